This is an optimization exercise on Yosys and OpenROAD, whose aim is small area, not a production implementation. RTL that was checked went through simulation tests only; none was proved equivalent to the original. The runs stand in the order in which they began. Some may have run side by side, so a run need not build on the results above it, and the first need not be the original design. Not every run is shown, and edits may drop behaviour that the tests do not exercise. Function not checked in runs 3 and 4: the RTL went through the layout flow alone.

==> flow/design.v <==
module signal(
	input clk,							 
	input rst,
	input [9:0] input_signal,		 
	input en_dec,						 
	input en_inc,						 
	output reg SPWM_1,				 
	output reg SPWM_2				 
);
reg [9:0] conteo;
localparam [9:0] limite = 1023 / 5;
always @(posedge clk) begin
	if(rst)begin
		conteo <= 0;
	end else if(input_signal < 1)begin
		conteo <= conteo + limite;
	end
end
always @(posedge clk)begin
	if(rst)begin
		SPWM_1 <= 1'b0;
		SPWM_2 <= 1'b0;
	end else if(en_inc == 1'b1 && en_dec == 1'b0)begin
		SPWM_2 <= 1'b0;
		if(input_signal <= conteo && input_signal < 1023)begin
			SPWM_1 <= 1'b1;
		end else begin
			SPWM_1 <= 1'b0;
		end
	end else if(en_inc == 1'b0 && en_dec == 1'b1)begin
		SPWM_1 <= 1'b0;
		if(input_signal >= conteo)begin
			SPWM_2 <= 1'b1;
		end else begin
			SPWM_2 <= 1'b0;
		end
	end
end
endmodule
module mem2(
	input clk,									 
	input rst,
	input  [14:0] selector2,				 
	output reg[9:0] output_data_2 		 
);
reg [9:0] mem2 [0:15359];
initial begin
	$readmemh("mem2.hex", mem2);
end
always @(posedge clk) begin
	if (rst)
		output_data_2 <= 10'd0;
	else if (selector2 < 15'd15360)
		output_data_2 <= mem2[selector2[13:0]];
	else
		output_data_2 <= 10'd0;
end
endmodule
module Incrementador(
	input clk,
	input rst,
	input en,
	output reg[14:0] i
);
reg[10:0] contador;
always @(posedge clk) begin
	if(rst)begin
		contador <= 0;
		i <= 0;
	end else if(en == 1'b1 || i < 15359)begin
		contador <= contador + 1'b1;
			if(contador > 1)begin
				i <= i + 1'b1;
				contador <= 0;
			end
	end else begin
		contador <= 0;
		i <= 0;	
	end
end
endmodule
module Decrementador(
	input clk,
	input rst,
	input en,
	output reg[14:0] salida
);
reg[13:0]i;
reg[10:0] contador;
always @(posedge clk) begin
	if(rst)begin
		contador <= 0;
		i <= 0;
		salida <= 0;
	end else if(en == 1'b1 || i < 15359)begin
		contador <= contador + 1'b1;
			if(contador > 1)begin
				i <= i + 1'b1;
				salida <= 15'd15358 - {1'b0, i};
				contador <= 0;
			end
	end else begin
		contador <= 0;
		i <= 0;	
	end
end
endmodule
module contador1(
	input clk,						 
	input rst,
	input [14:0] cnt_inc,		 
	input [14:0] cnt_dec,		 
	output reg en_inc,			 
	output reg en_dec,			 
	output reg[14:0] salida,		 
	output reg[13:0]cont_in_inc,	 
	output reg[13:0]cont_in_dec	 
);
reg[10:0] contador;
reg e_inc, e_dec;
reg[13:0] c_inc, c_dec;
always @(posedge clk) begin
	if(rst)begin
		en_inc <= 1'b1;
		en_dec <= 1'b0;
		salida <= 0;
		cont_in_inc <= 0;
		cont_in_dec <= 0;
		contador <= 0;
	end else begin
	e_inc = en_inc;
	e_dec = en_dec;
	c_inc = cont_in_inc;
	c_dec = cont_in_dec;
	if(cnt_inc == 15358 && (e_inc == 1'b1 && e_dec == 1'b0))begin
	contador <= contador + 1'b1;
		if(contador == 1)begin
			c_inc = c_inc + 1'b1;
			c_dec = 0;
			contador <= 0;
			if(c_inc == 5)begin
				e_dec = 1'b1;
				e_inc = ~e_dec;
				c_inc = 0;
			end
		end
	end else begin
		if(e_inc == 1'b0 && e_dec == 1'b1)begin
			salida <= cnt_dec;
		end else begin
			salida <= cnt_inc;
		end
	end
	if(cnt_dec == 0 && (e_inc == 1'b0 && e_dec == 1'b1))begin
	contador <= contador + 1'b1;
		if(contador == 1)begin
			c_dec = c_dec + 1'b1;
			c_inc = 0;
			contador <= 0;
			if(c_dec == 5)begin	 
				e_inc = 1'b1;
				e_dec = ~e_inc;
				c_dec = 0;
			end
		end	
	end else begin
		if(e_inc == 1'b1 && e_dec == 1'b0)begin
			salida <= cnt_inc;
		end else begin
			salida <= cnt_dec;
		end
	end
	en_inc <= e_inc;
	en_dec <= e_dec;
	cont_in_inc <= c_inc;
	cont_in_dec <= c_dec;
	end
end
endmodule
module TopLevel(
	input clk,
	input rst,
	output [9:0] output_data,
	output SPWM_1,
	output SPWM_2
);
wire [9:0] input_signal_top;
wire en1;
wire en2;
wire[14:0] salida_inc;
wire[14:0] salida_dec;
wire[14:0] salida_contador_ic_dec;
wire[13:0] conteo_incrementos;
wire[13:0] conteo_decrementos;
signal inst_signal(
	.clk(clk),
	.rst(rst),
	.input_signal(input_signal_top),
	.en_dec(en2),
	.en_inc(en1),
	.SPWM_1(SPWM_1),
	.SPWM_2(SPWM_2)
);
mem2 inst_mem2(
	.clk(clk),
	.rst(rst),
	.output_data_2(input_signal_top),
	.selector2({1'b0, salida_contador_ic_dec[13:0]})
);
Incrementador inst_inc(
	.clk(clk),
	.rst(rst),
	.en(en1),
	.i(salida_inc)
);
Decrementador inst_dec(
	.clk(clk),
	.rst(rst),
	.en(en2),
	.salida(salida_dec)
);
contador1 inst_contador1(
	.clk(clk),
	.rst(rst),
	.salida(salida_contador_ic_dec),
	.en_inc(en1),
	.en_dec(en2),
	.cnt_inc({1'b0, salida_inc[13:0]}),
	.cnt_dec({1'b0, salida_dec[13:0]}),
	.cont_in_inc(conteo_incrementos),
	.cont_in_dec(conteo_decrementos)
);
assign output_data = input_signal_top;
endmodule
==> flow/mem2.hex <==
000
000
000
000
000
000
000
000
000
000
000
000
000
000
000
000
000
000
000
000
000
000
000
000
000
000
000
000
000
000
000
000
000
000
000
000
000
000
000
000
000
000
000
000
000
000
000
000
000
000
000
000
000
000
000
000
000
000
000
000
000
000
000
000
000
000
000
000
000
000
000
000
000
000
000
000
000
000
000
000
000
000
000
000
000
000
000
000
000
000
000
000
000
000
000
000
000
000
000
000
000
000
000
000
000
000
000
000
000
000
000
000
000
000
000
000
000
000
000
000
000
000
000
000
000
000
000
000
000
000
000
000
000
000
000
000
000
000
000
000
000
000
000
000
000
000
000
000
000
000
000
000
000
000
000
000
000
000
000
000
000
000
000
000
000
000
000
000
000
000
000
000
000
000
000
000
000
000
000
000
000
000
000
000
000
000
000
000
000
000
000
000
000
000
000
000
000
000
000
000
000
000
000
000
000
000
000
000
000
000
000
000
000
000
000
000
000
000
000
000
000
000
000
000
000
000
000
000
000
000
000
000
000
000
000
000
000
000
000
000
000
000
000
000
000
000
000
000
000
000
000
000
000
000
000
000
000
000
000
000
000
000
000
000
000
000
000
000
000
000
000
000
000
000
000
000
000
000
000
000
000
000
000
000
000
000
000
000
000
000
000
000
000
000
000
000
000
000
000
000
000
000
000
000
000
000
001
001
001
001
001
001
001
001
001
001
001
001
001
001
001
001
001
001
001
001
001
001
001
001
001
001
001
001
001
001
001
001
001
001
001
001
001
001
001
001
001
001
001
001
001
001
001
001
001
001
001
001
001
001
001
001
001
001
001
001
001
001
001
001
001
001
001
001
001
001
001
001
001
001
001
001
001
001
001
001
001
001
001
001
001
001
001
001
001
001
001
001
001
001
001
001
001
001
001
001
001
001
001
001
001
001
001
001
001
001
001
001
001
001
001
001
001
001
001
001
001
001
001
001
001
001
001
002
002
002
002
002
002
002
002
002
002
002
002
002
002
002
002
002
002
002
002
002
002
002
002
002
002
002
002
002
002
002
002
002
002
002
002
002
002
002
002
002
002
002
002
002
002
002
002
002
002
002
002
002
002
002
002
002
002
002
002
002
002
002
002
002
002
002
002
002
002
002
002
002
002
002
002
002
002
002
002
002
002
002
002
002
002
002
002
002
002
002
002
002
002
002
002
002
003
003
003
003
003
003
003
003
003
003
003
003
003
003
003
003
003
003
003
003
003
003
003
003
003
003
003
003
003
003
003
003
003
003
003
003
003
003
003
003
003
003
003
003
003
003
003
003
003
003
003
003
003
003
003
003
003
003
003
003
003
003
003
003
003
003
003
003
003
003
003
003
003
003
003
003
003
003
003
003
003
003
004
004
004
004
004
004
004
004
004
004
004
004
004
004
004
004
004
004
004
004
004
004
004
004
004
004
004
004
004
004
004
004
004
004
004
004
004
004
004
004
004
004
004
004
004
004
004
004
004
004
004
004
004
004
004
004
004
004
004
004
004
004
004
004
004
004
004
004
004
004
004
004
005
005
005
005
005
005
005
005
005
005
005
005
005
005
005
005
005
005
005
005
005
005
005
005
005
005
005
005
005
005
005
005
005
005
005
005
005
005
005
005
005
005
005
005
005
005
005
005
005
005
005
005
005
005
005
005
005
005
005
005
005
005
005
005
005
006
006
006
006
006
006
006
006
006
006
006
006
006
006
006
006
006
006
006
006
006
006
006
006
006
006
006
006
006
006
006
006
006
006
006
006
006
006
006
006
006
006
006
006
006
006
006
006
006
006
006
006
006
006
006
006
006
006
006
006
006
007
007
007
007
007
007
007
007
007
007
007
007
007
007
007
007
007
007
007
007
007
007
007
007
007
007
007
007
007
007
007
007
007
007
007
007
007
007
007
007
007
007
007
007
007
007
007
007
007
007
007
007
007
007
007
007
008
008
008
008
008
008
008
008
008
008
008
008
008
008
008
008
008
008
008
008
008
008
008
008
008
008
008
008
008
008
008
008
008
008
008
008
008
008
008
008
008
008
008
008
008
008
008
008
008
008
008
008
009
009
009
009
009
009
009
009
009
009
009
009
009
009
009
009
009
009
009
009
009
009
009
009
009
009
009
009
009
009
009
009
009
009
009
009
009
009
009
009
009
009
009
009
009
009
009
009
009
009
00a
00a
00a
00a
00a
00a
00a
00a
00a
00a
00a
00a
00a
00a
00a
00a
00a
00a
00a
00a
00a
00a
00a
00a
00a
00a
00a
00a
00a
00a
00a
00a
00a
00a
00a
00a
00a
00a
00a
00a
00a
00a
00a
00a
00a
00a
00a
00a
00b
00b
00b
00b
00b
00b
00b
00b
00b
00b
00b
00b
00b
00b
00b
00b
00b
00b
00b
00b
00b
00b
00b
00b
00b
00b
00b
00b
00b
00b
00b
00b
00b
00b
00b
00b
00b
00b
00b
00b
00b
00b
00b
00b
00b
00c
00c
00c
00c
00c
00c
00c
00c
00c
00c
00c
00c
00c
00c
00c
00c
00c
00c
00c
00c
00c
00c
00c
00c
00c
00c
00c
00c
00c
00c
00c
00c
00c
00c
00c
00c
00c
00c
00c
00c
00c
00c
00c
00d
00d
00d
00d
00d
00d
00d
00d
00d
00d
00d
00d
00d
00d
00d
00d
00d
00d
00d
00d
00d
00d
00d
00d
00d
00d
00d
00d
00d
00d
00d
00d
00d
00d
00d
00d
00d
00d
00d
00d
00d
00d
00e
00e
00e
00e
00e
00e
00e
00e
00e
00e
00e
00e
00e
00e
00e
00e
00e
00e
00e
00e
00e
00e
00e
00e
00e
00e
00e
00e
00e
00e
00e
00e
00e
00e
00e
00e
00e
00e
00e
00e
00e
00f
00f
00f
00f
00f
00f
00f
00f
00f
00f
00f
00f
00f
00f
00f
00f
00f
00f
00f
00f
00f
00f
00f
00f
00f
00f
00f
00f
00f
00f
00f
00f
00f
00f
00f
00f
00f
00f
00f
010
010
010
010
010
010
010
010
010
010
010
010
010
010
010
010
010
010
010
010
010
010
010
010
010
010
010
010
010
010
010
010
010
010
010
010
010
010
011
011
011
011
011
011
011
011
011
011
011
011
011
011
011
011
011
011
011
011
011
011
011
011
011
011
011
011
011
011
011
011
011
011
011
011
012
012
012
012
012
012
012
012
012
012
012
012
012
012
012
012
012
012
012
012
012
012
012
012
012
012
012
012
012
012
012
012
012
012
012
012
013
013
013
013
013
013
013
013
013
013
013
013
013
013
013
013
013
013
013
013
013
013
013
013
013
013
013
013
013
013
013
013
013
013
013
014
014
014
014
014
014
014
014
014
014
014
014
014
014
014
014
014
014
014
014
014
014
014
014
014
014
014
014
014
014
014
014
014
014
015
015
015
015
015
015
015
015
015
015
015
015
015
015
015
015
015
015
015
015
015
015
015
015
015
015
015
015
015
015
015
015
015
015
016
016
016
016
016
016
016
016
016
016
016
016
016
016
016
016
016
016
016
016
016
016
016
016
016
016
016
016
016
016
016
016
017
017
017
017
017
017
017
017
017
017
017
017
017
017
017
017
017
017
017
017
017
017
017
017
017
017
017
017
017
017
017
017
018
018
018
018
018
018
018
018
018
018
018
018
018
018
018
018
018
018
018
018
018
018
018
018
018
018
018
018
018
018
018
019
019
019
019
019
019
019
019
019
019
019
019
019
019
019
019
019
019
019
019
019
019
019
019
019
019
019
019
019
019
019
01a
01a
01a
01a
01a
01a
01a
01a
01a
01a
01a
01a
01a
01a
01a
01a
01a
01a
01a
01a
01a
01a
01a
01a
01a
01a
01a
01a
01a
01a
01b
01b
01b
01b
01b
01b
01b
01b
01b
01b
01b
01b
01b
01b
01b
01b
01b
01b
01b
01b
01b
01b
01b
01b
01b
01b
01b
01b
01b
01b
01c
01c
01c
01c
01c
01c
01c
01c
01c
01c
01c
01c
01c
01c
01c
01c
01c
01c
01c
01c
01c
01c
01c
01c
01c
01c
01c
01c
01c
01d
01d
01d
01d
01d
01d
01d
01d
01d
01d
01d
01d
01d
01d
01d
01d
01d
01d
01d
01d
01d
01d
01d
01d
01d
01d
01d
01d
01e
01e
01e
01e
01e
01e
01e
01e
01e
01e
01e
01e
01e
01e
01e
01e
01e
01e
01e
01e
01e
01e
01e
01e
01e
01e
01e
01e
01f
01f
01f
01f
01f
01f
01f
01f
01f
01f
01f
01f
01f
01f
01f
01f
01f
01f
01f
01f
01f
01f
01f
01f
01f
01f
01f
01f
020
020
020
020
020
020
020
020
020
020
020
020
020
020
020
020
020
020
020
020
020
020
020
020
020
020
020
021
021
021
021
021
021
021
021
021
021
021
021
021
021
021
021
021
021
021
021
021
021
021
021
021
021
021
022
022
022
022
022
022
022
022
022
022
022
022
022
022
022
022
022
022
022
022
022
022
022
022
022
022
023
023
023
023
023
023
023
023
023
023
023
023
023
023
023
023
023
023
023
023
023
023
023
023
023
023
023
024
024
024
024
024
024
024
024
024
024
024
024
024
024
024
024
024
024
024
024
024
024
024
024
024
025
025
025
025
025
025
025
025
025
025
025
025
025
025
025
025
025
025
025
025
025
025
025
025
025
025
026
026
026
026
026
026
026
026
026
026
026
026
026
026
026
026
026
026
026
026
026
026
026
026
026
027
027
027
027
027
027
027
027
027
027
027
027
027
027
027
027
027
027
027
027
027
027
027
027
027
028
028
028
028
028
028
028
028
028
028
028
028
028
028
028
028
028
028
028
028
028
028
028
028
029
029
029
029
029
029
029
029
029
029
029
029
029
029
029
029
029
029
029
029
029
029
029
029
02a
02a
02a
02a
02a
02a
02a
02a
02a
02a
02a
02a
02a
02a
02a
02a
02a
02a
02a
02a
02a
02a
02a
02a
02b
02b
02b
02b
02b
02b
02b
02b
02b
02b
02b
02b
02b
02b
02b
02b
02b
02b
02b
02b
02b
02b
02b
02b
02c
02c
02c
02c
02c
02c
02c
02c
02c
02c
02c
02c
02c
02c
02c
02c
02c
02c
02c
02c
02c
02c
02c
02d
02d
02d
02d
02d
02d
02d
02d
02d
02d
02d
02d
02d
02d
02d
02d
02d
02d
02d
02d
02d
02d
02d
02d
02e
02e
02e
02e
02e
02e
02e
02e
02e
02e
02e
02e
02e
02e
02e
02e
02e
02e
02e
02e
02e
02e
02f
02f
02f
02f
02f
02f
02f
02f
02f
02f
02f
02f
02f
02f
02f
02f
02f
02f
02f
02f
02f
02f
02f
030
030
030
030
030
030
030
030
030
030
030
030
030
030
030
030
030
030
030
030
030
030
030
031
031
031
031
031
031
031
031
031
031
031
031
031
031
031
031
031
031
031
031
031
031
032
032
032
032
032
032
032
032
032
032
032
032
032
032
032
032
032
032
032
032
032
032
033
033
033
033
033
033
033
033
033
033
033
033
033
033
033
033
033
033
033
033
033
033
034
034
034
034
034
034
034
034
034
034
034
034
034
034
034
034
034
034
034
034
034
035
035
035
035
035
035
035
035
035
035
035
035
035
035
035
035
035
035
035
035
035
035
036
036
036
036
036
036
036
036
036
036
036
036
036
036
036
036
036
036
036
036
036
037
037
037
037
037
037
037
037
037
037
037
037
037
037
037
037
037
037
037
037
037
038
038
038
038
038
038
038
038
038
038
038
038
038
038
038
038
038
038
038
038
038
039
039
039
039
039
039
039
039
039
039
039
039
039
039
039
039
039
039
039
039
039
03a
03a
03a
03a
03a
03a
03a
03a
03a
03a
03a
03a
03a
03a
03a
03a
03a
03a
03a
03a
03a
03b
03b
03b
03b
03b
03b
03b
03b
03b
03b
03b
03b
03b
03b
03b
03b
03b
03b
03b
03b
03c
03c
03c
03c
03c
03c
03c
03c
03c
03c
03c
03c
03c
03c
03c
03c
03c
03c
03c
03c
03d
03d
03d
03d
03d
03d
03d
03d
03d
03d
03d
03d
03d
03d
03d
03d
03d
03d
03d
03d
03e
03e
03e
03e
03e
03e
03e
03e
03e
03e
03e
03e
03e
03e
03e
03e
03e
03e
03e
03e
03f
03f
03f
03f
03f
03f
03f
03f
03f
03f
03f
03f
03f
03f
03f
03f
03f
03f
03f
03f
040
040
040
040
040
040
040
040
040
040
040
040
040
040
040
040
040
040
040
040
041
041
041
041
041
041
041
041
041
041
041
041
041
041
041
041
041
041
041
042
042
042
042
042
042
042
042
042
042
042
042
042
042
042
042
042
042
042
042
043
043
043
043
043
043
043
043
043
043
043
043
043
043
043
043
043
043
043
044
044
044
044
044
044
044
044
044
044
044
044
044
044
044
044
044
044
044
045
045
045
045
045
045
045
045
045
045
045
045
045
045
045
045
045
045
045
046
046
046
046
046
046
046
046
046
046
046
046
046
046
046
046
046
046
046
047
047
047
047
047
047
047
047
047
047
047
047
047
047
047
047
047
047
048
048
048
048
048
048
048
048
048
048
048
048
048
048
048
048
048
048
048
049
049
049
049
049
049
049
049
049
049
049
049
049
049
049
049
049
049
049
04a
04a
04a
04a
04a
04a
04a
04a
04a
04a
04a
04a
04a
04a
04a
04a
04a
04a
04b
04b
04b
04b
04b
04b
04b
04b
04b
04b
04b
04b
04b
04b
04b
04b
04b
04b
04c
04c
04c
04c
04c
04c
04c
04c
04c
04c
04c
04c
04c
04c
04c
04c
04c
04c
04d
04d
04d
04d
04d
04d
04d
04d
04d
04d
04d
04d
04d
04d
04d
04d
04d
04d
04e
04e
04e
04e
04e
04e
04e
04e
04e
04e
04e
04e
04e
04e
04e
04e
04e
04e
04f
04f
04f
04f
04f
04f
04f
04f
04f
04f
04f
04f
04f
04f
04f
04f
04f
04f
050
050
050
050
050
050
050
050
050
050
050
050
050
050
050
050
050
050
051
051
051
051
051
051
051
051
051
051
051
051
051
051
051
051
051
051
052
052
052
052
052
052
052
052
052
052
052
052
052
052
052
052
052
053
053
053
053
053
053
053
053
053
053
053
053
053
053
053
053
053
053
054
054
054
054
054
054
054
054
054
054
054
054
054
054
054
054
054
055
055
055
055
055
055
055
055
055
055
055
055
055
055
055
055
055
056
056
056
056
056
056
056
056
056
056
056
056
056
056
056
056
056
057
057
057
057
057
057
057
057
057
057
057
057
057
057
057
057
057
058
058
058
058
058
058
058
058
058
058
058
058
058
058
058
058
058
059
059
059
059
059
059
059
059
059
059
059
059
059
059
059
059
059
05a
05a
05a
05a
05a
05a
05a
05a
05a
05a
05a
05a
05a
05a
05a
05a
05a
05b
05b
05b
05b
05b
05b
05b
05b
05b
05b
05b
05b
05b
05b
05b
05b
05b
05c
05c
05c
05c
05c
05c
05c
05c
05c
05c
05c
05c
05c
05c
05c
05c
05c
05d
05d
05d
05d
05d
05d
05d
05d
05d
05d
05d
05d
05d
05d
05d
05d
05e
05e
05e
05e
05e
05e
05e
05e
05e
05e
05e
05e
05e
05e
05e
05e
05e
05f
05f
05f
05f
05f
05f
05f
05f
05f
05f
05f
05f
05f
05f
05f
05f
060
060
060
060
060
060
060
060
060
060
060
060
060
060
060
060
061
061
061
061
061
061
061
061
061
061
061
061
061
061
061
061
061
062
062
062
062
062
062
062
062
062
062
062
062
062
062
062
062
063
063
063
063
063
063
063
063
063
063
063
063
063
063
063
063
064
064
064
064
064
064
064
064
064
064
064
064
064
064
064
064
065
065
065
065
065
065
065
065
065
065
065
065
065
065
065
065
066
066
066
066
066
066
066
066
066
066
066
066
066
066
066
066
067
067
067
067
067
067
067
067
067
067
067
067
067
067
067
067
068
068
068
068
068
068
068
068
068
068
068
068
068
068
068
068
069
069
069
069
069
069
069
069
069
069
069
069
069
069
069
06a
06a
06a
06a
06a
06a
06a
06a
06a
06a
06a
06a
06a
06a
06a
06a
06b
06b
06b
06b
06b
06b
06b
06b
06b
06b
06b
06b
06b
06b
06b
06c
06c
06c
06c
06c
06c
06c
06c
06c
06c
06c
06c
06c
06c
06c
06c
06d
06d
06d
06d
06d
06d
06d
06d
06d
06d
06d
06d
06d
06d
06d
06e
06e
06e
06e
06e
06e
06e
06e
06e
06e
06e
06e
06e
06e
06e
06e
06f
06f
06f
06f
06f
06f
06f
06f
06f
06f
06f
06f
06f
06f
06f
070
070
070
070
070
070
070
070
070
070
070
070
070
070
070
071
071
071
071
071
071
071
071
071
071
071
071
071
071
071
071
072
072
072
072
072
072
072
072
072
072
072
072
072
072
072
073
073
073
073
073
073
073
073
073
073
073
073
073
073
073
074
074
074
074
074
074
074
074
074
074
074
074
074
074
074
075
075
075
075
075
075
075
075
075
075
075
075
075
075
075
076
076
076
076
076
076
076
076
076
076
076
076
076
076
076
077
077
077
077
077
077
077
077
077
077
077
077
077
077
077
078
078
078
078
078
078
078
078
078
078
078
078
078
078
079
079
079
079
079
079
079
079
079
079
079
079
079
079
079
07a
07a
07a
07a
07a
07a
07a
07a
07a
07a
07a
07a
07a
07a
07a
07b
07b
07b
07b
07b
07b
07b
07b
07b
07b
07b
07b
07b
07b
07b
07c
07c
07c
07c
07c
07c
07c
07c
07c
07c
07c
07c
07c
07c
07d
07d
07d
07d
07d
07d
07d
07d
07d
07d
07d
07d
07d
07d
07d
07e
07e
07e
07e
07e
07e
07e
07e
07e
07e
07e
07e
07e
07e
07f
07f
07f
07f
07f
07f
07f
07f
07f
07f
07f
07f
07f
07f
07f
080
080
080
080
080
080
080
080
080
080
080
080
080
080
081
081
081
081
081
081
081
081
081
081
081
081
081
081
081
082
082
082
082
082
082
082
082
082
082
082
082
082
082
083
083
083
083
083
083
083
083
083
083
083
083
083
083
084
084
084
084
084
084
084
084
084
084
084
084
084
084
085
085
085
085
085
085
085
085
085
085
085
085
085
085
085
086
086
086
086
086
086
086
086
086
086
086
086
086
086
087
087
087
087
087
087
087
087
087
087
087
087
087
087
088
088
088
088
088
088
088
088
088
088
088
088
088
088
089
089
089
089
089
089
089
089
089
089
089
089
089
089
08a
08a
08a
08a
08a
08a
08a
08a
08a
08a
08a
08a
08a
08a
08b
08b
08b
08b
08b
08b
08b
08b
08b
08b
08b
08b
08b
08b
08c
08c
08c
08c
08c
08c
08c
08c
08c
08c
08c
08c
08c
08c
08d
08d
08d
08d
08d
08d
08d
08d
08d
08d
08d
08d
08d
08e
08e
08e
08e
08e
08e
08e
08e
08e
08e
08e
08e
08e
08e
08f
08f
08f
08f
08f
08f
08f
08f
08f
08f
08f
08f
08f
08f
090
090
090
090
090
090
090
090
090
090
090
090
090
090
091
091
091
091
091
091
091
091
091
091
091
091
091
092
092
092
092
092
092
092
092
092
092
092
092
092
092
093
093
093
093
093
093
093
093
093
093
093
093
093
093
094
094
094
094
094
094
094
094
094
094
094
094
094
095
095
095
095
095
095
095
095
095
095
095
095
095
095
096
096
096
096
096
096
096
096
096
096
096
096
096
097
097
097
097
097
097
097
097
097
097
097
097
097
097
098
098
098
098
098
098
098
098
098
098
098
098
098
099
099
099
099
099
099
099
099
099
099
099
099
099
09a
09a
09a
09a
09a
09a
09a
09a
09a
09a
09a
09a
09a
09a
09b
09b
09b
09b
09b
09b
09b
09b
09b
09b
09b
09b
09b
09c
09c
09c
09c
09c
09c
09c
09c
09c
09c
09c
09c
09c
09d
09d
09d
09d
09d
09d
09d
09d
09d
09d
09d
09d
09d
09d
09e
09e
09e
09e
09e
09e
09e
09e
09e
09e
09e
09e
09e
09f
09f
09f
09f
09f
09f
09f
09f
09f
09f
09f
09f
09f
0a0
0a0
0a0
0a0
0a0
0a0
0a0
0a0
0a0
0a0
0a0
0a0
0a0
0a1
0a1
0a1
0a1
0a1
0a1
0a1
0a1
0a1
0a1
0a1
0a1
0a1
0a2
0a2
0a2
0a2
0a2
0a2
0a2
0a2
0a2
0a2
0a2
0a2
0a2
0a3
0a3
0a3
0a3
0a3
0a3
0a3
0a3
0a3
0a3
0a3
0a3
0a3
0a4
0a4
0a4
0a4
0a4
0a4
0a4
0a4
0a4
0a4
0a4
0a4
0a4
0a5
0a5
0a5
0a5
0a5
0a5
0a5
0a5
0a5
0a5
0a5
0a5
0a5
0a6
0a6
0a6
0a6
0a6
0a6
0a6
0a6
0a6
0a6
0a6
0a6
0a6
0a7
0a7
0a7
0a7
0a7
0a7
0a7
0a7
0a7
0a7
0a7
0a7
0a7
0a8
0a8
0a8
0a8
0a8
0a8
0a8
0a8
0a8
0a8
0a8
0a8
0a8
0a9
0a9
0a9
0a9
0a9
0a9
0a9
0a9
0a9
0a9
0a9
0a9
0a9
0aa
0aa
0aa
0aa
0aa
0aa
0aa
0aa
0aa
0aa
0aa
0aa
0aa
0ab
0ab
0ab
0ab
0ab
0ab
0ab
0ab
0ab
0ab
0ab
0ab
0ac
0ac
0ac
0ac
0ac
0ac
0ac
0ac
0ac
0ac
0ac
0ac
0ac
0ad
0ad
0ad
0ad
0ad
0ad
0ad
0ad
0ad
0ad
0ad
0ad
0ad
0ae
0ae
0ae
0ae
0ae
0ae
0ae
0ae
0ae
0ae
0ae
0ae
0ae
0af
0af
0af
0af
0af
0af
0af
0af
0af
0af
0af
0af
0b0
0b0
0b0
0b0
0b0
0b0
0b0
0b0
0b0
0b0
0b0
0b0
0b0
0b1
0b1
0b1
0b1
0b1
0b1
0b1
0b1
0b1
0b1
0b1
0b1
0b2
0b2
0b2
0b2
0b2
0b2
0b2
0b2
0b2
0b2
0b2
0b2
0b2
0b3
0b3
0b3
0b3
0b3
0b3
0b3
0b3
0b3
0b3
0b3
0b3
0b3
0b4
0b4
0b4
0b4
0b4
0b4
0b4
0b4
0b4
0b4
0b4
0b4
0b5
0b5
0b5
0b5
0b5
0b5
0b5
0b5
0b5
0b5
0b5
0b5
0b5
0b6
0b6
0b6
0b6
0b6
0b6
0b6
0b6
0b6
0b6
0b6
0b6
0b7
0b7
0b7
0b7
0b7
0b7
0b7
0b7
0b7
0b7
0b7
0b7
0b7
0b8
0b8
0b8
0b8
0b8
0b8
0b8
0b8
0b8
0b8
0b8
0b8
0b9
0b9
0b9
0b9
0b9
0b9
0b9
0b9
0b9
0b9
0b9
0b9
0ba
0ba
0ba
0ba
0ba
0ba
0ba
0ba
0ba
0ba
0ba
0ba
0ba
0bb
0bb
0bb
0bb
0bb
0bb
0bb
0bb
0bb
0bb
0bb
0bb
0bc
0bc
0bc
0bc
0bc
0bc
0bc
0bc
0bc
0bc
0bc
0bc
0bd
0bd
0bd
0bd
0bd
0bd
0bd
0bd
0bd
0bd
0bd
0bd
0bd
0be
0be
0be
0be
0be
0be
0be
0be
0be
0be
0be
0be
0bf
0bf
0bf
0bf
0bf
0bf
0bf
0bf
0bf
0bf
0bf
0bf
0c0
0c0
0c0
0c0
0c0
0c0
0c0
0c0
0c0
0c0
0c0
0c0
0c1
0c1
0c1
0c1
0c1
0c1
0c1
0c1
0c1
0c1
0c1
0c1
0c1
0c2
0c2
0c2
0c2
0c2
0c2
0c2
0c2
0c2
0c2
0c2
0c2
0c3
0c3
0c3
0c3
0c3
0c3
0c3
0c3
0c3
0c3
0c3
0c3
0c4
0c4
0c4
0c4
0c4
0c4
0c4
0c4
0c4
0c4
0c4
0c4
0c5
0c5
0c5
0c5
0c5
0c5
0c5
0c5
0c5
0c5
0c5
0c5
0c6
0c6
0c6
0c6
0c6
0c6
0c6
0c6
0c6
0c6
0c6
0c6
0c7
0c7
0c7
0c7
0c7
0c7
0c7
0c7
0c7
0c7
0c7
0c7
0c8
0c8
0c8
0c8
0c8
0c8
0c8
0c8
0c8
0c8
0c8
0c8
0c9
0c9
0c9
0c9
0c9
0c9
0c9
0c9
0c9
0c9
0c9
0c9
0ca
0ca
0ca
0ca
0ca
0ca
0ca
0ca
0ca
0ca
0ca
0ca
0cb
0cb
0cb
0cb
0cb
0cb
0cb
0cb
0cb
0cb
0cb
0cb
0cc
0cc
0cc
0cc
0cc
0cc
0cc
0cc
0cc
0cc
0cc
0cc
0cd
0cd
0cd
0cd
0cd
0cd
0cd
0cd
0cd
0cd
0cd
0cd
0ce
0ce
0ce
0ce
0ce
0ce
0ce
0ce
0ce
0ce
0ce
0ce
0cf
0cf
0cf
0cf
0cf
0cf
0cf
0cf
0cf
0cf
0cf
0cf
0d0
0d0
0d0
0d0
0d0
0d0
0d0
0d0
0d0
0d0
0d0
0d0
0d1
0d1
0d1
0d1
0d1
0d1
0d1
0d1
0d1
0d1
0d1
0d1
0d2
0d2
0d2
0d2
0d2
0d2
0d2
0d2
0d2
0d2
0d2
0d3
0d3
0d3
0d3
0d3
0d3
0d3
0d3
0d3
0d3
0d3
0d3
0d4
0d4
0d4
0d4
0d4
0d4
0d4
0d4
0d4
0d4
0d4
0d4
0d5
0d5
0d5
0d5
0d5
0d5
0d5
0d5
0d5
0d5
0d5
0d5
0d6
0d6
0d6
0d6
0d6
0d6
0d6
0d6
0d6
0d6
0d6
0d6
0d7
0d7
0d7
0d7
0d7
0d7
0d7
0d7
0d7
0d7
0d7
0d8
0d8
0d8
0d8
0d8
0d8
0d8
0d8
0d8
0d8
0d8
0d8
0d9
0d9
0d9
0d9
0d9
0d9
0d9
0d9
0d9
0d9
0d9
0d9
0da
0da
0da
0da
0da
0da
0da
0da
0da
0da
0da
0db
0db
0db
0db
0db
0db
0db
0db
0db
0db
0db
0db
0dc
0dc
0dc
0dc
0dc
0dc
0dc
0dc
0dc
0dc
0dc
0dd
0dd
0dd
0dd
0dd
0dd
0dd
0dd
0dd
0dd
0dd
0dd
0de
0de
0de
0de
0de
0de
0de
0de
0de
0de
0de
0de
0df
0df
0df
0df
0df
0df
0df
0df
0df
0df
0df
0e0
0e0
0e0
0e0
0e0
0e0
0e0
0e0
0e0
0e0
0e0
0e0
0e1
0e1
0e1
0e1
0e1
0e1
0e1
0e1
0e1
0e1
0e1
0e2
0e2
0e2
0e2
0e2
0e2
0e2
0e2
0e2
0e2
0e2
0e2
0e3
0e3
0e3
0e3
0e3
0e3
0e3
0e3
0e3
0e3
0e3
0e4
0e4
0e4
0e4
0e4
0e4
0e4
0e4
0e4
0e4
0e4
0e4
0e5
0e5
0e5
0e5
0e5
0e5
0e5
0e5
0e5
0e5
0e5
0e6
0e6
0e6
0e6
0e6
0e6
0e6
0e6
0e6
0e6
0e6
0e6
0e7
0e7
0e7
0e7
0e7
0e7
0e7
0e7
0e7
0e7
0e7
0e8
0e8
0e8
0e8
0e8
0e8
0e8
0e8
0e8
0e8
0e8
0e9
0e9
0e9
0e9
0e9
0e9
0e9
0e9
0e9
0e9
0e9
0e9
0ea
0ea
0ea
0ea
0ea
0ea
0ea
0ea
0ea
0ea
0ea
0eb
0eb
0eb
0eb
0eb
0eb
0eb
0eb
0eb
0eb
0eb
0eb
0ec
0ec
0ec
0ec
0ec
0ec
0ec
0ec
0ec
0ec
0ec
0ed
0ed
0ed
0ed
0ed
0ed
0ed
0ed
0ed
0ed
0ed
0ee
0ee
0ee
0ee
0ee
0ee
0ee
0ee
0ee
0ee
0ee
0ef
0ef
0ef
0ef
0ef
0ef
0ef
0ef
0ef
0ef
0ef
0ef
0f0
0f0
0f0
0f0
0f0
0f0
0f0
0f0
0f0
0f0
0f0
0f1
0f1
0f1
0f1
0f1
0f1
0f1
0f1
0f1
0f1
0f1
0f2
0f2
0f2
0f2
0f2
0f2
0f2
0f2
0f2
0f2
0f2
0f3
0f3
0f3
0f3
0f3
0f3
0f3
0f3
0f3
0f3
0f3
0f3
0f4
0f4
0f4
0f4
0f4
0f4
0f4
0f4
0f4
0f4
0f4
0f5
0f5
0f5
0f5
0f5
0f5
0f5
0f5
0f5
0f5
0f5
0f6
0f6
0f6
0f6
0f6
0f6
0f6
0f6
0f6
0f6
0f6
0f7
0f7
0f7
0f7
0f7
0f7
0f7
0f7
0f7
0f7
0f7
0f8
0f8
0f8
0f8
0f8
0f8
0f8
0f8
0f8
0f8
0f8
0f8
0f9
0f9
0f9
0f9
0f9
0f9
0f9
0f9
0f9
0f9
0f9
0fa
0fa
0fa
0fa
0fa
0fa
0fa
0fa
0fa
0fa
0fa
0fb
0fb
0fb
0fb
0fb
0fb
0fb
0fb
0fb
0fb
0fb
0fc
0fc
0fc
0fc
0fc
0fc
0fc
0fc
0fc
0fc
0fc
0fd
0fd
0fd
0fd
0fd
0fd
0fd
0fd
0fd
0fd
0fd
0fe
0fe
0fe
0fe
0fe
0fe
0fe
0fe
0fe
0fe
0fe
0ff
0ff
0ff
0ff
0ff
0ff
0ff
0ff
0ff
0ff
0ff
100
100
100
100
100
100
100
100
100
100
100
101
101
101
101
101
101
101
101
101
101
101
102
102
102
102
102
102
102
102
102
102
102
103
103
103
103
103
103
103
103
103
103
103
104
104
104
104
104
104
104
104
104
104
104
105
105
105
105
105
105
105
105
105
105
105
106
106
106
106
106
106
106
106
106
106
106
107
107
107
107
107
107
107
107
107
107
107
108
108
108
108
108
108
108
108
108
108
108
109
109
109
109
109
109
109
109
109
109
109
10a
10a
10a
10a
10a
10a
10a
10a
10a
10a
10a
10b
10b
10b
10b
10b
10b
10b
10b
10b
10b
10c
10c
10c
10c
10c
10c
10c
10c
10c
10c
10c
10d
10d
10d
10d
10d
10d
10d
10d
10d
10d
10d
10e
10e
10e
10e
10e
10e
10e
10e
10e
10e
10e
10f
10f
10f
10f
10f
10f
10f
10f
10f
10f
10f
110
110
110
110
110
110
110
110
110
110
110
111
111
111
111
111
111
111
111
111
111
112
112
112
112
112
112
112
112
112
112
112
113
113
113
113
113
113
113
113
113
113
113
114
114
114
114
114
114
114
114
114
114
114
115
115
115
115
115
115
115
115
115
115
116
116
116
116
116
116
116
116
116
116
116
117
117
117
117
117
117
117
117
117
117
117
118
118
118
118
118
118
118
118
118
118
118
119
119
119
119
119
119
119
119
119
119
11a
11a
11a
11a
11a
11a
11a
11a
11a
11a
11a
11b
11b
11b
11b
11b
11b
11b
11b
11b
11b
11b
11c
11c
11c
11c
11c
11c
11c
11c
11c
11c
11d
11d
11d
11d
11d
11d
11d
11d
11d
11d
11d
11e
11e
11e
11e
11e
11e
11e
11e
11e
11e
11e
11f
11f
11f
11f
11f
11f
11f
11f
11f
11f
120
120
120
120
120
120
120
120
120
120
120
121
121
121
121
121
121
121
121
121
121
122
122
122
122
122
122
122
122
122
122
122
123
123
123
123
123
123
123
123
123
123
123
124
124
124
124
124
124
124
124
124
124
125
125
125
125
125
125
125
125
125
125
125
126
126
126
126
126
126
126
126
126
126
127
127
127
127
127
127
127
127
127
127
127
128
128
128
128
128
128
128
128
128
128
129
129
129
129
129
129
129
129
129
129
129
12a
12a
12a
12a
12a
12a
12a
12a
12a
12a
12b
12b
12b
12b
12b
12b
12b
12b
12b
12b
12b
12c
12c
12c
12c
12c
12c
12c
12c
12c
12c
12d
12d
12d
12d
12d
12d
12d
12d
12d
12d
12d
12e
12e
12e
12e
12e
12e
12e
12e
12e
12e
12f
12f
12f
12f
12f
12f
12f
12f
12f
12f
12f
130
130
130
130
130
130
130
130
130
130
131
131
131
131
131
131
131
131
131
131
131
132
132
132
132
132
132
132
132
132
132
133
133
133
133
133
133
133
133
133
133
134
134
134
134
134
134
134
134
134
134
134
135
135
135
135
135
135
135
135
135
135
136
136
136
136
136
136
136
136
136
136
136
137
137
137
137
137
137
137
137
137
137
138
138
138
138
138
138
138
138
138
138
139
139
139
139
139
139
139
139
139
139
139
13a
13a
13a
13a
13a
13a
13a
13a
13a
13a
13b
13b
13b
13b
13b
13b
13b
13b
13b
13b
13c
13c
13c
13c
13c
13c
13c
13c
13c
13c
13c
13d
13d
13d
13d
13d
13d
13d
13d
13d
13d
13e
13e
13e
13e
13e
13e
13e
13e
13e
13e
13f
13f
13f
13f
13f
13f
13f
13f
13f
13f
13f
140
140
140
140
140
140
140
140
140
140
141
141
141
141
141
141
141
141
141
141
142
142
142
142
142
142
142
142
142
142
142
143
143
143
143
143
143
143
143
143
143
144
144
144
144
144
144
144
144
144
144
145
145
145
145
145
145
145
145
145
145
146
146
146
146
146
146
146
146
146
146
146
147
147
147
147
147
147
147
147
147
147
148
148
148
148
148
148
148
148
148
148
149
149
149
149
149
149
149
149
149
149
14a
14a
14a
14a
14a
14a
14a
14a
14a
14a
14b
14b
14b
14b
14b
14b
14b
14b
14b
14b
14b
14c
14c
14c
14c
14c
14c
14c
14c
14c
14c
14d
14d
14d
14d
14d
14d
14d
14d
14d
14d
14e
14e
14e
14e
14e
14e
14e
14e
14e
14e
14f
14f
14f
14f
14f
14f
14f
14f
14f
14f
150
150
150
150
150
150
150
150
150
150
150
151
151
151
151
151
151
151
151
151
151
152
152
152
152
152
152
152
152
152
152
153
153
153
153
153
153
153
153
153
153
154
154
154
154
154
154
154
154
154
154
155
155
155
155
155
155
155
155
155
155
156
156
156
156
156
156
156
156
156
156
157
157
157
157
157
157
157
157
157
157
158
158
158
158
158
158
158
158
158
158
158
159
159
159
159
159
159
159
159
159
159
15a
15a
15a
15a
15a
15a
15a
15a
15a
15a
15b
15b
15b
15b
15b
15b
15b
15b
15b
15b
15c
15c
15c
15c
15c
15c
15c
15c
15c
15c
15d
15d
15d
15d
15d
15d
15d
15d
15d
15d
15e
15e
15e
15e
15e
15e
15e
15e
15e
15e
15f
15f
15f
15f
15f
15f
15f
15f
15f
15f
160
160
160
160
160
160
160
160
160
160
161
161
161
161
161
161
161
161
161
161
162
162
162
162
162
162
162
162
162
162
163
163
163
163
163
163
163
163
163
163
164
164
164
164
164
164
164
164
164
164
165
165
165
165
165
165
165
165
165
165
166
166
166
166
166
166
166
166
166
166
167
167
167
167
167
167
167
167
167
167
168
168
168
168
168
168
168
168
168
168
169
169
169
169
169
169
169
169
169
169
16a
16a
16a
16a
16a
16a
16a
16a
16a
16a
16b
16b
16b
16b
16b
16b
16b
16b
16b
16b
16c
16c
16c
16c
16c
16c
16c
16c
16c
16c
16d
16d
16d
16d
16d
16d
16d
16d
16d
16d
16e
16e
16e
16e
16e
16e
16e
16e
16e
16e
16f
16f
16f
16f
16f
16f
16f
16f
16f
16f
170
170
170
170
170
170
170
170
170
170
171
171
171
171
171
171
171
171
171
171
172
172
172
172
172
172
172
172
172
172
173
173
173
173
173
173
173
173
173
173
174
174
174
174
174
174
174
174
174
174
175
175
175
175
175
175
175
175
175
175
176
176
176
176
176
176
176
176
176
176
177
177
177
177
177
177
177
177
177
177
178
178
178
178
178
178
178
178
178
179
179
179
179
179
179
179
179
179
179
17a
17a
17a
17a
17a
17a
17a
17a
17a
17a
17b
17b
17b
17b
17b
17b
17b
17b
17b
17b
17c
17c
17c
17c
17c
17c
17c
17c
17c
17c
17d
17d
17d
17d
17d
17d
17d
17d
17d
17d
17e
17e
17e
17e
17e
17e
17e
17e
17e
17e
17f
17f
17f
17f
17f
17f
17f
17f
17f
17f
180
180
180
180
180
180
180
180
180
181
181
181
181
181
181
181
181
181
181
182
182
182
182
182
182
182
182
182
182
183
183
183
183
183
183
183
183
183
183
184
184
184
184
184
184
184
184
184
184
185
185
185
185
185
185
185
185
185
185
186
186
186
186
186
186
186
186
186
186
187
187
187
187
187
187
187
187
187
188
188
188
188
188
188
188
188
188
188
189
189
189
189
189
189
189
189
189
189
18a
18a
18a
18a
18a
18a
18a
18a
18a
18a
18b
18b
18b
18b
18b
18b
18b
18b
18b
18b
18c
18c
18c
18c
18c
18c
18c
18c
18c
18d
18d
18d
18d
18d
18d
18d
18d
18d
18d
18e
18e
18e
18e
18e
18e
18e
18e
18e
18e
18f
18f
18f
18f
18f
18f
18f
18f
18f
18f
190
190
190
190
190
190
190
190
190
190
191
191
191
191
191
191
191
191
191
192
192
192
192
192
192
192
192
192
192
193
193
193
193
193
193
193
193
193
193
194
194
194
194
194
194
194
194
194
194
195
195
195
195
195
195
195
195
195
196
196
196
196
196
196
196
196
196
196
197
197
197
197
197
197
197
197
197
197
198
198
198
198
198
198
198
198
198
198
199
199
199
199
199
199
199
199
199
19a
19a
19a
19a
19a
19a
19a
19a
19a
19a
19b
19b
19b
19b
19b
19b
19b
19b
19b
19b
19c
19c
19c
19c
19c
19c
19c
19c
19c
19c
19d
19d
19d
19d
19d
19d
19d
19d
19d
19e
19e
19e
19e
19e
19e
19e
19e
19e
19e
19f
19f
19f
19f
19f
19f
19f
19f
19f
19f
1a0
1a0
1a0
1a0
1a0
1a0
1a0
1a0
1a0
1a0
1a1
1a1
1a1
1a1
1a1
1a1
1a1
1a1
1a1
1a2
1a2
1a2
1a2
1a2
1a2
1a2
1a2
1a2
1a2
1a3
1a3
1a3
1a3
1a3
1a3
1a3
1a3
1a3
1a3
1a4
1a4
1a4
1a4
1a4
1a4
1a4
1a4
1a4
1a5
1a5
1a5
1a5
1a5
1a5
1a5
1a5
1a5
1a5
1a6
1a6
1a6
1a6
1a6
1a6
1a6
1a6
1a6
1a6
1a7
1a7
1a7
1a7
1a7
1a7
1a7
1a7
1a7
1a8
1a8
1a8
1a8
1a8
1a8
1a8
1a8
1a8
1a8
1a9
1a9
1a9
1a9
1a9
1a9
1a9
1a9
1a9
1a9
1aa
1aa
1aa
1aa
1aa
1aa
1aa
1aa
1aa
1aa
1ab
1ab
1ab
1ab
1ab
1ab
1ab
1ab
1ab
1ac
1ac
1ac
1ac
1ac
1ac
1ac
1ac
1ac
1ac
1ad
1ad
1ad
1ad
1ad
1ad
1ad
1ad
1ad
1ad
1ae
1ae
1ae
1ae
1ae
1ae
1ae
1ae
1ae
1af
1af
1af
1af
1af
1af
1af
1af
1af
1af
1b0
1b0
1b0
1b0
1b0
1b0
1b0
1b0
1b0
1b0
1b1
1b1
1b1
1b1
1b1
1b1
1b1
1b1
1b1
1b2
1b2
1b2
1b2
1b2
1b2
1b2
1b2
1b2
1b2
1b3
1b3
1b3
1b3
1b3
1b3
1b3
1b3
1b3
1b3
1b4
1b4
1b4
1b4
1b4
1b4
1b4
1b4
1b4
1b5
1b5
1b5
1b5
1b5
1b5
1b5
1b5
1b5
1b5
1b6
1b6
1b6
1b6
1b6
1b6
1b6
1b6
1b6
1b6
1b7
1b7
1b7
1b7
1b7
1b7
1b7
1b7
1b7
1b8
1b8
1b8
1b8
1b8
1b8
1b8
1b8
1b8
1b8
1b9
1b9
1b9
1b9
1b9
1b9
1b9
1b9
1b9
1ba
1ba
1ba
1ba
1ba
1ba
1ba
1ba
1ba
1ba
1bb
1bb
1bb
1bb
1bb
1bb
1bb
1bb
1bb
1bb
1bc
1bc
1bc
1bc
1bc
1bc
1bc
1bc
1bc
1bd
1bd
1bd
1bd
1bd
1bd
1bd
1bd
1bd
1bd
1be
1be
1be
1be
1be
1be
1be
1be
1be
1be
1bf
1bf
1bf
1bf
1bf
1bf
1bf
1bf
1bf
1c0
1c0
1c0
1c0
1c0
1c0
1c0
1c0
1c0
1c0
1c1
1c1
1c1
1c1
1c1
1c1
1c1
1c1
1c1
1c1
1c2
1c2
1c2
1c2
1c2
1c2
1c2
1c2
1c2
1c3
1c3
1c3
1c3
1c3
1c3
1c3
1c3
1c3
1c3
1c4
1c4
1c4
1c4
1c4
1c4
1c4
1c4
1c4
1c5
1c5
1c5
1c5
1c5
1c5
1c5
1c5
1c5
1c5
1c6
1c6
1c6
1c6
1c6
1c6
1c6
1c6
1c6
1c6
1c7
1c7
1c7
1c7
1c7
1c7
1c7
1c7
1c7
1c8
1c8
1c8
1c8
1c8
1c8
1c8
1c8
1c8
1c8
1c9
1c9
1c9
1c9
1c9
1c9
1c9
1c9
1c9
1ca
1ca
1ca
1ca
1ca
1ca
1ca
1ca
1ca
1ca
1cb
1cb
1cb
1cb
1cb
1cb
1cb
1cb
1cb
1cb
1cc
1cc
1cc
1cc
1cc
1cc
1cc
1cc
1cc
1cd
1cd
1cd
1cd
1cd
1cd
1cd
1cd
1cd
1cd
1ce
1ce
1ce
1ce
1ce
1ce
1ce
1ce
1ce
1cf
1cf
1cf
1cf
1cf
1cf
1cf
1cf
1cf
1cf
1d0
1d0
1d0
1d0
1d0
1d0
1d0
1d0
1d0
1d0
1d1
1d1
1d1
1d1
1d1
1d1
1d1
1d1
1d1
1d2
1d2
1d2
1d2
1d2
1d2
1d2
1d2
1d2
1d2
1d3
1d3
1d3
1d3
1d3
1d3
1d3
1d3
1d3
1d4
1d4
1d4
1d4
1d4
1d4
1d4
1d4
1d4
1d4
1d5
1d5
1d5
1d5
1d5
1d5
1d5
1d5
1d5
1d6
1d6
1d6
1d6
1d6
1d6
1d6
1d6
1d6
1d6
1d7
1d7
1d7
1d7
1d7
1d7
1d7
1d7
1d7
1d7
1d8
1d8
1d8
1d8
1d8
1d8
1d8
1d8
1d8
1d9
1d9
1d9
1d9
1d9
1d9
1d9
1d9
1d9
1d9
1da
1da
1da
1da
1da
1da
1da
1da
1da
1db
1db
1db
1db
1db
1db
1db
1db
1db
1db
1dc
1dc
1dc
1dc
1dc
1dc
1dc
1dc
1dc
1dc
1dd
1dd
1dd
1dd
1dd
1dd
1dd
1dd
1dd
1de
1de
1de
1de
1de
1de
1de
1de
1de
1de
1df
1df
1df
1df
1df
1df
1df
1df
1df
1e0
1e0
1e0
1e0
1e0
1e0
1e0
1e0
1e0
1e0
1e1
1e1
1e1
1e1
1e1
1e1
1e1
1e1
1e1
1e2
1e2
1e2
1e2
1e2
1e2
1e2
1e2
1e2
1e2
1e3
1e3
1e3
1e3
1e3
1e3
1e3
1e3
1e3
1e4
1e4
1e4
1e4
1e4
1e4
1e4
1e4
1e4
1e4
1e5
1e5
1e5
1e5
1e5
1e5
1e5
1e5
1e5
1e5
1e6
1e6
1e6
1e6
1e6
1e6
1e6
1e6
1e6
1e7
1e7
1e7
1e7
1e7
1e7
1e7
1e7
1e7
1e7
1e8
1e8
1e8
1e8
1e8
1e8
1e8
1e8
1e8
1e9
1e9
1e9
1e9
1e9
1e9
1e9
1e9
1e9
1e9
1ea
1ea
1ea
1ea
1ea
1ea
1ea
1ea
1ea
1eb
1eb
1eb
1eb
1eb
1eb
1eb
1eb
1eb
1eb
1ec
1ec
1ec
1ec
1ec
1ec
1ec
1ec
1ec
1ec
1ed
1ed
1ed
1ed
1ed
1ed
1ed
1ed
1ed
1ee
1ee
1ee
1ee
1ee
1ee
1ee
1ee
1ee
1ee
1ef
1ef
1ef
1ef
1ef
1ef
1ef
1ef
1ef
1f0
1f0
1f0
1f0
1f0
1f0
1f0
1f0
1f0
1f0
1f1
1f1
1f1
1f1
1f1
1f1
1f1
1f1
1f1
1f2
1f2
1f2
1f2
1f2
1f2
1f2
1f2
1f2
1f2
1f3
1f3
1f3
1f3
1f3
1f3
1f3
1f3
1f3
1f4
1f4
1f4
1f4
1f4
1f4
1f4
1f4
1f4
1f4
1f5
1f5
1f5
1f5
1f5
1f5
1f5
1f5
1f5
1f5
1f6
1f6
1f6
1f6
1f6
1f6
1f6
1f6
1f6
1f7
1f7
1f7
1f7
1f7
1f7
1f7
1f7
1f7
1f7
1f8
1f8
1f8
1f8
1f8
1f8
1f8
1f8
1f8
1f9
1f9
1f9
1f9
1f9
1f9
1f9
1f9
1f9
1f9
1fa
1fa
1fa
1fa
1fa
1fa
1fa
1fa
1fa
1fb
1fb
1fb
1fb
1fb
1fb
1fb
1fb
1fb
1fb
1fc
1fc
1fc
1fc
1fc
1fc
1fc
1fc
1fc
1fd
1fd
1fd
1fd
1fd
1fd
1fd
1fd
1fd
1fd
1fe
1fe
1fe
1fe
1fe
1fe
1fe
1fe
1fe
1ff
1ff
1ff
1ff
1ff
1ff
1ff
1ff
1ff
1ff
200
200
200
200
200
200
200
200
200
200
201
201
201
201
201
201
201
201
201
202
202
202
202
202
202
202
202
202
202
203
203
203
203
203
203
203
203
203
204
204
204
204
204
204
204
204
204
204
205
205
205
205
205
205
205
205
205
206
206
206
206
206
206
206
206
206
206
207
207
207
207
207
207
207
207
207
208
208
208
208
208
208
208
208
208
208
209
209
209
209
209
209
209
209
209
20a
20a
20a
20a
20a
20a
20a
20a
20a
20a
20b
20b
20b
20b
20b
20b
20b
20b
20b
20b
20c
20c
20c
20c
20c
20c
20c
20c
20c
20d
20d
20d
20d
20d
20d
20d
20d
20d
20d
20e
20e
20e
20e
20e
20e
20e
20e
20e
20f
20f
20f
20f
20f
20f
20f
20f
20f
20f
210
210
210
210
210
210
210
210
210
211
211
211
211
211
211
211
211
211
211
212
212
212
212
212
212
212
212
212
213
213
213
213
213
213
213
213
213
213
214
214
214
214
214
214
214
214
214
214
215
215
215
215
215
215
215
215
215
216
216
216
216
216
216
216
216
216
216
217
217
217
217
217
217
217
217
217
218
218
218
218
218
218
218
218
218
218
219
219
219
219
219
219
219
219
219
21a
21a
21a
21a
21a
21a
21a
21a
21a
21a
21b
21b
21b
21b
21b
21b
21b
21b
21b
21b
21c
21c
21c
21c
21c
21c
21c
21c
21c
21d
21d
21d
21d
21d
21d
21d
21d
21d
21d
21e
21e
21e
21e
21e
21e
21e
21e
21e
21f
21f
21f
21f
21f
21f
21f
21f
21f
21f
220
220
220
220
220
220
220
220
220
221
221
221
221
221
221
221
221
221
221
222
222
222
222
222
222
222
222
222
223
223
223
223
223
223
223
223
223
223
224
224
224
224
224
224
224
224
224
224
225
225
225
225
225
225
225
225
225
226
226
226
226
226
226
226
226
226
226
227
227
227
227
227
227
227
227
227
228
228
228
228
228
228
228
228
228
228
229
229
229
229
229
229
229
229
229
229
22a
22a
22a
22a
22a
22a
22a
22a
22a
22b
22b
22b
22b
22b
22b
22b
22b
22b
22b
22c
22c
22c
22c
22c
22c
22c
22c
22c
22d
22d
22d
22d
22d
22d
22d
22d
22d
22d
22e
22e
22e
22e
22e
22e
22e
22e
22e
22f
22f
22f
22f
22f
22f
22f
22f
22f
22f
230
230
230
230
230
230
230
230
230
230
231
231
231
231
231
231
231
231
231
232
232
232
232
232
232
232
232
232
232
233
233
233
233
233
233
233
233
233
234
234
234
234
234
234
234
234
234
234
235
235
235
235
235
235
235
235
235
235
236
236
236
236
236
236
236
236
236
237
237
237
237
237
237
237
237
237
237
238
238
238
238
238
238
238
238
238
239
239
239
239
239
239
239
239
239
239
23a
23a
23a
23a
23a
23a
23a
23a
23a
23a
23b
23b
23b
23b
23b
23b
23b
23b
23b
23c
23c
23c
23c
23c
23c
23c
23c
23c
23c
23d
23d
23d
23d
23d
23d
23d
23d
23d
23e
23e
23e
23e
23e
23e
23e
23e
23e
23e
23f
23f
23f
23f
23f
23f
23f
23f
23f
23f
240
240
240
240
240
240
240
240
240
241
241
241
241
241
241
241
241
241
241
242
242
242
242
242
242
242
242
242
242
243
243
243
243
243
243
243
243
243
244
244
244
244
244
244
244
244
244
244
245
245
245
245
245
245
245
245
245
245
246
246
246
246
246
246
246
246
246
247
247
247
247
247
247
247
247
247
247
248
248
248
248
248
248
248
248
248
249
249
249
249
249
249
249
249
249
249
24a
24a
24a
24a
24a
24a
24a
24a
24a
24a
24b
24b
24b
24b
24b
24b
24b
24b
24b
24c
24c
24c
24c
24c
24c
24c
24c
24c
24c
24d
24d
24d
24d
24d
24d
24d
24d
24d
24d
24e
24e
24e
24e
24e
24e
24e
24e
24e
24f
24f
24f
24f
24f
24f
24f
24f
24f
24f
250
250
250
250
250
250
250
250
250
250
251
251
251
251
251
251
251
251
251
252
252
252
252
252
252
252
252
252
252
253
253
253
253
253
253
253
253
253
253
254
254
254
254
254
254
254
254
254
255
255
255
255
255
255
255
255
255
255
256
256
256
256
256
256
256
256
256
256
257
257
257
257
257
257
257
257
257
257
258
258
258
258
258
258
258
258
258
259
259
259
259
259
259
259
259
259
259
25a
25a
25a
25a
25a
25a
25a
25a
25a
25a
25b
25b
25b
25b
25b
25b
25b
25b
25b
25c
25c
25c
25c
25c
25c
25c
25c
25c
25c
25d
25d
25d
25d
25d
25d
25d
25d
25d
25d
25e
25e
25e
25e
25e
25e
25e
25e
25e
25f
25f
25f
25f
25f
25f
25f
25f
25f
25f
260
260
260
260
260
260
260
260
260
260
261
261
261
261
261
261
261
261
261
261
262
262
262
262
262
262
262
262
262
263
263
263
263
263
263
263
263
263
263
264
264
264
264
264
264
264
264
264
264
265
265
265
265
265
265
265
265
265
265
266
266
266
266
266
266
266
266
266
267
267
267
267
267
267
267
267
267
267
268
268
268
268
268
268
268
268
268
268
269
269
269
269
269
269
269
269
269
269
26a
26a
26a
26a
26a
26a
26a
26a
26a
26b
26b
26b
26b
26b
26b
26b
26b
26b
26b
26c
26c
26c
26c
26c
26c
26c
26c
26c
26c
26d
26d
26d
26d
26d
26d
26d
26d
26d
26d
26e
26e
26e
26e
26e
26e
26e
26e
26e
26f
26f
26f
26f
26f
26f
26f
26f
26f
26f
270
270
270
270
270
270
270
270
270
270
271
271
271
271
271
271
271
271
271
271
272
272
272
272
272
272
272
272
272
272
273
273
273
273
273
273
273
273
273
274
274
274
274
274
274
274
274
274
274
275
275
275
275
275
275
275
275
275
275
276
276
276
276
276
276
276
276
276
276
277
277
277
277
277
277
277
277
277
277
278
278
278
278
278
278
278
278
278
279
279
279
279
279
279
279
279
279
279
27a
27a
27a
27a
27a
27a
27a
27a
27a
27a
27b
27b
27b
27b
27b
27b
27b
27b
27b
27b
27c
27c
27c
27c
27c
27c
27c
27c
27c
27c
27d
27d
27d
27d
27d
27d
27d
27d
27d
27d
27e
27e
27e
27e
27e
27e
27e
27e
27e
27e
27f
27f
27f
27f
27f
27f
27f
27f
27f
280
280
280
280
280
280
280
280
280
280
281
281
281
281
281
281
281
281
281
281
282
282
282
282
282
282
282
282
282
282
283
283
283
283
283
283
283
283
283
283
284
284
284
284
284
284
284
284
284
284
285
285
285
285
285
285
285
285
285
285
286
286
286
286
286
286
286
286
286
286
287
287
287
287
287
287
287
287
287
288
288
288
288
288
288
288
288
288
288
289
289
289
289
289
289
289
289
289
289
28a
28a
28a
28a
28a
28a
28a
28a
28a
28a
28b
28b
28b
28b
28b
28b
28b
28b
28b
28b
28c
28c
28c
28c
28c
28c
28c
28c
28c
28c
28d
28d
28d
28d
28d
28d
28d
28d
28d
28d
28e
28e
28e
28e
28e
28e
28e
28e
28e
28e
28f
28f
28f
28f
28f
28f
28f
28f
28f
28f
290
290
290
290
290
290
290
290
290
290
291
291
291
291
291
291
291
291
291
291
292
292
292
292
292
292
292
292
292
292
293
293
293
293
293
293
293
293
293
293
294
294
294
294
294
294
294
294
294
294
295
295
295
295
295
295
295
295
295
295
296
296
296
296
296
296
296
296
296
296
297
297
297
297
297
297
297
297
297
297
298
298
298
298
298
298
298
298
298
298
299
299
299
299
299
299
299
299
299
299
29a
29a
29a
29a
29a
29a
29a
29a
29a
29a
29b
29b
29b
29b
29b
29b
29b
29b
29b
29b
29c
29c
29c
29c
29c
29c
29c
29c
29c
29c
29d
29d
29d
29d
29d
29d
29d
29d
29d
29d
29e
29e
29e
29e
29e
29e
29e
29e
29e
29e
29f
29f
29f
29f
29f
29f
29f
29f
29f
29f
2a0
2a0
2a0
2a0
2a0
2a0
2a0
2a0
2a0
2a0
2a1
2a1
2a1
2a1
2a1
2a1
2a1
2a1
2a1
2a1
2a2
2a2
2a2
2a2
2a2
2a2
2a2
2a2
2a2
2a2
2a3
2a3
2a3
2a3
2a3
2a3
2a3
2a3
2a3
2a3
2a4
2a4
2a4
2a4
2a4
2a4
2a4
2a4
2a4
2a4
2a5
2a5
2a5
2a5
2a5
2a5
2a5
2a5
2a5
2a5
2a6
2a6
2a6
2a6
2a6
2a6
2a6
2a6
2a6
2a6
2a7
2a7
2a7
2a7
2a7
2a7
2a7
2a7
2a7
2a7
2a7
2a8
2a8
2a8
2a8
2a8
2a8
2a8
2a8
2a8
2a8
2a9
2a9
2a9
2a9
2a9
2a9
2a9
2a9
2a9
2a9
2aa
2aa
2aa
2aa
2aa
2aa
2aa
2aa
2aa
2aa
2ab
2ab
2ab
2ab
2ab
2ab
2ab
2ab
2ab
2ab
2ac
2ac
2ac
2ac
2ac
2ac
2ac
2ac
2ac
2ac
2ad
2ad
2ad
2ad
2ad
2ad
2ad
2ad
2ad
2ad
2ae
2ae
2ae
2ae
2ae
2ae
2ae
2ae
2ae
2ae
2af
2af
2af
2af
2af
2af
2af
2af
2af
2af
2af
2b0
2b0
2b0
2b0
2b0
2b0
2b0
2b0
2b0
2b0
2b1
2b1
2b1
2b1
2b1
2b1
2b1
2b1
2b1
2b1
2b2
2b2
2b2
2b2
2b2
2b2
2b2
2b2
2b2
2b2
2b3
2b3
2b3
2b3
2b3
2b3
2b3
2b3
2b3
2b3
2b4
2b4
2b4
2b4
2b4
2b4
2b4
2b4
2b4
2b4
2b4
2b5
2b5
2b5
2b5
2b5
2b5
2b5
2b5
2b5
2b5
2b6
2b6
2b6
2b6
2b6
2b6
2b6
2b6
2b6
2b6
2b7
2b7
2b7
2b7
2b7
2b7
2b7
2b7
2b7
2b7
2b8
2b8
2b8
2b8
2b8
2b8
2b8
2b8
2b8
2b8
2b9
2b9
2b9
2b9
2b9
2b9
2b9
2b9
2b9
2b9
2b9
2ba
2ba
2ba
2ba
2ba
2ba
2ba
2ba
2ba
2ba
2bb
2bb
2bb
2bb
2bb
2bb
2bb
2bb
2bb
2bb
2bc
2bc
2bc
2bc
2bc
2bc
2bc
2bc
2bc
2bc
2bd
2bd
2bd
2bd
2bd
2bd
2bd
2bd
2bd
2bd
2bd
2be
2be
2be
2be
2be
2be
2be
2be
2be
2be
2bf
2bf
2bf
2bf
2bf
2bf
2bf
2bf
2bf
2bf
2c0
2c0
2c0
2c0
2c0
2c0
2c0
2c0
2c0
2c0
2c0
2c1
2c1
2c1
2c1
2c1
2c1
2c1
2c1
2c1
2c1
2c2
2c2
2c2
2c2
2c2
2c2
2c2
2c2
2c2
2c2
2c3
2c3
2c3
2c3
2c3
2c3
2c3
2c3
2c3
2c3
2c3
2c4
2c4
2c4
2c4
2c4
2c4
2c4
2c4
2c4
2c4
2c5
2c5
2c5
2c5
2c5
2c5
2c5
2c5
2c5
2c5
2c6
2c6
2c6
2c6
2c6
2c6
2c6
2c6
2c6
2c6
2c6
2c7
2c7
2c7
2c7
2c7
2c7
2c7
2c7
2c7
2c7
2c8
2c8
2c8
2c8
2c8
2c8
2c8
2c8
2c8
2c8
2c9
2c9
2c9
2c9
2c9
2c9
2c9
2c9
2c9
2c9
2c9
2ca
2ca
2ca
2ca
2ca
2ca
2ca
2ca
2ca
2ca
2cb
2cb
2cb
2cb
2cb
2cb
2cb
2cb
2cb
2cb
2cb
2cc
2cc
2cc
2cc
2cc
2cc
2cc
2cc
2cc
2cc
2cd
2cd
2cd
2cd
2cd
2cd
2cd
2cd
2cd
2cd
2ce
2ce
2ce
2ce
2ce
2ce
2ce
2ce
2ce
2ce
2ce
2cf
2cf
2cf
2cf
2cf
2cf
2cf
2cf
2cf
2cf
2d0
2d0
2d0
2d0
2d0
2d0
2d0
2d0
2d0
2d0
2d0
2d1
2d1
2d1
2d1
2d1
2d1
2d1
2d1
2d1
2d1
2d2
2d2
2d2
2d2
2d2
2d2
2d2
2d2
2d2
2d2
2d2
2d3
2d3
2d3
2d3
2d3
2d3
2d3
2d3
2d3
2d3
2d4
2d4
2d4
2d4
2d4
2d4
2d4
2d4
2d4
2d4
2d4
2d5
2d5
2d5
2d5
2d5
2d5
2d5
2d5
2d5
2d5
2d6
2d6
2d6
2d6
2d6
2d6
2d6
2d6
2d6
2d6
2d6
2d7
2d7
2d7
2d7
2d7
2d7
2d7
2d7
2d7
2d7
2d8
2d8
2d8
2d8
2d8
2d8
2d8
2d8
2d8
2d8
2d8
2d9
2d9
2d9
2d9
2d9
2d9
2d9
2d9
2d9
2d9
2da
2da
2da
2da
2da
2da
2da
2da
2da
2da
2da
2db
2db
2db
2db
2db
2db
2db
2db
2db
2db
2dc
2dc
2dc
2dc
2dc
2dc
2dc
2dc
2dc
2dc
2dc
2dd
2dd
2dd
2dd
2dd
2dd
2dd
2dd
2dd
2dd
2dd
2de
2de
2de
2de
2de
2de
2de
2de
2de
2de
2df
2df
2df
2df
2df
2df
2df
2df
2df
2df
2df
2e0
2e0
2e0
2e0
2e0
2e0
2e0
2e0
2e0
2e0
2e1
2e1
2e1
2e1
2e1
2e1
2e1
2e1
2e1
2e1
2e1
2e2
2e2
2e2
2e2
2e2
2e2
2e2
2e2
2e2
2e2
2e2
2e3
2e3
2e3
2e3
2e3
2e3
2e3
2e3
2e3
2e3
2e4
2e4
2e4
2e4
2e4
2e4
2e4
2e4
2e4
2e4
2e4
2e5
2e5
2e5
2e5
2e5
2e5
2e5
2e5
2e5
2e5
2e5
2e6
2e6
2e6
2e6
2e6
2e6
2e6
2e6
2e6
2e6
2e7
2e7
2e7
2e7
2e7
2e7
2e7
2e7
2e7
2e7
2e7
2e8
2e8
2e8
2e8
2e8
2e8
2e8
2e8
2e8
2e8
2e8
2e9
2e9
2e9
2e9
2e9
2e9
2e9
2e9
2e9
2e9
2e9
2ea
2ea
2ea
2ea
2ea
2ea
2ea
2ea
2ea
2ea
2eb
2eb
2eb
2eb
2eb
2eb
2eb
2eb
2eb
2eb
2eb
2ec
2ec
2ec
2ec
2ec
2ec
2ec
2ec
2ec
2ec
2ec
2ed
2ed
2ed
2ed
2ed
2ed
2ed
2ed
2ed
2ed
2ed
2ee
2ee
2ee
2ee
2ee
2ee
2ee
2ee
2ee
2ee
2ef
2ef
2ef
2ef
2ef
2ef
2ef
2ef
2ef
2ef
2ef
2f0
2f0
2f0
2f0
2f0
2f0
2f0
2f0
2f0
2f0
2f0
2f1
2f1
2f1
2f1
2f1
2f1
2f1
2f1
2f1
2f1
2f1
2f2
2f2
2f2
2f2
2f2
2f2
2f2
2f2
2f2
2f2
2f2
2f3
2f3
2f3
2f3
2f3
2f3
2f3
2f3
2f3
2f3
2f3
2f4
2f4
2f4
2f4
2f4
2f4
2f4
2f4
2f4
2f4
2f5
2f5
2f5
2f5
2f5
2f5
2f5
2f5
2f5
2f5
2f5
2f6
2f6
2f6
2f6
2f6
2f6
2f6
2f6
2f6
2f6
2f6
2f7
2f7
2f7
2f7
2f7
2f7
2f7
2f7
2f7
2f7
2f7
2f8
2f8
2f8
2f8
2f8
2f8
2f8
2f8
2f8
2f8
2f8
2f9
2f9
2f9
2f9
2f9
2f9
2f9
2f9
2f9
2f9
2f9
2fa
2fa
2fa
2fa
2fa
2fa
2fa
2fa
2fa
2fa
2fa
2fb
2fb
2fb
2fb
2fb
2fb
2fb
2fb
2fb
2fb
2fb
2fc
2fc
2fc
2fc
2fc
2fc
2fc
2fc
2fc
2fc
2fc
2fd
2fd
2fd
2fd
2fd
2fd
2fd
2fd
2fd
2fd
2fd
2fe
2fe
2fe
2fe
2fe
2fe
2fe
2fe
2fe
2fe
2fe
2ff
2ff
2ff
2ff
2ff
2ff
2ff
2ff
2ff
2ff
2ff
300
300
300
300
300
300
300
300
300
300
300
301
301
301
301
301
301
301
301
301
301
301
302
302
302
302
302
302
302
302
302
302
302
303
303
303
303
303
303
303
303
303
303
303
304
304
304
304
304
304
304
304
304
304
304
305
305
305
305
305
305
305
305
305
305
305
306
306
306
306
306
306
306
306
306
306
306
307
307
307
307
307
307
307
307
307
307
307
307
308
308
308
308
308
308
308
308
308
308
308
309
309
309
309
309
309
309
309
309
309
309
30a
30a
30a
30a
30a
30a
30a
30a
30a
30a
30a
30b
30b
30b
30b
30b
30b
30b
30b
30b
30b
30b
30c
30c
30c
30c
30c
30c
30c
30c
30c
30c
30c
30c
30d
30d
30d
30d
30d
30d
30d
30d
30d
30d
30d
30e
30e
30e
30e
30e
30e
30e
30e
30e
30e
30e
30f
30f
30f
30f
30f
30f
30f
30f
30f
30f
30f
310
310
310
310
310
310
310
310
310
310
310
310
311
311
311
311
311
311
311
311
311
311
311
312
312
312
312
312
312
312
312
312
312
312
313
313
313
313
313
313
313
313
313
313
313
314
314
314
314
314
314
314
314
314
314
314
314
315
315
315
315
315
315
315
315
315
315
315
316
316
316
316
316
316
316
316
316
316
316
316
317
317
317
317
317
317
317
317
317
317
317
318
318
318
318
318
318
318
318
318
318
318
319
319
319
319
319
319
319
319
319
319
319
319
31a
31a
31a
31a
31a
31a
31a
31a
31a
31a
31a
31b
31b
31b
31b
31b
31b
31b
31b
31b
31b
31b
31b
31c
31c
31c
31c
31c
31c
31c
31c
31c
31c
31c
31d
31d
31d
31d
31d
31d
31d
31d
31d
31d
31d
31d
31e
31e
31e
31e
31e
31e
31e
31e
31e
31e
31e
31f
31f
31f
31f
31f
31f
31f
31f
31f
31f
31f
31f
320
320
320
320
320
320
320
320
320
320
320
321
321
321
321
321
321
321
321
321
321
321
321
322
322
322
322
322
322
322
322
322
322
322
322
323
323
323
323
323
323
323
323
323
323
323
324
324
324
324
324
324
324
324
324
324
324
324
325
325
325
325
325
325
325
325
325
325
325
326
326
326
326
326
326
326
326
326
326
326
326
327
327
327
327
327
327
327
327
327
327
327
327
328
328
328
328
328
328
328
328
328
328
328
329
329
329
329
329
329
329
329
329
329
329
329
32a
32a
32a
32a
32a
32a
32a
32a
32a
32a
32a
32a
32b
32b
32b
32b
32b
32b
32b
32b
32b
32b
32b
32b
32c
32c
32c
32c
32c
32c
32c
32c
32c
32c
32c
32c
32d
32d
32d
32d
32d
32d
32d
32d
32d
32d
32d
32e
32e
32e
32e
32e
32e
32e
32e
32e
32e
32e
32e
32f
32f
32f
32f
32f
32f
32f
32f
32f
32f
32f
32f
330
330
330
330
330
330
330
330
330
330
330
330
331
331
331
331
331
331
331
331
331
331
331
331
332
332
332
332
332
332
332
332
332
332
332
332
333
333
333
333
333
333
333
333
333
333
333
333
334
334
334
334
334
334
334
334
334
334
334
334
335
335
335
335
335
335
335
335
335
335
335
335
336
336
336
336
336
336
336
336
336
336
336
336
337
337
337
337
337
337
337
337
337
337
337
337
338
338
338
338
338
338
338
338
338
338
338
338
339
339
339
339
339
339
339
339
339
339
339
339
33a
33a
33a
33a
33a
33a
33a
33a
33a
33a
33a
33a
33b
33b
33b
33b
33b
33b
33b
33b
33b
33b
33b
33b
33c
33c
33c
33c
33c
33c
33c
33c
33c
33c
33c
33c
33d
33d
33d
33d
33d
33d
33d
33d
33d
33d
33d
33d
33e
33e
33e
33e
33e
33e
33e
33e
33e
33e
33e
33e
33e
33f
33f
33f
33f
33f
33f
33f
33f
33f
33f
33f
33f
340
340
340
340
340
340
340
340
340
340
340
340
341
341
341
341
341
341
341
341
341
341
341
341
342
342
342
342
342
342
342
342
342
342
342
342
342
343
343
343
343
343
343
343
343
343
343
343
343
344
344
344
344
344
344
344
344
344
344
344
344
345
345
345
345
345
345
345
345
345
345
345
345
345
346
346
346
346
346
346
346
346
346
346
346
346
347
347
347
347
347
347
347
347
347
347
347
347
348
348
348
348
348
348
348
348
348
348
348
348
348
349
349
349
349
349
349
349
349
349
349
349
349
34a
34a
34a
34a
34a
34a
34a
34a
34a
34a
34a
34a
34a
34b
34b
34b
34b
34b
34b
34b
34b
34b
34b
34b
34b
34c
34c
34c
34c
34c
34c
34c
34c
34c
34c
34c
34c
34c
34d
34d
34d
34d
34d
34d
34d
34d
34d
34d
34d
34d
34d
34e
34e
34e
34e
34e
34e
34e
34e
34e
34e
34e
34e
34f
34f
34f
34f
34f
34f
34f
34f
34f
34f
34f
34f
34f
350
350
350
350
350
350
350
350
350
350
350
350
351
351
351
351
351
351
351
351
351
351
351
351
351
352
352
352
352
352
352
352
352
352
352
352
352
352
353
353
353
353
353
353
353
353
353
353
353
353
353
354
354
354
354
354
354
354
354
354
354
354
354
355
355
355
355
355
355
355
355
355
355
355
355
355
356
356
356
356
356
356
356
356
356
356
356
356
356
357
357
357
357
357
357
357
357
357
357
357
357
357
358
358
358
358
358
358
358
358
358
358
358
358
358
359
359
359
359
359
359
359
359
359
359
359
359
359
35a
35a
35a
35a
35a
35a
35a
35a
35a
35a
35a
35a
35a
35b
35b
35b
35b
35b
35b
35b
35b
35b
35b
35b
35b
35b
35c
35c
35c
35c
35c
35c
35c
35c
35c
35c
35c
35c
35c
35d
35d
35d
35d
35d
35d
35d
35d
35d
35d
35d
35d
35d
35e
35e
35e
35e
35e
35e
35e
35e
35e
35e
35e
35e
35e
35f
35f
35f
35f
35f
35f
35f
35f
35f
35f
35f
35f
35f
360
360
360
360
360
360
360
360
360
360
360
360
360
361
361
361
361
361
361
361
361
361
361
361
361
361
362
362
362
362
362
362
362
362
362
362
362
362
362
362
363
363
363
363
363
363
363
363
363
363
363
363
363
364
364
364
364
364
364
364
364
364
364
364
364
364
365
365
365
365
365
365
365
365
365
365
365
365
365
365
366
366
366
366
366
366
366
366
366
366
366
366
366
367
367
367
367
367
367
367
367
367
367
367
367
367
368
368
368
368
368
368
368
368
368
368
368
368
368
368
369
369
369
369
369
369
369
369
369
369
369
369
369
36a
36a
36a
36a
36a
36a
36a
36a
36a
36a
36a
36a
36a
36a
36b
36b
36b
36b
36b
36b
36b
36b
36b
36b
36b
36b
36b
36c
36c
36c
36c
36c
36c
36c
36c
36c
36c
36c
36c
36c
36c
36d
36d
36d
36d
36d
36d
36d
36d
36d
36d
36d
36d
36d
36d
36e
36e
36e
36e
36e
36e
36e
36e
36e
36e
36e
36e
36e
36f
36f
36f
36f
36f
36f
36f
36f
36f
36f
36f
36f
36f
36f
370
370
370
370
370
370
370
370
370
370
370
370
370
370
371
371
371
371
371
371
371
371
371
371
371
371
371
371
372
372
372
372
372
372
372
372
372
372
372
372
372
373
373
373
373
373
373
373
373
373
373
373
373
373
373
374
374
374
374
374
374
374
374
374
374
374
374
374
374
375
375
375
375
375
375
375
375
375
375
375
375
375
375
376
376
376
376
376
376
376
376
376
376
376
376
376
376
377
377
377
377
377
377
377
377
377
377
377
377
377
377
378
378
378
378
378
378
378
378
378
378
378
378
378
378
379
379
379
379
379
379
379
379
379
379
379
379
379
379
37a
37a
37a
37a
37a
37a
37a
37a
37a
37a
37a
37a
37a
37a
37a
37b
37b
37b
37b
37b
37b
37b
37b
37b
37b
37b
37b
37b
37b
37c
37c
37c
37c
37c
37c
37c
37c
37c
37c
37c
37c
37c
37c
37d
37d
37d
37d
37d
37d
37d
37d
37d
37d
37d
37d
37d
37d
37e
37e
37e
37e
37e
37e
37e
37e
37e
37e
37e
37e
37e
37e
37e
37f
37f
37f
37f
37f
37f
37f
37f
37f
37f
37f
37f
37f
37f
380
380
380
380
380
380
380
380
380
380
380
380
380
380
380
381
381
381
381
381
381
381
381
381
381
381
381
381
381
382
382
382
382
382
382
382
382
382
382
382
382
382
382
382
383
383
383
383
383
383
383
383
383
383
383
383
383
383
384
384
384
384
384
384
384
384
384
384
384
384
384
384
384
385
385
385
385
385
385
385
385
385
385
385
385
385
385
385
386
386
386
386
386
386
386
386
386
386
386
386
386
386
386
387
387
387
387
387
387
387
387
387
387
387
387
387
387
388
388
388
388
388
388
388
388
388
388
388
388
388
388
388
389
389
389
389
389
389
389
389
389
389
389
389
389
389
389
38a
38a
38a
38a
38a
38a
38a
38a
38a
38a
38a
38a
38a
38a
38a
38b
38b
38b
38b
38b
38b
38b
38b
38b
38b
38b
38b
38b
38b
38b
38c
38c
38c
38c
38c
38c
38c
38c
38c
38c
38c
38c
38c
38c
38c
38d
38d
38d
38d
38d
38d
38d
38d
38d
38d
38d
38d
38d
38d
38d
38e
38e
38e
38e
38e
38e
38e
38e
38e
38e
38e
38e
38e
38e
38e
38e
38f
38f
38f
38f
38f
38f
38f
38f
38f
38f
38f
38f
38f
38f
38f
390
390
390
390
390
390
390
390
390
390
390
390
390
390
390
391
391
391
391
391
391
391
391
391
391
391
391
391
391
391
391
392
392
392
392
392
392
392
392
392
392
392
392
392
392
392
393
393
393
393
393
393
393
393
393
393
393
393
393
393
393
393
394
394
394
394
394
394
394
394
394
394
394
394
394
394
394
395
395
395
395
395
395
395
395
395
395
395
395
395
395
395
395
396
396
396
396
396
396
396
396
396
396
396
396
396
396
396
397
397
397
397
397
397
397
397
397
397
397
397
397
397
397
397
398
398
398
398
398
398
398
398
398
398
398
398
398
398
398
398
399
399
399
399
399
399
399
399
399
399
399
399
399
399
399
399
39a
39a
39a
39a
39a
39a
39a
39a
39a
39a
39a
39a
39a
39a
39a
39a
39b
39b
39b
39b
39b
39b
39b
39b
39b
39b
39b
39b
39b
39b
39b
39b
39c
39c
39c
39c
39c
39c
39c
39c
39c
39c
39c
39c
39c
39c
39c
39c
39d
39d
39d
39d
39d
39d
39d
39d
39d
39d
39d
39d
39d
39d
39d
39d
39e
39e
39e
39e
39e
39e
39e
39e
39e
39e
39e
39e
39e
39e
39e
39e
39e
39f
39f
39f
39f
39f
39f
39f
39f
39f
39f
39f
39f
39f
39f
39f
39f
3a0
3a0
3a0
3a0
3a0
3a0
3a0
3a0
3a0
3a0
3a0
3a0
3a0
3a0
3a0
3a0
3a1
3a1
3a1
3a1
3a1
3a1
3a1
3a1
3a1
3a1
3a1
3a1
3a1
3a1
3a1
3a1
3a1
3a2
3a2
3a2
3a2
3a2
3a2
3a2
3a2
3a2
3a2
3a2
3a2
3a2
3a2
3a2
3a2
3a3
3a3
3a3
3a3
3a3
3a3
3a3
3a3
3a3
3a3
3a3
3a3
3a3
3a3
3a3
3a3
3a3
3a4
3a4
3a4
3a4
3a4
3a4
3a4
3a4
3a4
3a4
3a4
3a4
3a4
3a4
3a4
3a4
3a4
3a5
3a5
3a5
3a5
3a5
3a5
3a5
3a5
3a5
3a5
3a5
3a5
3a5
3a5
3a5
3a5
3a5
3a6
3a6
3a6
3a6
3a6
3a6
3a6
3a6
3a6
3a6
3a6
3a6
3a6
3a6
3a6
3a6
3a6
3a7
3a7
3a7
3a7
3a7
3a7
3a7
3a7
3a7
3a7
3a7
3a7
3a7
3a7
3a7
3a7
3a7
3a8
3a8
3a8
3a8
3a8
3a8
3a8
3a8
3a8
3a8
3a8
3a8
3a8
3a8
3a8
3a8
3a8
3a9
3a9
3a9
3a9
3a9
3a9
3a9
3a9
3a9
3a9
3a9
3a9
3a9
3a9
3a9
3a9
3a9
3aa
3aa
3aa
3aa
3aa
3aa
3aa
3aa
3aa
3aa
3aa
3aa
3aa
3aa
3aa
3aa
3aa
3ab
3ab
3ab
3ab
3ab
3ab
3ab
3ab
3ab
3ab
3ab
3ab
3ab
3ab
3ab
3ab
3ab
3ac
3ac
3ac
3ac
3ac
3ac
3ac
3ac
3ac
3ac
3ac
3ac
3ac
3ac
3ac
3ac
3ac
3ac
3ad
3ad
3ad
3ad
3ad
3ad
3ad
3ad
3ad
3ad
3ad
3ad
3ad
3ad
3ad
3ad
3ad
3ae
3ae
3ae
3ae
3ae
3ae
3ae
3ae
3ae
3ae
3ae
3ae
3ae
3ae
3ae
3ae
3ae
3ae
3af
3af
3af
3af
3af
3af
3af
3af
3af
3af
3af
3af
3af
3af
3af
3af
3af
3af
3b0
3b0
3b0
3b0
3b0
3b0
3b0
3b0
3b0
3b0
3b0
3b0
3b0
3b0
3b0
3b0
3b0
3b0
3b1
3b1
3b1
3b1
3b1
3b1
3b1
3b1
3b1
3b1
3b1
3b1
3b1
3b1
3b1
3b1
3b1
3b1
3b2
3b2
3b2
3b2
3b2
3b2
3b2
3b2
3b2
3b2
3b2
3b2
3b2
3b2
3b2
3b2
3b2
3b2
3b3
3b3
3b3
3b3
3b3
3b3
3b3
3b3
3b3
3b3
3b3
3b3
3b3
3b3
3b3
3b3
3b3
3b3
3b4
3b4
3b4
3b4
3b4
3b4
3b4
3b4
3b4
3b4
3b4
3b4
3b4
3b4
3b4
3b4
3b4
3b4
3b5
3b5
3b5
3b5
3b5
3b5
3b5
3b5
3b5
3b5
3b5
3b5
3b5
3b5
3b5
3b5
3b5
3b5
3b6
3b6
3b6
3b6
3b6
3b6
3b6
3b6
3b6
3b6
3b6
3b6
3b6
3b6
3b6
3b6
3b6
3b6
3b6
3b7
3b7
3b7
3b7
3b7
3b7
3b7
3b7
3b7
3b7
3b7
3b7
3b7
3b7
3b7
3b7
3b7
3b7
3b7
3b8
3b8
3b8
3b8
3b8
3b8
3b8
3b8
3b8
3b8
3b8
3b8
3b8
3b8
3b8
3b8
3b8
3b8
3b9
3b9
3b9
3b9
3b9
3b9
3b9
3b9
3b9
3b9
3b9
3b9
3b9
3b9
3b9
3b9
3b9
3b9
3b9
3ba
3ba
3ba
3ba
3ba
3ba
3ba
3ba
3ba
3ba
3ba
3ba
3ba
3ba
3ba
3ba
3ba
3ba
3ba
3bb
3bb
3bb
3bb
3bb
3bb
3bb
3bb
3bb
3bb
3bb
3bb
3bb
3bb
3bb
3bb
3bb
3bb
3bb
3bc
3bc
3bc
3bc
3bc
3bc
3bc
3bc
3bc
3bc
3bc
3bc
3bc
3bc
3bc
3bc
3bc
3bc
3bc
3bd
3bd
3bd
3bd
3bd
3bd
3bd
3bd
3bd
3bd
3bd
3bd
3bd
3bd
3bd
3bd
3bd
3bd
3bd
3bd
3be
3be
3be
3be
3be
3be
3be
3be
3be
3be
3be
3be
3be
3be
3be
3be
3be
3be
3be
3bf
3bf
3bf
3bf
3bf
3bf
3bf
3bf
3bf
3bf
3bf
3bf
3bf
3bf
3bf
3bf
3bf
3bf
3bf
3bf
3c0
3c0
3c0
3c0
3c0
3c0
3c0
3c0
3c0
3c0
3c0
3c0
3c0
3c0
3c0
3c0
3c0
3c0
3c0
3c0
3c1
3c1
3c1
3c1
3c1
3c1
3c1
3c1
3c1
3c1
3c1
3c1
3c1
3c1
3c1
3c1
3c1
3c1
3c1
3c1
3c2
3c2
3c2
3c2
3c2
3c2
3c2
3c2
3c2
3c2
3c2
3c2
3c2
3c2
3c2
3c2
3c2
3c2
3c2
3c2
3c3
3c3
3c3
3c3
3c3
3c3
3c3
3c3
3c3
3c3
3c3
3c3
3c3
3c3
3c3
3c3
3c3
3c3
3c3
3c3
3c4
3c4
3c4
3c4
3c4
3c4
3c4
3c4
3c4
3c4
3c4
3c4
3c4
3c4
3c4
3c4
3c4
3c4
3c4
3c4
3c5
3c5
3c5
3c5
3c5
3c5
3c5
3c5
3c5
3c5
3c5
3c5
3c5
3c5
3c5
3c5
3c5
3c5
3c5
3c5
3c5
3c6
3c6
3c6
3c6
3c6
3c6
3c6
3c6
3c6
3c6
3c6
3c6
3c6
3c6
3c6
3c6
3c6
3c6
3c6
3c6
3c6
3c7
3c7
3c7
3c7
3c7
3c7
3c7
3c7
3c7
3c7
3c7
3c7
3c7
3c7
3c7
3c7
3c7
3c7
3c7
3c7
3c7
3c8
3c8
3c8
3c8
3c8
3c8
3c8
3c8
3c8
3c8
3c8
3c8
3c8
3c8
3c8
3c8
3c8
3c8
3c8
3c8
3c8
3c9
3c9
3c9
3c9
3c9
3c9
3c9
3c9
3c9
3c9
3c9
3c9
3c9
3c9
3c9
3c9
3c9
3c9
3c9
3c9
3c9
3ca
3ca
3ca
3ca
3ca
3ca
3ca
3ca
3ca
3ca
3ca
3ca
3ca
3ca
3ca
3ca
3ca
3ca
3ca
3ca
3ca
3ca
3cb
3cb
3cb
3cb
3cb
3cb
3cb
3cb
3cb
3cb
3cb
3cb
3cb
3cb
3cb
3cb
3cb
3cb
3cb
3cb
3cb
3cc
3cc
3cc
3cc
3cc
3cc
3cc
3cc
3cc
3cc
3cc
3cc
3cc
3cc
3cc
3cc
3cc
3cc
3cc
3cc
3cc
3cc
3cd
3cd
3cd
3cd
3cd
3cd
3cd
3cd
3cd
3cd
3cd
3cd
3cd
3cd
3cd
3cd
3cd
3cd
3cd
3cd
3cd
3cd
3ce
3ce
3ce
3ce
3ce
3ce
3ce
3ce
3ce
3ce
3ce
3ce
3ce
3ce
3ce
3ce
3ce
3ce
3ce
3ce
3ce
3ce
3cf
3cf
3cf
3cf
3cf
3cf
3cf
3cf
3cf
3cf
3cf
3cf
3cf
3cf
3cf
3cf
3cf
3cf
3cf
3cf
3cf
3cf
3cf
3d0
3d0
3d0
3d0
3d0
3d0
3d0
3d0
3d0
3d0
3d0
3d0
3d0
3d0
3d0
3d0
3d0
3d0
3d0
3d0
3d0
3d0
3d0
3d1
3d1
3d1
3d1
3d1
3d1
3d1
3d1
3d1
3d1
3d1
3d1
3d1
3d1
3d1
3d1
3d1
3d1
3d1
3d1
3d1
3d1
3d2
3d2
3d2
3d2
3d2
3d2
3d2
3d2
3d2
3d2
3d2
3d2
3d2
3d2
3d2
3d2
3d2
3d2
3d2
3d2
3d2
3d2
3d2
3d2
3d3
3d3
3d3
3d3
3d3
3d3
3d3
3d3
3d3
3d3
3d3
3d3
3d3
3d3
3d3
3d3
3d3
3d3
3d3
3d3
3d3
3d3
3d3
3d4
3d4
3d4
3d4
3d4
3d4
3d4
3d4
3d4
3d4
3d4
3d4
3d4
3d4
3d4
3d4
3d4
3d4
3d4
3d4
3d4
3d4
3d4
3d4
3d5
3d5
3d5
3d5
3d5
3d5
3d5
3d5
3d5
3d5
3d5
3d5
3d5
3d5
3d5
3d5
3d5
3d5
3d5
3d5
3d5
3d5
3d5
3d5
3d6
3d6
3d6
3d6
3d6
3d6
3d6
3d6
3d6
3d6
3d6
3d6
3d6
3d6
3d6
3d6
3d6
3d6
3d6
3d6
3d6
3d6
3d6
3d6
3d7
3d7
3d7
3d7
3d7
3d7
3d7
3d7
3d7
3d7
3d7
3d7
3d7
3d7
3d7
3d7
3d7
3d7
3d7
3d7
3d7
3d7
3d7
3d7
3d8
3d8
3d8
3d8
3d8
3d8
3d8
3d8
3d8
3d8
3d8
3d8
3d8
3d8
3d8
3d8
3d8
3d8
3d8
3d8
3d8
3d8
3d8
3d8
3d8
3d9
3d9
3d9
3d9
3d9
3d9
3d9
3d9
3d9
3d9
3d9
3d9
3d9
3d9
3d9
3d9
3d9
3d9
3d9
3d9
3d9
3d9
3d9
3d9
3d9
3da
3da
3da
3da
3da
3da
3da
3da
3da
3da
3da
3da
3da
3da
3da
3da
3da
3da
3da
3da
3da
3da
3da
3da
3da
3da
3db
3db
3db
3db
3db
3db
3db
3db
3db
3db
3db
3db
3db
3db
3db
3db
3db
3db
3db
3db
3db
3db
3db
3db
3db
3dc
3dc
3dc
3dc
3dc
3dc
3dc
3dc
3dc
3dc
3dc
3dc
3dc
3dc
3dc
3dc
3dc
3dc
3dc
3dc
3dc
3dc
3dc
3dc
3dc
3dc
3dc
3dd
3dd
3dd
3dd
3dd
3dd
3dd
3dd
3dd
3dd
3dd
3dd
3dd
3dd
3dd
3dd
3dd
3dd
3dd
3dd
3dd
3dd
3dd
3dd
3dd
3dd
3de
3de
3de
3de
3de
3de
3de
3de
3de
3de
3de
3de
3de
3de
3de
3de
3de
3de
3de
3de
3de
3de
3de
3de
3de
3de
3de
3df
3df
3df
3df
3df
3df
3df
3df
3df
3df
3df
3df
3df
3df
3df
3df
3df
3df
3df
3df
3df
3df
3df
3df
3df
3df
3df
3e0
3e0
3e0
3e0
3e0
3e0
3e0
3e0
3e0
3e0
3e0
3e0
3e0
3e0
3e0
3e0
3e0
3e0
3e0
3e0
3e0
3e0
3e0
3e0
3e0
3e0
3e0
3e0
3e1
3e1
3e1
3e1
3e1
3e1
3e1
3e1
3e1
3e1
3e1
3e1
3e1
3e1
3e1
3e1
3e1
3e1
3e1
3e1
3e1
3e1
3e1
3e1
3e1
3e1
3e1
3e1
3e2
3e2
3e2
3e2
3e2
3e2
3e2
3e2
3e2
3e2
3e2
3e2
3e2
3e2
3e2
3e2
3e2
3e2
3e2
3e2
3e2
3e2
3e2
3e2
3e2
3e2
3e2
3e2
3e3
3e3
3e3
3e3
3e3
3e3
3e3
3e3
3e3
3e3
3e3
3e3
3e3
3e3
3e3
3e3
3e3
3e3
3e3
3e3
3e3
3e3
3e3
3e3
3e3
3e3
3e3
3e3
3e3
3e4
3e4
3e4
3e4
3e4
3e4
3e4
3e4
3e4
3e4
3e4
3e4
3e4
3e4
3e4
3e4
3e4
3e4
3e4
3e4
3e4
3e4
3e4
3e4
3e4
3e4
3e4
3e4
3e4
3e4
3e5
3e5
3e5
3e5
3e5
3e5
3e5
3e5
3e5
3e5
3e5
3e5
3e5
3e5
3e5
3e5
3e5
3e5
3e5
3e5
3e5
3e5
3e5
3e5
3e5
3e5
3e5
3e5
3e5
3e5
3e6
3e6
3e6
3e6
3e6
3e6
3e6
3e6
3e6
3e6
3e6
3e6
3e6
3e6
3e6
3e6
3e6
3e6
3e6
3e6
3e6
3e6
3e6
3e6
3e6
3e6
3e6
3e6
3e6
3e6
3e6
3e7
3e7
3e7
3e7
3e7
3e7
3e7
3e7
3e7
3e7
3e7
3e7
3e7
3e7
3e7
3e7
3e7
3e7
3e7
3e7
3e7
3e7
3e7
3e7
3e7
3e7
3e7
3e7
3e7
3e7
3e7
3e8
3e8
3e8
3e8
3e8
3e8
3e8
3e8
3e8
3e8
3e8
3e8
3e8
3e8
3e8
3e8
3e8
3e8
3e8
3e8
3e8
3e8
3e8
3e8
3e8
3e8
3e8
3e8
3e8
3e8
3e8
3e8
3e9
3e9
3e9
3e9
3e9
3e9
3e9
3e9
3e9
3e9
3e9
3e9
3e9
3e9
3e9
3e9
3e9
3e9
3e9
3e9
3e9
3e9
3e9
3e9
3e9
3e9
3e9
3e9
3e9
3e9
3e9
3e9
3ea
3ea
3ea
3ea
3ea
3ea
3ea
3ea
3ea
3ea
3ea
3ea
3ea
3ea
3ea
3ea
3ea
3ea
3ea
3ea
3ea
3ea
3ea
3ea
3ea
3ea
3ea
3ea
3ea
3ea
3ea
3ea
3ea
3ea
3eb
3eb
3eb
3eb
3eb
3eb
3eb
3eb
3eb
3eb
3eb
3eb
3eb
3eb
3eb
3eb
3eb
3eb
3eb
3eb
3eb
3eb
3eb
3eb
3eb
3eb
3eb
3eb
3eb
3eb
3eb
3eb
3eb
3eb
3ec
3ec
3ec
3ec
3ec
3ec
3ec
3ec
3ec
3ec
3ec
3ec
3ec
3ec
3ec
3ec
3ec
3ec
3ec
3ec
3ec
3ec
3ec
3ec
3ec
3ec
3ec
3ec
3ec
3ec
3ec
3ec
3ec
3ec
3ec
3ed
3ed
3ed
3ed
3ed
3ed
3ed
3ed
3ed
3ed
3ed
3ed
3ed
3ed
3ed
3ed
3ed
3ed
3ed
3ed
3ed
3ed
3ed
3ed
3ed
3ed
3ed
3ed
3ed
3ed
3ed
3ed
3ed
3ed
3ed
3ed
3ee
3ee
3ee
3ee
3ee
3ee
3ee
3ee
3ee
3ee
3ee
3ee
3ee
3ee
3ee
3ee
3ee
3ee
3ee
3ee
3ee
3ee
3ee
3ee
3ee
3ee
3ee
3ee
3ee
3ee
3ee
3ee
3ee
3ee
3ee
3ee
3ef
3ef
3ef
3ef
3ef
3ef
3ef
3ef
3ef
3ef
3ef
3ef
3ef
3ef
3ef
3ef
3ef
3ef
3ef
3ef
3ef
3ef
3ef
3ef
3ef
3ef
3ef
3ef
3ef
3ef
3ef
3ef
3ef
3ef
3ef
3ef
3ef
3ef
3f0
3f0
3f0
3f0
3f0
3f0
3f0
3f0
3f0
3f0
3f0
3f0
3f0
3f0
3f0
3f0
3f0
3f0
3f0
3f0
3f0
3f0
3f0
3f0
3f0
3f0
3f0
3f0
3f0
3f0
3f0
3f0
3f0
3f0
3f0
3f0
3f0
3f0
3f0
3f1
3f1
3f1
3f1
3f1
3f1
3f1
3f1
3f1
3f1
3f1
3f1
3f1
3f1
3f1
3f1
3f1
3f1
3f1
3f1
3f1
3f1
3f1
3f1
3f1
3f1
3f1
3f1
3f1
3f1
3f1
3f1
3f1
3f1
3f1
3f1
3f1
3f1
3f1
3f1
3f1
3f2
3f2
3f2
3f2
3f2
3f2
3f2
3f2
3f2
3f2
3f2
3f2
3f2
3f2
3f2
3f2
3f2
3f2
3f2
3f2
3f2
3f2
3f2
3f2
3f2
3f2
3f2
3f2
3f2
3f2
3f2
3f2
3f2
3f2
3f2
3f2
3f2
3f2
3f2
3f2
3f2
3f2
3f3
3f3
3f3
3f3
3f3
3f3
3f3
3f3
3f3
3f3
3f3
3f3
3f3
3f3
3f3
3f3
3f3
3f3
3f3
3f3
3f3
3f3
3f3
3f3
3f3
3f3
3f3
3f3
3f3
3f3
3f3
3f3
3f3
3f3
3f3
3f3
3f3
3f3
3f3
3f3
3f3
3f3
3f3
3f4
3f4
3f4
3f4
3f4
3f4
3f4
3f4
3f4
3f4
3f4
3f4
3f4
3f4
3f4
3f4
3f4
3f4
3f4
3f4
3f4
3f4
3f4
3f4
3f4
3f4
3f4
3f4
3f4
3f4
3f4
3f4
3f4
3f4
3f4
3f4
3f4
3f4
3f4
3f4
3f4
3f4
3f4
3f4
3f4
3f5
3f5
3f5
3f5
3f5
3f5
3f5
3f5
3f5
3f5
3f5
3f5
3f5
3f5
3f5
3f5
3f5
3f5
3f5
3f5
3f5
3f5
3f5
3f5
3f5
3f5
3f5
3f5
3f5
3f5
3f5
3f5
3f5
3f5
3f5
3f5
3f5
3f5
3f5
3f5
3f5
3f5
3f5
3f5
3f5
3f5
3f5
3f5
3f6
3f6
3f6
3f6
3f6
3f6
3f6
3f6
3f6
3f6
3f6
3f6
3f6
3f6
3f6
3f6
3f6
3f6
3f6
3f6
3f6
3f6
3f6
3f6
3f6
3f6
3f6
3f6
3f6
3f6
3f6
3f6
3f6
3f6
3f6
3f6
3f6
3f6
3f6
3f6
3f6
3f6
3f6
3f6
3f6
3f6
3f6
3f6
3f6
3f6
3f7
3f7
3f7
3f7
3f7
3f7
3f7
3f7
3f7
3f7
3f7
3f7
3f7
3f7
3f7
3f7
3f7
3f7
3f7
3f7
3f7
3f7
3f7
3f7
3f7
3f7
3f7
3f7
3f7
3f7
3f7
3f7
3f7
3f7
3f7
3f7
3f7
3f7
3f7
3f7
3f7
3f7
3f7
3f7
3f7
3f7
3f7
3f7
3f7
3f7
3f7
3f7
3f8
3f8
3f8
3f8
3f8
3f8
3f8
3f8
3f8
3f8
3f8
3f8
3f8
3f8
3f8
3f8
3f8
3f8
3f8
3f8
3f8
3f8
3f8
3f8
3f8
3f8
3f8
3f8
3f8
3f8
3f8
3f8
3f8
3f8
3f8
3f8
3f8
3f8
3f8
3f8
3f8
3f8
3f8
3f8
3f8
3f8
3f8
3f8
3f8
3f8
3f8
3f8
3f8
3f8
3f8
3f8
3f9
3f9
3f9
3f9
3f9
3f9
3f9
3f9
3f9
3f9
3f9
3f9
3f9
3f9
3f9
3f9
3f9
3f9
3f9
3f9
3f9
3f9
3f9
3f9
3f9
3f9
3f9
3f9
3f9
3f9
3f9
3f9
3f9
3f9
3f9
3f9
3f9
3f9
3f9
3f9
3f9
3f9
3f9
3f9
3f9
3f9
3f9
3f9
3f9
3f9
3f9
3f9
3f9
3f9
3f9
3f9
3f9
3f9
3f9
3f9
3f9
3fa
3fa
3fa
3fa
3fa
3fa
3fa
3fa
3fa
3fa
3fa
3fa
3fa
3fa
3fa
3fa
3fa
3fa
3fa
3fa
3fa
3fa
3fa
3fa
3fa
3fa
3fa
3fa
3fa
3fa
3fa
3fa
3fa
3fa
3fa
3fa
3fa
3fa
3fa
3fa
3fa
3fa
3fa
3fa
3fa
3fa
3fa
3fa
3fa
3fa
3fa
3fa
3fa
3fa
3fa
3fa
3fa
3fa
3fa
3fa
3fa
3fa
3fa
3fa
3fa
3fb
3fb
3fb
3fb
3fb
3fb
3fb
3fb
3fb
3fb
3fb
3fb
3fb
3fb
3fb
3fb
3fb
3fb
3fb
3fb
3fb
3fb
3fb
3fb
3fb
3fb
3fb
3fb
3fb
3fb
3fb
3fb
3fb
3fb
3fb
3fb
3fb
3fb
3fb
3fb
3fb
3fb
3fb
3fb
3fb
3fb
3fb
3fb
3fb
3fb
3fb
3fb
3fb
3fb
3fb
3fb
3fb
3fb
3fb
3fb
3fb
3fb
3fb
3fb
3fb
3fb
3fb
3fb
3fb
3fb
3fb
3fb
3fc
3fc
3fc
3fc
3fc
3fc
3fc
3fc
3fc
3fc
3fc
3fc
3fc
3fc
3fc
3fc
3fc
3fc
3fc
3fc
3fc
3fc
3fc
3fc
3fc
3fc
3fc
3fc
3fc
3fc
3fc
3fc
3fc
3fc
3fc
3fc
3fc
3fc
3fc
3fc
3fc
3fc
3fc
3fc
3fc
3fc
3fc
3fc
3fc
3fc
3fc
3fc
3fc
3fc
3fc
3fc
3fc
3fc
3fc
3fc
3fc
3fc
3fc
3fc
3fc
3fc
3fc
3fc
3fc
3fc
3fc
3fc
3fc
3fc
3fc
3fc
3fc
3fc
3fc
3fc
3fc
3fc
3fd
3fd
3fd
3fd
3fd
3fd
3fd
3fd
3fd
3fd
3fd
3fd
3fd
3fd
3fd
3fd
3fd
3fd
3fd
3fd
3fd
3fd
3fd
3fd
3fd
3fd
3fd
3fd
3fd
3fd
3fd
3fd
3fd
3fd
3fd
3fd
3fd
3fd
3fd
3fd
3fd
3fd
3fd
3fd
3fd
3fd
3fd
3fd
3fd
3fd
3fd
3fd
3fd
3fd
3fd
3fd
3fd
3fd
3fd
3fd
3fd
3fd
3fd
3fd
3fd
3fd
3fd
3fd
3fd
3fd
3fd
3fd
3fd
3fd
3fd
3fd
3fd
3fd
3fd
3fd
3fd
3fd
3fd
3fd
3fd
3fd
3fd
3fd
3fd
3fd
3fd
3fd
3fd
3fd
3fd
3fd
3fd
3fe
3fe
3fe
3fe
3fe
3fe
3fe
3fe
3fe
3fe
3fe
3fe
3fe
3fe
3fe
3fe
3fe
3fe
3fe
3fe
3fe
3fe
3fe
3fe
3fe
3fe
3fe
3fe
3fe
3fe
3fe
3fe
3fe
3fe
3fe
3fe
3fe
3fe
3fe
3fe
3fe
3fe
3fe
3fe
3fe
3fe
3fe
3fe
3fe
3fe
3fe
3fe
3fe
3fe
3fe
3fe
3fe
3fe
3fe
3fe
3fe
3fe
3fe
3fe
3fe
3fe
3fe
3fe
3fe
3fe
3fe
3fe
3fe
3fe
3fe
3fe
3fe
3fe
3fe
3fe
3fe
3fe
3fe
3fe
3fe
3fe
3fe
3fe
3fe
3fe
3fe
3fe
3fe
3fe
3fe
3fe
3fe
3fe
3fe
3fe
3fe
3fe
3fe
3fe
3fe
3fe
3fe
3fe
3fe
3fe
3fe
3fe
3fe
3fe
3fe
3fe
3fe
3fe
3fe
3fe
3fe
3fe
3fe
3fe
3fe
3fe
3fe
3ff
3ff
3ff
3ff
3ff
3ff
3ff
3ff
3ff
3ff
3ff
3ff
3ff
3ff
3ff
3ff
3ff
3ff
3ff
3ff
3ff
3ff
3ff
3ff
3ff
3ff
3ff
3ff
3ff
3ff
3ff
3ff
3ff
3ff
3ff
3ff
3ff
3ff
3ff
3ff
3ff
3ff
3ff
3ff
3ff
3ff
3ff
3ff
3ff
3ff
3ff
3ff
3ff
3ff
3ff
3ff
3ff
3ff
3ff
3ff
3ff
3ff
3ff
3ff
3ff
3ff
3ff
3ff
3ff
3ff
3ff
3ff
3ff
3ff
3ff
3ff
3ff
3ff
3ff
3ff
3ff
3ff
3ff
3ff
3ff
3ff
3ff
3ff
3ff
3ff
3ff
3ff
3ff
3ff
3ff
3ff
3ff
3ff
3ff
3ff
3ff
3ff
3ff
3ff
3ff
3ff
3ff
3ff
3ff
3ff
3ff
3ff
3ff
3ff
3ff
3ff
3ff
3ff
3ff
3ff
3ff
3ff
3ff
3ff
3ff
3ff
3ff
3ff
3ff
3ff
3ff
3ff
3ff
3ff
3ff
3ff
3ff
3ff
3ff
3ff
3ff
3ff
3ff
3ff
3ff
3ff
3ff
3ff
3ff
3ff
3ff
3ff
3ff
3ff
3ff
3ff
3ff
3ff
3ff
3ff
3ff
3ff
3ff
3ff
3ff
3ff
3ff
3ff
3ff
3ff
3ff
3ff
3ff
3ff
3ff
3ff
3ff
3ff
3ff
3ff
3ff
3ff
3ff
3ff
3ff
3ff
3ff
3ff
3ff
3ff
3ff
3ff
3ff
3ff
3ff
3ff
3ff
3ff
3ff
3ff
3ff
3ff
3ff
3ff
3ff
3ff
3ff
3ff
3ff
3ff
3ff
3ff
3ff
3ff
3ff
3ff
3ff
3ff
3ff
3ff
3ff
3ff
3ff
3ff
3ff
3ff
3ff
3ff
3ff
3ff
3ff
3ff
3ff
3ff
3ff
3ff
3ff
3ff
3ff
3ff
3ff
3ff
3ff
3ff
3ff
3ff
3ff
3ff
3ff
3ff
3ff
3ff
3ff
3ff
3ff
3ff
3ff
3ff
3ff
3ff
3ff
3ff
3ff
3ff
3ff
3ff
3ff
3ff
3ff
3ff
3ff
3ff
3ff
3ff
3ff
3ff
3ff
3ff
3ff
3ff
3ff
3ff
3ff
3ff
3ff
3ff
3ff
3ff
3ff
3ff
3ff
3ff
3ff
3ff
3ff
3ff
3ff
3ff
3ff
3ff
3ff
3ff
3ff
3ff
3ff
3ff
==> flow/run.sh <==
#!/bin/bash
# synth_recipe.tcl (not shown) runs the flow's synth.tcl, then flattens the netlist and writes it again
# the make line also repeats each setting of config.mk as NAME=value (left out here)
make -C /OpenROAD-flow-scripts/flow DESIGN_CONFIG=/design/flow/config.mk WORK_HOME=/design/flow/orfs CLKGATE_MAP_FILE= SYNTH_SCRIPT=/design/flow/synth_recipe.tcl finish
==> flow/config.mk <==
export PLATFORM = sky130hd
export DESIGN_NAME = TopLevel
export DESIGN_NICKNAME = TopLevel
export VERILOG_FILES = /design/flow/design.v
export SDC_FILE = /design/flow/constraint.sdc
export NUM_CORES = 4
export LEC_CHECK = 0
export CAP_MARGIN = 20
export CORE_MARGIN = 2
export CORE_UTILIZATION = 20
export PLACE_DENSITY = 0.35
export SLEW_MARGIN = 20
export SYNTH_MEMORY_MAX_BITS = 262144
==> flow/constraint.sdc <==
create_clock -name core_clock -period 10.0 [get_ports {clk}]
set_input_delay 2.0000 -clock core_clock [delete_from_list [all_inputs] [get_ports {clk}]]
set_output_delay 2.0000 -clock core_clock [all_outputs]
set_load 0.01 [all_outputs]
==> flow_summary.ini, run 1 <==
[synthesis]
synth_fa_ha_area_share_pct = 2.192
syn_inst = 3284
avgSynthCellArea_sq_um = 6.363
yosysWarnings = 5
syn-cell-area_sq_um = 20900
synth_ff_type = dfxtp_1
synth-xor-area-share_pct = 3.060
synth-async-reset-ratio_pct = 0
synth_top_family_by_area = compound AO/OA/AOI/OAI gates
ys_seq_area_share_pct = 13.41
synthDistinctLibCells = 102
synth_edf_count = 0
synth_mux_area_share_pct = 1.665
synth_seq_cells = 140
synthSimpleGateAreaFrac_pct = 23.96
synth_compound_area_share_pct = 47.05

[clocking]
h-tree-depth = 4
cts_num_sinks = 140
holdBufCountCts = 0
cts_tree = yes
clkTransAtPathRegs_ps = 100
cts_buffers = 17
ctsResizeCount = 0
cts_setup_buffers = 0
root_buffer = clkbuf_16
cts_max_path_buffers = 2
clock_latency_ps = 460

[worst_setup_path]
crit_path_start = inst_contador1.salida[4]$_SDFFE_PP0P_
startpoint_type = flip-flop
worst-path-max-fanout = 114
worstReg2RegEnd = inst_mem2.output_data_2[0]$_SDFF_PP0_
crit_path_end_kind = flip-flop
required_ps = 10280
r2r_start = inst_contador1.salida[4]$_SDFFE_PP0P_
critPathCapture = inst_mem2.output_data_2[0]$_SDFF_PP0_
reg2reg_slack_ps = 4470
cp_data_arrival_time_ps = 5810
r2r_cells = 9
critical_path_class = reg2reg

[hold_path]
hold_class = reg2reg

[finish]
final_cells = 4519
fin_nets = 3149
drive_gt1_share_pct = 10.05
final_util_pct = 22.41
final_area_sq_um = 23230
fill_cells = 11985
syn2layout_area_growth_pct = 11.17

[floorplan]
die_w_um = 327.2
core_area_sq_um = 103600
rows = 118
start_util_pct = 20.16
die_y_um = 327.2
dieArea_sq_um = 107100
ios = 14

[route]
vias = 30793
drtAntennaViolNets = 0
drc = 0
drt_pass1_iterations = 10
dr.first_iter.drc_count = 5769
drt-vias-per-instance = 6.814
wire_per_inst_um = 39.21
wirelength_um = 177200

[sta]
timing.final.crit_period_ps = 5531
max_freq_mhz = 180.8
period_share_pct = 55.31
slew_violations = 0
slew_headroom_pct = 9.804
fin_skew_ps = 33.84
fin_tns_setup_ps = 0
setup_violations = 0
hold_viol = 0
tightest_slew_ps = 1339
rsz0062_at_grt = false

[grt]
antenna_found_initial = 19
grt_pass1_wl_um = 242100
grt_max_degree = 121
overflow = 0
track_usage_pct = 31.79
grt_pass1_vias = 28329

[placed_design]
dpl.cell_count = 4473
gp_congestion = 1.074
dpl.hpwl_um = 119600
dpl_cell_area_sq_um = 22590
numPortBuffers = 13

[run]
maxCapViolCount = 0

[outcome]
status = finished clean
metal layers:
metal | global-route usage, % | share of wire [%] | vias to the layer above
met5 | 0.2662 | 0.052 | -
met4 | 21.49 | 8.8 | 14
met3 | 13.16 | 14 | 935
met2 | 44.06 | 39 | 2863
met1 | 39.74 | 38 | 14808
li1 | - | - | 12173
synthesized netlist by cell type (10+ instances only):
master | n | area (sq um)
o211ai_1 | 74 | 555.5
a221oi_1 | 44 | 385.4
buf_2 | 107 | 535.5
buf_1 | 37 | 138.9
a22oi_1 | 20 | 150.1
o21a_1 | 13 | 97.59
o21ai_0 | 360 | 1802
nand2b_1 | 29 | 181.4
nor4_1 | 21 | 131.4
inv_1 | 53 | 198.9
o32ai_1 | 13 | 113.9
mux2i_1 | 19 | 190.2
a311oi_1 | 29 | 254.0
or2_2 | 18 | 112.6
nand4_1 | 33 | 206.5
a221o_1 | 14 | 140.1
or4_1 | 13 | 97.59
a41oi_1 | 14 | 122.6
a2111oi_0 | 26 | 227.7
a31oi_1 | 59 | 369.1
o41ai_1 | 10 | 87.58
nor3_1 | 75 | 375.4
dfxtp_1 | 140 | 2803
a32oi_1 | 21 | 183.9
o311ai_0 | 20 | 175.2
a211oi_2 | 10 | 125.1
nor2_1 | 360 | 1351
nor2b_1 | 28 | 175.2
a211o_1 | 28 | 245.2
or3_1 | 23 | 143.9
clkbuf_1 | 226 | 848.3
xnor2_1 | 39 | 341.6
o22ai_1 | 66 | 412.9
a211oi_1 | 71 | 533.0
and3_1 | 35 | 219.0
and2_1 | 16 | 100.1
nand2_1 | 334 | 1254
ha_1 | 35 | 437.9
o2111ai_1 | 23 | 201.4
o221ai_1 | 45 | 394.1
nand3_1 | 76 | 380.4
xor2_1 | 34 | 297.8
a21oi_1 | 365 | 1827
o31ai_1 | 29 | 217.7
registers in the layout, indices dropped and copies added (netlist names):
register	cells
inst_dec.i	14
inst_dec.salida	14
inst_contador1.en_inc	1
inst_contador1.cont_in_dec	14
inst_inc.i	15
inst_signal.SPWM_1	1
inst_inc.contador	11
inst_contador1.cont_in_inc	14
inst_dec.contador	11
inst_contador1.contador	11
inst_mem2.output_data_2	10
inst_signal.conteo	8
inst_signal.SPWM_2	1
inst_contador1.en_dec	1
inst_contador1.salida	14
cell type report:
type,instances,area [sq um],share of cell area (%)
multi-input cells,2726,16440,70.78
diodes,14,35.03,0.1508
repair buffers,172,1394,6.001
well taps,1380,1727,7.433
clock buffers,18,429.2,1.848
clock inverters,14,158.9,0.6841
inverters,55,206.4,0.8888
flip-flops and latches,140,2838,12.22
stage by stage:
step	hold slack, ps	setup slack [ps]
3_3_place_gp	453.0	4914
5_1_grt	493.5	4572
3_5_place_dp	459.0	5025
4_1_cts	473.7	4985
6_report	465.2	4469
2_1_floorplan	433.2	6706
worst max-delay path, stage by stage, from the launching register on:
cell and delay, ps:
dfxtp_4 710, buf_12 490, nand2_1 790, nor2_1 1210, o32ai_1 270, o211a_1 280, o211ai_1 200, nand2_1 190
o41ai_1 900, o221ai_1 250
layout by cell type (no fill, tap or decap), drive strengths merged, types with 35 or more instances in the layout:
cell    count
o21ai     368
a21oi     367
nor2      361
nand2     335
buf       160
dfxtp     140
a211oi     81
nand3      77
nor3       75
o211ai     74
o22ai      66
a31oi      59
inv        58
a221oi     53
o221ai     45
xnor2      39
and3       35
ha         35
kinds of logic (layout without fill, tap and decap cells):
| kind of cell | after synthesis | count (layout) |
|---|---|---|
| AND/OR/NAND/NOR | 1092 | 1092 |
| adder cells (fa/ha/maj) | 37 | 37 |
| XOR/XNOR | 73 | 73 |
| multiplexers | 28 | 28 |
| buffers and inverters | 433 | 259 |
| other | 1 | 30 |
| AO/OA/AOI/OAI | 1480 | 1480 |
| flip-flops | 140 | 140 |
how the worst min path moves through the flow:
stage	to	startpoint	depth (start not counted)	slack, ps
finish	inst_inc.contador[0]$_SDFF_PP0_	inst_inc.contador[0]$_SDFF_PP0_	1	470
global route	inst_inc.contador[0]$_SDFF_PP0_	inst_inc.contador[0]$_SDFF_PP0_	1	490
CTS	inst_inc.contador[0]$_SDFF_PP0_	inst_inc.contador[0]$_SDFF_PP0_	1	470
detailed placement	inst_inc.contador[0]$_SDFF_PP0_	inst_inc.contador[0]$_SDFF_PP0_	1	460
global placement	inst_inc.contador[0]$_SDFF_PP0_	inst_inc.contador[0]$_SDFF_PP0_	1	450
floorplan	inst_inc.contador[0]$_SDFF_PP0_	inst_inc.contador[0]$_SDFF_PP0_	1	430
Power of run 1 is not shown: the default activity estimate is doubtful for this run.
==> inputs of run 2 (changes only) <==
==> flow/design.v (replaced) <==
module signal(
	input clk,
	input rst,
	input [9:0] input_signal,
	input en_inc,						 
	output reg SPWM_1,
	output reg SPWM_2
);
reg [9:0] conteo;
localparam [9:0] limite = 1023 / 5;
always @(posedge clk) begin
	if (rst) begin
		conteo <= 0;
	end else if (input_signal == 10'd0) begin
		conteo <= conteo + limite;
	end
end
always @(posedge clk) begin
	if (rst) begin
		SPWM_1 <= 1'b0;
		SPWM_2 <= 1'b0;
	end else if (en_inc) begin
		SPWM_2 <= 1'b0;
		SPWM_1 <= input_signal <= conteo && input_signal != 10'd1023;
	end else begin
		SPWM_1 <= 1'b0;
		SPWM_2 <= input_signal >= conteo;
	end
end
endmodule
module mem2(
	input  [9:0] k,
	output reg [8:0] g
);
wire [8:0] h = k[9] ? ~k[8:0] : k[8:0];
always @* begin
	case (h)
		9'd0: g = 9'd306;
		9'd1: g = 9'd127;
		9'd2: g = 9'd97;
		9'd3: g = 9'd82;
		9'd4: g = 9'd72;
		9'd5: g = 9'd65;
		9'd6: g = 9'd61;
		9'd7: g = 9'd56;
		9'd8: g = 9'd52;
		9'd9: g = 9'd50;
		9'd10: g = 9'd48;
		9'd11: g = 9'd45;
		9'd12: g = 9'd43;
		9'd13: g = 9'd42;
		9'd14: g = 9'd41;
		9'd15: g = 9'd39;
		9'd16: g = 9'd38;
		9'd17: g = 9'd36;
		9'd18: g = 9'd36;
		9'd19: g = 9'd35;
		9'd20: g = 9'd34;
		9'd21: g = 9'd34;
		9'd22: g = 9'd32;
		9'd23: g = 9'd32;
		9'd24: g = 9'd31;
		9'd25: g = 9'd31;
		9'd26: g = 9'd30;
		9'd27: g = 9'd30;
		9'd28: g = 9'd29;
		9'd29: g = 9'd28;
		9'd30: g = 9'd28;
		9'd31: g = 9'd28;
		9'd32: g = 9'd27;
		9'd33: g = 9'd27;
		9'd34: g = 9'd26;
		9'd35: g = 9'd27;
		9'd36: g = 9'd25;
		9'd37: g = 9'd26;
		9'd38: g = 9'd25;
		9'd39: g = 9'd25;
		9'd40: g = 9'd24;
		9'd41: g = 9'd24;
		9'd42: g = 9'd24;
		9'd43: g = 9'd24;
		9'd44: g = 9'd23;
		9'd45: g = 9'd24;
		9'd46: g = 9'd22;
		9'd47: g = 9'd23;
		9'd48: g = 9'd23;
		9'd49: g = 9'd22;
		9'd50: g = 9'd22;
		9'd51: g = 9'd22;
		9'd52: g = 9'd21;
		9'd53: g = 9'd22;
		9'd54: g = 9'd21;
		9'd55: g = 9'd21;
		9'd56: g = 9'd21;
		9'd57: g = 9'd21;
		9'd58: g = 9'd21;
		9'd59: g = 9'd20;
		9'd60: g = 9'd20;
		9'd61: g = 9'd20;
		9'd62: g = 9'd20;
		9'd63: g = 9'd20;
		9'd64: g = 9'd20;
		9'd65: g = 9'd19;
		9'd66: g = 9'd20;
		9'd67: g = 9'd19;
		9'd68: g = 9'd19;
		9'd69: g = 9'd19;
		9'd70: g = 9'd19;
		9'd71: g = 9'd18;
		9'd72: g = 9'd19;
		9'd73: g = 9'd19;
		9'd74: g = 9'd18;
		9'd75: g = 9'd18;
		9'd76: g = 9'd18;
		9'd77: g = 9'd18;
		9'd78: g = 9'd18;
		9'd79: g = 9'd18;
		9'd80: g = 9'd18;
		9'd81: g = 9'd18;
		9'd82: g = 9'd17;
		9'd83: g = 9'd18;
		9'd84: g = 9'd17;
		9'd85: g = 9'd17;
		9'd86: g = 9'd17;
		9'd87: g = 9'd17;
		9'd88: g = 9'd17;
		9'd89: g = 9'd17;
		9'd90: g = 9'd17;
		9'd91: g = 9'd17;
		9'd92: g = 9'd17;
		9'd93: g = 9'd16;
		9'd94: g = 9'd17;
		9'd95: g = 9'd16;
		9'd96: g = 9'd16;
		9'd97: g = 9'd17;
		9'd98: g = 9'd16;
		9'd99: g = 9'd16;
		9'd100: g = 9'd16;
		9'd101: g = 9'd16;
		9'd102: g = 9'd16;
		9'd103: g = 9'd16;
		9'd104: g = 9'd16;
		9'd105: g = 9'd15;
		9'd106: g = 9'd16;
		9'd107: g = 9'd15;
		9'd108: g = 9'd16;
		9'd109: g = 9'd15;
		9'd110: g = 9'd16;
		9'd111: g = 9'd15;
		9'd112: g = 9'd15;
		9'd113: g = 9'd16;
		9'd114: g = 9'd15;
		9'd115: g = 9'd15;
		9'd116: g = 9'd15;
		9'd117: g = 9'd15;
		9'd118: g = 9'd15;
		9'd119: g = 9'd15;
		9'd120: g = 9'd14;
		9'd121: g = 9'd15;
		9'd122: g = 9'd15;
		9'd123: g = 9'd15;
		9'd124: g = 9'd14;
		9'd125: g = 9'd15;
		9'd126: g = 9'd14;
		9'd127: g = 9'd15;
		9'd128: g = 9'd14;
		9'd129: g = 9'd15;
		9'd130: g = 9'd14;
		9'd131: g = 9'd14;
		9'd132: g = 9'd14;
		9'd133: g = 9'd15;
		9'd134: g = 9'd14;
		9'd135: g = 9'd14;
		9'd136: g = 9'd14;
		9'd137: g = 9'd14;
		9'd138: g = 9'd14;
		9'd139: g = 9'd14;
		9'd140: g = 9'd14;
		9'd141: g = 9'd13;
		9'd142: g = 9'd14;
		9'd143: g = 9'd14;
		9'd144: g = 9'd14;
		9'd145: g = 9'd13;
		9'd146: g = 9'd14;
		9'd147: g = 9'd14;
		9'd148: g = 9'd13;
		9'd149: g = 9'd14;
		9'd150: g = 9'd13;
		9'd151: g = 9'd14;
		9'd152: g = 9'd13;
		9'd153: g = 9'd13;
		9'd154: g = 9'd14;
		9'd155: g = 9'd13;
		9'd156: g = 9'd13;
		9'd157: g = 9'd14;
		9'd158: g = 9'd13;
		9'd159: g = 9'd13;
		9'd160: g = 9'd13;
		9'd161: g = 9'd13;
		9'd162: g = 9'd13;
		9'd163: g = 9'd13;
		9'd164: g = 9'd13;
		9'd165: g = 9'd13;
		9'd166: g = 9'd13;
		9'd167: g = 9'd13;
		9'd168: g = 9'd13;
		9'd169: g = 9'd13;
		9'd170: g = 9'd13;
		9'd171: g = 9'd12;
		9'd172: g = 9'd13;
		9'd173: g = 9'd13;
		9'd174: g = 9'd13;
		9'd175: g = 9'd12;
		9'd176: g = 9'd13;
		9'd177: g = 9'd12;
		9'd178: g = 9'd13;
		9'd179: g = 9'd13;
		9'd180: g = 9'd12;
		9'd181: g = 9'd13;
		9'd182: g = 9'd12;
		9'd183: g = 9'd13;
		9'd184: g = 9'd12;
		9'd185: g = 9'd12;
		9'd186: g = 9'd13;
		9'd187: g = 9'd12;
		9'd188: g = 9'd12;
		9'd189: g = 9'd13;
		9'd190: g = 9'd12;
		9'd191: g = 9'd12;
		9'd192: g = 9'd12;
		9'd193: g = 9'd13;
		9'd194: g = 9'd12;
		9'd195: g = 9'd12;
		9'd196: g = 9'd12;
		9'd197: g = 9'd12;
		9'd198: g = 9'd12;
		9'd199: g = 9'd12;
		9'd200: g = 9'd12;
		9'd201: g = 9'd12;
		9'd202: g = 9'd12;
		9'd203: g = 9'd12;
		9'd204: g = 9'd12;
		9'd205: g = 9'd12;
		9'd206: g = 9'd12;
		9'd207: g = 9'd12;
		9'd208: g = 9'd12;
		9'd209: g = 9'd12;
		9'd210: g = 9'd11;
		9'd211: g = 9'd12;
		9'd212: g = 9'd12;
		9'd213: g = 9'd12;
		9'd214: g = 9'd12;
		9'd215: g = 9'd11;
		9'd216: g = 9'd12;
		9'd217: g = 9'd12;
		9'd218: g = 9'd11;
		9'd219: g = 9'd12;
		9'd220: g = 9'd11;
		9'd221: g = 9'd12;
		9'd222: g = 9'd12;
		9'd223: g = 9'd11;
		9'd224: g = 9'd12;
		9'd225: g = 9'd11;
		9'd226: g = 9'd12;
		9'd227: g = 9'd11;
		9'd228: g = 9'd12;
		9'd229: g = 9'd11;
		9'd230: g = 9'd12;
		9'd231: g = 9'd11;
		9'd232: g = 9'd11;
		9'd233: g = 9'd12;
		9'd234: g = 9'd11;
		9'd235: g = 9'd12;
		9'd236: g = 9'd11;
		9'd237: g = 9'd11;
		9'd238: g = 9'd11;
		9'd239: g = 9'd12;
		9'd240: g = 9'd11;
		9'd241: g = 9'd11;
		9'd242: g = 9'd11;
		9'd243: g = 9'd12;
		9'd244: g = 9'd11;
		9'd245: g = 9'd11;
		9'd246: g = 9'd11;
		9'd247: g = 9'd11;
		9'd248: g = 9'd12;
		9'd249: g = 9'd11;
		9'd250: g = 9'd11;
		9'd251: g = 9'd11;
		9'd252: g = 9'd11;
		9'd253: g = 9'd11;
		9'd254: g = 9'd11;
		9'd255: g = 9'd11;
		9'd256: g = 9'd11;
		9'd257: g = 9'd11;
		9'd258: g = 9'd11;
		9'd259: g = 9'd11;
		9'd260: g = 9'd11;
		9'd261: g = 9'd11;
		9'd262: g = 9'd11;
		9'd263: g = 9'd11;
		9'd264: g = 9'd11;
		9'd265: g = 9'd11;
		9'd266: g = 9'd11;
		9'd267: g = 9'd10;
		9'd268: g = 9'd11;
		9'd269: g = 9'd11;
		9'd270: g = 9'd11;
		9'd271: g = 9'd11;
		9'd272: g = 9'd11;
		9'd273: g = 9'd10;
		9'd274: g = 9'd11;
		9'd275: g = 9'd11;
		9'd276: g = 9'd11;
		9'd277: g = 9'd10;
		9'd278: g = 9'd11;
		9'd279: g = 9'd11;
		9'd280: g = 9'd11;
		9'd281: g = 9'd10;
		9'd282: g = 9'd11;
		9'd283: g = 9'd11;
		9'd284: g = 9'd10;
		9'd285: g = 9'd11;
		9'd286: g = 9'd11;
		9'd287: g = 9'd10;
		9'd288: g = 9'd11;
		9'd289: g = 9'd10;
		9'd290: g = 9'd11;
		9'd291: g = 9'd11;
		9'd292: g = 9'd10;
		9'd293: g = 9'd11;
		9'd294: g = 9'd10;
		9'd295: g = 9'd11;
		9'd296: g = 9'd10;
		9'd297: g = 9'd11;
		9'd298: g = 9'd10;
		9'd299: g = 9'd11;
		9'd300: g = 9'd10;
		9'd301: g = 9'd11;
		9'd302: g = 9'd10;
		9'd303: g = 9'd11;
		9'd304: g = 9'd10;
		9'd305: g = 9'd11;
		9'd306: g = 9'd10;
		9'd307: g = 9'd10;
		9'd308: g = 9'd11;
		9'd309: g = 9'd10;
		9'd310: g = 9'd11;
		9'd311: g = 9'd10;
		9'd312: g = 9'd10;
		9'd313: g = 9'd11;
		9'd314: g = 9'd10;
		9'd315: g = 9'd10;
		9'd316: g = 9'd11;
		9'd317: g = 9'd10;
		9'd318: g = 9'd10;
		9'd319: g = 9'd11;
		9'd320: g = 9'd10;
		9'd321: g = 9'd10;
		9'd322: g = 9'd11;
		9'd323: g = 9'd10;
		9'd324: g = 9'd10;
		9'd325: g = 9'd10;
		9'd326: g = 9'd11;
		9'd327: g = 9'd10;
		9'd328: g = 9'd10;
		9'd329: g = 9'd10;
		9'd330: g = 9'd10;
		9'd331: g = 9'd11;
		9'd332: g = 9'd10;
		9'd333: g = 9'd10;
		9'd334: g = 9'd10;
		9'd335: g = 9'd10;
		9'd336: g = 9'd11;
		9'd337: g = 9'd10;
		9'd338: g = 9'd10;
		9'd339: g = 9'd10;
		9'd340: g = 9'd10;
		9'd341: g = 9'd10;
		9'd342: g = 9'd10;
		9'd343: g = 9'd10;
		9'd344: g = 9'd11;
		9'd345: g = 9'd10;
		9'd346: g = 9'd10;
		9'd347: g = 9'd10;
		9'd348: g = 9'd10;
		9'd349: g = 9'd10;
		9'd350: g = 9'd10;
		9'd351: g = 9'd10;
		9'd352: g = 9'd10;
		9'd353: g = 9'd10;
		9'd354: g = 9'd10;
		9'd355: g = 9'd10;
		9'd356: g = 9'd10;
		9'd357: g = 9'd10;
		9'd358: g = 9'd10;
		9'd359: g = 9'd10;
		9'd360: g = 9'd10;
		9'd361: g = 9'd10;
		9'd362: g = 9'd10;
		9'd363: g = 9'd10;
		9'd364: g = 9'd10;
		9'd365: g = 9'd10;
		9'd366: g = 9'd10;
		9'd367: g = 9'd10;
		9'd368: g = 9'd10;
		9'd369: g = 9'd10;
		9'd370: g = 9'd10;
		9'd371: g = 9'd10;
		9'd372: g = 9'd10;
		9'd373: g = 9'd10;
		9'd374: g = 9'd10;
		9'd375: g = 9'd10;
		9'd376: g = 9'd9;
		9'd377: g = 9'd10;
		9'd378: g = 9'd10;
		9'd379: g = 9'd10;
		9'd380: g = 9'd10;
		9'd381: g = 9'd10;
		9'd382: g = 9'd10;
		9'd383: g = 9'd10;
		9'd384: g = 9'd9;
		9'd385: g = 9'd10;
		9'd386: g = 9'd10;
		9'd387: g = 9'd10;
		9'd388: g = 9'd10;
		9'd389: g = 9'd10;
		9'd390: g = 9'd10;
		9'd391: g = 9'd9;
		9'd392: g = 9'd10;
		9'd393: g = 9'd10;
		9'd394: g = 9'd10;
		9'd395: g = 9'd10;
		9'd396: g = 9'd9;
		9'd397: g = 9'd10;
		9'd398: g = 9'd10;
		9'd399: g = 9'd10;
		9'd400: g = 9'd10;
		9'd401: g = 9'd9;
		9'd402: g = 9'd10;
		9'd403: g = 9'd10;
		9'd404: g = 9'd10;
		9'd405: g = 9'd9;
		9'd406: g = 9'd10;
		9'd407: g = 9'd10;
		9'd408: g = 9'd10;
		9'd409: g = 9'd9;
		9'd410: g = 9'd10;
		9'd411: g = 9'd10;
		9'd412: g = 9'd10;
		9'd413: g = 9'd9;
		9'd414: g = 9'd10;
		9'd415: g = 9'd10;
		9'd416: g = 9'd10;
		9'd417: g = 9'd9;
		9'd418: g = 9'd10;
		9'd419: g = 9'd10;
		9'd420: g = 9'd9;
		9'd421: g = 9'd10;
		9'd422: g = 9'd10;
		9'd423: g = 9'd9;
		9'd424: g = 9'd10;
		9'd425: g = 9'd10;
		9'd426: g = 9'd10;
		9'd427: g = 9'd9;
		9'd428: g = 9'd10;
		9'd429: g = 9'd10;
		9'd430: g = 9'd9;
		9'd431: g = 9'd10;
		9'd432: g = 9'd10;
		9'd433: g = 9'd9;
		9'd434: g = 9'd10;
		9'd435: g = 9'd10;
		9'd436: g = 9'd9;
		9'd437: g = 9'd10;
		9'd438: g = 9'd10;
		9'd439: g = 9'd9;
		9'd440: g = 9'd10;
		9'd441: g = 9'd9;
		9'd442: g = 9'd10;
		9'd443: g = 9'd10;
		9'd444: g = 9'd9;
		9'd445: g = 9'd10;
		9'd446: g = 9'd10;
		9'd447: g = 9'd9;
		9'd448: g = 9'd10;
		9'd449: g = 9'd10;
		9'd450: g = 9'd9;
		9'd451: g = 9'd10;
		9'd452: g = 9'd9;
		9'd453: g = 9'd10;
		9'd454: g = 9'd10;
		9'd455: g = 9'd9;
		9'd456: g = 9'd10;
		9'd457: g = 9'd9;
		9'd458: g = 9'd10;
		9'd459: g = 9'd10;
		9'd460: g = 9'd9;
		9'd461: g = 9'd10;
		9'd462: g = 9'd9;
		9'd463: g = 9'd10;
		9'd464: g = 9'd10;
		9'd465: g = 9'd9;
		9'd466: g = 9'd10;
		9'd467: g = 9'd9;
		9'd468: g = 9'd10;
		9'd469: g = 9'd9;
		9'd470: g = 9'd10;
		9'd471: g = 9'd10;
		9'd472: g = 9'd9;
		9'd473: g = 9'd10;
		9'd474: g = 9'd9;
		9'd475: g = 9'd10;
		9'd476: g = 9'd10;
		9'd477: g = 9'd9;
		9'd478: g = 9'd10;
		9'd479: g = 9'd9;
		9'd480: g = 9'd10;
		9'd481: g = 9'd9;
		9'd482: g = 9'd10;
		9'd483: g = 9'd9;
		9'd484: g = 9'd10;
		9'd485: g = 9'd10;
		9'd486: g = 9'd9;
		9'd487: g = 9'd10;
		9'd488: g = 9'd9;
		9'd489: g = 9'd10;
		9'd490: g = 9'd9;
		9'd491: g = 9'd10;
		9'd492: g = 9'd10;
		9'd493: g = 9'd9;
		9'd494: g = 9'd10;
		9'd495: g = 9'd9;
		9'd496: g = 9'd10;
		9'd497: g = 9'd9;
		9'd498: g = 9'd10;
		9'd499: g = 9'd9;
		9'd500: g = 9'd10;
		9'd501: g = 9'd10;
		9'd502: g = 9'd9;
		9'd503: g = 9'd10;
		9'd504: g = 9'd9;
		9'd505: g = 9'd10;
		9'd506: g = 9'd9;
		9'd507: g = 9'd10;
		9'd508: g = 9'd9;
		9'd509: g = 9'd10;
		9'd510: g = 9'd9;
		default: g = 9'd10;
	endcase
end
endmodule
module tracker(
	input clk,
	input load0,		 
	input step,			 
	output reg [9:0] v
);
reg [8:0] r;
wire [9:0] v1 = v + 1'b1;
wire [8:0] g;
mem2 tab(.k(v1), .g(g));
always @(posedge clk) begin
	if (load0) begin
		v <= 10'd0;
		r <= 9'd306;
	end else if (step) begin
		if (r == 9'd1) begin
			v <= v1;
			r <= g;
		end else begin
			r <= r - 1'b1;
		end
	end
end
endmodule
module Incrementador(
	input clk,
	input rst,
	input en,
	output at_end,			 
	output [9:0] value		 
);
reg [14:0] i;
reg [1:0] contador;
wire run = en || i < 15'd15359;
wire stp = run && contador[1];
wire [14:0] inext = i + 1'b1;
always @(posedge clk) begin
	if (rst) begin
		contador <= 0;
		i <= 0;
	end else if (run) begin
		if (contador[1]) begin
			i <= inext;
			contador <= 0;
		end else begin
			contador <= contador + 1'b1;
		end
	end else begin
		contador <= 0;
		i <= 0;
	end
end
wire [9:0] v;
tracker trk(.clk(clk), .load0(rst || !run || (stp && inext[13:0] == 14'd0)), .step(stp), .v(v));
assign at_end = i[13:0] == 14'd15358;
assign value = (&i[13:10]) ? 10'd0 : v;
endmodule
module Decrementador(
	input clk,
	input rst,
	input en,
	output at_zero,			 
	output [9:0] value		 
);
reg [13:0] i;
reg [1:0] contador;
reg dz, dzh;
wire run = en || i < 14'd15359;
wire stp = run && contador[1];
wire [13:0] inext = i + 1'b1;
always @(posedge clk) begin
	if (rst) begin
		contador <= 0;
		i <= 0;
		dz <= 1'b1;
		dzh <= 1'b0;
	end else if (run) begin
		if (contador[1]) begin
			i <= inext;
			contador <= 0;
			dz <= 1'b0;
		end else begin
			contador <= contador + 1'b1;
		end
	end else begin
		contador <= 0;
		i <= 0;
		dz <= 1'b1;
		dzh <= i != 14'd15359;
	end
end
wire [9:0] v;
tracker trk(.clk(clk), .load0(rst || !run || (stp && inext == 14'd0)), .step(stp), .v(v));
assign at_zero = dz ? !dzh : (i == 14'd15359);
assign value = (dz || &i[13:10]) ? 10'd0 : ~v;
endmodule
module contador1(
	input clk,
	input rst,
	input inc_end,				 
	input dec_zero,				 
	input [9:0] v_inc,			 
	input [9:0] v_dec,			 
	output reg en_inc,			 
	output reg [9:0] salida		 
);
reg contador;
reg [2:0] cont_in_inc;
reg [2:0] cont_in_dec;
reg e_inc;
reg [2:0] c_inc, c_dec;
always @(posedge clk) begin
	if (rst) begin
		en_inc <= 1'b1;
		salida <= 0;
		cont_in_inc <= 0;
		cont_in_dec <= 0;
		contador <= 0;
	end else begin
		e_inc = en_inc;
		c_inc = cont_in_inc;
		c_dec = cont_in_dec;
		if (inc_end && e_inc) begin
			contador <= ~contador;
			if (contador) begin
				c_inc = c_inc + 1'b1;
				c_dec = 0;
				if (c_inc == 3'd5) begin
					e_inc = 1'b0;
					c_inc = 0;
				end
			end
		end else begin
			salida <= en_inc ? v_inc : v_dec;
		end
		if (dec_zero && !e_inc) begin
			contador <= ~contador;
			if (contador) begin
				c_dec = c_dec + 1'b1;
				c_inc = 0;
				if (c_dec == 3'd5) begin
					e_inc = 1'b1;
					c_dec = 0;
				end
			end
		end else begin
			salida <= e_inc ? v_inc : v_dec;
		end
		en_inc <= e_inc;
		cont_in_inc <= c_inc;
		cont_in_dec <= c_dec;
	end
end
endmodule
module TopLevel(
	input clk,
	input rst,
	output reg [9:0] output_data,
	output SPWM_1,
	output SPWM_2
);
wire en_inc;
wire inc_end, dec_zero;
wire [9:0] v_inc, v_dec, salida;
Incrementador inst_inc(
	.clk(clk),
	.rst(rst),
	.en(en_inc),
	.at_end(inc_end),
	.value(v_inc)
);
Decrementador inst_dec(
	.clk(clk),
	.rst(rst),
	.en(!en_inc),
	.at_zero(dec_zero),
	.value(v_dec)
);
contador1 inst_contador1(
	.clk(clk),
	.rst(rst),
	.inc_end(inc_end),
	.dec_zero(dec_zero),
	.v_inc(v_inc),
	.v_dec(v_dec),
	.en_inc(en_inc),
	.salida(salida)
);
always @(posedge clk) begin
	if (rst)
		output_data <= 10'd0;
	else
		output_data <= salida;
end
signal inst_signal(
	.clk(clk),
	.rst(rst),
	.input_signal(output_data),
	.en_inc(en_inc),
	.SPWM_1(SPWM_1),
	.SPWM_2(SPWM_2)
);
endmodule
removed: flow/mem2.hex
==> flow_summary.ini, run 2 <==
[outcome]
status = finished clean

[run]
maxCapViolCount = 0

[route]
dr.first_iter.drc_count = 877
drtAntennaViolNets = 0
wire_per_inst_um = 17.41
vias = 10541
drt_pass1_iterations = 7
wirelength_um = 35330
drc = 0
drt-vias-per-instance = 5.195

[placed_design]
dpl.hpwl_um = 24970
dpl_cell_area_sq_um = 10820
gp_congestion = 0.8519
numPortBuffers = 13

[clocking]
ctsResizeCount = 0
cts_tree = yes
cts_num_sinks = 111
holdBufCountCts = 0
cts_buffers = 9
cts_max_path_buffers = 2
clock_latency_ps = 360
cts_setup_buffers = 0
root_buffer = clkbuf_16
h-tree-depth = 3
clkTransAtPathRegs_ps = 80

[worst_setup_path]
worst-path-max-fanout = 20
startpoint_type = flip-flop
crit_path_end_kind = flip-flop
crit_path_start = inst_dec.trk.v[3]$_SDFFE_PP0P_
required_ps = 10270
r2r_start = inst_dec.trk.v[3]$_SDFFE_PP0P_
cp_data_arrival_time_ps = 5430
critical_path_class = reg2reg

[finish]
final_area_sq_um = 11110
syn2layout_area_growth_pct = 10.01
top_regs = inst_inc.i: 15 flops, inst_dec.i: 14 flops
top_register = inst_inc.i
fin_nets = 1398
layout_commonest_cell = nor2_1
largest_register_ff_count = 15
layout_common_cells = nor2_1, nand2_1, dfxtp_1
diodes = 0
drive_gt1_share_pct = 5.601

[sta]
tightest_slew_ps = 1114
max_freq_mhz = 194.1
rsz0062_at_grt = false
hold_viol = 0
fin_tns_setup_ps = 0
slew_violations = 0
fin_skew_ps = 10.60
setup_violations = 0
period_share_pct = 51.53
timing.final.crit_period_ps = 5153
slew_headroom_pct = 24.76

[grt]
grt_pass1_wl_um = 57000
use_met1_pct = 18.54
grt-busiest-layer = met2
grt_max_degree = 40
grt_use_met3_pct = 1.160
antenna_found_initial = 0
grt_pass1_vias = 9870
met2_usage_pct = 20.97
overflow = 0
track_usage_pct = 13.25

[synthesis]
yosysWarnings = 7
synthMostInstantiatedCell = nor2_1
avgSynthCellArea_sq_um = 7.116
synth_ff_type = dfxtp_1
synth_area_leader_cell = dfxtp_1
synth_seq_cells = 111
yosys-top-cells-area = dfxtp_1, nor2_1, ha_1
yosys-top-cells-count = nor2_1, nand2_1, dfxtp_1, a21oi_1, o21ai_0
syn_inst = 1419
syn-cell-area_sq_um = 10100
synth_edf_count = 0
synth_top_cell_area_share_pct = 22.01
ys_seq_area_share_pct = 22.01
synth-async-reset-ratio_pct = 0
synthDistinctLibCells = 89

[floorplan]
dieArea_sq_um = 52300
die_w_um = 228.7
start_util_pct = 20.21
die_y_um = 228.7
core_area_sq_um = 49970
ios = 14
rows = 82

[hold_path]
hp-start = inst_inc.contador[0]$_SDFF_PP0_
hold_class = reg2reg
run 2: cell types whose count changed after synthesis, moves of 52 or more:
cell      delta
o21ai_0    -259
a21oi_1    -257
nand2_1    -199
nor2_1     -199
clkbuf_1   -150
buf_2       -85
o22ai_1     -52
run 2: final cells by class:
class / instances / area [sq um]
inverter: 39 / 146.4
sequential: 111 / 2222
timing repair buffer: 35 / 295.3
clock buffer: 11 / 242.7
tap: 672 / 840.8
fill: 5635 / 38860
multi-input combinational: 1156 / 7315
clock inverter: 5 / 46.29
run 2: critical path, cell delays in order, from the launching register on:
cell and delay [ps]:
dfxtp_1 760, nand4_1 440, nor3_2 420, xnor2_1 260, xor2_1 580, inv_1 210
ha_1 520, nor3_1 270, a31oi_1 50, a21boi_0 150, o21ai_0 200, o22ai_1 120
a2111oi_0 540, a31oi_1 120, nand4_1 110, a32oi_1 90, o31ai_1 230
run 2: kinds of logic after synthesis:
group	synth area share (%)
muxes	1.351
DFF	22.01
AOI/OAI and AO/OA	28.93
buffers and inverters	6.258
adders and majority gates	5.452
xor gates and xnor gates	8.761
and+or+nand+nor	27.24
run 2: path summary, 6_finish.rpt:
check / endpoint / slack (ps) / cells after the start
max: inst_dec.trk.r[0]$_SDFFE_PP0P_ / 4850 / 16
min reg2reg: inst_inc.contador[0]$_SDFF_PP0_ / 410 / 1
min: inst_inc.contador[0]$_SDFF_PP0_ / 410 / 1
max reg2reg: inst_dec.trk.r[0]$_SDFFE_PP0P_ / 4850 / 16
run 2: through the flow:
stage               util, %  setup WS [ps]  instances  hold slack [ps]
floorplan                 -           6359       1419            389.1
global placement      21.64           5137       2013            397.5
detailed placement    21.65           4947       2013            402.1
CTS                   22.23           4915       2029            412.8
global route          22.23           4315       2029            438.2
finish                22.23           4847       2029            410.6
run 2: metal layers:
layer	part of all wire (%)	up-vias
met5	0	-
met1	48	5041
met3	4.5	57
met4	2.9	0
li1	-	5112
met2	45	331
Power of run 2 is not shown: the default activity estimate is doubtful for this run.
==> inputs of run 3 (changes only) <==
--- a/flow/design.v
+++ b/flow/design.v
@@ -9,3 +9,28 @@
 reg [9:0] conteo;
-localparam [9:0] limite = 1023 / 5;
+wire [9:0] sum;
+wire [9:2] cy;
+assign sum[1:0] = conteo[1:0];
+assign sum[2] = ~conteo[2];
+assign cy[3]  = conteo[2];
+assign sum[3] = ~(conteo[3] ^ cy[3]);
+assign cy[4]  = conteo[3] | cy[3];
+assign sum[4] = conteo[4] ^ cy[4];
+assign cy[5]  = conteo[4] & cy[4];
+assign sum[5] = conteo[5] ^ cy[5];
+assign cy[6]  = conteo[5] & cy[5];
+assign sum[6] = ~(conteo[6] ^ cy[6]);
+assign cy[7]  = conteo[6] | cy[6];
+assign sum[7] = ~(conteo[7] ^ cy[7]);
+assign cy[8]  = conteo[7] | cy[7];
+assign sum[8] = conteo[8] ^ cy[8];
+assign cy[9]  = conteo[8] & cy[8];
+assign sum[9] = conteo[9] ^ cy[9];
+wire [10:0] lt, eq;
+assign lt[10] = 1'b0;
+assign eq[10] = 1'b1;
+genvar j;
+generate for (j = 9; j >= 0; j = j - 1) begin : cmp
+	assign lt[j] = lt[j+1] | (eq[j+1] & ~input_signal[j] & conteo[j]);
+	assign eq[j] = eq[j+1] & ~(input_signal[j] ^ conteo[j]);
+end endgenerate
 always @(posedge clk) begin
@@ -13,4 +38,4 @@
 		conteo <= 0;
-	end else if (input_signal == 10'd0) begin
-		conteo <= conteo + limite;
+	end else if (~|input_signal) begin
+		conteo <= sum;
 	end
@@ -23,6 +48,6 @@
 		SPWM_2 <= 1'b0;
-		SPWM_1 <= input_signal <= conteo && input_signal != 10'd1023;
+		SPWM_1 <= (lt[0] | eq[0]) & ~&input_signal;
 	end else begin
 		SPWM_1 <= 1'b0;
-		SPWM_2 <= input_signal >= conteo;
+		SPWM_2 <= ~lt[0];
 	end
@@ -556,2 +581,5 @@
 	input step,			 
+	input grant,		 
+	input [8:0] g,
+	output need,
 	output reg [9:0] v
@@ -559,5 +587,6 @@
 reg [8:0] r;
-wire [9:0] v1 = v + 1'b1;
-wire [8:0] g;
-mem2 tab(.k(v1), .g(g));
+wire [9:0] vc = {vc[8:0] & v[8:0], 1'b1};
+wire [8:0] rb = {rb[7:0] & ~r[7:0], 1'b1};
+assign need = ~|r;
+wire last = r[0] & ~|r[8:1];
 always @(posedge clk) begin
@@ -565,10 +594,10 @@
 		v <= 10'd0;
-		r <= 9'd306;
-	end else if (step) begin
-		if (r == 9'd1) begin
-			v <= v1;
+		r <= 9'd0;
+	end else if (need) begin
+		if (grant)
 			r <= g;
-		end else begin
-			r <= r - 1'b1;
-		end
+	end else if (step) begin
+		if (last)
+			v <= v ^ vc;
+		r <= r ^ rb;
 	end
@@ -581,3 +610,5 @@
 	output at_end,			 
-	output [9:0] value		 
+	output region,			 
+	output load0,			 
+	output step				 
 );
@@ -585,5 +616,5 @@
 reg [1:0] contador;
-wire run = en || i < 15'd15359;
-wire stp = run && contador[1];
-wire [14:0] inext = i + 1'b1;
+wire below = ~i[14] & (~i[13] | ~i[12] | ~i[11] | (~i[10] & ~&i[9:0]));
+wire run = en | below;
+wire [14:0] ic = {ic[13:0] & i[13:0], 1'b1};
 always @(posedge clk) begin
@@ -594,6 +625,6 @@
 		if (contador[1]) begin
-			i <= inext;
+			i <= i ^ ic;
 			contador <= 0;
 		end else begin
-			contador <= contador + 1'b1;
+			contador <= {contador[0], ~contador[0]};
 		end
@@ -604,6 +635,6 @@
 end
-wire [9:0] v;
-tracker trk(.clk(clk), .load0(rst || !run || (stp && inext[13:0] == 14'd0)), .step(stp), .v(v));
+assign step = run & contador[1];
+assign load0 = rst | ~run | (step & &i[13:0]);
 assign at_end = i[13:0] == 14'd15358;
-assign value = (&i[13:10]) ? 10'd0 : v;
+assign region = &i[13:10];
 endmodule
@@ -614,3 +645,5 @@
 	output at_zero,			 
-	output [9:0] value		 
+	output zero_value,		 
+	output load0,			 
+	output step				 
 );
@@ -619,5 +652,6 @@
 reg dz, dzh;
-wire run = en || i < 14'd15359;
-wire stp = run && contador[1];
-wire [13:0] inext = i + 1'b1;
+wire below = ~i[13] | ~i[12] | ~i[11] | (~i[10] & ~&i[9:0]);
+wire run = en | below;
+wire [13:0] ic = {ic[12:0] & i[12:0], 1'b1};
+wire at15359 = i == 14'd15359;
 always @(posedge clk) begin
@@ -630,3 +664,3 @@
 		if (contador[1]) begin
-			i <= inext;
+			i <= i ^ ic;
 			contador <= 0;
@@ -634,3 +668,3 @@
 		end else begin
-			contador <= contador + 1'b1;
+			contador <= {contador[0], ~contador[0]};
 		end
@@ -640,9 +674,9 @@
 		dz <= 1'b1;
-		dzh <= i != 14'd15359;
+		dzh <= ~at15359;
 	end
 end
-wire [9:0] v;
-tracker trk(.clk(clk), .load0(rst || !run || (stp && inext == 14'd0)), .step(stp), .v(v));
-assign at_zero = dz ? !dzh : (i == 14'd15359);
-assign value = (dz || &i[13:10]) ? 10'd0 : ~v;
+assign step = run & contador[1];
+assign load0 = rst | ~run | (step & &i);
+assign at_zero = dz ? ~dzh : at15359;
+assign zero_value = dz | &i[13:10];
 endmodule
@@ -659,6 +693,5 @@
 reg contador;
-reg [2:0] cont_in_inc;
-reg [2:0] cont_in_dec;
+reg [2:0] cont;
 reg e_inc;
-reg [2:0] c_inc, c_dec;
+reg [2:0] c;
 always @(posedge clk) begin
@@ -667,4 +700,3 @@
 		salida <= 0;
-		cont_in_inc <= 0;
-		cont_in_dec <= 0;
+		cont <= 0;
 		contador <= 0;
@@ -672,4 +704,3 @@
 		e_inc = en_inc;
-		c_inc = cont_in_inc;
-		c_dec = cont_in_dec;
+		c = cont;
 		if (inc_end && e_inc) begin
@@ -677,7 +708,6 @@
 			if (contador) begin
-				c_inc = c_inc + 1'b1;
-				c_dec = 0;
-				if (c_inc == 3'd5) begin
+				c = {c[2] ^ (c[1] & c[0]), c[1] ^ c[0], ~c[0]};
+				if (c == 3'd5) begin
 					e_inc = 1'b0;
-					c_inc = 0;
+					c = 0;
 				end
@@ -690,7 +720,6 @@
 			if (contador) begin
-				c_dec = c_dec + 1'b1;
-				c_inc = 0;
-				if (c_dec == 3'd5) begin
+				c = {c[2] ^ (c[1] & c[0]), c[1] ^ c[0], ~c[0]};
+				if (c == 3'd5) begin
 					e_inc = 1'b1;
-					c_dec = 0;
+					c = 0;
 				end
@@ -701,4 +730,3 @@
 		en_inc <= e_inc;
-		cont_in_inc <= c_inc;
-		cont_in_dec <= c_dec;
+		cont <= c;
 	end
@@ -714,4 +742,7 @@
 wire en_inc;
-wire inc_end, dec_zero;
-wire [9:0] v_inc, v_dec, salida;
+wire inc_end, inc_region, inc_load0, inc_step;
+wire dec_zero, dec_zval, dec_load0, dec_step;
+wire [9:0] vi, vd, salida;
+wire need_i, need_d;
+wire [8:0] g;
 Incrementador inst_inc(
@@ -721,3 +752,5 @@
 	.at_end(inc_end),
-	.value(v_inc)
+	.region(inc_region),
+	.load0(inc_load0),
+	.step(inc_step)
 );
@@ -728,4 +761,9 @@
 	.at_zero(dec_zero),
-	.value(v_dec)
+	.zero_value(dec_zval),
+	.load0(dec_load0),
+	.step(dec_step)
 );
+mem2 inst_mem2(.k(need_i ? vi : vd), .g(g));
+tracker trk_inc(.clk(clk), .load0(inc_load0), .step(inc_step), .grant(1'b1), .g(g), .need(need_i), .v(vi));
+tracker trk_dec(.clk(clk), .load0(dec_load0), .step(dec_step), .grant(!need_i), .g(g), .need(need_d), .v(vd));
 contador1 inst_contador1(
@@ -735,4 +773,4 @@
 	.dec_zero(dec_zero),
-	.v_inc(v_inc),
-	.v_dec(v_dec),
+	.v_inc(inc_region ? 10'd0 : vi),
+	.v_dec(dec_zval ? 10'd0 : ~vd),
 	.en_inc(en_inc),
==> flow/flow/run.sh (new file) <==
#!/bin/bash
# Own layout flow: the standard layout (standard.sh, ORFS make), with one
# change to synthesis: the final ABC mapping uses an area-oriented script
# (flow/area.abc) and no buffering/upsizing, and the ORFS adder
# extraction (extract_fa) and Kogge-Stone lookahead map are not used.
# Everything else (Yosys front end, -nofsm -noshare, flattening, renaming,
# floorplan, PDN, placement, CTS, routing) is the standard flow.
set -euo pipefail
W=$(pwd)
# synthesis script: ORFS synth.tcl with only its abc call replaced
sed "s#log_cmd abc {\*}\$abc_args#abc -script $W/flow/area.abc {*}\$lib_args {*}\$lib_dont_use_args#" \
  "$FLOW_HOME/scripts/synth.tcl" > "$W/own_synth_body.tcl"
grep -q "flow/area.abc" "$W/own_synth_body.tcl"
sed "s#source \$::env(SCRIPTS_DIR)/synth.tcl#source $W/own_synth_body.tcl#" \
  "$W/synth_recipe.tcl" > "$W/own_synth.tcl"
grep -q "own_synth_body.tcl" "$W/own_synth.tcl"
bash "$W/standard.sh" SYNTH_SCRIPT="$W/own_synth.tcl" ADDER_MAP_FILE= SYNTH_OPERATIONS_ARGS=-nordff finish \
  > "$W/flow_make.log" 2>&1
test -f "$W/out/final.def"
==> flow/flow/area.abc (new file) <==
strash
&get -n
&fraig -x
&put
scorr
dc2
strash
&get -n
&dch -f
&nf -a
&put
==> flow/standard.sh (new file) <==
#!/bin/bash
# synth_recipe.tcl (not shown) runs the flow's synth.tcl, then flattens the netlist and writes it again
# the make line also repeats each setting of config.mk as NAME=value (left out here)
make -C /OpenROAD-flow-scripts/flow DESIGN_CONFIG=/design/flow/config.mk WORK_HOME=/design/flow/orfs CLKGATE_MAP_FILE= SYNTH_SCRIPT=/design/flow/synth_recipe.tcl "${@:-finish}"
--- a/flow/config.mk
+++ b/flow/config.mk
@@ -7,2 +7,3 @@
 export LEC_CHECK = 0
+export ABC_AREA = 1
 export CAP_MARGIN = 20
removed: flow/run.sh
==> flow_summary.ini, run 3 <==
[grt]
grt_max_degree = 40
grt_pass1_vias = 4887
antenna_found_initial = 0
track_usage_pct = 11.40
grt_pass1_wl_um = 26890
overflow = 0

[finish]
layout_common_cells = dfxtp_1, nor2_1, nor3_1
regArea_sq_um = 2162
multiInputGateArea_sq_um = 3428
largest_register_ff_count = 15
layout_commonest_cell = dfxtp_1
drive_gt1_share_pct = 4.101
top_register = inst_inc.i
fill_cells = 3072
diodes = 0
fin_nets = 753
top_regs = inst_inc.i: 15 flops, inst_dec.i: 14 flops
syn2layout_area_growth_pct = 18.25

[worst_setup_path]
slowest_stage = xor2_1
startpoint_type = flip-flop
r2r_cells = 14
crit_chain = or4_1, nor4_2, buf_4, mux2i_2, buf_4, xor2_1, nand2_1, nor2_1, o221ai_1, a21o_1, o21ai_0, and2_0, o21ai_0, a311oi_1
r2r_start = trk_inc.r[0]$_SDFFE_PP0P_
worstReg2RegEnd = trk_dec.r[0]$_SDFFE_PP0P_
required_ps = 10270
cp_data_arrival_time_ps = 5300
worst-path-max-fanout = 17
cp_slowest_stage_delay_ps = 800
critical_path_class = reg2reg
reg2reg_slack_ps = 4960
crit_path_end_kind = flip-flop

[sta]
setup_violations = 0
max_freq_mhz = 198.6
fin_tns_setup_ps = 0
period_share_pct = 50.35
timing.final.crit_period_ps = 5035
slew_headroom_pct = 32.78
tightest_slew_ps = 1001
slew_violations = 0
rsz0062_at_grt = false
hold_viol = 0
fin_skew_ps = 10.65

[synthesis]
syn-cell-area_sq_um = 5622
synth_area_leader_cell = dfxtp_1
yosys-top-cells-count = dfxtp_1, nor2_1, nor3_1, a21oi_1, o21ai_0
syn_inst = 715
yosys-top-cells-area = dfxtp_1, nor3_1, nor2_1
synthDistinctLibCells = 54
ys_seq_area_share_pct = 38.46
synth_seq_cells = 108
yosysWarnings = 7
synth_edf_count = 0
synth_ff_type = dfxtp_1
avgSynthCellArea_sq_um = 7.862
synthMostInstantiatedCell = dfxtp_1
synth-async-reset-ratio_pct = 0
synth_top_cell_area_share_pct = 38.46

[clocking]
holdBufCountCts = 0
clock_latency_ps = 360
cts_buffers = 9
clkTransAtPathRegs_ps = 80
cts_tree = yes
root_buffer = clkbuf_16
ctsResizeCount = 0
cts_setup_buffers = 0
cts_max_path_buffers = 2
cts_num_sinks = 108
h-tree-depth = 3

[route]
wirelength_um = 16330
drt_pass1_iterations = 6
drtAntennaViolNets = 0
drc = 0
dr.first_iter.drc_count = 581
drt-vias-per-instance = 4.693
vias = 5322
wire_per_inst_um = 14.40

[hold_path]
worstHoldPathCells = 1
hp-start = inst_inc.contador[0]$_SDFF_PP0_
hold_class = reg2reg
min_to = inst_inc.contador[0]$_SDFF_PP0_

[placed_design]
numPortBuffers = 13
dpl.hpwl_um = 11720
gp_congestion = 0.8406

[floorplan]
die_y_um = 171.7
ios = 14
start_util_pct = 20.29
rows = 61
die_w_um = 171.7
core_area_sq_um = 27710
dieArea_sq_um = 29470

[run]
maxCapViolCount = 0

[outcome]
status = finished clean
==> run 3: changes by cell type after synthesis, moves of 29 or more <==
cell	previous run	this run
ha_1	44	0
nor2_1	161	95
nor3_1	44	81
nand2_1	135	48
nand3_1	52	17
a21oi_1	108	59
xnor2_1	47	18
clkbuf_1	76	0
o21ai_0	101	51
inv_1	34	0
==> run 3: final cells by class <==
class	count	area share, %
Inverter	13	0.7340
Tap cell	378	7.115
Sequential cell	108	32.52
Multi-Input combinational cell	594	51.57
Clock buffer	9	3.388
Timing Repair Buffer	25	3.313
Clock inverter	7	1.355
==> run 3: worst max-delay path by stage <==
stage,from,end,slack [ps],cells after the start
6_report,trk_inc.r[0]$_SDFFE_PP0P_,trk_dec.r[0]$_SDFFE_PP0P_,4960,14
3_3_place_gp,trk_inc.r[0]$_SDFFE_PP0P_,trk_dec.r[0]$_SDFFE_PP0P_,5060,14
2_1_floorplan,trk_inc.r[0]$_SDFFE_PP0P_,trk_dec.r[0]$_SDFFE_PP0P_,3230,12
5_1_grt,trk_inc.r[0]$_SDFFE_PP0P_,trk_dec.r[0]$_SDFFE_PP0P_,4520,13
4_1_cts,trk_inc.r[0]$_SDFFE_PP0P_,trk_dec.r[0]$_SDFFE_PP0P_,5000,14
3_5_place_dp,trk_inc.r[0]$_SDFFE_PP0P_,trk_dec.r[0]$_SDFFE_PP0P_,5020,14
==> run 3: worst max-delay path: cells and delay by family, from the launching register on <==
family                    cells  cell delay (ps)
buffers and inverters         2              660
and+or+nand+nor               5             1910
xor gates and xnor gates      1              800
AOI/OAI and AO/OA             5              960
DFF                           1              350
muxes                         1              230
==> run 3: kinds of logic after synthesis <==
family | Yosys count | share of synthesized area [%]
compound gates | 194 | 21.63
xor+xnor | 40 | 6.232
buf+inv | 13 | 0.8681
flops | 108 | 38.46
mux | 11 | 1.959
simple gates | 349 | 30.85
==> run 3: routing by layer <==
layer  GRT usage [%]  wire [um]  up-vias
li1                -          -     2746
met1           15.99       8240     2435
met2           17.65       7185      119
met3           2.002        613       22
met4           3.611        295        0
met5               0          0        -
==> run 3: per-stage QoR <==
step	utilization, %	cells	hold WS (ps)	instance area [sq um]	setup WS [ps]
after floorplan	-	715	389.1	5622	3230
after global placement	22.86	1118	398.0	6332	5061
after detailed placement	22.86	1118	402.8	6332	5021
after CTS	23.99	1134	414.8	6648	5000
after global routing	23.99	1134	432.0	6648	4524
final	23.99	1134	415.1	6648	4965
Power of run 3 is not shown: the default activity estimate is doubtful for this run.
==> inputs of run 4 (changes only) <==
--- a/flow/flow/run.sh
+++ b/flow/flow/run.sh
@@ -16,3 +16,3 @@
 grep -q "own_synth_body.tcl" "$W/own_synth.tcl"
-bash "$W/standard.sh" SYNTH_SCRIPT="$W/own_synth.tcl" ADDER_MAP_FILE= SYNTH_OPERATIONS_ARGS=-nordff finish \
+bash "$W/standard.sh" SYNTH_SCRIPT="$W/own_synth.tcl" ADDER_MAP_FILE= SYNTH_OPERATIONS_ARGS=-nordff BUFFER_PORTS_ARGS="-buffer_cell sky130_fd_sc_hd__buf_1" finish \
   > "$W/flow_make.log" 2>&1
--- a/flow/config.mk
+++ b/flow/config.mk
@@ -11,2 +11,3 @@
 export CORE_UTILIZATION = 20
+export CTS_BUF_LIST = sky130_fd_sc_hd__clkbuf_8
 export PLACE_DENSITY = 0.35
==> flow_summary.ini, run 4 <==
[outcome]
status = finished clean

[grt]
grt_pass1_wl_um = 26360
grt_max_degree = 40
antenna_found_initial = 0
met2_usage_pct = 18.04
grt-busiest-layer = met2
grt_pass1_vias = 5015
use_met1_pct = 14.79
grt_use_met3_pct = 2.278
overflow = 0
track_usage_pct = 11.16

[placed_design]
dpl.hpwl_um = 11470
gp_congestion = 0.8853
numPortBuffers = 13
dpl_cell_area_sq_um = 6237

[route]
drt_pass1_iterations = 5
drt-vias-per-instance = 4.731
dr.first_iter.drc_count = 479
wirelength_um = 15970
vias = 5356
wire_per_inst_um = 14.11
drc = 0
drtAntennaViolNets = 0

[hold_path]
min_to = inst_dec.contador[0]$_SDFF_PP0_
hold_class = reg2reg
worstHoldPathCells = 1
hp-start = inst_dec.contador[0]$_SDFF_PP0_

[worst_setup_path]
required_ps = 10260
startpoint_type = flip-flop
reg2reg_slack_ps = 4950
cp_data_arrival_time_ps = 5310
crit_path_end_kind = flip-flop
r2r_cells = 13
worstReg2RegEnd = trk_inc.r[0]$_SDFFE_PP0P_
crit_path_start = trk_inc.r[1]$_SDFFE_PP0P_
worst-path-max-fanout = 17
r2r_start = trk_inc.r[1]$_SDFFE_PP0P_
critical_path_class = reg2reg

[finish]
top_register = inst_inc.i
layout_commonest_cell = dfxtp_1
layout_common_cells = dfxtp_1, nor2_1, nor3_1
drive_gt1_share_pct = 3.979
top_regs = inst_inc.i: 15 flops, inst_dec.i: 14 flops
diodes = 0
final_area_sq_um = 6437
fin_nets = 751
largest_register_ff_count = 15
syn2layout_area_growth_pct = 14.51

[synthesis]
synthMostInstantiatedCell = dfxtp_1
yosysWarnings = 7
syn-cell-area_sq_um = 5622
yosys-top-cells-area = dfxtp_1, nor3_1, nor2_1
avgSynthCellArea_sq_um = 7.862
synth_ff_type = dfxtp_1
synth-async-reset-ratio_pct = 0
synthDistinctLibCells = 54
synth_area_leader_cell = dfxtp_1
yosys-top-cells-count = dfxtp_1, nor2_1, nor3_1, a21oi_1, o21ai_0
synth_seq_cells = 108
syn_inst = 715
synth_edf_count = 0
ys_seq_area_share_pct = 38.46
synth_top_cell_area_share_pct = 38.46

[clocking]
cts_num_sinks = 108
clock_latency_ps = 400
cts_max_path_buffers = 2
ctsResizeCount = 0
root_buffer = clkbuf_8
cts_buffers = 9
holdBufCountCts = 0
clkTransAtPathRegs_ps = 110
h-tree-depth = 3
cts_setup_buffers = 0
cts_tree = yes

[sta]
tightest_slew_ps = 1043
hold_viol = 0
fin_tns_setup_ps = 0
setup_violations = 0
rsz0062_at_grt = false
fin_skew_ps = 18.88
timing.final.crit_period_ps = 5051
max_freq_mhz = 198.0
slew_headroom_pct = 30.21
slew_violations = 0
period_share_pct = 50.51

[floorplan]
start_util_pct = 20.29
die_w_um = 171.7
dieArea_sq_um = 29470
rows = 61
ios = 14
core_area_sq_um = 27710
die_y_um = 171.7

[run]
maxCapViolCount = 0
run 4: worst max-delay path by stage:
stage | end | cells after the start
floorplan | trk_dec.r[0]$_SDFFE_PP0P_ | 12
global placement | trk_inc.r[0]$_SDFFE_PP0P_ | 13
detailed placement | trk_dec.r[0]$_SDFFE_PP0P_ | 14
CTS | trk_dec.r[0]$_SDFFE_PP0P_ | 14
global route | trk_dec.r[0]$_SDFFE_PP0P_ | 13
finish | trk_inc.r[0]$_SDFFE_PP0P_ | 13
run 4: worst max-delay path, cell delays in order, from the launching register on:
cell and delay [ps]:
dfxtp_1 370, or4_1 550, nor4_2 490, buf_4 350, mux2i_2 240, buf_4 300
xor2_1 850, o21ai_0 430, o211ai_1 290, a31oi_1 210, o31ai_1 310, o211ai_1 150
nor3_1 260, a211oi_1 80
run 4: stage by stage:
stage                     hold slack (ps)  setup WS [ps]  util, %  std cells
final                               413.0           4949    23.24       1132
after global routing                429.0           4562    23.24       1132
after CTS                           418.9           5040    23.24       1132
after detailed placement            400.9           5093    22.51       1116
after global placement              399.7           5131    22.51       1116
after floorplan                     389.1           3230        -        715
run 4: cell type report:
cell class	count	area, sq um
clock buffers	9	123.9
clock inverters	7	76.32
fillers	3067	21270
inverters	13	48.80
multi-input cells	594	3428
flip-flops and latches	108	2162
well taps	378	473.0
repair buffers	23	125.1
run 4: cell families after synthesis:
family,Yosys count,synth area share (%)
multiplexers,11,1.959
AO/OA/AOI/OAI,194,21.63
buffers and inverters,13,0.8681
flip-flops,108,38.46
AND/OR/NAND/NOR,349,30.85
XOR/XNOR,40,6.232
run 4: layer usage:
layer / vias up / part of all wire, %
li1: 2744 / -
met1: 2413 / 49
met2: 157 / 44
met3: 42 / 4.3
met4: 0 / 2.7
met5: - / 0
Power of run 4 is not shown: the default activity estimate is doubtful for this run.
==> inputs of run 5 (changes only) <==
--- a/flow/design.v
+++ b/flow/design.v
@@ -584,3 +584,7 @@
 	output need,
-	output reg [9:0] v
+	output reg [9:0] v,
+	output reg rg,		 
+	output at15358,
+	output at15359,
+	output wrap			 
 );
@@ -589,4 +593,8 @@
 wire [8:0] rb = {rb[7:0] & ~r[7:0], 1'b1};
-assign need = ~|r;
+wire vmax = &v;
 wire last = r[0] & ~|r[8:1];
+assign need = ~rg & ~|r;
+assign at15359 = ~rg & vmax & last;
+assign at15358 = ~rg & vmax & r[1] & ~r[0] & ~|r[8:2];
+assign wrap = step & rg & vmax;
 always @(posedge clk) begin
@@ -595,2 +603,3 @@
 		r <= 9'd0;
+		rg <= 1'b0;
 	end else if (need) begin
@@ -599,5 +608,9 @@
 	end else if (step) begin
-		if (last)
+		if (rg | last) begin
 			v <= v ^ vc;
-		r <= r ^ rb;
+			if (vmax)
+				rg <= ~rg;
+		end
+		if (~rg)
+			r <= r ^ rb;
 	end
@@ -609,4 +622,5 @@
 	input en,
-	output at_end,			 
-	output region,			 
+	input rg,				 
+	input at15359,			 
+	input wrap,				 
 	output load0,			 
@@ -614,7 +628,5 @@
 );
-reg [14:0] i;
 reg [1:0] contador;
-wire below = ~i[14] & (~i[13] | ~i[12] | ~i[11] | (~i[10] & ~&i[9:0]));
-wire run = en | below;
-wire [14:0] ic = {ic[13:0] & i[13:0], 1'b1};
+reg b14;					 
+wire run = en | (~b14 & ~rg & ~at15359);
 always @(posedge clk) begin
@@ -622,7 +634,8 @@
 		contador <= 0;
-		i <= 0;
+		b14 <= 1'b0;
 	end else if (run) begin
 		if (contador[1]) begin
-			i <= i ^ ic;
 			contador <= 0;
+			if (wrap)
+				b14 <= ~b14;
 		end else begin
@@ -632,3 +645,3 @@
 		contador <= 0;
-		i <= 0;
+		b14 <= 1'b0;
 	end
@@ -636,5 +649,3 @@
 assign step = run & contador[1];
-assign load0 = rst | ~run | (step & &i[13:0]);
-assign at_end = i[13:0] == 14'd15358;
-assign region = &i[13:10];
+assign load0 = rst | ~run;
 endmodule
@@ -644,2 +655,4 @@
 	input en,
+	input rg,				 
+	input at15359,			 
 	output at_zero,			 
@@ -649,9 +662,5 @@
 );
-reg [13:0] i;
 reg [1:0] contador;
 reg dz, dzh;
-wire below = ~i[13] | ~i[12] | ~i[11] | (~i[10] & ~&i[9:0]);
-wire run = en | below;
-wire [13:0] ic = {ic[12:0] & i[12:0], 1'b1};
-wire at15359 = i == 14'd15359;
+wire run = en | (~rg & ~at15359);
 always @(posedge clk) begin
@@ -659,3 +668,2 @@
 		contador <= 0;
-		i <= 0;
 		dz <= 1'b1;
@@ -664,3 +672,2 @@
 		if (contador[1]) begin
-			i <= i ^ ic;
 			contador <= 0;
@@ -672,3 +679,2 @@
 		contador <= 0;
-		i <= 0;
 		dz <= 1'b1;
@@ -678,5 +684,5 @@
 assign step = run & contador[1];
-assign load0 = rst | ~run | (step & &i);
+assign load0 = rst | ~run;
 assign at_zero = dz ? ~dzh : at15359;
-assign zero_value = dz | &i[13:10];
+assign zero_value = dz | rg;
 endmodule
@@ -742,4 +748,4 @@
 wire en_inc;
-wire inc_end, inc_region, inc_load0, inc_step;
-wire dec_zero, dec_zval, dec_load0, dec_step;
+wire inc_load0, inc_step, inc_rg, inc_15358, inc_15359, inc_wrap;
+wire dec_load0, dec_step, dec_rg, dec_15359, dec_zero, dec_zval;
 wire [9:0] vi, vd, salida;
@@ -751,4 +757,5 @@
 	.en(en_inc),
-	.at_end(inc_end),
-	.region(inc_region),
+	.rg(inc_rg),
+	.at15359(inc_15359),
+	.wrap(inc_wrap),
 	.load0(inc_load0),
@@ -760,2 +767,4 @@
 	.en(!en_inc),
+	.rg(dec_rg),
+	.at15359(dec_15359),
 	.at_zero(dec_zero),
@@ -766,4 +775,6 @@
 mem2 inst_mem2(.k(need_i ? vi : vd), .g(g));
-tracker trk_inc(.clk(clk), .load0(inc_load0), .step(inc_step), .grant(1'b1), .g(g), .need(need_i), .v(vi));
-tracker trk_dec(.clk(clk), .load0(dec_load0), .step(dec_step), .grant(!need_i), .g(g), .need(need_d), .v(vd));
+tracker trk_inc(.clk(clk), .load0(inc_load0), .step(inc_step), .grant(1'b1), .g(g), .need(need_i),
+	.v(vi), .rg(inc_rg), .at15358(inc_15358), .at15359(inc_15359), .wrap(inc_wrap));
+tracker trk_dec(.clk(clk), .load0(dec_load0), .step(dec_step), .grant(!need_i), .g(g), .need(need_d),
+	.v(vd), .rg(dec_rg), .at15358(), .at15359(dec_15359), .wrap());
 contador1 inst_contador1(
@@ -771,5 +782,5 @@
 	.rst(rst),
-	.inc_end(inc_end),
+	.inc_end(inc_15358),
 	.dec_zero(dec_zero),
-	.v_inc(inc_region ? 10'd0 : vi),
+	.v_inc(inc_rg ? 10'd0 : vi),
 	.v_dec(dec_zval ? 10'd0 : ~vd),
--- a/flow/flow/run.sh
+++ b/flow/flow/run.sh
@@ -5,2 +5,3 @@
 # extraction (extract_fa) and Kogge-Stone lookahead map are not used.
+# Port buffers use the smallest buffer cell.
 # Everything else (Yosys front end, -nofsm -noshare, flattening, renaming,
==> flow/flow/area.abc (replaced) <==
strash
&get -n
&deepsyn -T 60
&put
dch -f
amap
--- a/flow/config.mk
+++ b/flow/config.mk
@@ -11,3 +11,2 @@
 export CORE_UTILIZATION = 20
-export CTS_BUF_LIST = sky130_fd_sc_hd__clkbuf_8
 export PLACE_DENSITY = 0.35
==> flow_summary.ini, run 5 <==
[floorplan]
ios = 14
dieArea_sq_um = 22180
core_area_sq_um = 20820
die_y_um = 148.9
start_util_pct = 20.17
rows = 53
die_w_um = 148.9

[clocking]
cts_max_path_buffers = 2
clock_latency_ps = 340
holdBufCountCts = 0
root_buffer = clkbuf_16
ctsResizeCount = 0
cts_num_sinks = 82
cts_setup_buffers = 0
cts_tree = yes
clkTransAtPathRegs_ps = 60
cts_buffers = 9
h-tree-depth = 3

[worst_setup_path]
crit_path_end_kind = flip-flop
slowest_stage = o221ai_1
startpoint_type = flip-flop
crit_top_cell = nor2_1
worst-path-max-fanout = 9
crit_chain = nor4_1, nand2_1, or2_0, nor2_1, nand2_1, o221ai_1, clkinv_1, nor2_1, clkinv_1, nor2_1, clkinv_1, o31ai_1, nor3_1, a31oi_1, nor2_1, nor2_1, a31oi_1, o21ai_0, o221a_1, nor2_1
required_ps = 10220
cp_slowest_stage_delay_ps = 830
critical_path_class = reg2reg
cp_data_arrival_time_ps = 5620

[sta]
period_share_pct = 54.06
setup_violations = 0
fin_skew_ps = 7.335
slew_violations = 0
tightest_slew_ps = 999.8
timing.final.crit_period_ps = 5406
slew_headroom_pct = 33.35
hold_viol = 0
max_freq_mhz = 185.0
fin_tns_setup_ps = 0
rsz0062_at_grt = false

[synthesis]
synth_edf_count = 0
yosys-top-cells-area = dfxtp_1, nor2_1, clkinv_1
yosys-top-cells-count = nor2_1, clkinv_1, dfxtp_1, nand2_1, o21ai_0
syn_inst = 590
synth-async-reset-ratio_pct = 0
synthDistinctLibCells = 39
ys_seq_area_share_pct = 39.08
syn-cell-area_sq_um = 4200
synth_ff_type = dfxtp_1
avgSynthCellArea_sq_um = 7.119
synth_top_cell_area_share_pct = 39.08
yosysWarnings = 7
synthMostInstantiatedCell = nor2_1
synth_area_leader_cell = dfxtp_1
synth_seq_cells = 82

[route]
drtAntennaViolNets = 0
drc = 0
wire_per_inst_um = 15.25
vias = 4304
drt_pass1_iterations = 5
wirelength_um = 13700
drt-vias-per-instance = 4.793
dr.first_iter.drc_count = 215

[grt]
track_usage_pct = 12.98
grt_pass1_wl_um = 22340
overflow = 0
grt_max_degree = 28
antenna_found_initial = 0
grt_pass1_vias = 4185

[hold_path]
hold_class = reg2reg

[placed_design]
gp_congestion = 0.8900
dpl.hpwl_um = 10820
numPortBuffers = 13

[finish]
fin_nets = 621
syn2layout_area_growth_pct = 17.84
layout_common_cells = nor2_1, clkinv_1, dfxtp_1
drive_gt1_share_pct = 3.050
diodes = 0
layout_commonest_cell = nor2_1

[run]
maxCapViolCount = 0

[outcome]
status = finished clean
==> run 5: routing by layer <==
layer	up-vias	track usage [%]	wire length, um
met5	-	0	0
met3	42	1.835	449
met1	1974	15.14	5905
li1	2181	-	-
met2	107	22.56	6723
met4	0	7.762	619
==> run 5: logic make-up (layout without fill, tap and decap cells) <==
group	count (synthesis)	in the layout	synth area share (%)
and+or+nand+nor	244	244	25.35
DFF	82	82	39.08
buffers and inverters	89	122	7.954
AOI/OAI and AO/OA	175	175	27.61
==> run 5: final timing paths <==
check | slack, ps | start | endpoint | cells after the start
min reg2reg | 410 | inst_inc.contador[0]$_SDFF_PP0_ | inst_inc.contador[0]$_SDFF_PP0_ | 1
min | 410 | inst_inc.contador[0]$_SDFF_PP0_ | inst_inc.contador[0]$_SDFF_PP0_ | 1
max | 4590 | trk_inc.r[2]$_SDFFE_PP0P_ | trk_dec.r[1]$_SDFFE_PP0P_ | 20
max reg2reg | 4590 | trk_inc.r[2]$_SDFFE_PP0P_ | trk_dec.r[1]$_SDFFE_PP0P_ | 20
==> run 5: critical path, delay by kind of cell (launching register included) <==
kind	cells	cell delay (ps)
AO/OA/AOI/OAI	6	1980
buffers and inverters	3	870
flip-flops	1	320
AND/OR/NAND/NOR	11	2110
==> run 5: cell type report <==
class                      instances  area, sq um
timing repair buffer              18        86.33
fill                            2375        15870
sequential                        82         1642
multi-input combinational        419         2225
tap                              275        344.1
inverter                          89        334.1
clock buffer                      11        242.7
clock inverter                     4        76.32
==> run 5: stage by stage <==
stage	utilization (%)	setup slack (ps)	cells	hold slack (ps)	area, sq um
floorplan	-	6094	590	384.2	4200
global placement	22.24	4508	883	402.7	4631
detailed placement	22.24	4709	883	402.4	4631
CTS	23.77	4680	898	410.9	4950
global route	23.77	4061	898	430.8	4950
finish	23.77	4594	898	405.6	4950
Power of run 5 is not shown: the default activity estimate is doubtful for this run.
==> inputs of run 6 (changes only) <==
--- a/flow/config.mk
+++ b/flow/config.mk
@@ -11,2 +11,4 @@
 export CORE_UTILIZATION = 20
+export CTS_CLUSTER_SIZE = 30
+export GPL_TIMING_DRIVEN = 0
 export PLACE_DENSITY = 0.35
==> flow_summary.ini, run 6 <==
[clocking]
cts_setup_buffers = 0
clkTransAtPathRegs_ps = 60
clock_latency_ps = 340
ctsResizeCount = 0
cts_num_sinks = 82
root_buffer = clkbuf_16
cts_buffers = 9
holdBufCountCts = 0
cts_max_path_buffers = 2
h-tree-depth = 3
cts_tree = yes

[worst_setup_path]
critPathCapture = trk_dec.r[1]$_SDFFE_PP0P_
cp_slowest_stage_delay_ps = 820
r2r_start = trk_inc.r[4]$_SDFFE_PP0P_
crit_path_end_kind = flip-flop
cp_data_arrival_time_ps = 5750
critical_path_class = reg2reg
required_ps = 10210
crit_path_start = trk_inc.r[4]$_SDFFE_PP0P_
crit_top_cell = nor2_1
r2r_cells = 20
reg2reg_slack_ps = 4460
startpoint_type = flip-flop
worst-path-max-fanout = 9
worstReg2RegEnd = trk_dec.r[1]$_SDFFE_PP0P_
slowest_stage = o221ai_1
crit_chain = nor4_1, nand2_1, or2_0, nor2_1, nand2_1, o221ai_1, clkinv_1, nor2_1, clkinv_1, nor2_1, clkinv_1, o31ai_1, nor3_1, a31oi_1, nor2_1, nor2_1, a31oi_1, o21ai_0, o221a_1, nor2_1

[route]
drt_pass1_iterations = 5
vias = 4297
drt-vias-per-instance = 4.812
wirelength_um = 13220
drc = 0
drtAntennaViolNets = 0
wire_per_inst_um = 14.81
dr.first_iter.drc_count = 336

[grt]
track_usage_pct = 12.44
overflow = 0
grt_pass1_vias = 4137
grt_pass1_wl_um = 21480
antenna_found_initial = 0
grt_max_degree = 28

[synthesis]
syn-cell-area_sq_um = 4200
synth_seq_cells = 82
avgSynthCellArea_sq_um = 7.119
synth-async-reset-ratio_pct = 0
yosys-top-cells-count = nor2_1, clkinv_1, dfxtp_1, nand2_1, o21ai_0
yosys-top-cells-area = dfxtp_1, nor2_1, clkinv_1
yosysWarnings = 7
synthMostInstantiatedCell = nor2_1
synth_edf_count = 0
synth_area_leader_cell = dfxtp_1
synth_top_cell_area_share_pct = 39.08
syn_inst = 590
synthDistinctLibCells = 39
synth_ff_type = dfxtp_1
ys_seq_area_share_pct = 39.08

[sta]
slew_headroom_pct = 32.92
rsz0062_at_grt = false
tightest_slew_ps = 1006
hold_viol = 0
finalWorstSetupSlack_ps = 4462
timing.final.crit_period_ps = 5538
fin_skew_ps = 6.628
fin_tns_setup_ps = 0
finalHoldWorstSlack_ps = 403.9
setup_violations = 0
max_freq_mhz = 180.6
slew_violations = 0
period_share_pct = 55.38

[run]
maxCapViolCount = 0

[placed_design]
pre_cts_slack_ps = 4517
dpl.hpwl_um = 10340
numPortBuffers = 13
gp_congestion = 0.8856

[floorplan]
dieArea_sq_um = 22180
start_util_pct = 20.17
core_area_sq_um = 20820
die_y_um = 148.9
rows = 53
die_w_um = 148.9
ios = 14

[finish]
layout_common_cells = nor2_1, clkinv_1, dfxtp_1
diodes = 0
syn2layout_area_growth_pct = 16.32
drive_gt1_share_pct = 2.589
fill_cells = 2326
fin_nets = 616
layout_commonest_cell = nor2_1
final_util_pct = 23.46

[outcome]
status = finished clean

[hold_path]
hold_class = reg2reg
==> run 6: cell count changes in the layout (fill, tap and decap cells not counted), sizes merged <==
cell	before	now
buf	18	13
bufinv	2	1
clkbuf	11	10
clkinv	90	92
==> run 6: cell type report <==
cell class / instances / area (sq um) / share of cell area, %
Multi-Input combinational cell: 419 / 2231 / 45.66
Sequential cell: 82 / 1642 / 33.60
Tap cell: 275 / 344.1 / 7.042
Inverter: 89 / 334.1 / 6.837
Clock buffer: 10 / 229.0 / 4.686
Clock inverter: 5 / 56.30 / 1.152
Timing Repair Buffer: 13 / 50.05 / 1.024
==> run 6: worst min path at each step <==
stage                                    start                               to  slack [ps]  depth (start not counted)
2_1_floorplan  inst_dec.contador[0]$_SDFF_PP0_  inst_dec.contador[0]$_SDFF_PP0_         380                          1
3_3_place_gp   inst_inc.contador[0]$_SDFF_PP0_  inst_inc.contador[0]$_SDFF_PP0_         390                          1
3_5_place_dp   inst_inc.contador[0]$_SDFF_PP0_  inst_inc.contador[0]$_SDFF_PP0_         400                          1
4_1_cts        inst_inc.contador[0]$_SDFF_PP0_  inst_inc.contador[0]$_SDFF_PP0_         400                          1
5_1_grt        inst_inc.contador[0]$_SDFF_PP0_  inst_inc.contador[0]$_SDFF_PP0_         430                          1
6_report       inst_inc.contador[0]$_SDFF_PP0_  inst_inc.contador[0]$_SDFF_PP0_         400                          1
==> run 6: routing by layer <==
| layer | vias to the layer above | track usage (%) | part of all wire (%) | wire length, um |
|---|---|---|---|---|
| met5 | - | 0 | 0 | 0 |
| met1 | 1931 | 14.93 | 44 | 5808 |
| met2 | 167 | 21.22 | 47 | 6274 |
| met4 | 0 | 6.048 | 3.6 | 480 |
| li1 | 2167 | - | - | - |
| met3 | 32 | 2.477 | 5.0 | 658 |
==> run 6: critical path: cells and delay by family, from the launching register on <==
kind / cells / cell delay, ps
and+or+nand+nor: 11 / 2100
buffers and inverters: 3 / 890
DFF: 1 / 330
AOI/OAI and AO/OA: 6 / 2080
==> run 6: logic make-up after synthesis <==
logic type | synth area share [%]
compound gates | 27.61
buf+inv | 7.954
flops | 39.08
simple gates | 25.35
==> run 6: stage by stage <==
step / std cells / cell area [sq um]
after floorplan: 590 / 4200
after global placement: 878 / 4593
after detailed placement: 878 / 4601
after CTS: 893 / 4886
after global routing: 893 / 4886
final: 893 / 4886
Power of run 6 is not shown: the default activity estimate is doubtful for this run.
==> inputs of run 7 (changes only) <==
--- a/flow/config.mk
+++ b/flow/config.mk
@@ -11,3 +11,4 @@
 export CORE_UTILIZATION = 20
-export CTS_CLUSTER_SIZE = 30
+export CTS_BUF_LIST = sky130_fd_sc_hd__clkbuf_8
+export CTS_CLUSTER_SIZE = 20
 export GPL_TIMING_DRIVEN = 0
==> flow_summary.ini, run 7 <==
[sta]
finalWorstSetupSlack_ps = 4497
max_freq_mhz = 181.7
slew_violations = 0
slew_headroom_pct = 32.84
period_share_pct = 55.03
fin_tns_setup_ps = 0
rsz0062_at_grt = false
setup_violations = 0
hold_viol = 0
tightest_slew_ps = 1007
fin_skew_ps = 10.17
timing.final.crit_period_ps = 5503

[synthesis]
synthMostInstantiatedCell = nor2_1
yosys-top-cells-count = nor2_1, clkinv_1, dfxtp_1, nand2_1, o21ai_0
avgSynthCellArea_sq_um = 7.119
synth_top_cell_area_share_pct = 39.08
yosys-top-cells-area = dfxtp_1, nor2_1, clkinv_1
synth_edf_count = 0
syn_inst = 590
synth_area_leader_cell = dfxtp_1
syn-cell-area_sq_um = 4200
synth_ff_type = dfxtp_1
yosysWarnings = 7
synth_seq_cells = 82
synthDistinctLibCells = 39
ys_seq_area_share_pct = 39.08
synth-async-reset-ratio_pct = 0

[worst_setup_path]
startpoint_type = flip-flop
cp_num_buf_inv = 3
r2r_start = trk_inc.r[4]$_SDFFE_PP0P_
cp_slowest_stage_delay_ps = 840
path_delay_family = compound AO/OA/AOI/OAI gates
reg2reg_slack_ps = 4500
crit_top_cell = nor2_1
crit_chain = nor4_1, nand2_1, or2_0, nor2_1, nand2_1, o221ai_1, clkinv_1, nor2_1, clkinv_1, nor2_1, clkinv_1, o31ai_1, nor3_1, a31oi_1, nor2_1, nor2_1, a31oi_1, o21ai_0, o221a_1, nor2_1
cp_data_arrival_time_ps = 5750
worst-path-max-fanout = 9
critical_path_class = reg2reg
crit_path_end_kind = flip-flop
required_ps = 10250
r2r_cells = 20
worstReg2RegEnd = trk_dec.r[1]$_SDFFE_PP0P_
slowest_stage = o221ai_1

[hold_path]
min_to = inst_inc.contador[0]$_SDFF_PP0_
hold_class = reg2reg
hp-start = inst_inc.contador[0]$_SDFF_PP0_
worstHoldPathCells = 1

[clocking]
clkTransAtPathRegs_ps = 90
clock_latency_ps = 360
cts_max_path_buffers = 2
cts_buffers = 9
cts_num_sinks = 82
h-tree-depth = 3
ctsResizeCount = 0
root_buffer = clkbuf_8
holdBufCountCts = 0
cts_tree = yes
cts_setup_buffers = 0

[floorplan]
rows = 53
start_util_pct = 20.17
dieArea_sq_um = 22180
die_w_um = 148.9
core_area_sq_um = 20820
die_y_um = 148.9
ios = 14

[grt]
grt_pass1_vias = 4133
track_usage_pct = 12.48
grt_pass1_wl_um = 21510
grt_max_degree = 28
antenna_found_initial = 0
overflow = 0

[route]
vias = 4306
drt-vias-per-instance = 4.822
wire_per_inst_um = 14.84
dr.first_iter.drc_count = 289
drc = 0
drtAntennaViolNets = 0
drt_pass1_iterations = 4
wirelength_um = 13250

[placed_design]
gp_congestion = 0.8856
pre_cts_slack_ps = 4517
numPortBuffers = 13
dpl_cell_area_sq_um = 4601
dpl.hpwl_um = 10340
dpl.cell_count = 878

[finish]
final_cells = 893
layout_commonest_cell = nor2_1
diodes = 0
fin_nets = 616
drive_gt1_share_pct = 2.589
fill_cells = 2337
layout_common_cells = nor2_1, clkinv_1, dfxtp_1
final_area_sq_um = 4785
syn2layout_area_growth_pct = 13.91

[run]
maxCapViolCount = 0

[outcome]
status = finished clean
run 7: changes by cell type in the layout (fill, tap and decap cells not counted):
| cell | delta |
|---|---|
| clkbuf_16 | -9 |
| clkbuf_1 | -1 |
| inv_1 | +1 |
| clkbuf_8 | +9 |
run 7: through the flow:
stage	util (%)	hold WS, ps
2_1_floorplan	-	384.2
3_3_place_gp	22.06	393.5
3_5_place_dp	22.09	395.0
4_1_cts	22.98	407.0
5_1_grt	22.98	434.5
6_report	22.98	408.9
run 7: logic make-up after synthesis:
group	Yosys count	share of synthesized area, %
flops	82	39.08
buf+inv	89	7.954
compound gates	175	27.61
simple gates	244	25.35
run 7: layer usage:
metal | vias up | global-route usage, % | share of wire, %
li1 | 2162 | - | -
met1 | 1954 | 14.88 | 43
met2 | 154 | 21.22 | 48
met3 | 36 | 2.324 | 4.9
met4 | 0 | 6.762 | 3.8
met5 | - | 0 | 0
run 7: cell type report:
type / instances / area (sq um) / area share (%)
Tap cell: 275 / 344.1 / 7.191
Clock inverter: 6 / 60.06 / 1.255
Clock buffer: 9 / 123.9 / 2.589
Sequential cell: 82 / 1642 / 34.31
Inverter: 89 / 334.1 / 6.982
Multi-Input combinational cell: 419 / 2231 / 46.63
Timing Repair Buffer: 13 / 50.05 / 1.046
run 7: worst max-delay path by stage:
stage,startpoint,to,slack [ps],cells after the start
6_report,trk_inc.r[4]$_SDFFE_PP0P_,trk_dec.r[1]$_SDFFE_PP0P_,4500,20
5_1_grt,trk_inc.r[4]$_SDFFE_PP0P_,trk_dec.r[1]$_SDFFE_PP0P_,3960,18
4_1_cts,trk_inc.r[4]$_SDFFE_PP0P_,trk_dec.r[1]$_SDFFE_PP0P_,4500,20
3_5_place_dp,trk_inc.r[2]$_SDFFE_PP0P_,trk_dec.r[1]$_SDFFE_PP0P_,4520,20
3_3_place_gp,trk_inc.r[2]$_SDFFE_PP0P_,trk_dec.r[1]$_SDFFE_PP0P_,4380,18
2_1_floorplan,trk_inc.r[2]$_SDFFE_PP0P_,trk_dec.r[1]$_SDFFE_PP0P_,6090,21
Power of run 7 is not shown: the default activity estimate is doubtful for this run.
==> inputs of run 8 (changes only) <==
--- a/flow/flow/run.sh
+++ b/flow/flow/run.sh
@@ -17,3 +17,3 @@
 grep -q "own_synth_body.tcl" "$W/own_synth.tcl"
-bash "$W/standard.sh" SYNTH_SCRIPT="$W/own_synth.tcl" ADDER_MAP_FILE= SYNTH_OPERATIONS_ARGS=-nordff BUFFER_PORTS_ARGS="-buffer_cell sky130_fd_sc_hd__buf_1" finish \
+bash "$W/standard.sh" SYNTH_SCRIPT="$W/own_synth.tcl" ADDER_MAP_FILE= SYNTH_OPERATIONS_ARGS=-nordff BUFFER_PORTS_ARGS="-buffer_cell sky130_fd_sc_hd__buf_1" CTS_ARGS="-sink_clustering_enable -repair_clock_nets -dont_use_dummy_load -sink_clustering_size 30 -sink_clustering_max_diameter 100" finish \
   > "$W/flow_make.log" 2>&1
--- a/flow/config.mk
+++ b/flow/config.mk
@@ -11,4 +11,3 @@
 export CORE_UTILIZATION = 20
-export CTS_BUF_LIST = sky130_fd_sc_hd__clkbuf_8
-export CTS_CLUSTER_SIZE = 20
+export CTS_CLUSTER_SIZE = 30
 export GPL_TIMING_DRIVEN = 0
==> flow_summary.ini, run 8 <==
[finish]
regArea_sq_um = 1642
layout_commonest_cell = nor2_1
multiInputGateArea_sq_um = 2231
fin_nets = 616
drive_gt1_share_pct = 1.797
syn2layout_area_growth_pct = 14.89
fill_cells = 2330
final_util_pct = 23.18
diodes = 0
final_cells = 887
layout_common_cells = nor2_1, clkinv_1, dfxtp_1

[sta]
fin_tns_setup_ps = 0
max_freq_mhz = 181.2
tightest_slew_ps = 1055
finalWorstSetupSlack_ps = 4480
setup_violations = 0
slew_headroom_pct = 29.68
rsz0062_at_grt = false
period_share_pct = 55.20
fin_skew_ps = 15.24
timing.final.crit_period_ps = 5520
hold_viol = 0
slew_violations = 0

[route]
drt-vias-per-instance = 4.813
drc = 0
dr.first_iter.drc_count = 318
drtAntennaViolNets = 0
wire_per_inst_um = 14.92
drt_pass1_iterations = 4
vias = 4269
wirelength_um = 13230

[hold_path]
hold_class = reg2reg

[worst_setup_path]
crit_top_cell = nor2_1
critical_path_class = reg2reg
slowest_stage = o221ai_1
required_ps = 10220
crit_path_end_kind = flip-flop
cp_slowest_stage_delay_ps = 840
crit_chain = nor4_1, nand2_1, or2_0, nor2_1, nand2_1, o221ai_1, clkinv_1, nor2_1, clkinv_1, nor2_1, clkinv_1, o31ai_1, nor3_1, a31oi_1, nor2_1, nor2_1, a31oi_1, o21ai_0, o221a_1, nor2_1
cp_num_buf_inv = 3
reg2reg_slack_ps = 4480
path_delay_family = compound AO/OA/AOI/OAI gates
startpoint_type = flip-flop
worst-path-max-fanout = 9
cp_data_arrival_time_ps = 5740

[placed_design]
dpl.cell_count = 878
gp_congestion = 0.8856
dpl.hpwl_um = 10340
numPortBuffers = 13
pre_cts_slack_ps = 4517

[run]
maxCapViolCount = 0

[synthesis]
yosys-top-cells-area = dfxtp_1, nor2_1, clkinv_1
synth_top_cell_area_share_pct = 39.08
synth_mux_area_share_pct = 0
synth_compound_area_share_pct = 27.61
synth_top_family_by_area = compound AO/OA/AOI/OAI gates
synth_seq_cells = 82
ys_seq_area_share_pct = 39.08
syn_inst = 590
yosys-top-cells-count = nor2_1, clkinv_1, dfxtp_1, nand2_1, o21ai_0
synthMostInstantiatedCell = nor2_1
synth_fa_ha_area_share_pct = 0
yosysWarnings = 7
syn-cell-area_sq_um = 4200
synthSimpleGateAreaFrac_pct = 25.35
synth_edf_count = 0
synth-async-reset-ratio_pct = 0
avgSynthCellArea_sq_um = 7.119
synth_area_leader_cell = dfxtp_1
synth-xor-area-share_pct = 0
synthDistinctLibCells = 39
synth_ff_type = dfxtp_1

[clocking]
holdBufCountCts = 0
cts_max_path_buffers = 2
cts_setup_buffers = 0
cts_buffers = 9
h-tree-depth = 3
clkTransAtPathRegs_ps = 60
cts_tree = yes
root_buffer = clkbuf_16
ctsResizeCount = 0
clock_latency_ps = 340
cts_num_sinks = 82

[grt]
grt_max_degree = 28
overflow = 0
antenna_found_initial = 0
grt_pass1_wl_um = 21380
track_usage_pct = 12.39
grt_pass1_vias = 4112

[floorplan]
die_y_um = 148.9
start_util_pct = 20.17
rows = 53
ios = 14
dieArea_sq_um = 22180
die_w_um = 148.9
core_area_sq_um = 20820

[outcome]
status = finished clean
==> run 8: cell counts after synthesis <==
Identical to the previous run, type by type.
==> run 8: layer usage <==
metal / track usage (%) / up-vias / wire length, um
li1: - / 2157 / -
met1: 14.80 / 1956 / 5873
met2: 21.41 / 133 / 6443
met3: 2.477 / 23 / 545
met4: 5.667 / 0 / 370
met5: 0 / - / 0
==> run 8: final timing paths <==
check	from	end	cells past startpoint
worst max-delay path	trk_inc.r[4]$_SDFFE_PP0P_	trk_dec.r[1]$_SDFFE_PP0P_	20
worst max register to register	trk_inc.r[4]$_SDFFE_PP0P_	trk_dec.r[1]$_SDFFE_PP0P_	20
worst min register to register	inst_inc.contador[0]$_SDFF_PP0_	inst_inc.contador[0]$_SDFF_PP0_	1
worst min-delay path	inst_inc.contador[0]$_SDFF_PP0_	inst_inc.contador[0]$_SDFF_PP0_	1
==> run 8: area by class of cell <==
type	instances	area share, %
clock buffer	9	4.667
timing repair buffer	13	1.037
sequential	82	34.02
multi-input combinational	419	46.23
tap	275	7.130
inverter	89	6.922
==> run 8: logic make-up after synthesis <==
logic type | Yosys count
simple gates | 244
compound gates | 175
buf+inv | 89
flops | 82
==> run 8: stage by stage <==
| step | hold WS (ps) | instance area [sq um] |
|---|---|---|
| 2_1_floorplan | 384.2 | 4200 |
| 3_3_place_gp | 393.5 | 4593 |
| 3_5_place_dp | 395.0 | 4601 |
| 4_1_cts | 402.8 | 4826 |
| 5_1_grt | 429.8 | 4826 |
| 6_report | 404.1 | 4826 |
==> run 8: worst register-to-register path: cells and delay by family, from the launching register on <==
family	cells	cell delay [ps]
AND/OR/NAND/NOR	11	2070
buffers and inverters	3	900
flip-flops	1	330
AO/OA/AOI/OAI	6	2090
Power of run 8 is not shown: the default activity estimate is doubtful for this run.
==> inputs of run 9 (changes only) <==
--- a/flow/flow/run.sh
+++ b/flow/flow/run.sh
@@ -17,3 +17,3 @@
 grep -q "own_synth_body.tcl" "$W/own_synth.tcl"
-bash "$W/standard.sh" SYNTH_SCRIPT="$W/own_synth.tcl" ADDER_MAP_FILE= SYNTH_OPERATIONS_ARGS=-nordff BUFFER_PORTS_ARGS="-buffer_cell sky130_fd_sc_hd__buf_1" CTS_ARGS="-sink_clustering_enable -repair_clock_nets -dont_use_dummy_load -sink_clustering_size 30 -sink_clustering_max_diameter 100" finish \
+bash "$W/standard.sh" SYNTH_SCRIPT="$W/own_synth.tcl" ADDER_MAP_FILE= SYNTH_OPERATIONS_ARGS=-nordff BUFFER_PORTS_ARGS="-buffer_cell sky130_fd_sc_hd__buf_1" CTS_ARGS="-sink_clustering_enable -repair_clock_nets -dont_use_dummy_load -sink_clustering_size 30 -sink_clustering_max_diameter 100 -buf_list sky130_fd_sc_hd__clkbuf_8" finish \
   > "$W/flow_make.log" 2>&1
==> flow_summary.ini, run 9 <==
[sta]
slew_headroom_pct = 32.40
fin_tns_setup_ps = 0
slew_violations = 0
timing.final.crit_period_ps = 5528
rsz0062_at_grt = false
period_share_pct = 55.28
fin_skew_ps = 22.06
max_freq_mhz = 180.9
tightest_slew_ps = 1014
hold_viol = 0
setup_violations = 0

[route]
dr.first_iter.drc_count = 313
vias = 4270
wire_per_inst_um = 14.82
drtAntennaViolNets = 0
drc = 0
drt_pass1_iterations = 4
wirelength_um = 13140
drt-vias-per-instance = 4.814

[outcome]
status = finished clean

[worst_setup_path]
crit_top_cell = nor2_1
critical_path_depth = 20
critical_path_class = reg2reg
cp_num_buf_inv = 3
crit_chain = nor4_1, nand2_1, or2_0, nor2_1, nand2_1, o221ai_1, clkinv_1, nor2_1, clkinv_1, nor2_1, clkinv_1, o31ai_1, nor3_1, a31oi_1, nor2_1, nor2_1, a31oi_1, o21ai_0, o221a_1, nor2_1
cp_slowest_stage_delay_ps = 840
worst-path-max-fanout = 9
crit_path_end_kind = flip-flop
slowest_stage = o221ai_1
r2r_cells = 20
cp_data_arrival_time_ps = 5770
required_ps = 10240
startpoint_type = flip-flop
path_delay_family = compound AO/OA/AOI/OAI gates

[floorplan]
core_area_sq_um = 20820
die_y_um = 148.9
rows = 53
dieArea_sq_um = 22180
ios = 14
die_w_um = 148.9
start_util_pct = 20.17

[synthesis]
synth_area_leader_cell = dfxtp_1
yosys-top-cells-count = nor2_1, clkinv_1, dfxtp_1, nand2_1, o21ai_0
yosys-top-cells-area = dfxtp_1, nor2_1, clkinv_1
synth_ff_type = dfxtp_1
syn_inst = 590
synthMostInstantiatedCell = nor2_1
synth-async-reset-ratio_pct = 0
avgSynthCellArea_sq_um = 7.119
syn-cell-area_sq_um = 4200
synth_top_cell_area_share_pct = 39.08
synth_seq_cells = 82
synth_edf_count = 0
synthDistinctLibCells = 39
yosysWarnings = 7
ys_seq_area_share_pct = 39.08

[clocking]
cts_setup_buffers = 0
cts_buffers = 9
cts_max_path_buffers = 2
root_buffer = clkbuf_8
clock_latency_ps = 360
cts_tree = yes
h-tree-depth = 3
holdBufCountCts = 0
clkTransAtPathRegs_ps = 80
ctsResizeCount = 0
cts_num_sinks = 82

[finish]
fin_nets = 616
syn2layout_area_growth_pct = 12.48
layout_common_cells = nor2_1, clkinv_1, dfxtp_1
drive_gt1_share_pct = 1.797
layout_commonest_cell = nor2_1
diodes = 0
regArea_sq_um = 1642
multiInputGateArea_sq_um = 2231
fill_cells = 2340

[placed_design]
dpl.hpwl_um = 10340
numPortBuffers = 13
gp_congestion = 0.8856

[grt]
grt_pass1_wl_um = 21430
grt_pass1_vias = 4107
grt_max_degree = 28
track_usage_pct = 12.44
antenna_found_initial = 0
overflow = 0

[hold_path]
worstHoldPathCells = 1
hold_class = reg2reg

[run]
maxCapViolCount = 0
run 9: metal layers:
layer	up-vias	GRT usage (%)	routed length [um]
met2	145	21.31	6351
met4	0	6.238	420
li1	2155	-	-
met3	35	2.324	682
met5	-	0	0
met1	1935	14.90	5688
run 9: layout make-up:
type | count | share of cell area (%)
tap | 275 | 7.283
sequential | 82 | 34.75
clock buffer | 9 | 2.622
timing repair buffer | 13 | 1.059
inverter | 89 | 7.071
multi-input combinational | 419 | 47.22
run 9: final timing paths:
path	endpoint	slack, ps	start
worst max-delay path	trk_dec.r[1]$_SDFFE_PP0P_	4470	trk_inc.r[4]$_SDFFE_PP0P_
worst min-delay path	inst_inc.contador[0]$_SDFF_PP0_	410	inst_inc.contador[0]$_SDFF_PP0_
worst max register to register	trk_dec.r[1]$_SDFFE_PP0P_	4470	trk_inc.r[4]$_SDFFE_PP0P_
worst min register to register	inst_inc.contador[0]$_SDFF_PP0_	410	inst_inc.contador[0]$_SDFF_PP0_
run 9: logic make-up (layout without fill, tap and decap cells):
family | Yosys count | in the layout | share of synthesized area [%]
buf+inv | 89 | 111 | 7.954
compound gates | 175 | 175 | 27.61
flops | 82 | 82 | 39.08
simple gates | 244 | 244 | 25.35
run 9: metrics by stage:
| step | std cells | utilization, % | area (sq um) | hold WS [ps] | setup WS [ps] |
|---|---|---|---|---|---|
| floorplan | 590 | - | 4200 | 384.2 | 6094 |
| CTS | 887 | 22.69 | 4725 | 405.5 | 4500 |
| global route | 887 | 22.69 | 4725 | 432.8 | 3958 |
| finish | 887 | 22.69 | 4725 | 406.6 | 4472 |
| global placement | 878 | 22.06 | 4593 | 393.5 | 4384 |
| detailed placement | 878 | 22.09 | 4601 | 395.0 | 4517 |
Power of run 9 is not shown: the default activity estimate is doubtful for this run.
==> inputs of run 10 (changes only) <==
--- a/flow/flow/run.sh
+++ b/flow/flow/run.sh
@@ -17,3 +17,3 @@
 grep -q "own_synth_body.tcl" "$W/own_synth.tcl"
-bash "$W/standard.sh" SYNTH_SCRIPT="$W/own_synth.tcl" ADDER_MAP_FILE= SYNTH_OPERATIONS_ARGS=-nordff BUFFER_PORTS_ARGS="-buffer_cell sky130_fd_sc_hd__buf_1" CTS_ARGS="-sink_clustering_enable -repair_clock_nets -dont_use_dummy_load -sink_clustering_size 30 -sink_clustering_max_diameter 100 -buf_list sky130_fd_sc_hd__clkbuf_8" finish \
+bash "$W/standard.sh" SYNTH_SCRIPT="$W/own_synth.tcl" ADDER_MAP_FILE= SYNTH_OPERATIONS_ARGS=-nordff BUFFER_PORTS_ARGS="-buffer_cell sky130_fd_sc_hd__buf_1" CTS_ARGS="-sink_clustering_enable -repair_clock_nets -dont_use_dummy_load -root_buf sky130_fd_sc_hd__clkbuf_8 -buf_list sky130_fd_sc_hd__clkbuf_4" finish \
   > "$W/flow_make.log" 2>&1
--- a/flow/config.mk
+++ b/flow/config.mk
@@ -10,6 +10,5 @@
 export CORE_MARGIN = 2
-export CORE_UTILIZATION = 20
-export CTS_CLUSTER_SIZE = 30
+export CORE_UTILIZATION = 50
 export GPL_TIMING_DRIVEN = 0
-export PLACE_DENSITY = 0.35
+export PLACE_DENSITY = 0.6
 export SLEW_MARGIN = 20
==> flow_summary.ini, run 10 <==
[outcome]
status = finished clean

[synthesis]
synth_seq_cells = 82
synth-async-reset-ratio_pct = 0
synth_area_leader_cell = dfxtp_1
synth_edf_count = 0
synth_top_cell_area_share_pct = 39.08
avgSynthCellArea_sq_um = 7.119
yosys-top-cells-area = dfxtp_1, nor2_1, clkinv_1
yosysWarnings = 7
ys_seq_area_share_pct = 39.08
syn_inst = 590
synth_ff_type = dfxtp_1
syn-cell-area_sq_um = 4200
synthDistinctLibCells = 39
synthMostInstantiatedCell = nor2_1
yosys-top-cells-count = nor2_1, clkinv_1, dfxtp_1, nand2_1, o21ai_0

[floorplan]
die_y_um = 95.66
die_w_um = 95.66
dieArea_sq_um = 9150
core_area_sq_um = 8175
ios = 14
start_util_pct = 51.38
rows = 33

[sta]
fin_skew_ps = 33.42
setup_violations = 0
slew_headroom_pct = 29.78
hold_viol = 0
max_freq_mhz = 186.3
period_share_pct = 53.66
fin_tns_setup_ps = 0
tightest_slew_ps = 1053
slew_violations = 0
finalHoldWorstSlack_ps = 403.6
rsz0062_at_grt = false
timing.final.crit_period_ps = 5366

[route]
drt_pass1_iterations = 5
vias = 4321
wire_per_inst_um = 16.28
drc = 0
drtAntennaViolNets = 0
drt-vias-per-instance = 6.026
wirelength_um = 11670
dr.first_iter.drc_count = 245

[worst_setup_path]
critical_path_class = reg2reg
crit_top_cell = nor2_1
worst-path-max-fanout = 9
r2r_start = trk_inc.r[2]$_SDFFE_PP0P_
startpoint_type = flip-flop
cp_data_arrival_time_ps = 5650
reg2reg_slack_ps = 4630
worstReg2RegEnd = trk_dec.r[1]$_SDFFE_PP0P_
crit_path_end_kind = flip-flop
path_delay_family = simple AND/OR/NAND/NOR gates
cp_slowest_stage_delay_ps = 860
crit_chain = nor4_1, nand2_1, or2_0, nor2_1, nand2_1, o221ai_1, clkinv_1, nor2_1, clkinv_1, a211oi_1, nor3_1, nor3_1, a31oi_1, nor2_1, nor2_1, a31oi_1, o21ai_0, o221a_1, nor2_1
required_ps = 10280
cp_num_buf_inv = 2
r2r_cells = 19
slowest_stage = o221ai_1

[grt]
antenna_found_initial = 0
grt_pass1_vias = 3936
track_usage_pct = 26.24
grt_max_degree = 28
overflow = 0
grt_pass1_wl_um = 18570

[clocking]
h-tree-depth = 3
holdBufCountCts = 0
cts_setup_buffers = 0
cts_buffers = 9
ctsResizeCount = 0
root_buffer = clkbuf_8
clkTransAtPathRegs_ps = 80
cts_max_path_buffers = 2
cts_tree = yes
clock_latency_ps = 360
cts_num_sinks = 82

[hold_path]
hold_class = reg2reg
min_to = output_data[3]$_SDFF_PP0_
worstHoldPathCells = 2
hp-start = inst_contador1.salida[3]$_SDFFE_PP0P_

[finish]
final_util_pct = 55.19
syn2layout_area_growth_pct = 7.417
drive_gt1_share_pct = 1.797
fill_cells = 802
layout_commonest_cell = nor2_1
fin_nets = 616
layout_common_cells = nor2_1, clkinv_1, dfxtp_1
diodes = 0

[run]
maxCapViolCount = 0

[placed_design]
numPortBuffers = 13
dpl.hpwl_um = 8934
gp_congestion = 0.9826
==> run 10: cell count changes in the layout (fill, tap and decap cells not counted) <==
| cell | delta |
|---|---|
| buf_2 | -1 |
| clkbuf_2 | +1 |
==> run 10: per-stage QoR <==
stage                     setup slack, ps  std cells  cell area [sq um]
after global placement               4687        708               4380
after floorplan                      6094        590               4200
final                                4634        717               4512
after detailed placement             4807        708               4387
after CTS                            4810        717               4511
after global routing                 4128        717               4512
==> run 10: how the worst max path moves through the flow <==
stage | slack, ps | endpoint | cells after the start | from
after floorplan | 6090 | trk_dec.r[1]$_SDFFE_PP0P_ | 21 | trk_inc.r[2]$_SDFFE_PP0P_
after global placement | 4690 | trk_dec.r[1]$_SDFFE_PP0P_ | 14 | trk_inc.r[2]$_SDFFE_PP0P_
after detailed placement | 4810 | trk_dec.r[1]$_SDFFE_PP0P_ | 20 | trk_inc.r[2]$_SDFFE_PP0P_
after CTS | 4810 | trk_dec.r[1]$_SDFFE_PP0P_ | 20 | trk_inc.r[2]$_SDFFE_PP0P_
after global routing | 4130 | trk_dec.r[1]$_SDFFE_PP0P_ | 20 | trk_inc.r[2]$_SDFFE_PP0P_
final | 4630 | trk_dec.r[1]$_SDFFE_PP0P_ | 19 | trk_inc.r[2]$_SDFFE_PP0P_
==> run 10: logic make-up after synthesis <==
family | after synthesis | synth area share [%]
AO/OA/AOI/OAI | 175 | 27.61
AND/OR/NAND/NOR | 244 | 25.35
buffers and inverters | 89 | 7.954
flip-flops | 82 | 39.08
==> run 10: final cells by class <==
| class | instances | area, sq um | share of cell area (%) |
|---|---|---|---|
| Multi-Input combinational cell | 419 | 2231 | 49.45 |
| Sequential cell | 82 | 1642 | 36.38 |
| Inverter | 89 | 334.1 | 7.404 |
| Tap cell | 105 | 131.4 | 2.912 |
| Clock buffer | 9 | 123.9 | 2.745 |
| Timing Repair Buffer | 13 | 50.05 | 1.109 |
==> run 10: metal layers <==
metal	track usage (%)	wire length, um	up-vias
met5	0	0	-
met4	13.69	496	0
met3	5.059	630	37
met2	46.74	5620	163
met1	29.44	4923	1946
li1	-	-	2175
==> run 10: worst register-to-register path, delay by kind of cell, from the launching register on <==
kind	cells	cell delay [ps]
AOI/OAI and AO/OA	6	1870
buffers and inverters	2	770
DFF	1	340
and+or+nand+nor	11	2320
Power of run 10 is not shown: the default activity estimate is doubtful for this run.
==> inputs of run 11 (changes only) <==
--- a/flow/flow/run.sh
+++ b/flow/flow/run.sh
@@ -5,3 +5,4 @@
 # extraction (extract_fa) and Kogge-Stone lookahead map are not used.
-# Port buffers use the smallest buffer cell.
+# Port buffers use the smallest buffer cell. Clock tree: clkbuf_8 buffers,
+# no dummy loads.
 # Everything else (Yosys front end, -nofsm -noshare, flattening, renaming,
@@ -17,3 +18,3 @@
 grep -q "own_synth_body.tcl" "$W/own_synth.tcl"
-bash "$W/standard.sh" SYNTH_SCRIPT="$W/own_synth.tcl" ADDER_MAP_FILE= SYNTH_OPERATIONS_ARGS=-nordff BUFFER_PORTS_ARGS="-buffer_cell sky130_fd_sc_hd__buf_1" CTS_ARGS="-sink_clustering_enable -repair_clock_nets -dont_use_dummy_load -root_buf sky130_fd_sc_hd__clkbuf_8 -buf_list sky130_fd_sc_hd__clkbuf_4" finish \
+bash "$W/standard.sh" SYNTH_SCRIPT="$W/own_synth.tcl" ADDER_MAP_FILE= SYNTH_OPERATIONS_ARGS=-nordff BUFFER_PORTS_ARGS="-buffer_cell sky130_fd_sc_hd__buf_1" CTS_ARGS="-sink_clustering_enable -repair_clock_nets -dont_use_dummy_load -sink_clustering_size 30 -sink_clustering_max_diameter 100 -buf_list sky130_fd_sc_hd__clkbuf_8" finish \
   > "$W/flow_make.log" 2>&1
--- a/flow/config.mk
+++ b/flow/config.mk
@@ -10,5 +10,6 @@
 export CORE_MARGIN = 2
-export CORE_UTILIZATION = 50
+export CORE_UTILIZATION = 20
+export CTS_CLUSTER_SIZE = 30
 export GPL_TIMING_DRIVEN = 0
-export PLACE_DENSITY = 0.6
+export PLACE_DENSITY = 0.35
 export SLEW_MARGIN = 20
==> flow_summary.ini, run 11 <==
[outcome]
status = finished clean

[worst_setup_path]
critical_path_class = reg2reg
slowest_stage = o221ai_1
r2r_start = trk_inc.r[4]$_SDFFE_PP0P_
r2r_cells = 20
required_ps = 10240
crit_path_start = trk_inc.r[4]$_SDFFE_PP0P_
worstReg2RegEnd = trk_dec.r[1]$_SDFFE_PP0P_
path_delay_family = compound AO/OA/AOI/OAI gates
worst-path-max-fanout = 9
startpoint_type = flip-flop
cp_data_arrival_time_ps = 5770
crit_top_cell = nor2_1
crit_path_end_kind = flip-flop
cp_num_buf_inv = 3
critical_path_depth = 20
reg2reg_slack_ps = 4470
cp_slowest_stage_delay_ps = 840
crit_chain = nor4_1, nand2_1, or2_0, nor2_1, nand2_1, o221ai_1, clkinv_1, nor2_1, clkinv_1, nor2_1, clkinv_1, o31ai_1, nor3_1, a31oi_1, nor2_1, nor2_1, a31oi_1, o21ai_0, o221a_1, nor2_1
critPathCapture = trk_dec.r[1]$_SDFFE_PP0P_

[clocking]
cts_max_path_buffers = 2
clkTransAtPathRegs_ps = 80
clock_latency_ps = 360
h-tree-depth = 3
root_buffer = clkbuf_8
cts_num_sinks = 82
cts_buffers = 9
ctsResizeCount = 0
holdBufCountCts = 0
cts_setup_buffers = 0
cts_tree = yes

[finish]
diodes = 0
syn2layout_area_growth_pct = 12.48
drive_gt1_share_pct = 1.797
layout_common_cells = nor2_1, clkinv_1, dfxtp_1
final_area_sq_um = 4725
fin_nets = 616
layout_commonest_cell = nor2_1

[sta]
rsz0062_at_grt = false
fin_skew_ps = 22.06
max_freq_mhz = 180.9
timing.final.crit_period_ps = 5528
hold_viol = 0
finalHoldWorstSlack_ps = 406.6
period_share_pct = 55.28
fin_tns_setup_ps = 0
slew_violations = 0
tightest_slew_ps = 1014
slew_headroom_pct = 32.40
setup_violations = 0

[grt]
track_usage_pct = 12.44
overflow = 0
grt_pass1_wl_um = 21430
grt_max_degree = 28
grt_pass1_vias = 4107
antenna_found_initial = 0

[synthesis]
syn-cell-area_sq_um = 4200
yosys-top-cells-count = nor2_1, clkinv_1, dfxtp_1, nand2_1, o21ai_0
synth_seq_cells = 82
syn_inst = 590
synthDistinctLibCells = 39
synth_area_leader_cell = dfxtp_1
avgSynthCellArea_sq_um = 7.119
ys_seq_area_share_pct = 39.08
yosys-top-cells-area = dfxtp_1, nor2_1, clkinv_1
synth_edf_count = 0
yosysWarnings = 7
synth_top_cell_area_share_pct = 39.08
synthMostInstantiatedCell = nor2_1
synth-async-reset-ratio_pct = 0
synth_ff_type = dfxtp_1

[hold_path]
hold_class = reg2reg
worstHoldPathCells = 1

[floorplan]
die_w_um = 148.9
die_y_um = 148.9
rows = 53
core_area_sq_um = 20820
start_util_pct = 20.17
ios = 14
dieArea_sq_um = 22180

[route]
vias = 4270
wirelength_um = 13140
drtAntennaViolNets = 0
drc = 0
dr.first_iter.drc_count = 313
wire_per_inst_um = 14.82
drt-vias-per-instance = 4.814
drt_pass1_iterations = 4

[placed_design]
gp_congestion = 0.8856
numPortBuffers = 13
dpl_cell_area_sq_um = 4601
dpl.hpwl_um = 10340

[run]
maxCapViolCount = 0
## run 11: logic make-up after synthesis
group / Yosys count / synth area share [%]
and+or+nand+nor: 244 / 25.35
AOI/OAI and AO/OA: 175 / 27.61
buffers and inverters: 89 / 7.954
DFF: 82 / 39.08
## run 11: worst min-delay path by stage
stage                                 endpoint                       startpoint  slack (ps)
2_1_floorplan  inst_dec.contador[0]$_SDFF_PP0_  inst_dec.contador[0]$_SDFF_PP0_         380
4_1_cts        inst_inc.contador[0]$_SDFF_PP0_  inst_inc.contador[0]$_SDFF_PP0_         410
3_5_place_dp   inst_inc.contador[0]$_SDFF_PP0_  inst_inc.contador[0]$_SDFF_PP0_         400
6_report       inst_inc.contador[0]$_SDFF_PP0_  inst_inc.contador[0]$_SDFF_PP0_         410
3_3_place_gp   inst_inc.contador[0]$_SDFF_PP0_  inst_inc.contador[0]$_SDFF_PP0_         390
5_1_grt        inst_inc.contador[0]$_SDFF_PP0_  inst_inc.contador[0]$_SDFF_PP0_         430
## run 11: metrics by stage
stage | util (%) | setup slack [ps] | instances
global placement | 22.06 | 4384 | 878
floorplan | - | 6094 | 590
detailed placement | 22.09 | 4517 | 878
finish | 22.69 | 4472 | 887
CTS | 22.69 | 4500 | 887
global route | 22.69 | 3958 | 887
## run 11: per-layer routing
metal	GRT usage, %	share of wire (%)	wire [um]	up-vias
li1	-	-	-	2155
met1	14.90	43	5688	1935
met2	21.31	48	6351	145
met3	2.324	5.2	682	35
met4	6.238	3.2	420	0
met5	0	0	0	-
## run 11: layout make-up
class | instances | area, sq um
Multi-Input combinational cell | 419 | 2231
Sequential cell | 82 | 1642
Timing Repair Buffer | 13 | 50.05
Clock buffer | 9 | 123.9
Tap cell | 275 | 344.1
Inverter | 89 | 334.1
Fill cell | 2340 | 16100
Power of run 11 is not shown: the default activity estimate is doubtful for this run.
==> inputs of run 12 (changes only) <==
--- a/flow/flow/run.sh
+++ b/flow/flow/run.sh
@@ -18,3 +18,3 @@
 grep -q "own_synth_body.tcl" "$W/own_synth.tcl"
-bash "$W/standard.sh" SYNTH_SCRIPT="$W/own_synth.tcl" ADDER_MAP_FILE= SYNTH_OPERATIONS_ARGS=-nordff BUFFER_PORTS_ARGS="-buffer_cell sky130_fd_sc_hd__buf_1" CTS_ARGS="-sink_clustering_enable -repair_clock_nets -dont_use_dummy_load -sink_clustering_size 30 -sink_clustering_max_diameter 100 -buf_list sky130_fd_sc_hd__clkbuf_8" finish \
+bash "$W/standard.sh" SYNTH_SCRIPT="$W/own_synth.tcl" ADDER_MAP_FILE= SYNTH_OPERATIONS_ARGS=-nordff BUFFER_PORTS_ARGS="-buffer_cell sky130_fd_sc_hd__buf_1" CTS_ARGS="-sink_clustering_enable -repair_clock_nets -dont_use_dummy_load -sink_clustering_size 50 -sink_clustering_max_diameter 200 -sink_clustering_levels 1 -buf_list sky130_fd_sc_hd__clkbuf_8" finish \
   > "$W/flow_make.log" 2>&1
==> flow_summary.ini, run 12 <==
[grt]
overflow = 0
track_usage_pct = 12.44
grt_pass1_wl_um = 21430
grt_max_degree = 28
antenna_found_initial = 0
grt_pass1_vias = 4107

[synthesis]
synthMostInstantiatedCell = nor2_1
synth_area_leader_cell = dfxtp_1
synth_top_cell_area_share_pct = 39.08
yosys-top-cells-area = dfxtp_1, nor2_1, clkinv_1
yosysWarnings = 7
syn-cell-area_sq_um = 4200
avgSynthCellArea_sq_um = 7.119
synth_ff_type = dfxtp_1
synth-async-reset-ratio_pct = 0
syn_inst = 590
synth_seq_cells = 82
ys_seq_area_share_pct = 39.08
yosys-top-cells-count = nor2_1, clkinv_1, dfxtp_1, nand2_1, o21ai_0
synth_edf_count = 0
synthDistinctLibCells = 39

[floorplan]
die_y_um = 148.9
dieArea_sq_um = 22180
ios = 14
rows = 53
die_w_um = 148.9
start_util_pct = 20.17
core_area_sq_um = 20820

[sta]
tightest_slew_ps = 1014
slew_headroom_pct = 32.40
max_freq_mhz = 180.9
slew_violations = 0
hold_viol = 0
period_share_pct = 55.28
fin_skew_ps = 22.06
fin_tns_setup_ps = 0
setup_violations = 0
timing.final.crit_period_ps = 5528
finalWorstSetupSlack_ps = 4472
rsz0062_at_grt = false

[clocking]
cts_max_path_buffers = 2
cts_setup_buffers = 0
clock_latency_ps = 360
clkTransAtPathRegs_ps = 80
root_buffer = clkbuf_8
holdBufCountCts = 0
cts_buffers = 9
h-tree-depth = 3
cts_tree = yes
ctsResizeCount = 0
cts_num_sinks = 82

[worst_setup_path]
startpoint_type = flip-flop
crit_path_end_kind = flip-flop
required_ps = 10240
critical_path_class = reg2reg
worst-path-max-fanout = 9
cp_data_arrival_time_ps = 5770

[route]
dr.first_iter.drc_count = 313
drc = 0
drt-vias-per-instance = 4.814
drt_pass1_iterations = 4
wirelength_um = 13140
wire_per_inst_um = 14.82
drtAntennaViolNets = 0
vias = 4270

[placed_design]
gp_congestion = 0.8856
dpl_cell_area_sq_um = 4601
pre_cts_slack_ps = 4517
dpl.hpwl_um = 10340
numPortBuffers = 13

[finish]
fin_nets = 616
syn2layout_area_growth_pct = 12.48
diodes = 0
final_area_sq_um = 4725
drive_gt1_share_pct = 1.797
layout_commonest_cell = nor2_1
layout_common_cells = nor2_1, clkinv_1, dfxtp_1

[run]
maxCapViolCount = 0

[outcome]
status = finished clean

[hold_path]
hold_class = reg2reg
## run 12: critical path: stages (launching register included)
cell and delay, ps:
dfxtp_1 340, nor4_1 250, nand2_1 120, or2_0 250, nor2_1 280, nand2_1 270
o221ai_1 840, clkinv_1 510, nor2_1 390, clkinv_1 150, nor2_1 150, clkinv_1 230
o31ai_1 400, nor3_1 110, a31oi_1 220, nor2_1 60, nor2_1 150, a31oi_1 70
o21ai_0 310, o221a_1 250, nor2_1 40
## run 12: logic make-up (layout without fill, tap and decap cells)
group / after synthesis / after routing / synth area share (%)
AND/OR/NAND/NOR: 244 / 244 / 25.35
AO/OA/AOI/OAI: 175 / 175 / 27.61
flip-flops: 82 / 82 / 39.08
buffers and inverters: 89 / 111 / 7.954
## run 12: layer usage
metal	global-route usage [%]	part of all wire, %	vias to the layer above	wire length, um
li1	-	-	2155	-
met1	14.90	43	1935	5688
met2	21.31	48	145	6351
met3	2.324	5.2	35	682
met4	6.238	3.2	0	420
met5	0	0	-	0
## run 12: layout make-up
cell class | instances | area [sq um]
clock buffers | 9 | 123.9
fillers | 2340 | 16100
inverters | 89 | 334.1
multi-input cells | 419 | 2231
flip-flops and latches | 82 | 1642
well taps | 275 | 344.1
repair buffers | 13 | 50.05
## run 12: path summary, 6_finish.rpt
| path | start | endpoint | slack (ps) | depth (start not counted) |
|---|---|---|---|---|
| setup / recovery | trk_inc.r[4]$_SDFFE_PP0P_ | trk_dec.r[1]$_SDFFE_PP0P_ | 4470 | 20 |
| hold reg to reg | inst_inc.contador[0]$_SDFF_PP0_ | inst_inc.contador[0]$_SDFF_PP0_ | 410 | 1 |
| setup reg to reg | trk_inc.r[4]$_SDFFE_PP0P_ | trk_dec.r[1]$_SDFFE_PP0P_ | 4470 | 20 |
| hold / removal | inst_inc.contador[0]$_SDFF_PP0_ | inst_inc.contador[0]$_SDFF_PP0_ | 410 | 1 |
## run 12: per-stage QoR
step                      hold WS, ps  cells  util, %
final                           406.6    887    22.69
after global routing            432.8    887    22.69
after CTS                       405.5    887    22.69
after detailed placement        395.0    878    22.09
after global placement          393.5    878    22.06
after floorplan                 384.2    590        -
Power of run 12 is not shown: the default activity estimate is doubtful for this run.
==> inputs of run 13 (changes only) <==
--- a/flow/flow/run.sh
+++ b/flow/flow/run.sh
@@ -18,3 +18,3 @@
 grep -q "own_synth_body.tcl" "$W/own_synth.tcl"
-bash "$W/standard.sh" SYNTH_SCRIPT="$W/own_synth.tcl" ADDER_MAP_FILE= SYNTH_OPERATIONS_ARGS=-nordff BUFFER_PORTS_ARGS="-buffer_cell sky130_fd_sc_hd__buf_1" CTS_ARGS="-sink_clustering_enable -repair_clock_nets -dont_use_dummy_load -sink_clustering_size 50 -sink_clustering_max_diameter 200 -sink_clustering_levels 1 -buf_list sky130_fd_sc_hd__clkbuf_8" finish \
+bash "$W/standard.sh" SYNTH_SCRIPT="$W/own_synth.tcl" ADDER_MAP_FILE= SYNTH_OPERATIONS_ARGS=-nordff BUFFER_PORTS_ARGS="-buffer_cell sky130_fd_sc_hd__buf_1" CTS_ARGS="-sink_clustering_enable -repair_clock_nets -dont_use_dummy_load -sink_clustering_size 30 -sink_clustering_max_diameter 100 -buf_list sky130_fd_sc_hd__clkbuf_8" finish \
   > "$W/flow_make.log" 2>&1
==> flow/flow/area.abc (replaced) <==
strash
&get -n
&deepsyn -I 4 -T 240 -S 7
&put
dch -f
amap
==> flow_summary.ini, run 13 <==
[floorplan]
rows = 52
die_w_um = 148.1
die_y_um = 148.1
ios = 14
core_area_sq_um = 20300
start_util_pct = 20.45
dieArea_sq_um = 21920

[worst_setup_path]
r2r_start = trk_inc.r[2]$_SDFFE_PP0P_
r2r_cells = 21
critical_path_class = reg2reg
startpoint_type = flip-flop
worst-path-max-fanout = 9
worstReg2RegEnd = trk_dec.r[0]$_SDFFE_PP0P_
cp_data_arrival_time_ps = 6770
reg2reg_slack_ps = 3460
required_ps = 10220
crit_path_end_kind = flip-flop

[clocking]
cts_tree = yes
ctsResizeCount = 0
cts_buffers = 9
cts_num_sinks = 82
cts_max_path_buffers = 2
h-tree-depth = 3
clock_latency_ps = 370
holdBufCountCts = 0
root_buffer = clkbuf_8
cts_setup_buffers = 0
clkTransAtPathRegs_ps = 70

[grt]
use_met1_pct = 17.53
grt_max_degree = 26
met2_usage_pct = 19.44
grt_pass1_wl_um = 21550
antenna_found_initial = 0
grt-busiest-layer = met2
track_usage_pct = 12.50
overflow = 0
grt_pass1_vias = 3877
grt_use_met3_pct = 2.515

[sta]
hold_viol = 0
tightest_slew_ps = 1003
slew_violations = 0
fin_tns_setup_ps = 0
rsz0062_at_grt = false
period_share_pct = 65.43
fin_skew_ps = 22.04
slew_headroom_pct = 32.42
max_freq_mhz = 152.8
setup_violations = 0
timing.final.crit_period_ps = 6543

[hold_path]
worstHoldPathCells = 1
min_to = inst_dec.contador[0]$_SDFF_PP0_
hp-start = inst_dec.contador[0]$_SDFF_PP0_
hold_class = reg2reg

[finish]
drive_gt1_share_pct = 2.322
multiInputGateArea_sq_um = 2198
regArea_sq_um = 1642
fill_cells = 2314
fin_nets = 607
final_area_sq_um = 4682
syn2layout_area_growth_pct = 12.81
diodes = 0
layout_common_cells = nor2_1, clkinv_1, dfxtp_1
layout_commonest_cell = nor2_1
final_util_pct = 23.06

[synthesis]
synth-xor-area-share_pct = 0
yosysWarnings = 7
synthMostInstantiatedCell = nor2_1
synth_fa_ha_area_share_pct = 0
yosys-top-cells-count = nor2_1, clkinv_1, dfxtp_1, nand2_1, a21oi_1
synth-async-reset-ratio_pct = 0
synth_top_cell_area_share_pct = 39.55
synth_seq_cells = 82
avgSynthCellArea_sq_um = 7.143
syn-cell-area_sq_um = 4150
synth_mux_area_share_pct = 0
synth_edf_count = 0
syn_inst = 581
synth_ff_type = dfxtp_1
synthSimpleGateAreaFrac_pct = 26.05
yosys-top-cells-area = dfxtp_1, nor2_1, clkinv_1
synth_area_leader_cell = dfxtp_1
synthDistinctLibCells = 35
synth_compound_area_share_pct = 26.44
ys_seq_area_share_pct = 39.55
synth_top_family_by_area = compound AO/OA/AOI/OAI gates

[route]
drt_pass1_iterations = 5
wire_per_inst_um = 15.13
drc = 0
dr.first_iter.drc_count = 369
drt-vias-per-instance = 4.800
drtAntennaViolNets = 0
wirelength_um = 13210
vias = 4190

[run]
maxCapViolCount = 0

[placed_design]
gp_congestion = 0.8718
dpl.hpwl_um = 10300
dpl_cell_area_sq_um = 4551
numPortBuffers = 13

[outcome]
status = finished clean
run 13: layout make-up:
cell class / instances / area share (%)
multi-input cells: 411 / 46.95
repair buffers: 13 / 1.069
clock buffers: 9 / 2.646
well taps: 270 / 7.215
inverters: 88 / 7.055
flip-flops and latches: 82 / 35.06
run 13: worst max-delay path by stage:
stage | depth (start not counted) | to | startpoint
2_1_floorplan | 21 | trk_dec.r[0]$_SDFFE_PP0P_ | trk_inc.r[2]$_SDFFE_PP0P_
3_3_place_gp | 21 | trk_dec.r[0]$_SDFFE_PP0P_ | trk_inc.r[2]$_SDFFE_PP0P_
3_5_place_dp | 21 | trk_dec.r[0]$_SDFFE_PP0P_ | trk_inc.r[2]$_SDFFE_PP0P_
4_1_cts | 21 | trk_dec.r[0]$_SDFFE_PP0P_ | trk_inc.r[2]$_SDFFE_PP0P_
5_1_grt | 21 | trk_dec.r[0]$_SDFFE_PP0P_ | trk_inc.r[2]$_SDFFE_PP0P_
6_report | 21 | trk_dec.r[0]$_SDFFE_PP0P_ | trk_inc.r[2]$_SDFFE_PP0P_
run 13: logic make-up after synthesis:
group                  after synthesis
flip-flops                          82
AO/OA/AOI/OAI                      165
buffers and inverters               88
AND/OR/NAND/NOR                    246
run 13: through the flow:
stage                     setup WS (ps)  instances  hold WS [ps]
after detailed placement           3480        864         396.4
after global routing               2841        873         418.9
after CTS                          3429        873         406.9
after floorplan                    5506        581         384.2
final                              3457        873         405.3
after global placement             3352        864         394.6
run 13: per-layer routing:
layer | share of wire, % | wire (um)
met5 | 0 | 0
met4 | 1.5 | 199
met3 | 3.9 | 510
met2 | 44 | 5842
met1 | 50 | 6652
run 13: worst max-delay path, cell delays in order, from the launching register on:
cell and delay [ps]:
dfxtp_1 330, nor4_1 270, nand2_1 140, or3_1 340
nor2_1 580, clkinv_1 290, nand2_1 330, o22ai_1 120
nor2_1 480, clkinv_1 440, nor2_1 460, clkinv_1 200
nor2_1 190, a21oi_1 110, o22ai_1 350, nor2_1 110
o21a_1 190, o41ai_1 590, or3_1 200, a31oi_1 120
a211oi_1 420, o21ai_0 150
Power of run 13 is not shown: the default activity estimate is doubtful for this run.

-- re-timing with driven ports --
In the flow no input, the clock included, has a driving cell. The finished layouts below were timed again as built, in two steps.
Step 1 sets driving cells, clkbuf_16 on the clock port and buf_2 on the other inputs (assumed; they add their load-dependent delay and slew).
Step 2 adds t to the input delays and takes it off the output delays; t is the mean of the earliest and latest rising clock arrival at the registers after step 1. Input paths then give back, and output paths get back, about the clock's delay inside the block.
a / b / c = ideal / step 1 / step 2; a / b = the first two.
run	t (ns)	slack for setup (ns)	hold slack, ns	worst setup path after step 2	clock arrival spread, ns
run 1	0.505	4.469 / 4.469 / 4.469	0.465 / 0.465 / 0.465	register to register	0.034 / 0.034
run 2	0.400	4.847 / 4.847 / 4.847	0.411 / 0.411 / 0.411	register to register	0.011 / 0.010
run 3	0.398	4.965 / 4.965 / 4.965	0.415 / 0.415 / 0.415	register to register	0.011 / 0.011
run 4	0.428	4.949 / 4.949 / 4.949	0.413 / 0.413 / 0.413	register to register	0.019 / 0.019
run 5	0.377	4.594 / 4.594 / 4.594	0.406 / 0.406 / 0.406	register to register	0.008 / 0.008
run 6	0.375	4.462 / 4.462 / 4.462	0.404 / 0.404 / 0.404	register to register	0.007 / 0.006
run 7	0.395	4.497 / 4.497 / 4.497	0.409 / 0.409 / 0.409	register to register	0.010 / 0.011
run 8	0.372	4.480 / 4.480 / 4.480	0.404 / 0.404 / 0.404	register to register	0.016 / 0.015
run 9	0.387	4.472 / 4.472 / 4.472	0.407 / 0.407 / 0.407	register to register	0.023 / 0.022
run 10	0.372	4.634 / 4.634 / 4.634	0.404 / 0.404 / 0.404	register to register	0.034 / 0.034
run 11	0.387	4.472 / 4.472 / 4.472	0.407 / 0.407 / 0.407	register to register	0.023 / 0.022
run 12	0.387	4.472 / 4.472 / 4.472	0.407 / 0.407 / 0.407	register to register	0.023 / 0.022
run 13	0.388	3.457 / 3.457 / 3.457	0.405 / 0.405 / 0.405	register to register	0.022 / 0.022
After both steps setup and hold are still met in every run listed.
